From an optimization exercise on the open Yosys and OpenROAD flow, aimed at small area; shortcuts taken in it are not production practice.
At most, simulation tests tie the RTL to the original design; equivalence was not proved.
The runs stand in the order in which they began. Some may have run side by side, so a run need not build on the results above it, and the first need not be the original design.
The series may have gaps, and a smaller design here may also do less where the tests do not look.
Function not checked in runs 2, 3, 10 to 12 and 22: the RTL went through the layout flow alone.
The flow treats the clock pin as an ideal source, which a real chip does not have.

File: run.sh
#!/bin/bash
# synth_recipe.tcl (not shown) runs the flow's synth.tcl, then flattens the netlist and writes it again
# the make line also repeats each setting of config.mk as NAME=value (left out here)
make -C /OpenROAD-flow-scripts/flow DESIGN_CONFIG=/design/flow/config.mk WORK_HOME=/design/flow/orfs CLKGATE_MAP_FILE= SYNTH_SCRIPT=/design/flow/synth_recipe.tcl finish
File: config.mk
export PLATFORM = sky130hd
export DESIGN_NAME = psone
export DESIGN_NICKNAME = psone
export VERILOG_FILES = /design/flow/design.v
export SDC_FILE = /design/flow/constraint.sdc
export NUM_CORES = 4
export LEC_CHECK = 0
export CAP_MARGIN = 20
export CORE_MARGIN = 2
export CORE_UTILIZATION = 40
export SLEW_MARGIN = 20
File: constraint.sdc
create_clock -name core_clock -period 10.0 [get_ports {iCLK}]
set_input_delay 2.0000 -clock core_clock [delete_from_list [all_inputs] [get_ports {iCLK}]]
set_output_delay 2.0000 -clock core_clock [all_outputs]
set_load 0.01 [all_outputs]
File: design.v
module psone_debounce(
	input	iCLK,
	input	iRESET,
	input	iKEY,
	output	oKEY_FRONT
);
reg key_deb;
reg [1:0]  dff;
reg [1:0]  pressed;
reg [10:0] cnt;
always @(posedge iCLK or negedge iRESET) begin
	if (!iRESET) begin
		dff     <= 2'd0;
		pressed <= 2'd0;
		key_deb <= 1'b0;
	end else begin
		dff     <= {dff[0], iKEY};
		pressed <= {pressed[0], key_deb};
		if (cnt[10]) key_deb <= dff[1];
	end
end
always @(posedge iCLK) begin
	if (dff[0] ^ dff[1]) cnt <= 11'd0;
	else if (!cnt[10]) cnt <= cnt + 1'b1;
end
assign oKEY_FRONT = !pressed[0] & pressed[1];
endmodule
module psone(
	input		iCLK,
	input		iRESET,
	input		iKEY_ST,  
	output	oCS,
	output	oCLK,
	output	oMOSI,
	input		iMISO,
	input		iACK,
	input		iRX,
	output	oTX,
	output	oIND
);
wire KEY_PR;
reg en;		 
reg M;		 
reg cs;
reg clk;
reg mosi;
reg tx;
reg [11:0] H;
reg [4:0]  E;
reg [3:0]  B;
reg [1:0]  miso;
reg [71:0] sr;
wire HALF_PER   = (H == 12'd3500);
wire END_PACKET = (B == 4'd9);
wire EN_SPI     = en & ~M & ~END_PACKET;
wire SHIFT      = HALF_PER & E[0] & ~E[4];
always @(posedge iCLK or negedge iRESET) begin
	if (!iRESET) en <= 1'b0;
	else if (KEY_PR) en <= ~en;
end
always @(posedge iCLK or negedge iRESET) begin
	if (!iRESET) begin
		cs   <= 1'b1;
		clk  <= 1'b1;
		mosi <= 1'b0;
	end else begin
		cs   <= EN_SPI ? ((B == 4'd0) ? 1'b0 : cs) : 1'b1;
		clk  <= cs ? 1'b1 : ((HALF_PER & ~E[4]) ? ~clk : clk);
		mosi <= ~cs & (((B == 4'd0) & (E < 5'd3)) |
		               ((B == 4'd1) & ((E == 5'd3) | (E == 5'd4) | (E == 5'd13) | (E == 5'd14))));
	end
end
always @(posedge iCLK or negedge iRESET) begin
	if (!iRESET) begin
		M <= 1'b0;
		E <= 5'd0;
		B <= 4'd0;
	end else if (M) begin
		if (E == 5'd24) E <= 5'd0;
		else if (E >= 5'd22) E <= E + 1'b1;
		else if (HALF_PER) begin
			if (E == 5'd21) begin
				if (B == 4'd8) begin
					M <= 1'b0;
					E <= 5'd0;
					B <= 4'd0;
				end else begin
					E <= 5'd22;
					B <= B + 1'b1;
				end
			end else E <= E + 1'b1;
		end
	end else if (END_PACKET) begin
		M <= 1'b1;
		E <= 5'd24;
		B <= 4'd0;
	end else if (!cs) begin
		if (E == 5'd25) begin
			E <= 5'd0;
			B <= B + 1'b1;
		end else if (HALF_PER) E <= E + 1'b1;
	end else begin
		E <= 5'd0;
		B <= 4'd0;
	end
end
always @(posedge iCLK) begin
	if (M) begin
		if ((HALF_PER & (E == 5'd21) & (B == 4'd8))) H <= 12'd0;
		else if (HALF_PER | (E == 5'd24)) H <= 12'd897;
		else H <= H + 1'b1;
	end else begin
		if (EN_SPI & ~HALF_PER) H <= H + 1'b1;
		else H <= 12'd0;
	end
end
always @(posedge iCLK or negedge iRESET) begin
	if (!iRESET) tx <= 1'b1;
	else if (M) begin
		if (E == 5'd24) tx <= 1'b0;
		else if (HALF_PER & E[0]) tx <= sr[0] | E[4];
	end else tx <= 1'b1;
end
always @(posedge iCLK) begin
	miso <= {miso[0], iMISO};
	if (SHIFT) sr <= {miso[1], sr[71:1]};
end
psone_debounce DEB(
	.iCLK(iCLK),
	.iRESET(iRESET),
	.iKEY(iKEY_ST),
	.oKEY_FRONT(KEY_PR)
);
assign oCS   = cs;
assign oCLK  = clk;
assign oMOSI = mosi;
assign oTX   = tx;
assign oIND  = en;
endmodule
==> results of run 1 <==
[kinds of logic after synthesis]
kind of cell,Yosys count
AND/OR/NAND/NOR,111
flip-flops,117
XOR/XNOR,18
AO/OA/AOI/OAI,57
buffers and inverters,21
adder cells (fa/ha/maj),10
multiplexers,4
[area by class of cell]
class,count,area [um2],share of cell area [%]
multi-input combinational,200,1320,24.6
sequential,117,3170,58.9
clock inverter,14,153,2.84
tap,143,179,3.33
inverter,11,41.3,0.768
timing repair buffer,9,87.6,1.63
clock buffer,18,429,7.98
[stage by stage]
step                      area, um2  std cells  utilization, %  hold slack [ns]
after CTS                      5380        512            47.5            0.336
after floorplan                4600        338               -            0.310
after global placement         4800        480            42.4            0.316
after global routing           5380        512            47.5            0.351
final                          5380        512            47.5            0.332
after detailed placement       4800        480            42.4            0.317
[path summary, 6_finish.rpt]
kind / from / end / slack [ns] / cells past startpoint
max in group asynchronous: iRESET / M / 7.27 / 1
worst min register to register: miso[0] / miso[1] / 0.33 / 0
worst max-delay path: cs / oCS / 6.45 / 1
worst min-delay path: miso[0] / miso[1] / 0.33 / 0
min in group asynchronous: iRESET / B[2] / 2.12 / 1
worst max register to register: H[0] / sr[69] / 7.41 / 6
[routing by layer]
metal | vias up | global-route usage [%] | part of all wire (%)
met5 | - | 0 | 0
met4 | 0 | 6.17 | 1.3
met3 | 8 | 5.14 | 4.7
met2 | 43 | 18.1 | 45
met1 | 1259 | 17.1 | 49
li1 | 1286 | - | -
[layout by cell type, fill, tap and decap left out, types with 2 or more instances in the layout]
cell / netlist / layout
edfxtp_1: 72 / 72
clkinv_2: 0 / 2
nor3b_1: 2 / 2
and2_1: 3 / 3
o211ai_1: 6 / 6
dfstp_2: 3 / 3
nor2b_1: 3 / 3
and3_1: 3 / 3
clkinvlp_4: 0 / 2
xor2_1: 11 / 11
dfxtp_1: 25 / 25
nor3_1: 4 / 3
nand3b_1: 4 / 4
clkdlybuf4s50_1: 0 / 8
nand4b_1: 3 / 3
inv_1: 11 / 11
o22ai_1: 2 / 2
xnor2_1: 7 / 7
nor4_1: 2 / 2
o31ai_1: 5 / 5
nand3_1: 12 / 12
mux2_2: 3 / 3
inv_6: 0 / 2
dfrtp_1: 17 / 17
clkinv_4: 0 / 4
a31oi_1: 3 / 3
a21oi_1: 13 / 13
nand4_1: 4 / 4
o21ai_0: 16 / 16
ha_1: 10 / 10
bufinv_16: 0 / 2
clkbuf_16: 0 / 17
or3_1: 3 / 3
nor2_1: 31 / 31
a21o_1: 2 / 2
nand2_1: 25 / 25
[flip-flops by register name (all words and copies together) (netlist names), 2 cells and up]
register     count
E                5
B                4
sr              72
H               12
DEB.dff          2
DEB.pressed      2
DEB.cnt         11
miso             2
==> summary.txt, run 1 <==
Critical path endpoint category: output port
# IOs: 11
GRT Util Overall: 12.8%
Vias per cell: 5.07
Area delta synth->final: 17.0%
Initial DRT Pass Iterations: 4
Residual DRC count: 0
ANT nets after route: 0
Core Area: 11300 um2
CP Buf/Inv Count: 1
CTS buffer count: 17
Critical Path Start Type: flip-flop
Vias in the first global route: 2521
CTS sink cnt: 117
Die area: 12400 um2
Post-synth top cells: edfxtp_1 (72), nor2_1 (31), dfxtp_1 (25), nand2_1 (25), dfrtp_1 (17)
Port buffer count: 8
Mapped Cells: 338
Fillers: 1005
Starting DRT DRC Count: 214
Worst Path Max Fanout: 7
XOR/XNOR Fraction of Synth Area: 3.43%
Arrival @ worst endpoint: 1.55 ns
Cell Rows: 39
Fin worst setup slack: 6.45 ns
Clk_skew: 0.0142 ns
Synth Area in Compound Gates: 7.92%
Post-synth top flop: edfxtp_1
Unrepaired setup endpoints after global routing: no
Synth Area in Adders: 2.72%
Synth Cell Area: 4600 um2
CTS hold repair buffers: 0
Initial antenna violation count: 0
CTS root buffer: clkbuf_16
Critical-path cell list: clkdlybuf4s50_1
Share of the synthesized area in the top cell type: 47.0%
Die Y: 111 um
Global route total overflow: 0
Die Wd: 111 um
Max-slew headroom: 35.2%
Synthesized flop and latch total: 117
Clock-pin slew on the worst setup and hold paths: 0.06 ns
Ys async rst share: 17.1%
Post-synth top area cell: edfxtp_1
First-pass GRT wire length: 12.4 mm
Mux cell area share after synthesis: 0.953%
Yosys warnings: 2
CTS Buffer Depth: 2
Starting Density: 40.6%
Most numerous cell in the Yosys netlist: edfxtp_1
Total wire length: 7.33 mm
Area share of and/or/nand/nor cells after synthesis: 13.6%
Vias: 2596
Slowest Stage Delay on Critical Path: 0.59 ns
Pre-CTS setup slack: 6.78 ns
Post-synth EDFFs: 72
Final Slew Violations: 0
CTS tree: yes
DP HPWL: 4.32 mm
CP top delay family: flip-flops
Setup TNS: 0 ns
WP data required: 8.00 ns
Antenna Cells: 0
Largest family of logic cells by synthesized area: simple AND/OR/NAND/NOR gates
Crit share post-route: 35.5%
Layout cells sized above 1: 12.7%
Syn Nets: 354
Skew-Pair Late Insertion Delay: 0.41 ns
Hold Path Class: reg2reg
Post-CTS setup buffer count: 0
CTS H-tree depth: 4
Final hold violations: 0
# resized after CTS: 0
Max cap viols: 0
Slowest cell on the critical path: dfstp_2
Status: complete, no violations
Largest net degree at the start of global routing: 73
Syn avg cell area: 13.6 um2
Fin crit period: 3.55 ns
Largest cells by area after synthesis: edfxtp_1 (47%), dfxtp_1 (11%), dfrtp_1 (9.3%)
Setup violators final: 0
Worst Path Class, Setup: reg2out
Fin nets: 372
Wire per inst: 14.3 um
Slew @ Worst Pin: 0.970 ns
Placer Congestion: 0.809
Post-synthesis sequential area ratio: 68.9%
Unique masters post-synth: 57
Fmax achieved: 0.282 GHz
Power of run 1 is not shown: the default activity estimate is doubtful for this run.
==> run 2, diff against run 1 <==
--- a/design.v
+++ b/design.v
@@ -7,7 +7,8 @@
 reg key_deb;
 reg [1:0]  dff;
 reg [1:0]  pressed;
-reg [10:0] cnt;
+localparam N = 11;
+reg [N-1:0] cnt;
 always @(posedge iCLK or negedge iRESET) begin
 	if (!iRESET) begin
 		dff     <= 2'd0;
@@ -16,12 +17,12 @@
 	end else begin
 		dff     <= {dff[0], iKEY};
 		pressed <= {pressed[0], key_deb};
-		if (cnt[10]) key_deb <= dff[1];
+		if (cnt[N-1]) key_deb <= dff[1];
 	end
 end
 always @(posedge iCLK) begin
-	if (dff[0] ^ dff[1]) cnt <= 11'd0;
-	else if (!cnt[10]) cnt <= cnt + 1'b1;
+	if (dff[0] ^ dff[1]) cnt <= 0;
+	else if (!cnt[N-1]) cnt <= cnt + 1'b1;
 end
 assign oKEY_FRONT = !pressed[0] & pressed[1];
 endmodule
@@ -38,6 +39,9 @@
 	output	oTX,
 	output	oIND
 );
+localparam HP = 3500;			 
+localparam HB = 2604;			 
+localparam HR = HP - HB + 1;	 
 wire KEY_PR;
 reg en;		 
 reg M;		 
@@ -50,7 +54,7 @@
 reg [3:0]  B;
 reg [1:0]  miso;
 reg [71:0] sr;
-wire HALF_PER   = (H == 12'd3500);
+wire HALF_PER   = (H == HP);
 wire END_PACKET = (B == 4'd9);
 wire EN_SPI     = en & ~M & ~END_PACKET;
 wire SHIFT      = HALF_PER & E[0] & ~E[4];
@@ -107,7 +111,7 @@
 always @(posedge iCLK) begin
 	if (M) begin
 		if ((HALF_PER & (E == 5'd21) & (B == 4'd8))) H <= 12'd0;
-		else if (HALF_PER | (E == 5'd24)) H <= 12'd897;
+		else if (HALF_PER | (E == 5'd24)) H <= HR;
 		else H <= H + 1'b1;
 	end else begin
 		if (EN_SPI & ~HALF_PER) H <= H + 1'b1;
--- a/config.mk
+++ b/config.mk
@@ -8,4 +8,7 @@
 export CAP_MARGIN = 20
 export CORE_MARGIN = 2
 export CORE_UTILIZATION = 40
+export CTS_BUF_LIST = sky130_fd_sc_hd__clkbuf_4
+export CTS_CLUSTER_DIAMETER = 100
+export CTS_CLUSTER_SIZE = 40
 export SLEW_MARGIN = 20
==> run 2 against run 1 <==
Effect of this change: still clean on timing, DRC and antenna; cell count unchanged; count of clock-buffer cells in the layout unchanged; die area unchanged; worst setup slack got worse by 0.11 ns; via count increased by 0.31%; core utilization decreased by 2.6 points; global-route usage decreased by 0.11 points; clock skew increased by 0.0029 ns; first-iteration DRC count decreased by 5.1%; critical path type unchanged; critical endpoint unchanged.
==> summary.txt, run 2 <==
Cell count along the critical path: 1 (unchanged)
Setup TNS: 0 ns (unchanged)
Vias per cell: 5.09 (was 5.07)
CP endpoint: oCS (unchanged)
Arrival @ worst endpoint: 1.66 ns (was 1.55 ns)
Hold Path Class: reg2reg (unchanged)
CTS hold repair buffers: 0 (unchanged)
Clk_skew: 0.0172 ns (was 0.0142 ns)
# IOs: 11 (unchanged)
Worst Path Max Fanout: 7 (unchanged)
Post-CTS setup buffer count: 0 (unchanged)
Antenna Cells: 0 (unchanged)
Clock-pin slew on the worst setup and hold paths: 0.12 ns (was 0.06 ns)
Fmax achieved: 0.273 GHz (was 0.282 GHz)
Wire per inst: 14.1 um (was 14.3 um)
Crit share post-route: 36.6% (was 35.5%)
R2R Setup Slk: 7.42 ns (was 7.41 ns)
Post-synth top area cell: edfxtp_1 (unchanged)
Commonest non-fill, non-tap cell in the layout: edfxtp_1 (unchanged)
Vias in the first global route: 2471 (was 2521)
CTS Buffer Depth: 2 (unchanged)
Slowest cell on the critical path: dfstp_2 (unchanged)
Worst Path Class, Setup: reg2out (unchanged)
Top flop regs: sr (72), H (12), DEB.cnt (11) (unchanged)
Global route total overflow: 0 (unchanged)
CTS buffer count: 17 (unchanged)
Final hold violations: 0 (unchanged)
Top reg by flops: sr (unchanged)
Setup violators final: 0 (unchanged)
Worst Reg2Reg Path Length in Cells: 6 (unchanged)
Core Area: 11300 um2 (unchanged)
DP HPWL: 4.32 mm (unchanged)
Yosys warnings: 2 (unchanged)
Fillers: 1040 (was 1005)
Most frequent cells in the layout: edfxtp_1 (72), nor2_1 (31), dfxtp_1 (25), nand2_1 (25), clkbuf_4 (18) (was edfxtp_1 (72), nor2_1 (31), dfxtp_1 (25), nand2_1 (25))
Fin crit period: 3.66 ns (was 3.55 ns)
Share of the synthesized area in the top cell type: 47.0% (unchanged)
Syn avg cell area: 13.6 um2 (unchanged)
Largest register FFs: 72 (unchanged)
Cell Rows: 39 (unchanged)
Synth Cell Area: 4600 um2 (unchanged)
Crit Reg-Reg Endpoint: sr[69] (unchanged)
Die area: 12400 um2 (unchanged)
CP Buf/Inv Count: 1 (unchanged)
CTS sink cnt: 117 (unchanged)
Initial antenna violation count: 0 (unchanged)
Skew-Pair Late Insertion Delay: 0.51 ns (was 0.41 ns)
CTS tree: yes (unchanged)
Final Slew Violations: 0 (unchanged)
Status: complete, no violations (unchanged)
Min-Delay Startpoint: miso[0] (unchanged)
Total wire length: 7.23 mm (was 7.33 mm)
Port buffer count: 8 (unchanged)
Area delta synth->final: 10.5% (was 17.0%)
CTS root buffer: clkbuf_4 (was clkbuf_16)
Starting DRT DRC Count: 203 (was 214)
Post-synthesis sequential area ratio: 68.9% (unchanged)
Largest net degree at the start of global routing: 73 (unchanged)
Die Y: 111 um (unchanged)
Critical Path Start Type: flip-flop (unchanged)
Critical path startpoint: cs (unchanged)
Die Wd: 111 um (unchanged)
GRT Util Overall: 12.7% (was 12.8%)
Critical path endpoint category: output port (unchanged)
Critical-path cell list: clkdlybuf4s50_1 (unchanged)
Initial DRT Pass Iterations: 4 (unchanged)
Vias: 2604 (was 2596)
Residual DRC count: 0 (unchanged)
Ys async rst share: 17.1% (unchanged)
Syn Nets: 354 (unchanged)
Placer Congestion: 0.809 (unchanged)
Slew @ Worst Pin: 0.833 ns (was 0.970 ns)
Reg area: 3170 um2 (unchanged)
Area of the multi-input gates: 1320 um2 (unchanged)
R2R Path Start: H[0] (unchanged)
First-pass GRT wire length: 12.2 mm (was 12.4 mm)
Post-synth top flop: edfxtp_1 (unchanged)
CP top delay family: flip-flops (unchanged)
Unrepaired setup endpoints after global routing: no (unchanged)
Most numerous cell in the Yosys netlist: edfxtp_1 (unchanged)
Starting Density: 40.6% (unchanged)
Largest cells by area after synthesis: edfxtp_1 (47%), dfxtp_1 (11%), dfrtp_1 (9.3%) (unchanged)
Max cap viols: 0 (unchanged)
Synthesized flop and latch total: 117 (unchanged)
Post-synth EDFFs: 72 (unchanged)
Fin nets: 372 (unchanged)
# resized after CTS: 0 (unchanged)
ANT nets after route: 0 (unchanged)
Max-slew headroom: 44.2% (was 35.2%)
CTS H-tree depth: 4 (unchanged)
Layout cells sized above 1: 13.3% (was 12.7%)
Slowest Stage Delay on Critical Path: 0.61 ns (was 0.59 ns)
Unique masters post-synth: 57 (unchanged)
Post-synth top cells: edfxtp_1 (72), nor2_1 (31), dfxtp_1 (25), nand2_1 (25), dfrtp_1 (17) (unchanged)
WP data required: 8.00 ns (about the same)
Mapped Cells: 338 (unchanged)
run 2: cell types whose count changed in the layout (fill, tap and decap cells not counted), sizes merged:
cell / before / now
clkdlybuf4s50: 8 / 7
buf: 1 / 2
run 2: layout make-up:
class / count / area share (%)
repair buffers: 9 / 1.63
clock buffers: 18 / 2.66
flip-flops and latches: 117 / 62.3
inverters: 11 / 0.813
clock inverters: 14 / 3.00
well taps: 143 / 3.52
multi-input cells: 200 / 26.0
run 2: cells by family (layout without fill, tap and decap cells):
kind of cell	after synthesis	after routing	share of synthesized area (%)
adders and majority gates	10	10	2.72
AOI/OAI and AO/OA	57	57	7.92
and+or+nand+nor	111	111	13.6
DFF	117	117	68.9
buffers and inverters	21	52	2.42
xor gates and xnor gates	18	18	3.43
muxes	4	4	0.953
run 2: how the worst min path moves through the flow:
stage          endpoint  slack [ns]  cells after the start
2_1_floorplan   miso[1]        0.31                      0
6_report        miso[1]        0.35                      0
4_1_cts         miso[1]        0.35                      0
5_1_grt         miso[1]        0.36                      0
3_3_place_gp    miso[1]        0.32                      0
3_5_place_dp    miso[1]        0.32                      0
run 2: metrics by stage:
stage | setup slack (ns) | cells | hold slack [ns] | utilization [%] | area, um2
5_1_grt | 6.24 | 512 | 0.361 | 44.9 | 5080
2_1_floorplan | 3.16 | 338 | 0.310 | - | 4600
4_1_cts | 6.29 | 512 | 0.350 | 44.9 | 5080
6_report | 6.34 | 512 | 0.347 | 44.9 | 5080
3_3_place_gp | 6.84 | 480 | 0.316 | 42.4 | 4800
3_5_place_dp | 6.78 | 480 | 0.317 | 42.4 | 4800
run 2: layer usage:
layer  global-route usage (%)  wire (um)
met5                        0          0
met4                     5.76        105
met3                     5.30        301
met2                     17.9       3230
met1                     17.1       3600
Power of run 2 is not shown: the default activity estimate is doubtful for this run.
==> run 3, diff against run 2 <==
==> design.v (replaced) <==
module psone_debounce(
	input	iCLK,
	input	iRESET,
	input	iKEY,
	output	oKEY_FRONT
);
localparam N = 11;
function [N-1:0] lstep(input [N-1:0] s);
	if (N == 11) lstep = {s[N-2:0], ~(s[10] ^ s[8])};
	else         lstep = {s[N-2:0], ~(s[3] ^ s[2])};	 
endfunction
function [N-1:0] lpow(input integer n);
	integer i;
	begin
		lpow = {N{1'b0}};
		for (i = 0; i < n; i = i + 1) lpow = lstep(lpow);
	end
endfunction
localparam [N-1:0] L_LAST = lpow((1 << (N-1)) - 1);
reg key_deb;
reg [1:0]  dff;
reg [1:0]  pressed;
reg [N-1:0] cnt;
reg done;
always @(posedge iCLK or negedge iRESET) begin
	if (!iRESET) begin
		dff     <= 2'd0;
		pressed <= 2'd0;
		key_deb <= 1'b0;
	end else begin
		dff     <= {dff[0], iKEY};
		pressed <= {pressed[0], key_deb};
		if (done) key_deb <= dff[1];
	end
end
always @(posedge iCLK) begin
	if (dff[0] ^ dff[1]) begin
		cnt  <= {N{1'b0}};
		done <= 1'b0;
	end else begin
		cnt <= lstep(cnt);
		if (cnt == L_LAST) done <= 1'b1;
	end
end
assign oKEY_FRONT = !pressed[0] & pressed[1];
endmodule
module psone(
	input		iCLK,
	input		iRESET,
	input		iKEY_ST,  
	output	oCS,
	output	oCLK,
	output	oMOSI,
	input		iMISO,
	input		iACK,
	input		iRX,
	output	oTX,
	output	oIND
);
localparam HP = 3500;			 
localparam HB = 2604;			 
localparam HR = HP - HB + 1;	 
function [11:0] hstep(input [11:0] s);
	hstep = {s[10:0], ~(s[11] ^ s[5] ^ s[3] ^ s[0])};
endfunction
function [11:0] hpow(input integer n);
	integer i;
	begin
		hpow = 12'd0;
		for (i = 0; i < n; i = i + 1) hpow = hstep(hpow);
	end
endfunction
localparam [11:0] H_END = hpow(HP);	 
localparam [11:0] H_RE  = hpow(HR);	 
wire KEY_PR;
reg en;		 
reg M;		 
reg cs;
reg mosi;
reg tx;
reg [11:0] H;
reg [4:0]  E;
reg [3:0]  B;
reg [1:0]  miso;
reg        bit_buf;
reg [71:0] ring;
reg [3:0]  P9;
reg [2:0]  P8;
wire HALF_PER   = (H == H_END);
wire E25        = (E == 5'd25);
wire END_PACKET = (B == 4'd9);
wire EN_SPI     = en & ~M & ~END_PACKET;
wire FRONT      = HALF_PER & E[0] & ~E[4] & ~cs;	 
wire LAST       = HALF_PER & (E == 5'd22) & (B == 4'd8);	 
wire MATCH      = (P9 == B) & (P8 == E[3:1]);
wire WR         = MATCH & ~cs & (~E[4] | (E[3:1] == 3'd0));
always @(posedge iCLK or negedge iRESET) begin
	if (!iRESET) en <= 1'b0;
	else if (KEY_PR) en <= ~en;
end
always @(posedge iCLK or negedge iRESET) begin
	if (!iRESET) begin
		cs   <= 1'b1;
		mosi <= 1'b0;
	end else begin
		cs   <= EN_SPI ? ((B == 4'd0) ? 1'b0 : cs) : 1'b1;
		mosi <= ~cs & (((B == 4'd0) & (E < 5'd3)) |
		               ((B == 4'd1) & ((E == 5'd3) | (E == 5'd4) | (E == 5'd13) | (E == 5'd14))));
	end
end
always @(posedge iCLK or negedge iRESET) begin
	if (!iRESET) begin
		M <= 1'b0;
		E <= 5'd0;
		B <= 4'd0;
	end else if (M) begin
		if (E25) E <= 5'd1;
		else if (LAST) begin
			M <= 1'b0;
			E <= 5'd0;
			B <= 4'd0;
		end else if (HALF_PER | (E >= 5'd23)) begin
			E <= E + 1'b1;
			if (E == 5'd22) B <= B + 1'b1;
		end
	end else if (END_PACKET) begin
		M <= 1'b1;
		E <= 5'd25;
		B <= 4'd0;
	end else if (!cs) begin
		if (E25) begin
			E <= 5'd0;
			B <= B + 1'b1;
		end else if (HALF_PER) E <= E + 1'b1;
	end else begin
		E <= 5'd0;
		B <= 4'd0;
	end
end
always @(posedge iCLK) begin
	if (M) begin
		if (LAST) H <= 12'd0;
		else if (HALF_PER | E25) H <= H_RE;
		else H <= hstep(H);
	end else begin
		if (EN_SPI & ~HALF_PER) H <= hstep(H);
		else H <= 12'd0;
	end
end
always @(posedge iCLK or negedge iRESET) begin
	if (!iRESET) tx <= 1'b1;
	else if (M) begin
		if (E25) tx <= 1'b0;
		else if (HALF_PER & ~E[0]) tx <= bit_buf | (E[4] & (E[3:1] != 3'd0));
	end else tx <= 1'b1;
end
always @(posedge iCLK or negedge iRESET) begin
	if (!iRESET) begin
		P9 <= 4'd0;
		P8 <= 3'd0;
	end else begin
		P9 <= (P9 == 4'd8) ? 4'd0 : P9 + 1'b1;
		P8 <= P8 + 1'b1;
	end
end
always @(posedge iCLK) begin
	miso <= {miso[0], iMISO};
	if (FRONT) bit_buf <= miso[1];
	else if (M & MATCH) bit_buf <= ring[0];
	ring <= {WR ? bit_buf : ring[0], ring[71:1]};
end
psone_debounce DEB(
	.iCLK(iCLK),
	.iRESET(iRESET),
	.iKEY(iKEY_ST),
	.oKEY_FRONT(KEY_PR)
);
assign oCS   = cs;
assign oCLK  = ~(E[0] & ~E[4] & ~M);
assign oMOSI = mosi;
assign oTX   = tx;
assign oIND  = en;
endmodule
==> flow/run.sh (new file) <==
#!/bin/bash
# Standard layout, but clock tree synthesis without dummy loads.
set -euo pipefail
export CTS_ARGS="-sink_clustering_enable -repair_clock_nets -dont_use_dummy_load -buf_list sky130_fd_sc_hd__clkbuf_4 -sink_clustering_size 40 -sink_clustering_max_diameter 100"
bash standard.sh > standard.log 2>&1
==> standard.sh (new file) <==
#!/bin/bash
# synth_recipe.tcl (not shown) runs the flow's synth.tcl, then flattens the netlist and writes it again
# the make line also repeats each setting of config.mk as NAME=value (left out here)
make -C /OpenROAD-flow-scripts/flow DESIGN_CONFIG=/design/flow/config.mk WORK_HOME=/design/flow/orfs CLKGATE_MAP_FILE= SYNTH_SCRIPT=/design/flow/synth_recipe.tcl "${@:-finish}"
removed: run.sh
==> run 3 against run 2 <==
Effect of this change: die area is 15% lower; via count down 20%; synthesized area decreased by 16%; still clean on timing, DRC and antenna.
==> summary.txt, run 3 <==
Skew-Pair Late Insertion Delay: 0.48 ns (was 0.51 ns)
CTS buffer count: 17 (unchanged)
CTS hold repair buffers: 0 (unchanged)
Slew @ Worst Pin: 0.646 ns (was 0.833 ns)
First-pass GRT wire length: 9.35 mm (was 12.2 mm)
Post-synth top flop: dfxtp_1 (was edfxtp_1)
Top flop regs: ring (72), H (12), DEB.cnt (11) (was sr (72), H (12), DEB.cnt (11))
CTS Buffer Depth: 2 (unchanged)
Share of the synthesized area in the top cell type: 50.6% (was 47.0%)
Placer Congestion: 0.814 (was 0.809)
CTS root buffer: clkbuf_4 (unchanged)
Status: complete, no violations (unchanged)
Fmax achieved: 0.253 GHz (was 0.273 GHz)
Post-CTS setup buffer count: 0 (unchanged)
Largest register FFs: 72 (unchanged)
Vias per cell: 4.63 (was 5.09)
Critical Path Start Type: flip-flop (unchanged)
CTS sink cnt: 125 (was 117)
Final Slew Violations: 0 (unchanged)
Die Y: 102 um (was 111 um)
GRT Util Overall: 12.0% (was 12.7%)
Largest net degree at the start of global routing: 27 (was 73)
Die area: 10500 um2 (was 12400 um2)
Clock-pin slew on the worst setup and hold paths: 0.09 ns (was 0.12 ns)
Starting DRT DRC Count: 72 (was 203)
Pre-CTS setup slack: 6.54 ns (was 6.78 ns)
Post-synth top area cell: dfxtp_1 (was edfxtp_1)
Yosys warnings: 2 (unchanged)
Area delta synth->final: 8.97% (was 10.5%)
Critical path endpoint category: output port (unchanged)
Residual DRC count: 0 (unchanged)
Top reg by flops: ring (was sr)
Core Area: 9330 um2 (was 11300 um2)
Synthesized flop and latch total: 125 (was 117)
Initial antenna violation count: 0 (unchanged)
Starting Density: 41.6% (was 40.6%)
CTS tree: yes (unchanged)
Global route total overflow: 0 (unchanged)
Post-synth top cells: dfxtp_1 (98), dfrtp_1 (24), nand2_1 (20) (was edfxtp_1 (72), nor2_1 (31), dfxtp_1 (25), nand2_1 (25), dfrtp_1 (17))
Vias in the first global route: 1969 (was 2471)
Fin worst setup slack: 6.04 ns (was 6.34 ns)
Unique masters post-synth: 59 (was 57)
Wire per inst: 12.2 um (was 14.1 um)
Die Wd: 102 um (was 111 um)
Worst Path Class, Setup: reg2out (unchanged)
WP data required: 8.00 ns (about the same)
Hold Path Class: reg2reg (unchanged)
CTS H-tree depth: 4 (unchanged)
Syn Nets: 319 (was 354)
Max-slew headroom: 56.6% (was 44.2%)
Ys async rst share: 20.8% (was 17.1%)
Layout cells sized above 1: 12.1% (was 13.3%)
Fin nets: 341 (was 372)
Final hold violations: 0 (unchanged)
Syn avg cell area: 12.8 um2 (was 13.6 um2)
Synth Cell Area: 3880 um2 (was 4600 um2)
Setup TNS: 0 ns (unchanged)
Port buffer count: 8 (unchanged)
Initial DRT Pass Iterations: 4 (unchanged)
Total wire length: 5.50 mm (was 7.23 mm)
DP HPWL: 3.59 mm (was 4.32 mm)
ANT nets after route: 0 (unchanged)
Arrival @ worst endpoint: 1.96 ns (was 1.66 ns)
# IOs: 11 (unchanged)
Worst Path Max Fanout: 10 (was 7)
Most frequent cells in the layout: dfxtp_1 (98), dfrtp_1 (24), nand2_1 (20), clkbuf_4 (17), and2_1 (15) (was edfxtp_1 (72), nor2_1 (31), dfxtp_1 (25), nand2_1 (25), clkbuf_4 (18))
Setup violators final: 0 (unchanged)
Finished Core Util: 45.3% (was 44.9%)
Vias: 2093 (was 2604)
Cell Rows: 35 (was 39)
Commonest non-fill, non-tap cell in the layout: dfxtp_1 (was edfxtp_1)
Most numerous cell in the Yosys netlist: dfxtp_1 (was edfxtp_1)
Unrepaired setup endpoints after global routing: no (unchanged)
# resized after CTS: 0 (unchanged)
Post-synthesis sequential area ratio: 68.2% (was 68.9%)
Fin crit period: 3.96 ns (was 3.66 ns)
Clk_skew: 0.0302 ns (was 0.0172 ns)
Post-synth EDFFs: 1 (was 72)
Mapped Cells: 303 (was 338)
Antenna Cells: 0 (unchanged)
Largest cells by area after synthesis: dfxtp_1 (51%), dfrtp_1 (15%), ha_1 (3.2%) (was edfxtp_1 (47%), dfxtp_1 (11%), dfrtp_1 (9.3%))
Crit share post-route: 39.6% (was 36.6%)
Max cap viols: 0 (unchanged)
-- run 3: critical path, stage by stage (launching register included) --
cell	delay, ns
dfrtp_1	0.53
inv_1	0.13
or3_1	0.34
clkdlybuf4s50_1	0.49
-- run 3: final cells by class --
class / instances / area [um2]
Clock buffer: 17 / 128
Fill cell: 884 / 5100
Inverter: 11 / 41.3
Multi-Input combinational cell: 161 / 1160
Sequential cell: 125 / 2650
Tap cell: 129 / 161
Timing Repair Buffer: 9 / 87.6
-- run 3: worst paths after layout --
| kind | startpoint | cells after the start | slack, ns | end |
|---|---|---|---|---|
| setup / recovery | E[0] | 3 | 6.04 | oCLK |
| min in group asynchronous | iRESET | 2 | 1.90 | DEB.dff[0] |
| setup reg to reg | E[0] | 6 | 7.91 | E[2] |
| hold / removal | ring[71] | 0 | 0.30 | ring[70] |
| max in group asynchronous | iRESET | 2 | 7.79 | cs |
| hold reg to reg | ring[71] | 0 | 0.30 | ring[70] |
-- run 3: stage by stage --
step | std cells | area [um2] | hold WS, ns
4_1_cts | 452 | 4220 | 0.301
5_1_grt | 452 | 4220 | 0.304
3_5_place_dp | 435 | 4100 | 0.312
3_3_place_gp | 435 | 4100 | 0.312
2_1_floorplan | 303 | 3880 | 0.310
6_report | 452 | 4220 | 0.299
-- run 3: metal layers --
layer / part of all wire [%] / wire [um] / GRT usage, %
met2: 41 / 2240 / 16.2
met4: 0.76 / 42 / 4.31
met1: 53 / 2930 / 16.5
met3: 5.2 / 287 / 6.16
met5: 0 / 0 / 0
-- run 3: kinds of logic (layout without fill, tap and decap cells) --
logic type               after synthesis  after routing  share of synthesized area (%)
flip-flops                           125            125                           68.2
AND/OR/NAND/NOR                       86             86                           13.3
AO/OA/AOI/OAI                         47             47                           9.20
buffers and inverters                 17             37                           1.81
XOR/XNOR                              15             15                           3.39
adder cells (fa/ha/maj)               10             10                           3.23
multiplexers                           3              3                          0.871
Power of run 3 is not shown: the default activity estimate is doubtful for this run.
==> run 4, diff against run 3 <==
--- a/design.v
+++ b/design.v
@@ -81,7 +81,7 @@
 reg [11:0] H;
 reg [4:0]  E;
 reg [3:0]  B;
-reg [1:0]  miso;
+reg        miso;
 reg        bit_buf;
 reg [71:0] ring;
 reg [3:0]  P9;
@@ -90,10 +90,9 @@
 wire E25        = (E == 5'd25);
 wire END_PACKET = (B == 4'd9);
 wire EN_SPI     = en & ~M & ~END_PACKET;
-wire FRONT      = HALF_PER & E[0] & ~E[4] & ~cs;	 
 wire LAST       = HALF_PER & (E == 5'd22) & (B == 4'd8);	 
 wire MATCH      = (P9 == B) & (P8 == E[3:1]);
-wire WR         = MATCH & ~cs & (~E[4] | (E[3:1] == 3'd0));
+wire WR         = MATCH & ~M & ~E[0] & (~E[4] | (E[3:1] == 3'd0));
 always @(posedge iCLK or negedge iRESET) begin
 	if (!iRESET) en <= 1'b0;
 	else if (KEY_PR) en <= ~en;
@@ -113,39 +112,23 @@
 		M <= 1'b0;
 		E <= 5'd0;
 		B <= 4'd0;
-	end else if (M) begin
-		if (E25) E <= 5'd1;
-		else if (LAST) begin
-			M <= 1'b0;
-			E <= 5'd0;
-			B <= 4'd0;
-		end else if (HALF_PER | (E >= 5'd23)) begin
-			E <= E + 1'b1;
-			if (E == 5'd22) B <= B + 1'b1;
-		end
 	end else if (END_PACKET) begin
 		M <= 1'b1;
 		E <= 5'd25;
-		B <= 4'd0;
-	end else if (!cs) begin
-		if (E25) begin
-			E <= 5'd0;
-			B <= B + 1'b1;
-		end else if (HALF_PER) E <= E + 1'b1;
-	end else begin
+		B <= 4'd15;
+	end else if (M ? LAST : cs) begin
+		M <= 1'b0;
 		E <= 5'd0;
 		B <= 4'd0;
-	end
+	end else if (E25) begin
+		E <= {4'd0, M};
+		B <= B + 1'b1;
+	end else if (HALF_PER | (M & (E >= 5'd23))) E <= E + 1'b1;
 end
 always @(posedge iCLK) begin
-	if (M) begin
-		if (LAST) H <= 12'd0;
-		else if (HALF_PER | E25) H <= H_RE;
-		else H <= hstep(H);
-	end else begin
-		if (EN_SPI & ~HALF_PER) H <= hstep(H);
-		else H <= 12'd0;
-	end
+	if (M ? LAST : ~(EN_SPI & ~HALF_PER)) H <= 12'd0;
+	else if (M & (HALF_PER | E25)) H <= H_RE;
+	else H <= hstep(H);
 end
 always @(posedge iCLK or negedge iRESET) begin
 	if (!iRESET) tx <= 1'b1;
@@ -164,9 +147,10 @@
 	end
 end
 always @(posedge iCLK) begin
-	miso <= {miso[0], iMISO};
-	if (FRONT) bit_buf <= miso[1];
-	else if (M & MATCH) bit_buf <= ring[0];
+	miso <= iMISO;
+	if (M) begin
+		if (MATCH) bit_buf <= ring[0];
+	end else if (E[0] & ~HALF_PER) bit_buf <= miso;
 	ring <= {WR ? bit_buf : ring[0], ring[71:1]};
 end
 psone_debounce DEB(
==> run.sh (new file) <==
#!/bin/bash
# synth_recipe.tcl (not shown) runs the flow's synth.tcl, then flattens the netlist and writes it again
# the make line also repeats each setting of config.mk as NAME=value (left out here)
make -C /OpenROAD-flow-scripts/flow DESIGN_CONFIG=/design/flow/config.mk WORK_HOME=/design/flow/orfs CLKGATE_MAP_FILE= SYNTH_SCRIPT=/design/flow/synth_recipe.tcl finish
--- a/config.mk
+++ b/config.mk
@@ -8,7 +8,5 @@
 export CAP_MARGIN = 20
 export CORE_MARGIN = 2
 export CORE_UTILIZATION = 40
-export CTS_BUF_LIST = sky130_fd_sc_hd__clkbuf_4
-export CTS_CLUSTER_DIAMETER = 100
-export CTS_CLUSTER_SIZE = 40
+export CTS_BUF_LIST = sky130_fd_sc_hd__clkbuf_8
 export SLEW_MARGIN = 20
removed: flow/run.sh
removed: standard.sh
==> run 4 against run 3 <==
Effect of this change: maximum frequency fell by 0.78%; synthesized cell count fell by 1.7%; design area rose by 2.5%; still clean; global-route usage rose by 0.35 points; first-iteration DRC count fell by 25%; die area fell by 2.6%; core utilization rose by 1.8 points; via count fell by 1.9%; routed wire length fell by 0.85%; critical endpoint unchanged; largest cell class unchanged; cell count fell by 2.7%; worst hold slack improved by 0.024 ns.
==> summary.txt, run 4 <==
Status: complete, no violations (unchanged)
Fmax achieved: 0.251 GHz (was 0.253 GHz)
Setup TNS: 0 ns (unchanged)
Crit share post-route: 39.9% (was 39.6%)
Post-synth top flop: dfxtp_1 (unchanged)
Met2 WL: 2.53 mm (was 2.24 mm)
Setup violators final: 0 (unchanged)
Pre-CTS setup slack: 6.42 ns (was 6.54 ns)
CTS sink cnt: 124 (was 125)
Min-Delay Startpoint: ring[27] (was ring[71])
Mapped Cells: 298 (was 303)
Crit Reg-Reg Endpoint: E[0] (was E[2])
Port buffer count: 8 (unchanged)
Vias per cell: 4.67 (was 4.63)
Post-synth EDFFs: 1 (unchanged)
Largest cells by area after synthesis: dfxtp_1 (51%), dfrtp_1 (16%), ha_1 (3.3%) (was dfxtp_1 (51%), dfrtp_1 (15%), ha_1 (3.2%))
Critical Path Start Type: flip-flop (unchanged)
CTS buffer count: 17 (unchanged)
WP data required: 8.00 ns (about the same)
Initial DRT Pass Iterations: 4 (unchanged)
Most frequent cells in the layout: dfxtp_1 (97), dfrtp_1 (24), clkbuf_8 (19), nand2_1 (18), and2_1 (18) (was dfxtp_1 (98), dfrtp_1 (24), nand2_1 (20), clkbuf_4 (17), and2_1 (15))
CTS hold repair buffers: 0 (unchanged)
CTS H-tree depth: 4 (unchanged)
ANT nets after route: 0 (unchanged)
Layout cells sized above 1: 12.5% (was 12.1%)
Synthesized flop and latch total: 124 (was 125)
Starting Density: 41.0% (was 41.6%)
Slew @ Worst Pin: 0.630 ns (was 0.646 ns)
Critical path endpoint category: output port (unchanged)
WL met1: 2.63 mm (was 2.93 mm)
Synth Cell Area: 3770 um2 (was 3880 um2)
Max-slew headroom: 57.7% (was 56.6%)
Share of the synthesized area in the top cell type: 51.5% (was 50.6%)
Total wire length: 5.45 mm (was 5.50 mm)
DR WL met3: 217 um (was 287 um)
Fin worst setup slack: 6.01 ns (was 6.04 ns)
Arrival @ worst endpoint: 1.99 ns (was 1.96 ns)
Clk_skew: 0.00916 ns (was 0.0302 ns)
Clock-pin slew on the worst setup and hold paths: 0.07 ns (was 0.09 ns)
Final Slew Violations: 0 (unchanged)
Post-synthesis sequential area ratio: 69.6% (was 68.2%)
Die area: 10200 um2 (was 10500 um2)
DP HPWL: 3.42 mm (was 3.59 mm)
Yosys warnings: 2 (unchanged)
CTS tree: yes (unchanged)
Cell Rows: 35 (unchanged)
# resized after CTS: 0 (unchanged)
Post-synth top cells: dfxtp_1 (97), dfrtp_1 (24), and2_1 (18), nand2_1 (18), a21oi_1 (13) (was dfxtp_1 (98), dfrtp_1 (24), nand2_1 (20))
GRT Util Overall: 12.4% (was 12.0%)
Fillers: 818 (was 884)
Residual DRC count: 0 (unchanged)
Area of the multi-input gates: 1070 um2 (was 1160 um2)
Final hold violations: 0 (unchanged)
Top reg by flops: ring (unchanged)
Antenna Cells: 0 (unchanged)
Worst Path Class, Setup: reg2out (unchanged)
Vias: 2054 (was 2093)
Syn Nets: 314 (was 319)
Global route total overflow: 0 (unchanged)
Largest net degree at the start of global routing: 27 (unchanged)
Wire per inst: 12.4 um (was 12.2 um)
Unrepaired setup endpoints after global routing: no (unchanged)
Hold Path Class: reg2reg (unchanged)
Critical path startpoint: M (was E[0])
# IOs: 11 (unchanged)
Reg area: 2630 um2 (was 2650 um2)
Initial antenna violation count: 0 (unchanged)
Worst Reg2Reg Path Length in Cells: 5 (was 6)
Core Area: 9200 um2 (was 9330 um2)
R2R Path Start: H[8] (was E[0])
Placer Congestion: 0.765 (was 0.814)
Slowest cell on the critical path: dfrtp_1 (unchanged)
Syn avg cell area: 12.7 um2 (was 12.8 um2)
Ys async rst share: 21.0% (was 20.8%)
Most numerous cell in the Yosys netlist: dfxtp_1 (unchanged)
Hold EP: ring[26] (was ring[70])
Skew-Pair Late Insertion Delay: 0.41 ns (was 0.48 ns)
Fin nets: 332 (was 341)
Commonest non-fill, non-tap cell in the layout: dfxtp_1 (unchanged)
Critical-path cell list: or3_1 > clkdlybuf4s50_1 (was inv_1 > or3_1 > clkdlybuf4s50_1)
Worst Path Max Fanout: 21 (was 10)
Fin crit period: 3.99 ns (was 3.96 ns)
Max cap viols: 0 (unchanged)
Post-CTS setup buffer count: 0 (unchanged)
Area delta synth->final: 14.9% (was 8.97%)
First-pass GRT wire length: 9.45 mm (was 9.35 mm)
DR top layer: met4 (unchanged)
Slowest Stage Delay on Critical Path: 0.61 ns (was 0.53 ns)
Hold depth: 0 (unchanged)
Vias in the first global route: 2080 (was 1969)
Die Y: 101 um (was 102 um)
Die Wd: 101 um (was 102 um)
Post-synth top area cell: dfxtp_1 (unchanged)
Unique masters post-synth: 46 (was 59)
Starting DRT DRC Count: 54 (was 72)
CTS root buffer: clkbuf_8 (was clkbuf_4)
CTS Buffer Depth: 2 (unchanged)
Largest register FFs: 72 (unchanged)
R2R Setup Slk: 7.68 ns (was 7.91 ns)
Top flop regs: ring (72), H (12), DEB.cnt (11) (unchanged)
-- run 4: changes by cell type after synthesis, moves of 3 or more --
cell	change
clkbuf_1	+4
nand3_1	-5
and2_1	+3
a21oi_1	+4
o21a_1	-4
a211o_1	+3
xor2_1	+4
-- run 4: final cells by class --
cell class | count | area share [%]
well taps | 111 | 3.21
multi-input cells | 155 | 24.7
clock inverters | 13 | 2.63
flip-flops and latches | 124 | 60.6
inverters | 9 | 0.780
repair buffers | 9 | 2.02
clock buffers | 19 | 6.04
-- run 4: critical path, delay by kind of cell (launching register included) --
family | cells | cell delay, ns
flip-flops | 1 | 0.61
buffers and inverters | 1 | 0.49
AND/OR/NAND/NOR | 1 | 0.48
-- run 4: kinds of logic (layout without fill, tap and decap cells) --
group / after synthesis / after routing / share of synthesized area [%]
muxes: 5 / 5 / 1.46
buffers and inverters: 19 / 50 / 1.99
xor gates and xnor gates: 20 / 20 / 4.65
adders and majority gates: 10 / 10 / 3.32
AOI/OAI and AO/OA: 41 / 41 / 6.87
and+or+nand+nor: 79 / 79 / 12.1
DFF: 124 / 124 / 69.6
-- run 4: through the flow --
stage,area [um2],hold WS [ns],cells,util (%)
after global routing,4330,0.333,440,47.1
after global placement,3960,0.312,408,43.0
after CTS,4330,0.328,440,47.1
final,4330,0.323,440,47.1
after detailed placement,3960,0.312,408,43.0
after floorplan,3770,0.310,298,-
-- run 4: layer usage --
metal / vias up / global-route usage (%)
li1: 1039 / -
met1: 980 / 15.7
met2: 26 / 18.0
met3: 9 / 5.62
met4: 0 / 5.82
met5: - / 0
-- run 4: worst max path at each step --
stage               slack [ns]   end
finish                    6.01  oCLK
global route              5.92  oCLK
CTS                       5.96  oCLK
detailed placement        6.42  oCLK
global placement          6.43  oCLK
floorplan                 6.83  oCLK
Power of run 4 is not shown: the default activity estimate is doubtful for this run.
==> run 5, diff against run 4 <==
==> flow/run.sh (new file) <==
#!/bin/bash
# The standard layout (standard.sh), with two changes:
#  - clock tree synthesis without dummy loads, from clkbuf_4 buffers;
#  - port buffers are buf_1 cells.
set -euo pipefail
export CTS_ARGS="-sink_clustering_enable -repair_clock_nets -dont_use_dummy_load -buf_list sky130_fd_sc_hd__clkbuf_4 -sink_clustering_size 40 -sink_clustering_max_diameter 100"
export BUFFER_PORTS_ARGS="-buffer_cell sky130_fd_sc_hd__buf_1"
bash standard.sh > standard.log 2>&1
==> standard.sh (new file) <==
#!/bin/bash
# synth_recipe.tcl (not shown) runs the flow's synth.tcl, then flattens the netlist and writes it again
# the make line also repeats each setting of config.mk as NAME=value (left out here)
make -C /OpenROAD-flow-scripts/flow DESIGN_CONFIG=/design/flow/config.mk WORK_HOME=/design/flow/orfs CLKGATE_MAP_FILE= SYNTH_SCRIPT=/design/flow/synth_recipe.tcl "${@:-finish}"
--- a/config.mk
+++ b/config.mk
@@ -8,5 +8,7 @@
 export CAP_MARGIN = 20
 export CORE_MARGIN = 2
 export CORE_UTILIZATION = 40
-export CTS_BUF_LIST = sky130_fd_sc_hd__clkbuf_8
+export CTS_BUF_LIST = sky130_fd_sc_hd__clkbuf_4
+export CTS_CLUSTER_DIAMETER = 100
+export CTS_CLUSTER_SIZE = 40
 export SLEW_MARGIN = 20
removed: run.sh
==> run 5 against run 4 <==
Effect of this change: critical path type unchanged; largest cell class unchanged; synthesized area did not move; worst hold slack got worse by 0.018 ns; die area did not move; still clean; routed wire length rose by 0.77%; global-route usage rose by 0.12 points; clock skew rose by 0.026 ns; worst setup slack improved by 0.29 ns; maximum frequency rose by 7.8%; design area fell by 6.9%; via count fell by 1.8%; count of clock-buffer cells in the layout fell by 2.
==> summary.txt, run 5 <==
Clk_skew: 0.0350 ns (was 0.00916 ns)
Most frequent cells in the layout: dfxtp_1 (97), dfrtp_1 (24), nand2_1 (18), and2_1 (18), clkbuf_4 (17) (was dfxtp_1 (97), dfrtp_1 (24), clkbuf_8 (19), nand2_1 (18), and2_1 (18))
Final hold violations: 0 (unchanged)
Post-CTS setup buffer count: 0 (unchanged)
Synth Cell Area: 3770 um2 (unchanged)
Area delta synth->final: 6.97% (was 14.9%)
First-pass GRT wire length: 9.50 mm (was 9.45 mm)
ANT nets after route: 0 (unchanged)
Fmax achieved: 0.270 GHz (was 0.251 GHz)
Antenna Cells: 0 (unchanged)
Setup TNS: 0 ns (unchanged)
Setup violators final: 0 (unchanged)
Commonest non-fill, non-tap cell in the layout: dfxtp_1 (unchanged)
CTS H-tree depth: 4 (unchanged)
Max-slew headroom: 55.0% (was 57.7%)
Placer Congestion: 0.831 (was 0.765)
Hold Path Class: reg2reg (unchanged)
DP HPWL: 3.58 mm (was 3.42 mm)
Total wire length: 5.49 mm (was 5.45 mm)
Largest cells by area after synthesis: dfxtp_1 (51%), dfrtp_1 (16%), ha_1 (3.3%) (unchanged)
Critical-path cell list: or3_1 > buf_1 (was or3_1 > clkdlybuf4s50_1)
Die Wd: 101 um (unchanged)
Worst Reg2Reg Path Length in Cells: 5 (unchanged)
Global route total overflow: 0 (unchanged)
Largest net degree at the start of global routing: 22 (was 27)
CTS hold repair buffers: 0 (unchanged)
R2R Setup Slk: 7.66 ns (was 7.68 ns)
Cell Rows: 35 (unchanged)
Most numerous cell in the Yosys netlist: dfxtp_1 (unchanged)
Layout cells sized above 1: 8.60% (was 12.5%)
CP top delay family: flip-flops (unchanged)
Post-synth top cells: dfxtp_1 (97), dfrtp_1 (24), and2_1 (18), nand2_1 (18), a21oi_1 (13) (unchanged)
Top flop regs: ring (72), H (12), DEB.cnt (11) (unchanged)
Cell count along the critical path: 2 (unchanged)
Starting Density: 41.0% (unchanged)
CTS Buffer Depth: 2 (unchanged)
Die area: 10200 um2 (unchanged)
Die Y: 101 um (unchanged)
Syn avg cell area: 12.7 um2 (unchanged)
Starting DRT DRC Count: 45 (was 54)
Status: complete, no violations (unchanged)
Wire per inst: 12.9 um (was 12.4 um)
Critical Path Start Type: flip-flop (unchanged)
Initial DRT Pass Iterations: 4 (unchanged)
CP Buf/Inv Count: 1 (unchanged)
Post-synth top flop: dfxtp_1 (unchanged)
Worst Path Max Fanout: 21 (unchanged)
Clock-pin slew on the worst setup and hold paths: 0.09 ns (was 0.07 ns)
Critical path endpoint category: output port (unchanged)
Share of the synthesized area in the top cell type: 51.5% (unchanged)
Syn Nets: 314 (unchanged)
CTS root buffer: clkbuf_4 (was clkbuf_8)
Post-synth top area cell: dfxtp_1 (unchanged)
Worst Path Class, Setup: reg2out (unchanged)
Ys async rst share: 21.0% (unchanged)
CTS tree: yes (unchanged)
# resized after CTS: 0 (unchanged)
Synthesized flop and latch total: 124 (unchanged)
Post-synth EDFFs: 1 (unchanged)
Slowest Stage Delay on Critical Path: 0.62 ns (was 0.61 ns)
GRT Util Overall: 12.5% (was 12.4%)
Vias in the first global route: 2048 (was 2080)
Post-synthesis sequential area ratio: 69.6% (unchanged)
Hold depth: 0 (unchanged)
CTS buffer count: 17 (unchanged)
Vias: 2018 (was 2054)
Fin crit period: 3.70 ns (was 3.99 ns)
Residual DRC count: 0 (unchanged)
Final Slew Violations: 0 (unchanged)
Mapped Cells: 298 (unchanged)
Arrival @ worst endpoint: 1.70 ns (was 1.99 ns)
Max cap viols: 0 (unchanged)
Core Area: 9200 um2 (unchanged)
Slowest cell on the critical path: dfrtp_1 (unchanged)
# IOs: 11 (unchanged)
Skew-Pair Late Insertion Delay: 0.49 ns (was 0.41 ns)
Fin nets: 332 (unchanged)
Vias per cell: 4.75 (was 4.67)
Unrepaired setup endpoints after global routing: no (unchanged)
Unique masters post-synth: 46 (unchanged)
Top reg by flops: ring (unchanged)
Port buffer count: 8 (unchanged)
Slew @ Worst Pin: 0.670 ns (was 0.630 ns)
Initial antenna violation count: 0 (unchanged)
Yosys warnings: 2 (unchanged)
CTS sink cnt: 124 (unchanged)
WP data required: 8.00 ns (about the same)
Largest register FFs: 72 (unchanged)
Finished Core Util: 43.9% (was 47.1%)
Crit share post-route: 37.0% (was 39.9%)
run 5: logic make-up after synthesis:
group / synth area share (%)
XOR/XNOR: 4.65
AND/OR/NAND/NOR: 12.1
buffers and inverters: 1.99
multiplexers: 1.46
flip-flops: 69.6
adder cells (fa/ha/maj): 3.32
AO/OA/AOI/OAI: 6.87
run 5: cell type report:
type | instances | area [um2]
repair buffers | 9 | 37.5
well taps | 111 | 139
inverters | 9 | 33.8
flip-flops and latches | 124 | 2630
clock buffers | 17 | 128
multi-input cells | 155 | 1070
fillers | 867 | 5160
run 5: routing by layer:
| metal | track usage (%) | vias up | share of wire, % |
|---|---|---|---|
| met5 | 0 | - | 0 |
| met4 | 6.03 | 0 | 1.7 |
| met3 | 5.41 | 8 | 3.9 |
| met2 | 18.5 | 27 | 44 |
| met1 | 15.6 | 958 | 51 |
| li1 | - | 1025 | - |
run 5: stage by stage:
step	cell area, um2	hold WS, ns	worst slack (ns)	std cells
2_1_floorplan	3770	0.310	6.83	298
3_3_place_gp	3910	0.312	6.77	408
3_5_place_dp	3910	0.312	6.77	408
4_1_cts	4030	0.305	6.22	425
5_1_grt	4030	0.305	6.18	425
6_report	4030	0.305	6.30	425
run 5: worst paths after layout:
| path | end | start |
|---|---|---|
| max | oCLK | M |
| min | ring[22] | ring[23] |
| max reg2reg | E[0] | H[5] |
| min reg2reg | ring[22] | ring[23] |
| max in group asynchronous | cs | iRESET |
| min in group asynchronous | B[3] | iRESET |
Power of run 5 is not shown: the default activity estimate is doubtful for this run.
==> run 6, diff against run 5 <==
==> flow/run.sh (replaced) <==
#!/bin/bash
# The standard layout (standard.sh) with three changes:
#  - synthesis maps the logic with an area-oriented ABC script (flow/abc_area.script)
#    in place of ORFS's speed script; everything else in the synthesis is the
#    standard one (synth_recipe.tcl on ORFS's synth.tcl), so the registers and
#    their names are the standard synthesis's;
#  - clock tree synthesis without dummy loads, from clkbuf_4 buffers;
#  - port buffers are buf_1 cells.
# Each tool's output goes to a log file here.
set -euo pipefail
W=$(pwd)

# A copy of ORFS's scripts in which the speed ABC script is ours.
rm -rf "$W/orfs_scripts"
cp -r "$FLOW_HOME/scripts" "$W/orfs_scripts"
cp "$W/flow/abc_area.script" "$W/orfs_scripts/abc_speed.script"
{
  echo "set ::env(SCRIPTS_DIR) {$W/orfs_scripts}"
  cat "$W/synth_recipe.tcl"
} > "$W/area_synth.tcl"

export CTS_ARGS="-sink_clustering_enable -repair_clock_nets -dont_use_dummy_load -buf_list sky130_fd_sc_hd__clkbuf_4 -sink_clustering_size 40 -sink_clustering_max_diameter 100"
export BUFFER_PORTS_ARGS="-buffer_cell sky130_fd_sc_hd__buf_1"

# Synthesis only, with our script; standard.sh then finds it done and goes on.
make -C "$FLOW_HOME" DESIGN_CONFIG="$W/config.mk" WORK_HOME="$W/orfs" CLKGATE_MAP_FILE= \
  SYNTH_SCRIPT="$W/area_synth.tcl" synth > "$W/synth.log" 2>&1
bash standard.sh > "$W/standard.log" 2>&1
==> flow/abc_area.script (new file) <==
strash
&get -n
&st
&dch
&nf -p -R 1000 -C 32
&put
mfs2
strash
&get -n
&st
&dch
&nf -p -R 1000 -C 32
&put
mfs2
strash
&get -n
&st
&dch
&nf -p -R 1000 -C 32
&put
topo
==> run 6 against run 5 <==
Effect of this change: critical path depth grew 1; maximum frequency grew 2.0%; non-clock buffer count is the same; clock skew grew 0.0038 ns; routed wire length shrank 9.9%; register-to-register slack lost 0.26 ns; synthesized cell count shrank 8.4%; largest cell class unchanged.
==> summary.txt, run 6 <==
Status: complete, no violations (unchanged)
Clk_skew: 0.0388 ns (was 0.0350 ns)
Area of the multi-input gates: 963 um2 (was 1070 um2)
Critical path endpoint category: output port (unchanged)
Pre-CTS setup slack: 6.82 ns (was 6.77 ns)
Initial DRT Pass Iterations: 4 (unchanged)
Synth Cell Area: 3610 um2 (was 3770 um2)
R2R Setup Slk: 7.40 ns (was 7.66 ns)
CP top delay family: flip-flops (unchanged)
CTS hold repair buffers: 0 (unchanged)
Starting Density: 41.2% (was 41.0%)
Post-synth top flop: dfxtp_1 (unchanged)
Die area: 9810 um2 (was 10200 um2)
Total wire length: 4.95 mm (was 5.49 mm)
Core Area: 8760 um2 (was 9200 um2)
Final hold violations: 0 (unchanged)
Vias: 1903 (was 2018)
Final Slew Violations: 0 (unchanged)
CTS buffer count: 17 (unchanged)
First-pass GRT wire length: 8.94 mm (was 9.50 mm)
Largest cells by area after synthesis: dfxtp_1 (54%), dfrtp_1 (17%), ha_1 (3.5%) (was dfxtp_1 (51%), dfrtp_1 (16%), ha_1 (3.3%))
CTS sink cnt: 124 (unchanged)
Unrepaired setup endpoints after global routing: no (unchanged)
Die Wd: 99.1 um (was 101 um)
Post-synth top area cell: dfxtp_1 (unchanged)
Fin cells: 407 (was 425)
Clock-pin slew on the worst setup and hold paths: 0.10 ns (was 0.09 ns)
Worst Path Class, Setup: reg2out (unchanged)
CTS Buffer Depth: 2 (unchanged)
Fin worst setup slack: 6.38 ns (was 6.30 ns)
Skew-Pair Late Insertion Delay: 0.48 ns (was 0.49 ns)
Syn Nets: 289 (was 314)
ANT nets after route: 0 (unchanged)
Die Y: 99.1 um (was 101 um)
Area delta synth->final: 8.31% (was 6.97%)
Top flop regs: ring (72), H (12), DEB.cnt (11) (unchanged)
Cells after DPL: 390 (was 408)
Crit share post-route: 36.2% (was 37.0%)
Post-synth EDFFs: 1 (unchanged)
Fmax achieved: 0.276 GHz (was 0.270 GHz)
CTS tree: yes (unchanged)
Fin crit period: 3.62 ns (was 3.70 ns)
# IOs: 11 (unchanged)
Wire per inst: 12.2 um (was 12.9 um)
Ys async rst share: 21.0% (unchanged)
Arrival @ worst endpoint: 1.62 ns (was 1.70 ns)
Port buffer count: 8 (unchanged)
Largest register FFs: 72 (unchanged)
Layout cells sized above 1: 6.69% (was 8.60%)
WP data required: 8.00 ns (about the same)
Commonest non-fill, non-tap cell in the layout: dfxtp_1 (unchanged)
Unique masters post-synth: 32 (was 46)
Largest net degree at the start of global routing: 27 (was 22)
Most numerous cell in the Yosys netlist: dfxtp_1 (unchanged)
Post-synthesis sequential area ratio: 72.6% (was 69.6%)
Starting DRT DRC Count: 43 (was 45)
Slowest cell on the critical path: dfrtp_1 (unchanged)
Reg area: 2630 um2 (unchanged)
Slew @ Worst Pin: 0.694 ns (was 0.670 ns)
CTS root buffer: clkbuf_4 (unchanged)
Vias per cell: 4.68 (was 4.75)
Residual DRC count: 0 (unchanged)
CP Buf/Inv Count: 2 (was 1)
Fillers: 850 (was 867)
Yosys warnings: 2 (unchanged)
Vias in the first global route: 1915 (was 2048)
Initial antenna violation count: 0 (unchanged)
Hold Path Class: reg2reg (unchanged)
Post-CTS setup buffer count: 0 (unchanged)
Critical-path cell list: clkinv_1 > or3_1 > buf_1 (was or3_1 > buf_1)
Top reg by flops: ring (unchanged)
Syn avg cell area: 13.2 um2 (was 12.7 um2)
Post-synth top cells: dfxtp_1 (97), dfrtp_1 (24), and2_0 (19) (was dfxtp_1 (97), dfrtp_1 (24), and2_1 (18), nand2_1 (18), a21oi_1 (13))
DP HPWL: 3.20 mm (was 3.58 mm)
CTS H-tree depth: 4 (unchanged)
Worst Path Max Fanout: 7 (was 21)
Global route total overflow: 0 (unchanged)
Placer Congestion: 0.808 (was 0.831)
Most frequent cells in the layout: dfxtp_1 (97), dfrtp_1 (24), and2_0 (19), clkbuf_4 (17), nand2_1 (15) (was dfxtp_1 (97), dfrtp_1 (24), nand2_1 (18), and2_1 (18), clkbuf_4 (17))
Setup violators final: 0 (unchanged)
Max-slew headroom: 53.4% (was 55.0%)
GRT Util Overall: 11.9% (was 12.5%)
Setup TNS: 0 ns (unchanged)
# resized after CTS: 0 (unchanged)
Max cap viols: 0 (unchanged)
Share of the synthesized area in the top cell type: 53.7% (was 51.5%)
Slowest Stage Delay on Critical Path: 0.48 ns (was 0.62 ns)
Fin nets: 317 (was 332)
Mapped Cells: 273 (was 298)
Antenna Cells: 0 (unchanged)
Synthesized flop and latch total: 124 (unchanged)
Cell Rows: 34 (was 35)
Critical Path Start Type: flip-flop (unchanged)
run 6: cell types whose count changed in the layout (fill, tap and decap cells not counted), sizes merged, moves of 5 or more:
cell,previous run,this run
a21oi,13,7
inv,9,0
o21a,2,7
clkinv,0,7
run 6: per-layer routing:
| layer | vias to the layer above | GRT usage [%] | wire, um | part of all wire, % |
|---|---|---|---|---|
| li1 | 961 | - | - | - |
| met1 | 911 | 16.0 | 2640 | 53 |
| met2 | 20 | 16.1 | 2020 | 41 |
| met3 | 11 | 5.25 | 171 | 3.5 |
| met4 | 0 | 6.53 | 121 | 2.4 |
| met5 | - | 0 | 0 | 0 |
run 6: cell type report:
type | count | share of cell area (%)
flip-flops and latches | 124 | 67.1
multi-input cells | 142 | 24.6
well taps | 108 | 3.45
clock buffers | 17 | 3.26
repair buffers | 9 | 0.959
inverters | 7 | 0.671
run 6: path summary, 6_finish.rpt:
path	startpoint	endpoint	depth (start not counted)
worst max-delay path	E[0]	oCLK	3
worst min-delay path	ring[6]	ring[5]	0
worst min register to register	ring[6]	ring[5]	0
min in group asynchronous	iRESET	DEB.dff[0]	2
max in group asynchronous	iRESET	cs	2
worst max register to register	H[0]	B[3]	6
run 6: stage by stage:
step,cell area [um2],util [%],hold slack (ns)
after floorplan,3610,-,0.310
after global placement,3790,43.2,0.313
after detailed placement,3790,43.2,0.312
after CTS,3920,44.7,0.304
after global routing,3920,44.7,0.304
final,3920,44.7,0.303
run 6: worst register-to-register path: stages, from the launching register on:
cell and delay (ns):
dfxtp_1 0.35, nor4_1 0.31, nand4_1 0.33, o21ai_0 0.47, o21ai_0 0.35, and3_1 0.33, a221o_1 0.35
run 6: kinds of logic after synthesis:
logic type | share of synthesized area [%]
compound gates | 5.71
xor+xnor | 5.33
fa+ha+maj | 3.46
buf+inv | 0.727
flops | 72.6
mux | 1.80
simple gates | 10.3
Power of run 6 is not shown: the default activity estimate is doubtful for this run.
==> run 7, diff against run 6 <==
--- a/flow/run.sh
+++ b/flow/run.sh
@@ -24,5 +24,5 @@
 
 # Synthesis only, with our script; standard.sh then finds it done and goes on.
 make -C "$FLOW_HOME" DESIGN_CONFIG="$W/config.mk" WORK_HOME="$W/orfs" CLKGATE_MAP_FILE= \
-  SYNTH_SCRIPT="$W/area_synth.tcl" synth > "$W/synth.log" 2>&1
+  SYNTH_SCRIPT="$W/area_synth.tcl" ADDER_MAP_FILE= synth > "$W/synth.log" 2>&1
 bash standard.sh > "$W/standard.log" 2>&1
--- a/config.mk
+++ b/config.mk
@@ -7,8 +7,9 @@
 export LEC_CHECK = 0
 export CAP_MARGIN = 20
 export CORE_MARGIN = 2
-export CORE_UTILIZATION = 40
+export CORE_UTILIZATION = 65
 export CTS_BUF_LIST = sky130_fd_sc_hd__clkbuf_4
 export CTS_CLUSTER_DIAMETER = 100
 export CTS_CLUSTER_SIZE = 40
+export PLACE_DENSITY = 0.8
 export SLEW_MARGIN = 20
==> run 7 against run 6 <==
Effect of this change: sequential share of layout area is 2.3 points higher; maximum frequency increased by 6.2%; non-clock buffer count stayed put; global-route usage increased by 7.3 points; cell count is 12% lower; worst setup slack better by 0.21 ns; critical endpoint unchanged.
==> summary.txt, run 7 <==
Status: complete, no violations (unchanged)
CTS root buffer: clkbuf_4 (unchanged)
Ys async rst share: 21.0% (unchanged)
Starting Density: 68.3% (was 41.2%)
Largest net degree at the start of global routing: 27 (unchanged)
Syn Nets: 267 (was 289)
Skew-Pair Late Insertion Delay: 0.49 ns (was 0.48 ns)
CTS hold repair buffers: 0 (unchanged)
Met2 Track Usage GR: 26.5% (was 16.1%)
Vias per cell: 5.35 (was 4.68)
Syn avg cell area: 13.5 um2 (was 13.2 um2)
Most numerous cell in the Yosys netlist: dfxtp_1 (unchanged)
DP HPWL: 3.24 mm (was 3.20 mm)
Synth Cell Area: 3530 um2 (was 3610 um2)
R2R Path Start: H[0] (unchanged)
Total wire length: 4.92 mm (was 4.95 mm)
Die Y: 77.7 um (was 99.1 um)
Critical-path cell list: nor2b_1 > nand2b_1 > buf_1 (was clkinv_1 > or3_1 > buf_1)
Vias in the first global route: 1855 (was 1915)
GR Util met1: 25.3% (was 16.0%)
Unrepaired setup endpoints after global routing: no (unchanged)
Worst Path Max Fanout: 12 (was 7)
CTS sink cnt: 124 (unchanged)
Post-synthesis sequential area ratio: 74.3% (was 72.6%)
Largest cells by area after synthesis: dfxtp_1 (55%), dfrtp_1 (17%), xnor2_1 (3.5%) (was dfxtp_1 (54%), dfrtp_1 (17%), ha_1 (3.5%))
Global route total overflow: 0 (unchanged)
Vias: 1911 (was 1903)
Post-synth top flop: dfxtp_1 (unchanged)
ANT nets after route: 0 (unchanged)
Critical path startpoint: E[0] (unchanged)
Max-slew headroom: 52.9% (was 53.4%)
Final Slew Violations: 0 (unchanged)
Cell Rows: 26 (was 34)
Synthesized flop and latch total: 124 (unchanged)
Setup violators final: 0 (unchanged)
Clk_skew: 0.0391 ns (was 0.0388 ns)
GRT Util Overall: 19.2% (was 11.9%)
R2R Setup Slk: 7.33 ns (was 7.40 ns)
Antenna Cells: 0 (unchanged)
CP Buf/Inv Count: 1 (was 2)
Slowest Stage Delay on Critical Path: 0.53 ns (was 0.48 ns)
# resized after CTS: 0 (unchanged)
Mapped Cells: 261 (was 273)
Post-synth EDFFs: 1 (unchanged)
Area delta synth->final: 7.16% (was 8.31%)
CP top delay family: flip-flops (unchanged)
Placer Congestion: 0.823 (was 0.808)
Fin crit period: 3.41 ns (was 3.62 ns)
Port buffer count: 8 (unchanged)
Post-synth top cells: dfxtp_1 (97), dfrtp_1 (24), xnor2_1 (14) (was dfxtp_1 (97), dfrtp_1 (24), and2_0 (19))
Final hold violations: 0 (unchanged)
Initial DRT Pass Iterations: 5 (was 4)
# IOs: 11 (unchanged)
Share of the synthesized area in the top cell type: 55.0% (was 53.7%)
CTS H-tree depth: 4 (unchanged)
Wire per inst: 13.8 um (was 12.2 um)
Min-Delay Startpoint: ring[55] (was ring[6])
Yosys warnings: 2 (unchanged)
Commonest non-fill, non-tap cell in the layout: dfxtp_1 (unchanged)
First-pass GRT wire length: 8.51 mm (was 8.94 mm)
Die area: 6040 um2 (was 9810 um2)
Unique masters post-synth: 35 (was 32)
CTS buffer count: 17 (unchanged)
Setup TNS: 0 ns (unchanged)
Fmax achieved: 0.293 GHz (was 0.276 GHz)
Clock-pin slew on the worst setup and hold paths: 0.11 ns (was 0.10 ns)
GRT busiest layer: met2 (unchanged)
Crit share post-route: 34.1% (was 36.2%)
Max cap viols: 0 (unchanged)
Layout cells sized above 1: 6.97% (was 6.69%)
Post-CTS setup buffer count: 0 (unchanged)
Initial antenna violation count: 0 (unchanged)
Die Wd: 77.7 um (was 99.1 um)
Arrival @ worst endpoint: 1.41 ns (was 1.62 ns)
Residual DRC count: 0 (unchanged)
Met3 Usage GRT: 8.02% (was 5.25%)
Critical path endpoint category: output port (unchanged)
Slowest cell on the critical path: dfrtp_1 (unchanged)
Critical Path Start Type: flip-flop (unchanged)
Post-synth top area cell: dfxtp_1 (unchanged)
Largest register FFs: 72 (unchanged)
Top flop regs: ring (72), H (12), DEB.cnt (11) (unchanged)
CTS Buffer Depth: 2 (unchanged)
Fin nets: 295 (was 317)
Top reg by flops: ring (unchanged)
CTS tree: yes (unchanged)
Starting DRT DRC Count: 133 (was 43)
Worst Path Class, Setup: reg2out (unchanged)
Most frequent cells in the layout: dfxtp_1 (97), dfrtp_1 (24), clkbuf_4 (17), xnor2_1 (14), nor2b_1 (12) (was dfxtp_1 (97), dfrtp_1 (24), and2_0 (19), clkbuf_4 (17), nand2_1 (15))
Core Area: 5170 um2 (was 8760 um2)
WP data required: 8.00 ns (about the same)
Hold Path Class: reg2reg (unchanged)
Slew @ Worst Pin: 0.701 ns (was 0.694 ns)
==> run 7: worst reg2reg max path, delay by kind of cell (launching register included) <==
family           cells  cell delay, ns
AND/OR/NAND/NOR      4            1.08
flip-flops           1            0.34
AO/OA/AOI/OAI        2            0.77
multiplexers         1            0.36
==> run 7: path summary, 6_finish.rpt <==
path,depth (start not counted),endpoint
max,3,oCLK
min in group asynchronous,2,P9[0]
max in group asynchronous,2,tx
max reg2reg,7,E[2]
min reg2reg,0,ring[54]
min,0,ring[54]
==> run 7: final cells by class <==
cell class              instances  area (um2)
clock buffers                  17         128
fillers                       352        1390
inverters                       2        7.51
multi-input cells             135         898
flip-flops and latches        124        2630
well taps                      70        87.6
repair buffers                  9        37.5
==> run 7: cell families (layout without fill, tap and decap cells) <==
family                    after synthesis  after routing  synth area share (%)
AOI/OAI and AO/OA                      30             30                  5.71
and+or+nand+nor                        77             77                  12.5
buffers and inverters                   2             28                 0.213
muxes                                   4              4                  1.28
DFF                                   124            124                  74.3
xor gates and xnor gates               24             24                  5.95
==> run 7: layer usage <==
layer	part of all wire, %	vias up
li1	-	946
met1	48	916
met2	45	37
met3	5.0	12
met4	1.9	0
met5	0	-
==> run 7: metrics by stage <==
step	area, um2	hold slack, ns	instances	worst slack [ns]	util (%)
after floorplan	3530	0.310	261	7.25	-
after global placement	3660	0.312	340	7.07	70.7
after detailed placement	3660	0.312	340	7.08	70.7
after CTS	3780	0.304	357	6.55	73.1
after global routing	3780	0.306	357	6.50	73.1
final	3780	0.306	357	6.59	73.1
Power of run 7 is not shown: the default activity estimate is doubtful for this run.
==> run 8, diff against run 7 <==
--- a/config.mk
+++ b/config.mk
@@ -7,9 +7,8 @@
 export LEC_CHECK = 0
 export CAP_MARGIN = 20
 export CORE_MARGIN = 2
-export CORE_UTILIZATION = 65
+export CORE_UTILIZATION = 40
 export CTS_BUF_LIST = sky130_fd_sc_hd__clkbuf_4
 export CTS_CLUSTER_DIAMETER = 100
 export CTS_CLUSTER_SIZE = 40
-export PLACE_DENSITY = 0.8
 export SLEW_MARGIN = 20
==> run 8 against run 7 <==
Effect of this change: clock skew shrank 0.0022 ns; worst hold slack got worse by 0.0064 ns; maximum frequency is 1.5% lower; synthesized cell count unchanged; first-iteration DRC count shrank 38%; global-route usage decreased by 7.1 points; die area is 59% higher; count of clock-buffer cells in the layout unchanged; design area rose by 1.3%; worst setup slack worse by 0.051 ns; via count shrank 3.7%; sequential cell count is the same.
==> summary.txt, run 8 <==
Status: complete, no violations (unchanged)
Fillers: 822 (was 352)
ANT nets after route: 0 (unchanged)
Commonest non-fill, non-tap cell in the layout: dfxtp_1 (unchanged)
Unique masters post-synth: 35 (unchanged)
Arrival @ worst endpoint: 1.46 ns (was 1.41 ns)
Largest cells by area after synthesis: dfxtp_1 (55%), dfrtp_1 (17%), xnor2_1 (3.5%) (unchanged)
Global route total overflow: 0 (unchanged)
Cell Rows: 34 (was 26)
Vias: 1841 (was 1911)
CTS H-tree depth: 4 (unchanged)
Critical path endpoint category: output port (unchanged)
Initial antenna violation count: 0 (unchanged)
Post-CTS setup buffer count: 0 (unchanged)
Post-synth EDFFs: 1 (unchanged)
Port buffer count: 8 (unchanged)
Area delta synth->final: 8.50% (was 7.16%)
Slew @ Worst Pin: 0.683 ns (was 0.701 ns)
Starting DRT DRC Count: 82 (was 133)
Die Wd: 98.0 um (was 77.7 um)
CTS tree: yes (unchanged)
Skew-Pair Late Insertion Delay: 0.47 ns (was 0.49 ns)
Fin area: 3830 um2 (was 3780 um2)
Syn avg cell area: 13.5 um2 (unchanged)
Top reg by flops: ring (unchanged)
Top flop regs: ring (72), H (12), DEB.cnt (11) (unchanged)
Starting Density: 40.9% (was 68.3%)
Crit share post-route: 34.6% (was 34.1%)
Setup violators final: 0 (unchanged)
Die Y: 98.0 um (was 77.7 um)
Wire per inst: 12.6 um (was 13.8 um)
Area of the multi-input gates: 898 um2 (unchanged)
WP data required: 8.00 ns (about the same)
Vias in the first global route: 1825 (was 1855)
Post-synth top area cell: dfxtp_1 (unchanged)
Fmax achieved: 0.289 GHz (was 0.293 GHz)
Largest net degree at the start of global routing: 27 (unchanged)
# IOs: 11 (unchanged)
Critical Path Start Type: flip-flop (unchanged)
Largest register FFs: 72 (unchanged)
CTS sink cnt: 124 (unchanged)
Antenna Cells: 0 (unchanged)
CTS Buffer Depth: 2 (unchanged)
Ys async rst share: 21.0% (unchanged)
GRT Util Overall: 12.1% (was 19.2%)
Setup TNS: 0 ns (unchanged)
Vias per cell: 4.66 (was 5.35)
Post-synth top cells: dfxtp_1 (97), dfrtp_1 (24), xnor2_1 (14) (unchanged)
Placer Congestion: 0.823 (about the same)
Synthesized flop and latch total: 124 (unchanged)
Layout cells sized above 1: 6.97% (unchanged)
Hold Path Class: reg2reg (unchanged)
Hold Slack: 0.299 ns (was 0.306 ns)
Worst Path Max Fanout: 12 (unchanged)
Worst Reg2Reg Path Length in Cells: 7 (unchanged)
# resized after CTS: 0 (unchanged)
Max-slew headroom: 54.1% (was 52.9%)
Hold depth: 0 (unchanged)
Most frequent cells in the layout: dfxtp_1 (97), dfrtp_1 (24), clkbuf_4 (17), xnor2_1 (14), nor2b_1 (12) (unchanged)
Die area: 9600 um2 (was 6040 um2)
Unrepaired setup endpoints after global routing: no (unchanged)
Total wire length: 4.99 mm (was 4.92 mm)
Final Slew Violations: 0 (unchanged)
Most numerous cell in the Yosys netlist: dfxtp_1 (unchanged)
Placed Area: 3700 um2 (was 3660 um2)
Post-synth top flop: dfxtp_1 (unchanged)
CTS hold repair buffers: 0 (unchanged)
Mapped Cells: 261 (unchanged)
CTS root buffer: clkbuf_4 (unchanged)
Post-synthesis sequential area ratio: 74.3% (unchanged)
Final hold violations: 0 (unchanged)
Clk_skew: 0.0369 ns (was 0.0391 ns)
CTS buffer count: 17 (unchanged)
Fin crit period: 3.46 ns (was 3.41 ns)
Fin nets: 295 (unchanged)
Residual DRC count: 0 (unchanged)
Syn Nets: 267 (unchanged)
Synth Cell Area: 3530 um2 (unchanged)
Max cap viols: 0 (unchanged)
First-pass GRT wire length: 8.87 mm (was 8.51 mm)
Share of the synthesized area in the top cell type: 55.0% (unchanged)
Worst Path Class, Setup: reg2out (unchanged)
Clock-pin slew on the worst setup and hold paths: 0.10 ns (was 0.11 ns)
DP HPWL: 3.09 mm (was 3.24 mm)
Core Area: 8640 um2 (was 5170 um2)
Yosys warnings: 2 (unchanged)
Reg area: 2630 um2 (unchanged)
Initial DRT Pass Iterations: 4 (was 5)
-- run 8: cell counts after synthesis --
No cell type changed its count.
-- run 8: stage by stage --
stage	cells	setup slack (ns)	util, %
after floorplan	261	7.25	-
after global routing	395	6.38	44.4
after detailed placement	378	7.02	42.9
after global placement	378	7.02	42.9
after CTS	395	6.49	44.4
final	395	6.54	44.4
-- run 8: cells by family (layout without fill, tap and decap cells) --
logic type                count (synthesis)  count (layout)  synth area share, %
and+or+nand+nor                          77              77                 12.5
DFF                                     124             124                 74.3
buffers and inverters                     2              28                0.213
muxes                                     4               4                 1.28
xor gates and xnor gates                 24              24                 5.95
AOI/OAI and AO/OA                        30              30                 5.71
-- run 8: path summary, 6_finish.rpt --
path | end | slack [ns] | start
hold reg to reg | ring[4] | 0.30 | ring[5]
setup / recovery | oCLK | 6.54 | E[0]
min in group asynchronous | en | 1.51 | iRESET
setup reg to reg | E[2] | 7.21 | H[0]
hold / removal | ring[4] | 0.30 | ring[5]
max in group asynchronous | cs | 8.17 | iRESET
-- run 8: layout make-up --
class                           instances  area share, %
Inverter                                2          0.196
Timing Repair Buffer                    9          0.980
Multi-Input combinational cell        135           23.4
Sequential cell                       124           68.5
Clock buffer                           17           3.33
Tap cell                              108           3.53
-- run 8: critical path, cell delays in order, from the launching register on --
cell and delay, ns:
dfrtp_1 0.54, nor2b_1 0.25, nand2b_1 0.09, buf_1 0.13
-- run 8: per-layer routing --
layer  up-vias  GRT usage, %  wire (um)
li1        946             -          -
met1       856          16.7       2620
met2        29          15.8       2080
met3        10          6.01        216
met4         0          5.77         76
met5         -             0          0
Power of run 8 is not shown: the default activity estimate is doubtful for this run.
==> run 9, diff against run 8 <==
--- a/design.v
+++ b/design.v
@@ -5,23 +5,14 @@
 	output	oKEY_FRONT
 );
 localparam N = 11;
-function [N-1:0] lstep(input [N-1:0] s);
-	if (N == 11) lstep = {s[N-2:0], ~(s[10] ^ s[8])};
-	else         lstep = {s[N-2:0], ~(s[3] ^ s[2])};	 
-endfunction
-function [N-1:0] lpow(input integer n);
-	integer i;
-	begin
-		lpow = {N{1'b0}};
-		for (i = 0; i < n; i = i + 1) lpow = lstep(lpow);
-	end
-endfunction
-localparam [N-1:0] L_LAST = lpow((1 << (N-1)) - 1);
+localparam TAP = (N == 11) ? 8 : 2;	 
+localparam [N-1:0] SEED = (N == 11) ? 'h01f : 'h5;
 reg key_deb;
 reg [1:0]  dff;
 reg [1:0]  pressed;
 reg [N-1:0] cnt;
-reg done;
+wire low_ones = &cnt[N-2:0];
+wire done     = low_ones & cnt[N-1];
 always @(posedge iCLK or negedge iRESET) begin
 	if (!iRESET) begin
 		dff     <= 2'd0;
@@ -34,13 +25,8 @@
 	end
 end
 always @(posedge iCLK) begin
-	if (dff[0] ^ dff[1]) begin
-		cnt  <= {N{1'b0}};
-		done <= 1'b0;
-	end else begin
-		cnt <= lstep(cnt);
-		if (cnt == L_LAST) done <= 1'b1;
-	end
+	if (dff[0] ^ dff[1]) cnt <= SEED;
+	else cnt <= {cnt[N-2:0], ~(cnt[N-1] ^ cnt[TAP]) | low_ones};
 end
 assign oKEY_FRONT = !pressed[0] & pressed[1];
 endmodule
@@ -137,13 +123,16 @@
 		else if (HALF_PER & ~E[0]) tx <= bit_buf | (E[4] & (E[3:1] != 3'd0));
 	end else tx <= 1'b1;
 end
+function [2:0] p8step(input [2:0] s);
+	p8step = {s[1:0], s[2] ^ (s[1] | ~s[0])};
+endfunction
 always @(posedge iCLK or negedge iRESET) begin
 	if (!iRESET) begin
 		P9 <= 4'd0;
 		P8 <= 3'd0;
 	end else begin
-		P9 <= (P9 == 4'd8) ? 4'd0 : P9 + 1'b1;
-		P8 <= P8 + 1'b1;
+		P9 <= P9[3] ? 4'd0 : (P9[2:0] == 3'd4) ? 4'd8 : {1'b0, p8step(P9[2:0])};
+		P8 <= p8step(P8);
 	end
 end
 always @(posedge iCLK) begin
--- a/config.mk
+++ b/config.mk
@@ -7,8 +7,9 @@
 export LEC_CHECK = 0
 export CAP_MARGIN = 20
 export CORE_MARGIN = 2
-export CORE_UTILIZATION = 40
+export CORE_UTILIZATION = 65
 export CTS_BUF_LIST = sky130_fd_sc_hd__clkbuf_4
 export CTS_CLUSTER_DIAMETER = 100
 export CTS_CLUSTER_SIZE = 40
+export PLACE_DENSITY = 0.8
 export SLEW_MARGIN = 20
==> run 9 against run 8 <==
Effect of this change: still clean on timing, DRC and antenna; global-route usage is 7.5 points higher; count of clock-buffer cells in the layout unchanged; critical path depth unchanged; synthesized cell count rose by 0.38%; cell count is 9.4% lower; synthesized area down 1.8%; sequential cell count is 1 lower; core utilization grew 28 points; non-clock buffer count unchanged.
==> summary.txt, run 9 <==
Worst Reg2Reg Path Length in Cells: 7 (unchanged)
Critical path endpoint category: output port (unchanged)
R2R Setup Slk: 7.05 ns (was 7.21 ns)
CTS H-tree depth: 4 (unchanged)
DP HPWL: 3.17 mm (was 3.09 mm)
Synth Cell Area: 3470 um2 (was 3530 um2)
Post-synth top area cell: dfxtp_1 (unchanged)
Worst Path Class, Setup: reg2out (unchanged)
Mapped Cells: 262 (was 261)
Final hold violations: 0 (unchanged)
Wire per inst: 13.9 um (was 12.6 um)
Vias per cell: 5.26 (was 4.66)
CTS buffer count: 17 (unchanged)
Fmax achieved: 0.281 GHz (was 0.289 GHz)
Yosys warnings: 2 (unchanged)
Max cap viols: 0 (unchanged)
Largest net degree at the start of global routing: 27 (unchanged)
Fillers: 378 (was 822)
Die area: 5930 um2 (was 9600 um2)
Port buffer count: 8 (unchanged)
Post-synthesis sequential area ratio: 75.2% (was 74.3%)
Initial DRT Pass Iterations: 4 (unchanged)
Worst Path Max Fanout: 13 (was 12)
Share of the synthesized area in the top cell type: 55.5% (was 55.0%)
Clk_skew: 0.0277 ns (was 0.0369 ns)
CTS Buffer Depth: 2 (unchanged)
Top flop regs: ring (72), H (12), DEB.cnt (11) (unchanged)
ANT nets after route: 0 (unchanged)
Top reg by flops: ring (unchanged)
Largest register FFs: 72 (unchanged)
Core Area: 5140 um2 (was 8640 um2)
Max-slew headroom: 48.5% (was 54.1%)
CTS hold repair buffers: 0 (unchanged)
Largest cells by area after synthesis: dfxtp_1 (55%), dfrtp_1 (17%), xnor2_1 (3.3%) (was dfxtp_1 (55%), dfrtp_1 (17%), xnor2_1 (3.5%))
Status: complete, no violations (unchanged)
Fin crit period: 3.56 ns (was 3.46 ns)
Hold EP: ring[8] (was ring[4])
Vias: 1883 (was 1841)
CTS tree: yes (unchanged)
Hold depth: 0 (unchanged)
Clock-pin slew on the worst setup and hold paths: 0.09 ns (was 0.10 ns)
Setup TNS: 0 ns (unchanged)
Antenna Cells: 0 (unchanged)
Cell Rows: 26 (was 34)
GRT Util Overall: 19.7% (was 12.1%)
Placer Congestion: 0.833 (was 0.823)
Layout cells sized above 1: 6.94% (was 6.97%)
Area delta synth->final: 7.29% (was 8.50%)
Unique masters post-synth: 33 (was 35)
Total wire length: 4.96 mm (was 4.99 mm)
Area of the multi-input gates: 861 um2 (was 898 um2)
Ys async rst share: 21.1% (was 21.0%)
CTS root buffer: clkbuf_4 (unchanged)
R2R Path Start: H[1] (was H[0])
Die Y: 77.0 um (was 98.0 um)
# IOs: 11 (unchanged)
Min-Delay Startpoint: ring[9] (was ring[5])
Commonest non-fill, non-tap cell in the layout: dfxtp_1 (unchanged)
Post-synth top cells: dfxtp_1 (96), dfrtp_1 (24), nand2_1 (20) (was dfxtp_1 (97), dfrtp_1 (24), xnor2_1 (14))
Syn avg cell area: 13.2 um2 (was 13.5 um2)
Arrival @ worst endpoint: 1.56 ns (was 1.46 ns)
First-pass GRT wire length: 8.46 mm (was 8.87 mm)
Reg area: 2610 um2 (was 2630 um2)
Residual DRC count: 0 (unchanged)
Hold Path Class: reg2reg (unchanged)
WP data required: 8.00 ns (about the same)
Slew @ Worst Pin: 0.762 ns (was 0.683 ns)
Post-synth top flop: dfxtp_1 (unchanged)
Vias in the first global route: 1806 (was 1825)
CTS sink cnt: 123 (was 124)
Syn Nets: 268 (was 267)
Post-synth EDFFs: 1 (unchanged)
Unrepaired setup endpoints after global routing: no (unchanged)
Most numerous cell in the Yosys netlist: dfxtp_1 (unchanged)
Skew-Pair Late Insertion Delay: 0.48 ns (was 0.47 ns)
Setup violators final: 0 (unchanged)
Crit Reg-Reg Endpoint: E[3] (was E[2])
Critical Path Start Type: flip-flop (unchanged)
Fin nets: 296 (was 295)
Most frequent cells in the layout: dfxtp_1 (96), dfrtp_1 (24), nand2_1 (20), clkbuf_4 (17), and2_0 (14) (was dfxtp_1 (97), dfrtp_1 (24), clkbuf_4 (17), xnor2_1 (14), nor2b_1 (12))
Die Wd: 77.0 um (was 98.0 um)
Initial antenna violation count: 0 (unchanged)
Final Slew Violations: 0 (unchanged)
Starting Density: 67.4% (was 40.9%)
Starting DRT DRC Count: 154 (was 82)
Post-CTS setup buffer count: 0 (unchanged)
Global route total overflow: 0 (unchanged)
Crit share post-route: 35.6% (was 34.6%)
# resized after CTS: 0 (unchanged)
Synthesized flop and latch total: 123 (was 124)
## run 9: final cells by class
cell class	instances	share of cell area, %
Clock buffer	17	3.43
Multi-Input combinational cell	139	23.1
Sequential cell	123	70.1
Timing Repair Buffer	9	1.01
Tap cell	70	2.36
## run 9: per-stage QoR
| step | utilization [%] | worst slack, ns | cells | hold WS, ns | instance area [um2] |
|---|---|---|---|---|---|
| floorplan | - | 7.25 | 262 | 0.310 | 3470 |
| global placement | 69.9 | 7.02 | 341 | 0.313 | 3590 |
| detailed placement | 69.9 | 6.95 | 341 | 0.312 | 3590 |
| CTS | 72.3 | 6.41 | 358 | 0.304 | 3720 |
| global route | 72.3 | 6.30 | 358 | 0.305 | 3720 |
| finish | 72.3 | 6.44 | 358 | 0.301 | 3720 |
## run 9: how the worst max path moves through the flow
| stage | start | end | slack, ns | depth (start not counted) |
|---|---|---|---|---|
| finish | E[0] | oCLK | 6.44 | 3 |
| global route | E[0] | oCLK | 6.30 | 3 |
| CTS | E[0] | oCLK | 6.41 | 3 |
| detailed placement | E[0] | oCLK | 6.95 | 3 |
| global placement | E[0] | oCLK | 7.02 | 3 |
| floorplan | E[0] | oCLK | 7.25 | 2 |
## run 9: kinds of logic after synthesis
kind of cell	share of synthesized area, %
simple gates	12.9
xor+xnor	4.80
compound gates	6.21
mux	0.975
flops	75.2
## run 9: routing by layer
metal / track usage, % / part of all wire, % / vias up
li1: - / - / 946
met1: 26.1 / 49 / 879
met2: 25.9 / 43 / 47
met3: 10.9 / 5.3 / 11
met4: 9.64 / 1.9 / 0
met5: 0 / 0 / -
## run 9: worst max-delay path, stage by stage, from the launching register on
cell and delay (ns):
dfrtp_1 0.57, nor2b_1 0.31, nand2b_1 0.08, buf_1 0.13
Power of run 9 is not shown: the default activity estimate is doubtful for this run.
==> run 10, diff against run 9 <==
--- a/design.v
+++ b/design.v
@@ -10,9 +10,11 @@
 reg key_deb;
 reg [1:0]  dff;
 reg [1:0]  pressed;
-reg [N-1:0] cnt;
-wire low_ones = &cnt[N-2:0];
-wire done     = low_ones & cnt[N-1];
+reg [N-1:0] cnt;	 
+localparam [N-1:0] CPOL = {(N+1)/2{2'b01}};
+wire [N-1:0] cv = cnt ^ CPOL;
+wire low_ones = &cv[N-2:0];
+wire done     = low_ones & cv[N-1];
 always @(posedge iCLK or negedge iRESET) begin
 	if (!iRESET) begin
 		dff     <= 2'd0;
@@ -25,8 +27,8 @@
 	end
 end
 always @(posedge iCLK) begin
-	if (dff[0] ^ dff[1]) cnt <= SEED;
-	else cnt <= {cnt[N-2:0], ~(cnt[N-1] ^ cnt[TAP]) | low_ones};
+	if (dff[0] ^ dff[1]) cnt <= SEED ^ CPOL;
+	else cnt <= {cv[N-2:0], ~(cv[N-1] ^ cv[TAP]) | low_ones} ^ CPOL;
 end
 assign oKEY_FRONT = !pressed[0] & pressed[1];
 endmodule
@@ -64,7 +66,9 @@
 reg cs;
 reg mosi;
 reg tx;
-reg [11:0] H;
+reg [11:0] H;		 
+localparam [11:0] HPOL = 12'b101010101010;
+wire [11:0] hv = H ^ HPOL;
 reg [4:0]  E;
 reg [3:0]  B;
 reg        miso;
@@ -72,10 +76,9 @@
 reg [71:0] ring;
 reg [3:0]  P9;
 reg [2:0]  P8;
-wire HALF_PER   = (H == H_END);
+wire HALF_PER   = (hv == H_END);
 wire E25        = (E == 5'd25);
-wire END_PACKET = (B == 4'd9);
-wire EN_SPI     = en & ~M & ~END_PACKET;
+wire EN_SPI     = en & ~M;
 wire LAST       = HALF_PER & (E == 5'd22) & (B == 4'd8);	 
 wire MATCH      = (P9 == B) & (P8 == E[3:1]);
 wire WR         = MATCH & ~M & ~E[0] & (~E[4] | (E[3:1] == 3'd0));
@@ -98,23 +101,25 @@
 		M <= 1'b0;
 		E <= 5'd0;
 		B <= 4'd0;
-	end else if (END_PACKET) begin
-		M <= 1'b1;
-		E <= 5'd25;
-		B <= 4'd15;
 	end else if (M ? LAST : cs) begin
 		M <= 1'b0;
 		E <= 5'd0;
 		B <= 4'd0;
 	end else if (E25) begin
-		E <= {4'd0, M};
-		B <= B + 1'b1;
+		if (~M & (B == 4'd8)) begin
+			M <= 1'b1;
+			E <= 5'd24;
+			B <= 4'd15;
+		end else begin
+			E <= {4'd0, M};
+			B <= B + 1'b1;
+		end
 	end else if (HALF_PER | (M & (E >= 5'd23))) E <= E + 1'b1;
 end
 always @(posedge iCLK) begin
-	if (M ? LAST : ~(EN_SPI & ~HALF_PER)) H <= 12'd0;
-	else if (M & (HALF_PER | E25)) H <= H_RE;
-	else H <= hstep(H);
+	if (M ? LAST : ~(EN_SPI & ~HALF_PER)) H <= HPOL;
+	else if (M & (HALF_PER | E25)) H <= H_RE ^ HPOL;
+	else H <= hstep(hv) ^ HPOL;
 end
 always @(posedge iCLK or negedge iRESET) begin
 	if (!iRESET) tx <= 1'b1;
==> run 10 against run 9 <==
Effect of this change: still clean; first-iteration DRC count down 21%; register-to-register slack got worse by 0.02 ns; count of clock-buffer cells in the layout did not move; critical path depth stayed put; die area shrank 2.1%; sequential share of layout area is 1.5 points higher; routed wire length shrank 5.4%; synthesized area fell by 2.2%; worst hold slack worse by 0.0061 ns; via count fell by 1.6%; critical endpoint unchanged.
==> summary.txt, run 10 <==
Status: complete, no violations (unchanged)
Vias per cell: 5.21 (was 5.26)
First-pass GRT wire length: 8.20 mm (was 8.46 mm)
WP data required: 8.00 ns (about the same)
Area delta synth->final: 7.46% (was 7.29%)
Worst Path Class, Setup: reg2out (unchanged)
Slew @ Worst Pin: 0.845 ns (was 0.762 ns)
Worst Reg2Reg Path Length in Cells: 10 (was 7)
GRT Util Overall: 19.0% (was 19.7%)
Crit share post-route: 33.6% (was 35.6%)
Commonest non-fill, non-tap cell in the layout: dfxtp_1 (unchanged)
Max-slew headroom: 43.3% (was 48.5%)
# IOs: 11 (unchanged)
Crit Reg-Reg Endpoint: E[3] (unchanged)
Hold EP: ring[19] (was ring[8])
Post-synth EDFFs: 1 (unchanged)
Post-CTS setup buffer count: 0 (unchanged)
Met2 WL: 2.13 mm (was 2.15 mm)
DP HPWL: 3.02 mm (was 3.17 mm)
Ys async rst share: 21.1% (unchanged)
XOR/XNOR Fraction of Synth Area: 5.17% (was 4.80%)
Layout cells sized above 1: 6.99% (was 6.94%)
Core Area: 5070 um2 (was 5140 um2)
Vias: 1853 (was 1883)
CTS root buffer: clkbuf_4 (unchanged)
DR top layer: met4 (unchanged)
Mapped Cells: 260 (was 262)
Final Slew Violations: 0 (unchanged)
Unique masters post-synth: 32 (was 33)
Critical path endpoint category: output port (unchanged)
Syn avg cell area: 13.0 um2 (was 13.2 um2)
Most frequent cells in the layout: dfxtp_1 (96), nand2_1 (28), dfrtp_1 (24), nor2_1 (23), clkbuf_4 (17) (was dfxtp_1 (96), dfrtp_1 (24), nand2_1 (20), clkbuf_4 (17), and2_0 (14))
Hold depth: 0 (unchanged)
Wire per inst: 13.2 um (was 13.9 um)
WL met1: 2.25 mm (was 2.45 mm)
Fin crit period: 3.36 ns (was 3.56 ns)
Syn Nets: 266 (was 268)
DR WL met3: 255 um (was 265 um)
Cell Rows: 26 (unchanged)
Setup TNS: 0 ns (unchanged)
Critical Path Start Type: flip-flop (unchanged)
Fmax achieved: 0.298 GHz (was 0.281 GHz)
R2R Path Start: H[3] (was H[1])
CTS buffer count: 17 (unchanged)
Synth Cell Area: 3390 um2 (was 3470 um2)
Die Wd: 76.2 um (was 77.0 um)
Die Y: 76.2 um (was 77.0 um)
Residual DRC count: 0 (unchanged)
Largest net degree at the start of global routing: 27 (unchanged)
Largest register FFs: 72 (unchanged)
Final hold violations: 0 (unchanged)
Antenna Cells: 0 (unchanged)
Worst Path Max Fanout: 14 (was 13)
Hold Path Class: reg2reg (unchanged)
Most numerous cell in the Yosys netlist: dfxtp_1 (unchanged)
Post-synthesis sequential area ratio: 76.9% (was 75.2%)
Synthesized flop and latch total: 123 (unchanged)
Synth Area in Compound Gates: 5.28% (was 6.21%)
Top flop regs: ring (72), H (12), DEB.cnt (11) (unchanged)
Initial DRT Pass Iterations: 5 (was 4)
Yosys warnings: 2 (unchanged)
# resized after CTS: 0 (unchanged)
Skew-Pair Late Insertion Delay: 0.47 ns (was 0.48 ns)
Port buffer count: 8 (unchanged)
Max cap viols: 0 (unchanged)
Post-synth top flop: dfxtp_1 (unchanged)
Top reg by flops: ring (unchanged)
Setup violators final: 0 (unchanged)
CTS Buffer Depth: 2 (unchanged)
R2R Setup Slk: 7.03 ns (was 7.05 ns)
Vias in the first global route: 1784 (was 1806)
Initial antenna violation count: 0 (unchanged)
Placer Congestion: 0.819 (was 0.833)
Total wire length: 4.70 mm (was 4.96 mm)
Fin nets: 294 (was 296)
Mux cell area share after synthesis: 0.997% (was 0.975%)
Largest cells by area after synthesis: dfxtp_1 (57%), dfrtp_1 (18%), nand2_1 (3.1%) (was dfxtp_1 (55%), dfrtp_1 (17%), xnor2_1 (3.3%))
Area share of and/or/nand/nor cells after synthesis: 11.6% (was 12.9%)
CTS H-tree depth: 4 (unchanged)
CTS sink cnt: 123 (unchanged)
Starting DRT DRC Count: 122 (was 154)
Post-synth top cells: dfxtp_1 (96), nand2_1 (28), dfrtp_1 (24) (was dfxtp_1 (96), dfrtp_1 (24), nand2_1 (20))
Largest family of logic cells by synthesized area: simple AND/OR/NAND/NOR gates (unchanged)
CTS hold repair buffers: 0 (unchanged)
Min-Delay Startpoint: ring[20] (was ring[9])
Post-synth top area cell: dfxtp_1 (unchanged)
Share of the synthesized area in the top cell type: 56.7% (was 55.5%)
Unrepaired setup endpoints after global routing: no (unchanged)
Global route total overflow: 0 (unchanged)
ANT nets after route: 0 (unchanged)
CTS tree: yes (unchanged)
Clk_skew: 0.0408 ns (was 0.0277 ns)
Synth Area in Adders: 0% (unchanged)
Arrival @ worst endpoint: 1.36 ns (was 1.56 ns)
Die area: 5810 um2 (was 5930 um2)
Clock-pin slew on the worst setup and hold paths: 0.10 ns (was 0.09 ns)
Starting Density: 66.8% (was 67.4%)
==> run 10: cell types whose count changed in the layout (fill, tap and decap cells not counted), moves of 4 or more <==
| cell | change |
|---|---|
| nand2_1 | +8 |
| nor2_1 | +12 |
| nand2b_1 | -6 |
| and2_0 | -12 |
| xor2_1 | +4 |
| o21a_1 | -5 |
==> run 10: layer usage <==
| metal | vias up | global-route usage, % |
|---|---|---|
| met3 | 6 | 10.3 |
| met4 | 0 | 8.18 |
| met5 | - | 0 |
| met1 | 874 | 25.0 |
| li1 | 933 | - |
| met2 | 40 | 26.2 |
==> run 10: worst max path at each step <==
stage / cells past startpoint / from / slack, ns / end
2_1_floorplan: 2 / M / 7.33 / oCLK
3_5_place_dp: 3 / M / 7.10 / oCLK
5_1_grt: 3 / M / 6.44 / oCLK
4_1_cts: 3 / M / 6.59 / oCLK
6_report: 3 / M / 6.64 / oCLK
3_3_place_gp: 3 / M / 7.10 / oCLK
==> run 10: logic make-up after synthesis <==
family          count (synthesis)
compound gates                 30
xor+xnor                       20
buf+inv                         1
flops                         123
mux                             3
simple gates                   83
==> run 10: stage by stage <==
stage	cells	util [%]	setup WS (ns)	area, um2	hold WS [ns]
after floorplan	260	-	7.33	3390	0.310
after global placement	339	69.3	7.10	3510	0.312
after detailed placement	339	69.3	7.10	3510	0.312
after CTS	356	71.8	6.59	3640	0.302
after global routing	356	71.8	6.44	3640	0.303
final	356	71.8	6.64	3640	0.295
==> run 10: final cells by class <==
class                   count  area (um2)
flip-flops and latches    123        2610
fillers                   365        1430
repair buffers              9        37.5
well taps                  70        87.6
inverters                   1        3.75
multi-input cells         136         781
clock buffers              17         128
==> run 10: critical path: stages, from the launching register on <==
cell     delay, ns
dfrtp_1       0.59
nor2_1        0.07
nand2_1       0.09
buf_1         0.16
Power of run 10 is not shown: the default activity estimate is doubtful for this run.
==> run 11, diff against run 10 <==
--- a/design.v
+++ b/design.v
@@ -60,6 +60,9 @@
 endfunction
 localparam [11:0] H_END = hpow(HP);	 
 localparam [11:0] H_RE  = hpow(HR);	 
+function [3:0] bstep(input [3:0] s);
+	bstep = {s[2:0], s[3] ^ ~(s[2] | s[1])};
+endfunction
 wire KEY_PR;
 reg en;		 
 reg M;		 
@@ -109,10 +112,9 @@
 		if (~M & (B == 4'd8)) begin
 			M <= 1'b1;
 			E <= 5'd24;
-			B <= 4'd15;
 		end else begin
 			E <= {4'd0, M};
-			B <= B + 1'b1;
+			B <= bstep(B);
 		end
 	end else if (HALF_PER | (M & (E >= 5'd23))) E <= E + 1'b1;
 end
@@ -136,7 +138,7 @@
 		P9 <= 4'd0;
 		P8 <= 3'd0;
 	end else begin
-		P9 <= P9[3] ? 4'd0 : (P9[2:0] == 3'd4) ? 4'd8 : {1'b0, p8step(P9[2:0])};
+		P9 <= bstep(P9);
 		P8 <= p8step(P8);
 	end
 end
==> run 11 against run 10 <==
Effect of this change: cell count down 3.1%; non-clock buffer count stayed put; register-to-register slack improved by 0.28 ns; worst setup slack lost 0.098 ns; design area shrank 1.4%; critical path type unchanged; critical endpoint unchanged.
==> summary.txt, run 11 <==
Slowest Stage Delay on Critical Path: 0.53 ns (was 0.59 ns)
CP Buf/Inv Count: 1 (unchanged)
Post-synth EDFFs: 1 (unchanged)
Hold Path Class: reg2reg (unchanged)
DP HPWL: 2.97 mm (was 3.02 mm)
Crit share post-route: 34.5% (was 33.6%)
Fin worst setup slack: 6.55 ns (was 6.64 ns)
# resized after CTS: 0 (unchanged)
Slowest cell on the critical path: dfrtp_1 (unchanged)
Arrival @ worst endpoint: 1.45 ns (was 1.36 ns)
Most numerous cell in the Yosys netlist: dfxtp_1 (unchanged)
Vias per cell: 5.13 (was 5.21)
Share of the synthesized area in the top cell type: 57.6% (was 56.7%)
R2R Path Start: E[1] (was H[3])
CTS H-tree depth: 4 (unchanged)
Crit Reg-Reg Endpoint: E[0] (was E[3])
Unrepaired setup endpoints after global routing: no (unchanged)
CTS root buffer: clkbuf_4 (unchanged)
Largest net degree at the start of global routing: 27 (unchanged)
Antenna Cells: 0 (unchanged)
Initial antenna violation count: 0 (unchanged)
Starting DRT DRC Count: 154 (was 122)
Port buffer count: 8 (unchanged)
Post-CTS setup buffer count: 0 (unchanged)
Wire per inst: 13.8 um (was 13.2 um)
Worst Reg2Reg Path Length in Cells: 7 (was 10)
Most frequent cells in the layout: dfxtp_1 (96), dfrtp_1 (24), nand2_1 (22), nor2_1 (20), clkbuf_4 (17) (was dfxtp_1 (96), nand2_1 (28), dfrtp_1 (24), nor2_1 (23), clkbuf_4 (17))
Final Slew Violations: 0 (unchanged)
Core Area: 5040 um2 (was 5070 um2)
Layout cells sized above 1: 7.27% (was 6.99%)
Fmax achieved: 0.289 GHz (was 0.298 GHz)
Fin crit period: 3.45 ns (was 3.36 ns)
Placer Congestion: 0.828 (was 0.819)
Die Y: 75.7 um (was 76.2 um)
CTS sink cnt: 123 (unchanged)
Residual DRC count: 0 (unchanged)
Syn avg cell area: 13.4 um2 (was 13.0 um2)
Fin nets: 283 (was 294)
Synth Cell Area: 3340 um2 (was 3390 um2)
CTS tree: yes (unchanged)
Synthesized flop and latch total: 123 (unchanged)
Skew-Pair Late Insertion Delay: 0.48 ns (was 0.47 ns)
Unique masters post-synth: 30 (was 32)
Max cap viols: 0 (unchanged)
Worst Path Max Fanout: 10 (was 14)
First-pass GRT wire length: 7.59 mm (was 8.20 mm)
Ys async rst share: 21.1% (unchanged)
Top reg by flops: ring (unchanged)
Critical path endpoint category: output port (unchanged)
Die area: 5730 um2 (was 5810 um2)
ANT nets after route: 0 (unchanged)
Initial DRT Pass Iterations: 4 (was 5)
Syn Nets: 255 (was 266)
Post-synth top area cell: dfxtp_1 (unchanged)
Largest cells by area after synthesis: dfxtp_1 (58%), dfrtp_1 (18%), xnor2_1 (3.4%) (was dfxtp_1 (57%), dfrtp_1 (18%), nand2_1 (3.1%))
CTS hold repair buffers: 0 (unchanged)
Post-synth top cells: dfxtp_1 (96), dfrtp_1 (24), nand2_1 (22) (was dfxtp_1 (96), nand2_1 (28), dfrtp_1 (24))
Clock-pin slew on the worst setup and hold paths: 0.08 ns (was 0.10 ns)
GRT Util Overall: 19.2% (was 19.0%)
Critical Path Start Type: flip-flop (unchanged)
Pre-CTS setup slack: 7.07 ns (was 7.10 ns)
Largest register FFs: 72 (unchanged)
Yosys warnings: 2 (unchanged)
Fin area: 3590 um2 (was 3640 um2)
Hold depth: 0 (unchanged)
Min-Delay Startpoint: ring[15] (was ring[20])
Commonest non-fill, non-tap cell in the layout: dfxtp_1 (unchanged)
Placed Area: 3460 um2 (was 3510 um2)
Mapped Cells: 249 (was 260)
Worst Path Class, Setup: reg2out (unchanged)
CTS buffer count: 17 (unchanged)
Total wire length: 4.74 mm (was 4.70 mm)
Setup violators final: 0 (unchanged)
Setup TNS: 0 ns (unchanged)
Final hold violations: 0 (unchanged)
WP data required: 8.00 ns (about the same)
Hold EP: ring[14] (was ring[19])
# IOs: 11 (unchanged)
Critical-path cell list: nor2b_1 > nand2b_1 > buf_1 (was nor2_1 > nand2_1 > buf_1)
CTS Buffer Depth: 2 (unchanged)
CP top delay family: flip-flops (unchanged)
Post-synthesis sequential area ratio: 78.0% (was 76.9%)
Status: complete, no violations (unchanged)
R2R Setup Slk: 7.31 ns (was 7.03 ns)
Vias in the first global route: 1644 (was 1784)
Global route total overflow: 0 (unchanged)
Clk_skew: 0.0334 ns (was 0.0408 ns)
Hold Slack: 0.318 ns (was 0.295 ns)
Vias: 1771 (was 1853)
Area delta synth->final: 7.57% (was 7.46%)
Post-synth top flop: dfxtp_1 (unchanged)
Max-slew headroom: 42.9% (was 43.3%)
Die Wd: 75.7 um (was 76.2 um)
Cell Rows: 26 (unchanged)
Starting Density: 66.2% (was 66.8%)
Top flop regs: ring (72), H (12), DEB.cnt (11) (unchanged)
Slew @ Worst Pin: 0.851 ns (was 0.845 ns)
[run 11: cell type report]
class,count,area [um2]
inverters,1,3.75
well taps,70,87.6
multi-input cells,125,729
repair buffers,9,37.5
flip-flops and latches,123,2610
clock buffers,17,128
fillers,355,1450
[run 11: cells by family after synthesis]
group                     Yosys count  share of synthesized area, %
AOI/OAI and AO/OA                  32                          5.73
xor gates and xnor gates           18                          4.72
buffers and inverters               1                         0.112
DFF                               123                          78.0
muxes                               4                          1.35
and+or+nand+nor                    71                          10.0
[run 11: layer usage]
metal  GRT usage [%]  routed length, um  up-vias
met5               0                  0        -
li1                -                  -      891
met3            7.54                200       12
met4            13.1                104        0
met1            26.1               2380      825
met2            25.2               2060       43
[run 11: through the flow]
stage | util (%) | std cells
detailed placement | 68.7 | 328
finish | 71.2 | 345
CTS | 71.2 | 345
floorplan | - | 249
global placement | 68.7 | 328
global route | 71.2 | 345
[run 11: worst reg2reg max path: cells and delay by family, from the launching register on]
kind	cells	cell delay, ns
DFF	1	0.54
and+or+nand+nor	4	0.69
AOI/OAI and AO/OA	2	1.00
muxes	1	0.36
[run 11: worst max-delay path by stage]
stage               startpoint    to  cells past startpoint
floorplan                 E[0]  oCLK                      2
global placement          E[0]  oCLK                      3
detailed placement        E[0]  oCLK                      3
CTS                       E[0]  oCLK                      3
global route              E[0]  oCLK                      3
finish                    E[0]  oCLK                      3
Power of run 11 is not shown: the default activity estimate is doubtful for this run.
==> run 12, diff against run 11 <==
--- a/design.v
+++ b/design.v
@@ -103,20 +103,19 @@
 	if (!iRESET) begin
 		M <= 1'b0;
 		E <= 5'd0;
-		B <= 4'd0;
 	end else if (M ? LAST : cs) begin
 		M <= 1'b0;
 		E <= 5'd0;
-		B <= 4'd0;
 	end else if (E25) begin
 		if (~M & (B == 4'd8)) begin
 			M <= 1'b1;
 			E <= 5'd24;
-		end else begin
-			E <= {4'd0, M};
-			B <= bstep(B);
-		end
+		end else E <= {4'd0, M};
 	end else if (HALF_PER | (M & (E >= 5'd23))) E <= E + 1'b1;
+end
+always @(posedge iCLK) begin
+	if (M ? LAST : cs) B <= 4'd0;
+	else if (E25 & (M | (B != 4'd8))) B <= bstep(B);
 end
 always @(posedge iCLK) begin
 	if (M ? LAST : ~(EN_SPI & ~HALF_PER)) H <= HPOL;
==> run 12 against run 11 <==
Effect of this change: via count rose by 0.56%; maximum frequency rose by 3.7%; global-route usage decreased by 0.52 points; first-iteration DRC count fell by 27%; clock skew decreased by 0.0016 ns; design area about the same; worst setup slack improved by 0.12 ns; largest cell class unchanged.
==> summary.txt, run 12 <==
Fin crit period: 3.33 ns (was 3.45 ns)
Mux cell area share after synthesis: 1.32% (was 1.35%)
WP data required: 8.00 ns (about the same)
Met2 Track Usage GR: 24.6% (was 25.2%)
XOR/XNOR Fraction of Synth Area: 5.01% (was 4.72%)
Syn Nets: 258 (was 255)
Placer Congestion: 0.879 (was 0.828)
Starting Density: 66.4% (was 66.2%)
Worst Path Class, Setup: reg2out (unchanged)
# IOs: 11 (unchanged)
Final hold violations: 0 (unchanged)
Clk_skew: 0.0317 ns (was 0.0334 ns)
# resized after CTS: 0 (unchanged)
Fmax achieved: 0.300 GHz (was 0.289 GHz)
Area of the multi-input gates: 724 um2 (was 729 um2)
Vias per cell: 5.09 (was 5.13)
Post-synthesis sequential area ratio: 77.8% (was 78.0%)
Critical path startpoint: M (was E[0])
Max-slew headroom: 58.2% (was 42.9%)
Starting DRT DRC Count: 113 (was 154)
Ys async rst share: 17.9% (was 21.1%)
Die Y: 75.5 um (was 75.7 um)
Area share of and/or/nand/nor cells after synthesis: 9.86% (was 10.0%)
Synth Area in Compound Gates: 5.61% (was 5.73%)
CTS hold repair buffers: 0 (unchanged)
Residual DRC count: 0 (unchanged)
Die Wd: 75.5 um (was 75.7 um)
Vias: 1781 (was 1771)
Fillers: 359 (was 355)
Fin nets: 288 (was 283)
Commonest non-fill, non-tap cell in the layout: dfxtp_1 (unchanged)
CTS H-tree depth: 4 (unchanged)
Met3 Usage GRT: 9.52% (was 7.54%)
ANT nets after route: 0 (unchanged)
CTS buffer count: 17 (unchanged)
CTS Buffer Depth: 2 (unchanged)
Initial DRT Pass Iterations: 4 (unchanged)
Largest net degree at the start of global routing: 23 (was 27)
Die area: 5700 um2 (was 5730 um2)
Arrival @ worst endpoint: 1.33 ns (was 1.45 ns)
Port buffer count: 8 (unchanged)
Worst Path Max Fanout: 12 (was 10)
Layout cells sized above 1: 7.86% (was 7.27%)
Finished Core Util: 71.7% (was 71.2%)
Global route total overflow: 0 (unchanged)
Critical Path Start Type: flip-flop (unchanged)
Slew @ Worst Pin: 0.624 ns (was 0.851 ns)
Syn avg cell area: 13.2 um2 (was 13.4 um2)
CTS sink cnt: 123 (unchanged)
Reg area: 2580 um2 (was 2610 um2)
Vias in the first global route: 1582 (was 1644)
Area delta synth->final: 8.05% (was 7.57%)
Clock-pin slew on the worst setup and hold paths: 0.10 ns (was 0.08 ns)
Post-synth top cells: dfxtp_1 (100), nor2_1 (24), nand2_1 (22) (was dfxtp_1 (96), dfrtp_1 (24), nand2_1 (22))
R2R Path Start: E[1] (unchanged)
Max cap viols: 0 (unchanged)
GRT busiest layer: met1 (unchanged)
Status: complete, no violations (unchanged)
Core Area: 5010 um2 (was 5040 um2)
Hold Path Class: reg2reg (unchanged)
First-pass GRT wire length: 7.35 mm (was 7.59 mm)
DP HPWL: 2.87 mm (was 2.97 mm)
Post-synth EDFFs: 1 (unchanged)
Mapped Cells: 252 (was 249)
Post-synth top flop: dfxtp_1 (unchanged)
Setup TNS: 0 ns (unchanged)
Antenna Cells: 0 (unchanged)
Synth Area in Adders: 0% (unchanged)
Final Slew Violations: 0 (unchanged)
Top flop regs: ring (72), H (12), DEB.cnt (11) (unchanged)
Crit share post-route: 33.3% (was 34.5%)
Share of the synthesized area in the top cell type: 60.2% (was 57.6%)
Most frequent cells in the layout: dfxtp_1 (100), nor2_1 (24), nand2_1 (22), dfrtp_1 (20), clkbuf_4 (17) (was dfxtp_1 (96), dfrtp_1 (24), nand2_1 (22), nor2_1 (20), clkbuf_4 (17))
Post-synth top area cell: dfxtp_1 (unchanged)
Yosys warnings: 2 (unchanged)
Most numerous cell in the Yosys netlist: dfxtp_1 (unchanged)
Cell Rows: 26 (unchanged)
Unique masters post-synth: 30 (unchanged)
Skew-Pair Late Insertion Delay: 0.47 ns (was 0.48 ns)
Post-CTS setup buffer count: 0 (unchanged)
Setup violators final: 0 (unchanged)
Largest family of logic cells by synthesized area: simple AND/OR/NAND/NOR gates (unchanged)
Synthesized flop and latch total: 123 (unchanged)
Unrepaired setup endpoints after global routing: no (unchanged)
Synth Cell Area: 3320 um2 (was 3340 um2)
GRT Util Overall: 18.7% (was 19.2%)
Largest cells by area after synthesis: dfxtp_1 (60%), dfrtp_1 (15%), xnor2_1 (2.9%) (was dfxtp_1 (58%), dfrtp_1 (18%), xnor2_1 (3.4%))
Wire per inst: 12.9 um (was 13.8 um)
Top reg by flops: ring (unchanged)
Initial antenna violation count: 0 (unchanged)
GR Util met1: 25.0% (was 26.1%)
Critical path endpoint category: output port (unchanged)
CTS root buffer: clkbuf_4 (unchanged)
Total wire length: 4.53 mm (was 4.74 mm)
Largest register FFs: 72 (unchanged)
Min-Delay Startpoint: ring[8] (was ring[15])
CTS tree: yes (unchanged)
Hold Slack: 0.292 ns (was 0.318 ns)
==> run 12: critical path: stages (launching register included) <==
cell,delay [ns]
dfrtp_1,0.56
nor2_1,0.08
nand2_1,0.09
buf_1,0.15
==> run 12: logic make-up after synthesis <==
logic type,after synthesis
AOI/OAI and AO/OA,30
xor gates and xnor gates,19
buffers and inverters,4
DFF,123
muxes,4
and+or+nand+nor,72
==> run 12: path summary, 6_finish.rpt <==
check | to | slack (ns) | cells after the start
min | ring[7] | 0.29 | 0
max in group asynchronous | cs | 8.23 | 2
min in group asynchronous | DEB.pressed[0] | 1.48 | 2
max | oCLK | 6.67 | 3
min reg2reg | ring[7] | 0.29 | 0
max reg2reg | H[8] | 7.78 | 8
==> run 12: layout make-up <==
class / instances / area share [%]
clock buffers: 17 / 3.55
multi-input cells: 125 / 20.2
inverters: 4 / 0.418
repair buffers: 11 / 1.46
well taps: 70 / 2.44
flip-flops and latches: 123 / 72.0
==> run 12: through the flow <==
stage	std cells	cell area (um2)	setup slack, ns
final	350	3590	6.67
after CTS	350	3590	6.64
after global routing	350	3590	6.53
after detailed placement	333	3460	7.16
after floorplan	252	3320	7.34
after global placement	333	3460	7.16
==> run 12: metal layers <==
metal	vias to the layer above	wire (um)	share of wire [%]
li1	901	-	-
met1	833	2250	50
met2	42	2010	44
met3	5	209	4.6
met4	0	54	1.2
met5	-	0	0
Power of run 12 is not shown: the default activity estimate is doubtful for this run.
==> run 13, diff against run 12 <==
--- a/design.v
+++ b/design.v
@@ -49,7 +49,7 @@
 localparam HB = 2604;			 
 localparam HR = HP - HB + 1;	 
 function [11:0] hstep(input [11:0] s);
-	hstep = {s[10:0], ~(s[11] ^ s[5] ^ s[3] ^ s[0])};
+	hstep = {s[10:0], ~(s[11] ^ s[6] ^ s[1])};
 endfunction
 function [11:0] hpow(input integer n);
 	integer i;
@@ -60,6 +60,19 @@
 endfunction
 localparam [11:0] H_END = hpow(HP);	 
 localparam [11:0] H_RE  = hpow(HR);	 
+function integer pick_sk(input integer hp);
+	integer k;
+	reg [11:0] a, b, c;
+	begin
+		a = hpow(hp - 2);
+		b = hpow(hp - 1);
+		c = hpow(hp);
+		pick_sk = -1;
+		for (k = 11; k >= 0; k = k - 1)
+			if (a[k] & ~b[k] & ~c[k]) pick_sk = k;
+	end
+endfunction
+localparam integer SK = pick_sk(HP);
 function [3:0] bstep(input [3:0] s);
 	bstep = {s[2:0], s[3] ^ ~(s[2] | s[1])};
 endfunction
@@ -74,7 +87,6 @@
 wire [11:0] hv = H ^ HPOL;
 reg [4:0]  E;
 reg [3:0]  B;
-reg        miso;
 reg        bit_buf;
 reg [71:0] ring;
 reg [3:0]  P9;
@@ -142,10 +154,9 @@
 	end
 end
 always @(posedge iCLK) begin
-	miso <= iMISO;
 	if (M) begin
 		if (MATCH) bit_buf <= ring[0];
-	end else if (E[0] & ~HALF_PER) bit_buf <= miso;
+	end else if (E[0] & hv[SK]) bit_buf <= iMISO;
 	ring <= {WR ? bit_buf : ring[0], ring[71:1]};
 end
 psone_debounce DEB(
==> run 13 against run 12 <==
Effect of this change: global-route usage up 1.8 points; sequential cell count down 1; cell count down 2.6%; still clean; via count up 2.0%; sequential share of layout area down 0.16 points; design area down 0.56%; routed wire length up 6.0%; first-iteration DRC count unchanged.
==> summary.txt, run 13 <==
DP HPWL: 3.08 mm (was 2.87 mm)
Starting Density: 68.8% (was 66.4%)
GRT Util Overall: 20.4% (was 18.7%)
Critical-path cell list: clkinv_1 > nand2_1 > or2_0 > buf_1 (was nor2_1 > nand2_1 > buf_1)
Setup TNS: 0 ns (unchanged)
Slew @ Worst Pin: 0.976 ns (was 0.624 ns)
Reg area: 2560 um2 (was 2580 um2)
Antenna Cells: 0 (unchanged)
Area delta synth->final: 7.74% (was 8.05%)
Fillers: 327 (was 359)
Final Slew Violations: 0 (unchanged)
Top reg by flops: ring (unchanged)
Residual DRC count: 0 (unchanged)
Skew-Pair Late Insertion Delay: 0.48 ns (was 0.47 ns)
Top flop regs: ring (72), H (12), DEB.cnt (11) (unchanged)
CTS sink cnt: 122 (was 123)
Syn avg cell area: 13.4 um2 (was 13.2 um2)
CTS hold repair buffers: 0 (unchanged)
Total wire length: 4.80 mm (was 4.53 mm)
ANT nets after route: 0 (unchanged)
Initial DRT Pass Iterations: 4 (unchanged)
Port buffer count: 8 (unchanged)
Post-synth top cells: dfxtp_1 (99), nor2_1 (24), nand2_1 (22) (was dfxtp_1 (100), nor2_1 (24), nand2_1 (22))
Max-slew headroom: 34.5% (was 58.2%)
CTS H-tree depth: 4 (unchanged)
Fin nets: 282 (was 288)
Post-synth top area cell: dfxtp_1 (unchanged)
Placer Congestion: 0.828 (was 0.879)
CTS Buffer Depth: 2 (unchanged)
Largest cells by area after synthesis: dfxtp_1 (60%), dfrtp_1 (15%), nor2_1 (2.7%) (was dfxtp_1 (60%), dfrtp_1 (15%), xnor2_1 (2.9%))
Worst Reg2Reg Path Length in Cells: 6 (was 8)
Post-synthesis sequential area ratio: 77.4% (was 77.8%)
Most frequent cells in the layout: dfxtp_1 (99), nor2_1 (24), nand2_1 (22), dfrtp_1 (20), clkbuf_4 (17) (was dfxtp_1 (100), nor2_1 (24), nand2_1 (22), dfrtp_1 (20), clkbuf_4 (17))
Slowest cell on the critical path: dfrtp_1 (unchanged)
Wire per inst: 14.1 um (was 12.9 um)
# resized after CTS: 0 (unchanged)
Share of the synthesized area in the top cell type: 59.8% (was 60.2%)
Global route total overflow: 0 (unchanged)
Clk_skew: 0.0333 ns (was 0.0317 ns)
CTS root buffer: clkbuf_4 (unchanged)
Crit share post-route: 36.3% (was 33.3%)
Max cap viols: 0 (unchanged)
Post-synth top flop: dfxtp_1 (unchanged)
Vias: 1817 (was 1781)
CP endpoint: oCLK (unchanged)
Commonest non-fill, non-tap cell in the layout: dfxtp_1 (unchanged)
Crit Reg-Reg Endpoint: E[1] (was H[8])
Initial antenna violation count: 0 (unchanged)
Hold Slack: 0.310 ns (was 0.292 ns)
Vias in the first global route: 1724 (was 1582)
Cell Rows: 25 (was 26)
Ys async rst share: 18.0% (was 17.9%)
R2R Path Start: E[0] (was E[1])
First-pass GRT wire length: 8.05 mm (was 7.35 mm)
Slowest Stage Delay on Critical Path: 0.49 ns (was 0.56 ns)
Worst Path Class, Setup: reg2out (unchanged)
Die Y: 75.4 um (was 75.5 um)
Critical path startpoint: M (unchanged)
Vias per cell: 5.33 (was 5.09)
Fmax achieved: 0.275 GHz (was 0.300 GHz)
R2R Setup Slk: 7.42 ns (was 7.78 ns)
CTS buffer count: 17 (unchanged)
Unique masters post-synth: 36 (was 30)
Post-CTS setup buffer count: 0 (unchanged)
Status: complete, no violations (unchanged)
Die area: 5690 um2 (was 5700 um2)
# IOs: 11 (unchanged)
Synthesized flop and latch total: 122 (was 123)
Unrepaired setup endpoints after global routing: no (unchanged)
Final hold violations: 0 (unchanged)
Hold Path Class: reg2reg (unchanged)
Fin worst setup slack: 6.37 ns (was 6.67 ns)
Starting DRT DRC Count: 113 (unchanged)
Largest register FFs: 72 (unchanged)
Largest net degree at the start of global routing: 23 (unchanged)
Worst Path Max Fanout: 9 (was 12)
Clock-pin slew on the worst setup and hold paths: 0.09 ns (was 0.10 ns)
CTS tree: yes (unchanged)
Die Wd: 75.4 um (was 75.5 um)
Yosys warnings: 2 (unchanged)
Layout cells sized above 1: 7.66% (was 7.86%)
Pre-CTS setup slack: 6.87 ns (was 7.16 ns)
Critical Path Start Type: flip-flop (unchanged)
WP data required: 8.00 ns (about the same)
Critical path endpoint category: output port (unchanged)
Syn Nets: 253 (was 258)
Post-synth EDFFs: 1 (unchanged)
Most numerous cell in the Yosys netlist: dfxtp_1 (unchanged)
Arrival @ worst endpoint: 1.63 ns (was 1.33 ns)
Fin crit period: 3.63 ns (was 3.33 ns)
Core Area: 4820 um2 (was 5010 um2)
Setup violators final: 0 (unchanged)
Mapped Cells: 247 (was 252)
Synth Cell Area: 3320 um2 (about the same)
Area of the multi-input gates: 747 um2 (was 724 um2)
==> run 13: worst max-delay path, delay by kind of cell (launching register included) <==
| kind | cells | cell delay [ns] |
|---|---|---|
| DFF | 1 | 0.49 |
| and+or+nand+nor | 2 | 0.27 |
| buffers and inverters | 2 | 0.41 |
==> run 13: worst min-delay path by stage <==
stage / start / end / slack [ns] / cells after the start
after floorplan: ring[1] / ring[0] / 0.31 / 0
after global placement: ring[36] / ring[35] / 0.31 / 0
after detailed placement: ring[7] / ring[6] / 0.31 / 0
after CTS: ring[3] / ring[2] / 0.31 / 0
after global routing: ring[3] / ring[2] / 0.32 / 0
final: ring[3] / ring[2] / 0.31 / 0
==> run 13: cell type report <==
| cell class | count | area share, % |
|---|---|---|
| multi-input combinational | 124 | 20.9 |
| tap | 67 | 2.35 |
| clock buffer | 17 | 3.57 |
| inverter | 1 | 0.105 |
| timing repair buffer | 10 | 1.26 |
| sequential | 122 | 71.8 |
==> run 13: per-layer routing <==
metal  track usage (%)  wire [um]  vias to the layer above
met4              10.9         69                        0
met1              25.7       2320                      869
li1                  -          -                      901
met5                 0          0                        -
met3              10.6        205                        7
met2              28.7       2200                       40
==> run 13: kinds of logic (layout without fill, tap and decap cells) <==
logic type,count (synthesis),after routing,synth area share [%]
DFF,122,122,77.4
buffers and inverters,1,28,0.113
xor gates and xnor gates,17,17,4.49
muxes,6,6,1.96
AOI/OAI and AO/OA,32,32,6.42
and+or+nand+nor,69,69,9.66
==> run 13: stage by stage <==
stage / utilization, % / std cells / cell area [um2]
after CTS: 74.2 / 341 / 3570
after detailed placement: 71.5 / 324 / 3440
final: 74.2 / 341 / 3570
after global routing: 74.2 / 341 / 3570
after floorplan: - / 247 / 3320
after global placement: 71.5 / 324 / 3440
Power of run 13 is not shown: the default activity estimate is doubtful for this run.
==> run 14, diff against run 13 <==
--- a/flow/run.sh
+++ b/flow/run.sh
@@ -5,7 +5,8 @@
 #    standard one (synth_recipe.tcl on ORFS's synth.tcl), so the registers and
 #    their names are the standard synthesis's;
 #  - clock tree synthesis without dummy loads, from clkbuf_4 buffers;
-#  - port buffers are buf_1 cells.
+#  - port buffers are buf_1 cells;
+#  - after CTS, clock leaf buffers are downsized where the slew allows (flow/post_cts.tcl).
 # Each tool's output goes to a log file here.
 set -euo pipefail
 W=$(pwd)
@@ -21,6 +22,7 @@
 
 export CTS_ARGS="-sink_clustering_enable -repair_clock_nets -dont_use_dummy_load -buf_list sky130_fd_sc_hd__clkbuf_4 -sink_clustering_size 40 -sink_clustering_max_diameter 100"
 export BUFFER_PORTS_ARGS="-buffer_cell sky130_fd_sc_hd__buf_1"
+export POST_CTS_TCL="$W/flow/post_cts.tcl"
 
 # Synthesis only, with our script; standard.sh then finds it done and goes on.
 make -C "$FLOW_HOME" DESIGN_CONFIG="$W/config.mk" WORK_HOME="$W/orfs" CLKGATE_MAP_FILE= \
==> flow/post_cts.tcl (new file) <==
# After CTS: give each clock leaf buffer the smallest clkbuf cell that keeps
# the clock slew at its register pins (placement parasitics) under a target.
set leaf_slew_target 0.095
set sizes {sky130_fd_sc_hd__clkbuf_1 sky130_fd_sc_hd__clkbuf_2}
proc clk_pin_worst_slew {buf} {
  set worst 0
  set net [get_nets -of_objects [get_pins $buf/X]]
  foreach p [get_pins -of_objects $net] {
    if {[get_property $p direction] ne "input"} { continue }
    set s [get_property $p slew_max]
    if {$s > $worst} { set worst $s }
  }
  return $worst
}
estimate_parasitics -placement
foreach inst [[ord::get_db_block] getInsts] {
  set name [$inst getName]
  if {![string match "clkbuf_*" $name]} { continue }
  set orig [[$inst getMaster] getName]
  # leaves only: all loads are register clock pins
  set net [get_nets -of_objects [get_pins $name/X]]
  set leaf 1
  foreach p [get_pins -of_objects $net] {
    if {[get_property $p direction] eq "input" && [get_property [get_property $p lib_pin] name] ne "CLK"} { set leaf 0 }
  }
  if {!$leaf} { continue }
  foreach cell $sizes {
    replace_cell $name $cell
    estimate_parasitics -placement
    if {[clk_pin_worst_slew $name] <= $leaf_slew_target} {
      puts "post_cts: $name $orig -> $cell"
      break
    }
    replace_cell $name $orig
    estimate_parasitics -placement
  }
}
==> run 14 against run 13 <==
Effect of this change: the run now fails in 4_1_cts; synthesized cell count stayed put; synthesized area stayed put.
==> summary.txt, run 14 <==
Post-synth top area cell: dfxtp_1 (unchanged)
Synthesized flop and latch total: 122 (unchanged)
Yosys warnings: 2 (unchanged)
Post-synth top cells: dfxtp_1 (99), nor2_1 (24), nand2_1 (22) (unchanged)
# IOs: 11 (unchanged)
Ys async rst share: 18.0% (unchanged)
Post-synthesis sequential area ratio: 77.4% (unchanged)
Starting Density: 68.8% (unchanged)
Status: aborted with a tool error (was complete, no violations)
Die Y: 75.4 um (unchanged)
Error Message: Error: cts.tcl, 90 pin objects do not have a lib_pin property.
Syn Nets: 253 (unchanged)
Post-synth EDFFs: 1 (unchanged)
Synth Cell Area: 3320 um2 (unchanged)
Placer Congestion: 0.828 (unchanged)
Share of the synthesized area in the top cell type: 59.8% (unchanged)
Port buffer count: 8 (unchanged)
CTS sink cnt: 122 (unchanged)
Mapped Cells: 247 (unchanged)
Most numerous cell in the Yosys netlist: dfxtp_1 (unchanged)
Die Wd: 75.4 um (unchanged)
Syn avg cell area: 13.4 um2 (unchanged)
Post-synth top flop: dfxtp_1 (unchanged)
Cell Rows: 25 (unchanged)
DP HPWL: 3.08 mm (unchanged)
Cells after DPL: 324 (unchanged)
Largest cells by area after synthesis: dfxtp_1 (60%), dfrtp_1 (15%), nor2_1 (2.7%) (unchanged)
Unique masters post-synth: 36 (unchanged)
Fail Step: 4_1_cts
[run 14: through the flow]
stage	instance area, um2	worst slack, ns
after floorplan	3320	7.10
after global placement	3440	6.88
after detailed placement	3440	6.87
[run 14: cells by family after synthesis]
logic type | after synthesis | synth area share (%)
AND/OR/NAND/NOR | 69 | 9.66
buffers and inverters | 1 | 0.113
flip-flops | 122 | 77.4
multiplexers | 6 | 1.96
XOR/XNOR | 17 | 4.49
AO/OA/AOI/OAI | 32 | 6.42
[run 14: worst min-delay path by stage]
stage / end / slack (ns) / cells past startpoint
after floorplan: ring[0] / 0.31 / 0
after global placement: ring[35] / 0.31 / 0
after detailed placement: ring[6] / 0.31 / 0
==> run 15, diff against run 14 <==
==> flow/post_cts.tcl (replaced) <==
# After CTS: give each clock leaf buffer (one that drives only register clock
# pins) the smallest clkbuf cell that keeps the clock slew at those pins,
# with placement parasitics, under a target.
set leaf_slew_target 0.095
set sizes {sky130_fd_sc_hd__clkbuf_1 sky130_fd_sc_hd__clkbuf_2}
proc leaf_sink_pins {inst} {
  set pins {}
  set net [[$inst findITerm X] getNet]
  foreach it [$net getITerms] {
    if {[$it getInst] eq $inst} { continue }
    if {[[$it getMTerm] getName] ne "CLK"} { return {} }
    lappend pins "[[$it getInst] getName]/CLK"
  }
  return $pins
}
proc worst_slew {pins} {
  set worst 0
  foreach p $pins {
    set s [get_property [get_pins $p] slew_max]
    if {$s > $worst} { set worst $s }
  }
  return $worst
}
estimate_parasitics -placement
foreach inst [[ord::get_db_block] getInsts] {
  set name [$inst getName]
  if {![string match "clkbuf_*" $name]} { continue }
  set pins [leaf_sink_pins $inst]
  if {[llength $pins] == 0} { continue }
  set orig [[$inst getMaster] getName]
  foreach cell $sizes {
    replace_cell $name $cell
    estimate_parasitics -placement
    if {[worst_slew $pins] <= $leaf_slew_target} {
      puts "post_cts: $name ($orig, [llength $pins] sinks) -> $cell"
      break
    }
    replace_cell $name $orig
    estimate_parasitics -placement
  }
}
==> run 15 against run 14 <==
Effect of this change: now clean on timing, DRC and antenna; synthesized cell count unchanged; synthesized area unchanged.
==> summary.txt, run 15 <==
Status: complete, no violations (was aborted with a tool error)
# IOs: 11 (unchanged)
CTS tree: yes
XOR/XNOR Fraction of Synth Area: 4.49% (unchanged)
Slew @ Worst Pin: 0.975 ns
DP HPWL: 3.08 mm (unchanged)
Wire per inst: 14.0 um
Synthesized flop and latch total: 122 (unchanged)
Arrival @ worst endpoint: 1.63 ns
Synth Area in Compound Gates: 6.42% (unchanged)
Most numerous cell in the Yosys netlist: dfxtp_1 (unchanged)
Initial antenna violation count: 0
Slowest cell on the critical path: dfrtp_1
Max cap viols: 0
Core Area: 4820 um2
Largest net degree at the start of global routing: 23
Setup violators final: 0
Vias in the first global route: 1724
CTS sink cnt: 122 (unchanged)
Area share of and/or/nand/nor cells after synthesis: 9.66% (unchanged)
Most frequent cells in the layout: dfxtp_1 (99), nor2_1 (24), nand2_1 (22), dfrtp_1 (20), clkbuf_4 (14)
Port buffer count: 8 (unchanged)
Largest register FFs: 72
CP top delay family: flip-flops
Clk_skew: 0.0518 ns
Cell Rows: 25 (unchanged)
Mux cell area share after synthesis: 1.96% (unchanged)
Fin nets: 282
WP data required: 8.00 ns
Slowest Stage Delay on Critical Path: 0.49 ns
First-pass GRT wire length: 8.05 mm
CP Buf/Inv Count: 2
ANT nets after route: 0
Worst Path Class, Setup: reg2out
Starting DRT DRC Count: 113
Syn Nets: 253 (unchanged)
Unique masters post-synth: 36 (unchanged)
Synth Area in Adders: 0% (unchanged)
Post-synthesis sequential area ratio: 77.4% (unchanged)
Critical path endpoint category: output port
Mapped Cells: 247 (unchanged)
Vias: 1818
Layout cells sized above 1: 7.66%
Starting Density: 68.8% (unchanged)
Unrepaired setup endpoints after global routing: no
Clock-pin slew on the worst setup and hold paths: 0.09 ns
Final hold violations: 0
Synth Cell Area: 3320 um2 (unchanged)
Syn avg cell area: 13.4 um2 (unchanged)
Placed Area: 3440 um2 (unchanged)
Top reg by flops: ring
Ys async rst share: 18.0% (unchanged)
Post-synth top flop: dfxtp_1 (unchanged)
Pre-CTS setup slack: 6.87 ns (unchanged)
Post-synth EDFFs: 1 (unchanged)
Fin worst setup slack: 6.37 ns
Fmax achieved: 0.276 GHz
Total wire length: 4.79 mm
Critical-path cell list: clkinv_1 > nand2_1 > or2_0 > buf_1
Max-slew headroom: 34.6%
Critical Path Start Type: flip-flop
Worst Path Max Fanout: 9
Post-synth top area cell: dfxtp_1 (unchanged)
Commonest non-fill, non-tap cell in the layout: dfxtp_1
Share of the synthesized area in the top cell type: 59.8% (unchanged)
Fin area: 3560 um2
Initial DRT Pass Iterations: 4
Area delta synth->final: 7.51%
Placer Congestion: 0.828 (unchanged)
Die area: 5690 um2
Largest family of logic cells by synthesized area: simple AND/OR/NAND/NOR gates (unchanged)
Antenna Cells: 0
GRT Util Overall: 20.4%
Setup TNS: 0 ns
Vias per cell: 5.33
Post-synth top cells: dfxtp_1 (99), nor2_1 (24), nand2_1 (22) (unchanged)
Global route total overflow: 0
Skew-Pair Late Insertion Delay: 0.48 ns
Top flop regs: ring (72), H (12), DEB.cnt (11)
Hold Path Class: reg2reg
Crit share post-route: 36.3%
Die Y: 75.4 um (unchanged)
Fin crit period: 3.63 ns
Yosys warnings: 2 (unchanged)
Die Wd: 75.4 um (unchanged)
Residual DRC count: 0
Largest cells by area after synthesis: dfxtp_1 (60%), dfrtp_1 (15%), nor2_1 (2.7%) (unchanged)
Final Slew Violations: 0
## run 15: cell counts after synthesis
Identical to the previous run, type by type.
## run 15: worst reg2reg max path: stages, from the launching register on
cell and delay, ns:
dfrtp_1 0.57, nand3_1 0.17, nand2b_1 0.21, o41ai_1 0.15, a311oi_1 0.81, nor2_1 0.22, a32o_1 0.33
## run 15: routing by layer
metal	vias up	track usage, %	wire [um]
met4	0	10.9	68
met5	-	0	0
met1	865	25.7	2300
li1	900	-	-
met3	7	10.6	227
met2	46	28.7	2190
## run 15: final cells by class
class                           count  area, um2
Timing Repair Buffer               10       45.0
Clock buffer                       17        120
Inverter                            1       3.75
Multi-Input combinational cell    124        747
Sequential cell                   122       2560
Tap cell                           67       83.8
Fill cell                         330       1250
## run 15: path summary, 6_finish.rpt
path | start | to | slack, ns | cells after the start
setup reg to reg | E[0] | E[1] | 7.42 | 6
hold / removal | ring[3] | ring[2] | 0.31 | 0
max in group asynchronous | iRESET | cs | 8.20 | 2
setup / recovery | M | oCLK | 6.37 | 4
min in group asynchronous | iRESET | P9[1] | 1.48 | 2
hold reg to reg | ring[3] | ring[2] | 0.31 | 0
## run 15: cell families (layout without fill, tap and decap cells)
family,count (synthesis),after routing
buffers and inverters,1,28
AND/OR/NAND/NOR,69,69
multiplexers,6,6
flip-flops,122,122
AO/OA/AOI/OAI,32,32
XOR/XNOR,17,17
## run 15: metrics by stage
stage                     cells  util, %  hold WS, ns
final                       341     74.0        0.310
after global routing        341     74.0        0.317
after detailed placement    324     71.5        0.312
after global placement      324     71.5        0.312
after floorplan             247        -        0.310
Power of run 15 is not shown: the default activity estimate is doubtful for this run.
==> run 16, diff against run 15 <==
--- a/design.v
+++ b/design.v
@@ -92,9 +92,10 @@
 reg [3:0]  P9;
 reg [2:0]  P8;
 wire HALF_PER   = (hv == H_END);
-wire E25        = (E == 5'd25);
+wire E25        = E[4] & E[3] & E[0];			 
+wire B8         = B[3] & ~B[2] & ~B[0];			 
 wire EN_SPI     = en & ~M;
-wire LAST       = HALF_PER & (E == 5'd22) & (B == 4'd8);	 
+wire LAST       = HALF_PER & E[4] & E[2] & E[1] & B8;	 
 wire MATCH      = (P9 == B) & (P8 == E[3:1]);
 wire WR         = MATCH & ~M & ~E[0] & (~E[4] | (E[3:1] == 3'd0));
 always @(posedge iCLK or negedge iRESET) begin
@@ -106,9 +107,10 @@
 		cs   <= 1'b1;
 		mosi <= 1'b0;
 	end else begin
-		cs   <= EN_SPI ? ((B == 4'd0) ? 1'b0 : cs) : 1'b1;
-		mosi <= ~cs & (((B == 4'd0) & (E < 5'd3)) |
-		               ((B == 4'd1) & ((E == 5'd3) | (E == 5'd4) | (E == 5'd13) | (E == 5'd14))));
+		cs   <= ~EN_SPI;
+		mosi <= ~cs & ~B[3] & ~B[1] &
+		        (B[0] ? ((E == 5'd3) | (E == 5'd4) | (E == 5'd13) | (E == 5'd14))
+		              : (~B[2] & (E < 5'd3)));
 	end
 end
 always @(posedge iCLK or negedge iRESET) begin
@@ -119,15 +121,15 @@
 		M <= 1'b0;
 		E <= 5'd0;
 	end else if (E25) begin
-		if (~M & (B == 4'd8)) begin
+		if (~M & B8) begin
 			M <= 1'b1;
 			E <= 5'd24;
 		end else E <= {4'd0, M};
-	end else if (HALF_PER | (M & (E >= 5'd23))) E <= E + 1'b1;
+	end else if (HALF_PER | (M & E[4] & (E[3] | (E[2] & E[1] & E[0])))) E <= E + 1'b1;	 
 end
 always @(posedge iCLK) begin
 	if (M ? LAST : cs) B <= 4'd0;
-	else if (E25 & (M | (B != 4'd8))) B <= bstep(B);
+	else if (E25 & (M | ~B8)) B <= bstep(B);
 end
 always @(posedge iCLK) begin
 	if (M ? LAST : ~(EN_SPI & ~HALF_PER)) H <= HPOL;
@@ -138,7 +140,7 @@
 	if (!iRESET) tx <= 1'b1;
 	else if (M) begin
 		if (E25) tx <= 1'b0;
-		else if (HALF_PER & ~E[0]) tx <= bit_buf | (E[4] & (E[3:1] != 3'd0));
+		else if (HALF_PER & ~E[0]) tx <= bit_buf | (E[4] & (E[2] | E[1]));	 
 	end else tx <= 1'b1;
 end
 function [2:0] p8step(input [2:0] s);
==> run 16 against run 15 <==
Effect of this change: clock skew grew 0.0018 ns; worst hold slack lost 0.00071 ns; critical endpoint unchanged; register-to-register slack gained 0.32 ns; die area shrank 0.38%; largest cell class unchanged; synthesized area shrank 0.42%; sequential cell count is the same; critical path type unchanged; maximum frequency grew 0.50%; non-clock buffer count is the same; routed wire length shrank 7.9%; count of clock-buffer cells in the layout is the same.
==> summary.txt, run 16 <==
Synth Cell Area: 3300 um2 (was 3320 um2)
Post-synth top area cell: dfxtp_1 (unchanged)
Starting DRT DRC Count: 109 (was 113)
CTS tree: yes (unchanged)
Port buffer count: 8 (unchanged)
Setup TNS: 0 ns (unchanged)
Critical-path cell list: clkinv_1 > nand2_1 > or2_0 > buf_1 (unchanged)
Die area: 5670 um2 (was 5690 um2)
Syn avg cell area: 13.3 um2 (was 13.4 um2)
Largest cells by area after synthesis: dfxtp_1 (60%), dfrtp_1 (15%), xnor2_1 (2.9%) (was dfxtp_1 (60%), dfrtp_1 (15%), nor2_1 (2.7%))
Die Y: 75.3 um (was 75.4 um)
Largest register FFs: 72 (unchanged)
Worst Path Max Fanout: 11 (was 9)
Top flop regs: ring (72), H (12), DEB.cnt (11) (unchanged)
XOR/XNOR Fraction of Synth Area: 4.77% (was 4.49%)
Clk_skew: 0.0536 ns (was 0.0518 ns)
Syn Nets: 255 (was 253)
Finished Core Util: 73.8% (was 74.0%)
Max-slew headroom: 67.1% (was 34.6%)
Fmax achieved: 0.277 GHz (was 0.276 GHz)
Max cap viols: 0 (unchanged)
Synth Area in Compound Gates: 5.15% (was 6.42%)
Area share of and/or/nand/nor cells after synthesis: 10.1% (was 9.66%)
Layout cells sized above 1: 7.61% (was 7.66%)
Crit share post-route: 36.1% (was 36.3%)
Unique masters post-synth: 31 (was 36)
Final hold violations: 0 (unchanged)
Antenna Cells: 0 (unchanged)
Setup violators final: 0 (unchanged)
Largest family of logic cells by synthesized area: simple AND/OR/NAND/NOR gates (unchanged)
Mux cell area share after synthesis: 1.93% (was 1.96%)
Largest net degree at the start of global routing: 23 (unchanged)
Hold Path Class: reg2reg (unchanged)
Initial DRT Pass Iterations: 4 (unchanged)
Total wire length: 4.41 mm (was 4.79 mm)
Cell Rows: 25 (unchanged)
Yosys warnings: 2 (unchanged)
Worst Path Class, Setup: reg2out (unchanged)
CP Buf/Inv Count: 2 (unchanged)
Mapped Cells: 249 (was 247)
Area delta synth->final: 7.62% (was 7.51%)
Commonest non-fill, non-tap cell in the layout: dfxtp_1 (unchanged)
Synth Area in Adders: 0% (unchanged)
GRT Util Overall: 19.1% (was 20.4%)
Final Slew Violations: 0 (unchanged)
First-pass GRT wire length: 7.43 mm (was 8.05 mm)
Synthesized flop and latch total: 122 (unchanged)
DP HPWL: 2.86 mm (was 3.08 mm)
WP data required: 8.00 ns (about the same)
Critical Path Start Type: flip-flop (unchanged)
CP top delay family: flip-flops (unchanged)
Post-synthesis sequential area ratio: 77.7% (was 77.4%)
Status: complete, no violations (unchanged)
Share of the synthesized area in the top cell type: 60.0% (was 59.8%)
Vias per cell: 5.13 (was 5.33)
Starting Density: 68.5% (was 68.8%)
Slew @ Worst Pin: 0.489 ns (was 0.975 ns)
Fin nets: 284 (was 282)
Residual DRC count: 0 (unchanged)
Global route total overflow: 0 (unchanged)
Vias: 1761 (was 1818)
# IOs: 11 (unchanged)
Core Area: 4820 um2 (unchanged)
Die Wd: 75.3 um (was 75.4 um)
ANT nets after route: 0 (unchanged)
Critical path endpoint category: output port (unchanged)
Top reg by flops: ring (unchanged)
Post-synth top cells: dfxtp_1 (99), nor2_1 (23), nand2_1 (22) (was dfxtp_1 (99), nor2_1 (24), nand2_1 (22))
Clock-pin slew on the worst setup and hold paths: 0.11 ns (was 0.09 ns)
CTS sink cnt: 122 (unchanged)
Slowest Stage Delay on Critical Path: 0.55 ns (was 0.49 ns)
Fin worst setup slack: 6.39 ns (was 6.37 ns)
Wire per inst: 12.8 um (was 14.0 um)
Skew-Pair Late Insertion Delay: 0.47 ns (was 0.48 ns)
Fin crit period: 3.61 ns (was 3.63 ns)
Post-synth EDFFs: 1 (unchanged)
Arrival @ worst endpoint: 1.61 ns (was 1.63 ns)
Placer Congestion: 0.807 (was 0.828)
Ys async rst share: 18.0% (unchanged)
Most frequent cells in the layout: dfxtp_1 (99), nor2_1 (23), nand2_1 (22), dfrtp_1 (20), clkbuf_4 (15) (was dfxtp_1 (99), nor2_1 (24), nand2_1 (22), dfrtp_1 (20), clkbuf_4 (14))
Unrepaired setup endpoints after global routing: no (unchanged)
Pre-CTS setup slack: 6.85 ns (was 6.87 ns)
Post-synth top flop: dfxtp_1 (unchanged)
Initial antenna violation count: 0 (unchanged)
Most numerous cell in the Yosys netlist: dfxtp_1 (unchanged)
Vias in the first global route: 1648 (was 1724)
Slowest cell on the critical path: dfrtp_1 (unchanged)
run 16: cell count changes in the layout (fill, tap and decap cells not counted), sizes merged, moves of 2 or more:
cell,previous run,this run
o21ai,10,13
a211oi,1,3
a21oi,7,5
a31o,0,2
a32o,2,0
clkinv,1,3
nand3,2,4
nor2b,1,3
nor4,1,3
o41ai,3,1
run 16: cells by family after synthesis:
kind of cell	after synthesis
multiplexers	6
buffers and inverters	3
AO/OA/AOI/OAI	28
AND/OR/NAND/NOR	72
XOR/XNOR	18
flip-flops	122
run 16: through the flow:
stage               instance area, um2  hold slack [ns]  std cells
floorplan                         3300            0.310        249
global placement                  3430            0.312        326
detailed placement                3430            0.312        326
global route                      3550            0.304        343
finish                            3550            0.309        343
run 16: metal layers:
| metal | track usage [%] | wire [um] | vias up |
|---|---|---|---|
| li1 | - | - | 886 |
| met1 | 25.0 | 2240 | 831 |
| met2 | 25.3 | 1910 | 40 |
| met3 | 10.4 | 220 | 4 |
| met4 | 10.1 | 38 | 0 |
| met5 | 0 | 0 | - |
run 16: area by class of cell:
| cell class | instances | area [um2] |
|---|---|---|
| fill | 344 | 1260 |
| inverter | 3 | 11.3 |
| clock buffer | 17 | 123 |
| multi-input combinational | 124 | 726 |
| sequential | 122 | 2560 |
| tap | 67 | 83.8 |
| timing repair buffer | 10 | 45.0 |
run 16: worst reg2reg max path, cell delays in order, from the launching register on:
cell and delay [ns]:
dfxtp_1 0.42, nand2_1 0.09, nor4_1 0.28, nand4_1 0.23, o32ai_1 0.39, nor2_1 0.20, or3_1 0.35, o21ai_0 0.17
run 16: final timing paths:
check	endpoint	cells after the start	slack (ns)	start
min in group asynchronous	E[1]	2	1.51	iRESET
min	ring[15]	0	0.31	ring[16]
min reg2reg	ring[15]	0	0.31	ring[16]
max in group asynchronous	tx	2	8.19	iRESET
max reg2reg	E[2]	7	7.74	H[1]
max	oCLK	4	6.39	M
Power of run 16 is not shown: the default activity estimate is doubtful for this run.
==> run 17, diff against run 16 <==
--- a/config.mk
+++ b/config.mk
@@ -7,9 +7,9 @@
 export LEC_CHECK = 0
 export CAP_MARGIN = 20
 export CORE_MARGIN = 2
-export CORE_UTILIZATION = 65
+export CORE_UTILIZATION = 80
 export CTS_BUF_LIST = sky130_fd_sc_hd__clkbuf_4
 export CTS_CLUSTER_DIAMETER = 100
 export CTS_CLUSTER_SIZE = 40
-export PLACE_DENSITY = 0.8
+export PLACE_DENSITY = 0.9
 export SLEW_MARGIN = 20
==> run 17 against run 16 <==
Effect of this change: count of clock-buffer cells in the layout stayed put; routed wire length is 54% higher; core utilization is 15 points higher; sequential share of layout area is 0.28 points higher; critical path type unchanged; critical path depth stayed put; synthesized cell count stayed put; clock skew is 0.0049 ns lower; highest routed layer unchanged; maximum frequency is 5.3% lower; cell count is 5.0% lower.
==> summary.txt, run 17 <==
Hold depth: 0 (unchanged)
Status: complete, no violations (unchanged)
Final Slew Violations: 0 (unchanged)
Largest register FFs: 72 (unchanged)
Slowest cell on the critical path: dfrtp_1 (unchanged)
Synth Area in Adders: 0% (unchanged)
Post-synth EDFFs: 1 (unchanged)
Vias per cell: 6.14 (was 5.13)
Fillers: 161 (was 344)
Setup TNS: 0 ns (unchanged)
ANT nets after route: 0 (unchanged)
Post-synth top area cell: dfxtp_1 (unchanged)
Port buffer count: 8 (unchanged)
Die area: 4660 um2 (was 5670 um2)
Initial antenna violation count: 0 (unchanged)
Slowest Stage Delay on Critical Path: 0.58 ns (was 0.55 ns)
Vias: 2002 (was 1761)
Total wire length: 6.79 mm (was 4.41 mm)
Worst Path Class, Setup: reg2out (unchanged)
XOR/XNOR Fraction of Synth Area: 4.77% (unchanged)
Placer Congestion: 0.853 (was 0.807)
Area share of and/or/nand/nor cells after synthesis: 10.1% (unchanged)
Fmax achieved: 0.262 GHz (was 0.277 GHz)
# IOs: 11 (unchanged)
Largest family of logic cells by synthesized area: simple AND/OR/NAND/NOR gates (unchanged)
DP HPWL: 3.83 mm (was 2.86 mm)
Share of the synthesized area in the top cell type: 60.0% (unchanged)
Largest net degree at the start of global routing: 17 (was 23)
Vias in the first global route: 2009 (was 1648)
Most frequent cells in the layout: dfxtp_1 (99), nor2_1 (23), nand2_1 (22), dfrtp_1 (20), clkbuf_4 (15) (unchanged)
CTS sink cnt: 122 (unchanged)
Top flop regs: ring (72), H (12), DEB.cnt (11) (unchanged)
Starting Density: 82.5% (was 68.5%)
Setup violators final: 0 (unchanged)
Most numerous cell in the Yosys netlist: dfxtp_1 (unchanged)
Critical Path Start Type: flip-flop (unchanged)
Die Wd: 68.2 um (was 75.3 um)
Synth Cell Area: 3300 um2 (unchanged)
Final hold violations: 0 (unchanged)
Post-synth top cells: dfxtp_1 (99), nor2_1 (23), nand2_1 (22) (unchanged)
GRT Util Overall: 33.8% (was 19.1%)
Initial DRT Pass Iterations: 5 (was 4)
Mapped Cells: 249 (unchanged)
Synthesized flop and latch total: 122 (unchanged)
Critical-path cell list: clkinv_1 > nand2_1 > or2_0 > buf_1 (unchanged)
Worst Reg2Reg Path Length in Cells: 7 (unchanged)
Wire per inst: 20.8 um (was 12.8 um)
First-pass GRT wire length: 10.3 mm (was 7.43 mm)
Ys async rst share: 18.0% (unchanged)
Crit share post-route: 38.1% (was 36.1%)
Post-synth top flop: dfxtp_1 (unchanged)
Global route total overflow: 0 (unchanged)
Layout cells sized above 1: 7.61% (unchanged)
Cell Rows: 23 (was 25)
Fin crit period: 3.81 ns (was 3.61 ns)
Residual DRC count: 0 (unchanged)
Fin nets: 284 (unchanged)
Clk_skew: 0.0487 ns (was 0.0536 ns)
Die Y: 68.2 um (was 75.3 um)
Syn Nets: 255 (unchanged)
CTS tree: yes (unchanged)
Post-synthesis sequential area ratio: 77.7% (unchanged)
Mux cell area share after synthesis: 1.93% (unchanged)
Area delta synth->final: 7.20% (was 7.62%)
Skew-Pair Late Insertion Delay: 0.49 ns (was 0.47 ns)
Hold Path Class: reg2reg (unchanged)
Antenna Cells: 0 (unchanged)
Clock-pin slew on the worst setup and hold paths: 0.09 ns (was 0.11 ns)
Critical path endpoint category: output port (unchanged)
Starting DRT DRC Count: 383 (was 109)
Core Area: 4000 um2 (was 4820 um2)
Synth Area in Compound Gates: 5.15% (unchanged)
Unrepaired setup endpoints after global routing: no (unchanged)
Commonest non-fill, non-tap cell in the layout: dfxtp_1 (unchanged)
Slew @ Worst Pin: 0.710 ns (was 0.489 ns)
Unique masters post-synth: 31 (unchanged)
Yosys warnings: 2 (unchanged)
Worst Path Max Fanout: 11 (unchanged)
Arrival @ worst endpoint: 1.81 ns (was 1.61 ns)
Max cap viols: 0 (unchanged)
WP data required: 8.00 ns (about the same)
Largest cells by area after synthesis: dfxtp_1 (60%), dfrtp_1 (15%), xnor2_1 (2.9%) (unchanged)
Top reg by flops: ring (unchanged)
Max-slew headroom: 52.7% (was 67.1%)
Syn avg cell area: 13.3 um2 (unchanged)
==> run 17: final cells by class <==
type,instances,area (um2),area share [%]
clock buffers,17,123,3.46
inverters,3,11.3,0.318
multi-input cells,124,726,20.5
flip-flops and latches,122,2560,72.5
well taps,50,62.6,1.77
repair buffers,10,52.6,1.48
==> run 17: metal layers <==
metal  global-route usage, %  vias up  routed length (um)
met5                       0        -                   0
met4                    23.5        0                 380
met3                    16.6       54                 614
met2                    52.5      149                3300
met1                    35.8      915                2500
li1                        -      884                   -
==> run 17: critical path, delay by kind of cell, from the launching register on <==
family                 cells  cell delay [ns]
buffers and inverters      2             0.48
DFF                        1             0.58
and+or+nand+nor            2             0.28
==> run 17: worst paths after layout <==
kind                            endpoint  startpoint  slack (ns)
worst max-delay path                oCLK           M        6.19
worst min-delay path            ring[65]    ring[66]        0.31
worst max register to register      E[1]        H[1]        7.39
worst min register to register  ring[65]    ring[66]        0.31
max in group asynchronous             cs      iRESET        7.84
min in group asynchronous          P9[0]      iRESET        1.53
==> run 17: kinds of logic after synthesis <==
kind of cell	Yosys count
XOR/XNOR	18
multiplexers	6
AO/OA/AOI/OAI	28
flip-flops	122
buffers and inverters	3
AND/OR/NAND/NOR	72
==> run 17: through the flow <==
step | util [%] | instance area [um2] | worst slack (ns) | hold slack (ns) | instances
3_3_place_gp | 85.0 | 3400 | 6.89 | 0.311 | 308
2_1_floorplan | - | 3300 | 7.09 | 0.310 | 249
6_report | 88.5 | 3540 | 6.19 | 0.305 | 326
3_5_place_dp | 85.4 | 3420 | 6.80 | 0.312 | 309
5_1_grt | 88.5 | 3540 | 6.02 | 0.313 | 326
Power of run 17 is not shown: the default activity estimate is doubtful for this run.
==> run 18, diff against run 17 <==
--- a/config.mk
+++ b/config.mk
@@ -7,9 +7,9 @@
 export LEC_CHECK = 0
 export CAP_MARGIN = 20
 export CORE_MARGIN = 2
-export CORE_UTILIZATION = 80
+export CORE_UTILIZATION = 50
 export CTS_BUF_LIST = sky130_fd_sc_hd__clkbuf_4
 export CTS_CLUSTER_DIAMETER = 100
 export CTS_CLUSTER_SIZE = 40
-export PLACE_DENSITY = 0.9
+export PLACE_DENSITY = 0.7
 export SLEW_MARGIN = 20
==> run 18 against run 17 <==
Effect of this change: routed wire length shrank 35%; via count shrank 13%; register-to-register slack gained 0.43 ns; sequential cell count is the same; die area grew 56%; global-route usage shrank 19 points; sequential share of layout area shrank 0.53 points; core utilization shrank 33 points; first-iteration DRC count shrank 84%; non-clock buffer count is the same; critical path type unchanged; highest routed layer unchanged.
==> summary.txt, run 18 <==
Status: complete, no violations (unchanged)
Most frequent cells in the layout: dfxtp_1 (99), nor2_1 (23), nand2_1 (22), dfrtp_1 (20), clkbuf_4 (15) (unchanged)
Unrepaired setup endpoints after global routing: no (unchanged)
Unique masters post-synth: 31 (unchanged)
Layout cells sized above 1: 7.61% (unchanged)
Top reg by flops: ring (unchanged)
CP endpoint: oCLK (unchanged)
Top flop regs: ring (72), H (12), DEB.cnt (11) (unchanged)
Post-synth top area cell: dfxtp_1 (unchanged)
CTS sink cnt: 122 (unchanged)
Cell count along the critical path: 4 (unchanged)
Fin nets: 284 (unchanged)
Reg area: 2560 um2 (unchanged)
Largest net degree at the start of global routing: 23 (was 17)
Crit share post-route: 36.3% (was 38.1%)
First-pass GRT wire length: 7.72 mm (was 10.3 mm)
DR top layer: met4 (unchanged)
Die Wd: 85.3 um (was 68.2 um)
Area of the multi-input gates: 726 um2 (unchanged)
Antenna Cells: 0 (unchanged)
Cell Rows: 29 (was 23)
Setup violators final: 0 (unchanged)
Area delta synth->final: 8.00% (was 7.20%)
Fin area: 3570 um2 (was 3540 um2)
Die area: 7270 um2 (was 4660 um2)
Critical Path Start Type: flip-flop (unchanged)
CP Buf/Inv Count: 2 (unchanged)
DP HPWL: 2.76 mm (was 3.83 mm)
Initial antenna violation count: 0 (unchanged)
Ys async rst share: 18.0% (unchanged)
Starting Density: 51.7% (was 82.5%)
Most numerous cell in the Yosys netlist: dfxtp_1 (unchanged)
Synth Cell Area: 3300 um2 (unchanged)
Port buffer count: 8 (unchanged)
Starting DRT DRC Count: 61 (was 383)
Largest register FFs: 72 (unchanged)
Clk_skew: 0.0555 ns (was 0.0487 ns)
Vias in the first global route: 1730 (was 2009)
Synthesized flop and latch total: 122 (unchanged)
Post-synth top flop: dfxtp_1 (unchanged)
Worst Path Max Fanout: 11 (unchanged)
Critical path endpoint category: output port (unchanged)
Worst Reg2Reg Path Length in Cells: 8 (was 7)
Core Area: 6390 um2 (was 4000 um2)
R2R Setup Slk: 7.82 ns (was 7.39 ns)
Share of the synthesized area in the top cell type: 60.0% (unchanged)
Commonest non-fill, non-tap cell in the layout: dfxtp_1 (unchanged)
Total wire length: 4.42 mm (was 6.79 mm)
R2R Path Start: H[1] (unchanged)
Post-synth top cells: dfxtp_1 (99), nor2_1 (23), nand2_1 (22) (unchanged)
Slowest Stage Delay on Critical Path: 0.54 ns (was 0.58 ns)
Global route total overflow: 0 (unchanged)
Wire per inst: 12.5 um (was 20.8 um)
Largest cells by area after synthesis: dfxtp_1 (60%), dfrtp_1 (15%), xnor2_1 (2.9%) (unchanged)
Post-synthesis sequential area ratio: 77.7% (unchanged)
WL met1: 2.29 mm (was 2.50 mm)
Skew-Pair Late Insertion Delay: 0.49 ns (about the same)
Syn avg cell area: 13.3 um2 (unchanged)
CTS tree: yes (unchanged)
Hold Path Class: reg2reg (unchanged)
Final Slew Violations: 0 (unchanged)
Mapped Cells: 249 (unchanged)
Max cap viols: 0 (unchanged)
Met2 WL: 1.83 mm (was 3.30 mm)
Syn Nets: 255 (unchanged)
Placer Congestion: 0.789 (was 0.853)
Clock-pin slew on the worst setup and hold paths: 0.09 ns (about the same)
Critical path startpoint: M (unchanged)
Residual DRC count: 0 (unchanged)
Yosys warnings: 2 (unchanged)
Vias: 1741 (was 2002)
Fmax achieved: 0.275 GHz (was 0.262 GHz)
Die Y: 85.3 um (was 68.2 um)
Fin worst setup slack: 6.37 ns (was 6.19 ns)
Initial DRT Pass Iterations: 4 (was 5)
Fillers: 541 (was 161)
ANT nets after route: 0 (unchanged)
Max-slew headroom: 66.2% (was 52.7%)
Crit Reg-Reg Endpoint: H[0] (was E[1])
CP top delay family: flip-flops (unchanged)
Pre-CTS setup slack: 6.86 ns (was 6.80 ns)
Slowest cell on the critical path: dfrtp_1 (unchanged)
Slew @ Worst Pin: 0.503 ns (was 0.710 ns)
Critical-path cell list: clkinv_1 > nand2_1 > or2_0 > buf_1 (unchanged)
Final hold violations: 0 (unchanged)
Worst Path Class, Setup: reg2out (unchanged)
GRT Util Overall: 14.4% (was 33.8%)
Placed Area: 3440 um2 (was 3420 um2)
Post-synth EDFFs: 1 (unchanged)
Setup TNS: 0 ns (unchanged)
Vias per cell: 4.93 (was 6.14)
Fin crit period: 3.63 ns (was 3.81 ns)
Arrival @ worst endpoint: 1.63 ns (was 1.81 ns)
WP data required: 8.00 ns (about the same)
# IOs: 11 (unchanged)
DR WL met3: 238 um (was 614 um)
[run 18: cell counts after synthesis]
No cell type changed its count.
[run 18: how the worst min path moves through the flow]
stage	to	cells past startpoint	start
floorplan	ring[0]	0	ring[1]
global placement	ring[42]	0	ring[43]
detailed placement	ring[1]	0	ring[2]
global route	ring[13]	0	ring[14]
finish	ring[13]	0	ring[14]
[run 18: cells by family after synthesis]
logic type | share of synthesized area, %
buffers and inverters | 0.341
AOI/OAI and AO/OA | 5.15
and+or+nand+nor | 10.1
muxes | 1.93
xor gates and xnor gates | 4.77
DFF | 77.7
[run 18: routing by layer]
| metal | track usage [%] | up-vias |
|---|---|---|
| met5 | 0 | - |
| met4 | 9.96 | 0 |
| met3 | 7.78 | 6 |
| met2 | 18.0 | 37 |
| met1 | 18.7 | 815 |
| li1 | - | 883 |
[run 18: per-stage QoR]
step                instances  hold slack, ns  utilization, %
global placement          336           0.312            53.9
detailed placement        336           0.312            53.9
finish                    353           0.301            55.8
global route              353           0.313            55.8
floorplan                 249           0.310               -
[run 18: cell type report]
type / count / area share [%]
flip-flops and latches: 122 / 71.9
multi-input cells: 124 / 20.4
clock buffers: 17 / 3.44
well taps: 77 / 2.70
repair buffers: 10 / 1.26
inverters: 3 / 0.316
Power of run 18 is not shown: the default activity estimate is doubtful for this run.
==> run 19, diff against run 18 <==
--- a/flow/abc_area.script
+++ b/flow/abc_area.script
@@ -1,3 +1,10 @@
+strash
+&get -n
+&st
+&dch
+&nf -p -R 1000 -C 32
+&put
+mfs2
 strash
 &get -n
 &st
==> config.mk (replaced) <==
export PLATFORM = sky130hd
export DESIGN_NAME = psone
export DESIGN_NICKNAME = psone
export VERILOG_FILES = /design/flow/design.v
export SDC_FILE = /design/flow/constraint.sdc
export NUM_CORES = 4
export LEC_CHECK = 0
export CAP_MARGIN = 0
export CORE_MARGIN = 2
export CORE_UTILIZATION = 65
export CTS_BUF_LIST = sky130_fd_sc_hd__clkbuf_4
export CTS_CLUSTER_DIAMETER = 100
export CTS_CLUSTER_SIZE = 40
export PLACE_DENSITY = 0.8
export SLEW_MARGIN = 0
==> run 19 against run 18 <==
Effect of this change: global-route usage grew 4.3 points; non-clock buffer count shrank 1; maximum frequency shrank 0.17%; count of clock-buffer cells in the layout is the same; critical path depth is the same; sequential share of layout area grew 0.71 points; synthesized area shrank 0.38%; synthesized cell count shrank 1.6%; routed wire length grew 3.4%.
==> summary.txt, run 19 <==
Fin nets: 279 (was 284)
Critical-path cell list: clkinv_1 > nand2_1 > or2_0 > buf_1 (unchanged)
Global route total overflow: 0 (unchanged)
Die Y: 75.1 um (was 85.3 um)
Top flop regs: ring (72), H (12), DEB.cnt (11) (unchanged)
Most frequent cells in the layout: dfxtp_1 (99), nor2_1 (23), dfrtp_1 (20), nand2_1 (19), clkbuf_4 (14) (was dfxtp_1 (99), nor2_1 (23), nand2_1 (22), dfrtp_1 (20), clkbuf_4 (15))
Setup TNS: 0 ns (unchanged)
Arrival @ worst endpoint: 1.64 ns (was 1.63 ns)
Yosys warnings: 2 (unchanged)
First-pass GRT wire length: 7.34 mm (was 7.72 mm)
Initial DRT Pass Iterations: 4 (unchanged)
# IOs: 11 (unchanged)
Crit share post-route: 36.4% (was 36.3%)
Post-synth top flop: dfxtp_1 (unchanged)
Post-synth top cells: dfxtp_1 (99), nor2_1 (23), dfrtp_1 (20) (was dfxtp_1 (99), nor2_1 (23), nand2_1 (22))
Largest register FFs: 72 (unchanged)
Top reg by flops: ring (unchanged)
WP data required: 8.00 ns (about the same)
Reg area: 2560 um2 (unchanged)
Slowest cell on the critical path: dfrtp_1 (unchanged)
Fmax achieved: 0.275 GHz (about the same)
Layout cells sized above 1: 7.38% (was 7.61%)
Clock-pin slew on the worst setup and hold paths: 0.09 ns (about the same)
Cell Rows: 25 (was 29)
Core Area: 4820 um2 (was 6390 um2)
Antenna Cells: 0 (unchanged)
Total wire length: 4.57 mm (was 4.42 mm)
Worst Reg2Reg Path Length in Cells: 7 (was 8)
Fin crit period: 3.64 ns (was 3.63 ns)
ANT nets after route: 0 (unchanged)
CP top delay family: flip-flops (unchanged)
Starting DRT DRC Count: 185 (was 61)
Area of the multi-input gates: 717 um2 (was 726 um2)
Placer Congestion: 0.828 (was 0.789)
R2R Setup Slk: 7.23 ns (was 7.82 ns)
DP HPWL: 2.91 mm (was 2.76 mm)
Synth Cell Area: 3290 um2 (was 3300 um2)
Syn avg cell area: 13.4 um2 (was 13.3 um2)
Largest cells by area after synthesis: dfxtp_1 (60%), dfrtp_1 (15%), xnor2_1 (2.9%) (unchanged)
Final Slew Violations: 0 (unchanged)
Hold depth: 0 (unchanged)
Die area: 5650 um2 (was 7270 um2)
Most numerous cell in the Yosys netlist: dfxtp_1 (unchanged)
Ys async rst share: 18.0% (unchanged)
Critical path endpoint category: output port (unchanged)
GRT Util Overall: 18.7% (was 14.4%)
Share of the synthesized area in the top cell type: 60.3% (was 60.0%)
Worst Path Max Fanout: 12 (was 11)
Synthesized flop and latch total: 122 (unchanged)
Mapped Cells: 245 (was 249)
Post-synthesis sequential area ratio: 78.0% (was 77.7%)
Vias: 1782 (was 1741)
Unique masters post-synth: 33 (was 31)
Slowest Stage Delay on Critical Path: 0.57 ns (was 0.54 ns)
Max cap viols: 0 (unchanged)
Final hold violations: 0 (unchanged)
Post-synth top area cell: dfxtp_1 (unchanged)
Worst Path Class, Setup: reg2out (unchanged)
Starting Density: 68.3% (was 51.7%)
Cell count along the critical path: 4 (unchanged)
Slew @ Worst Pin: 1.12 ns (was 0.503 ns)
Skew-Pair Late Insertion Delay: 0.47 ns (was 0.49 ns)
Status: complete, no violations (unchanged)
Vias per cell: 5.27 (was 4.93)
Largest net degree at the start of global routing: 23 (unchanged)
Setup violators final: 0 (unchanged)
CTS tree: yes (unchanged)
Syn Nets: 251 (was 255)
Fillers: 331 (was 541)
Commonest non-fill, non-tap cell in the layout: dfxtp_1 (unchanged)
Wire per inst: 13.5 um (was 12.5 um)
Hold Path Class: reg2reg (unchanged)
Max-slew headroom: 25.2% (was 66.2%)
Post-synth EDFFs: 1 (unchanged)
Area delta synth->final: 7.34% (was 8.00%)
Unrepaired setup endpoints after global routing: no (unchanged)
CP Buf/Inv Count: 2 (unchanged)
Residual DRC count: 0 (unchanged)
Initial antenna violation count: 0 (unchanged)
Clk_skew: 0.0431 ns (was 0.0555 ns)
CTS sink cnt: 122 (unchanged)
Vias in the first global route: 1585 (was 1730)
Critical Path Start Type: flip-flop (unchanged)
Port buffer count: 8 (unchanged)
Die Wd: 75.1 um (was 85.3 um)
[run 19: final cells by class]
class                      count  share of cell area [%]
tap                           67                    2.37
sequential                   122                    72.6
timing repair buffer           9                    1.06
multi-input combinational    121                    20.3
inverter                       2                   0.213
clock buffer                  17                    3.40
[run 19: path summary, 6_finish.rpt]
kind,from,to
min in group asynchronous,iRESET,P9[0]
hold / removal,ring[13],ring[12]
max in group asynchronous,iRESET,P9[3]
setup / recovery,M,oCLK
setup reg to reg,H[1],E[3]
hold reg to reg,ring[13],ring[12]
[run 19: stage by stage]
stage          hold WS, ns  util [%]  instance area, um2  setup slack, ns  std cells
2_1_floorplan        0.310         -                3290             7.09        245
5_1_grt              0.309      73.3                3530             6.16        338
6_report             0.308      73.3                3530             6.36        338
3_5_place_dp         0.312      70.8                3410             6.84        321
3_3_place_gp         0.312      70.8                3410             6.86        321
[run 19: kinds of logic after synthesis]
logic type	Yosys count	synth area share (%)
AOI/OAI and AO/OA	28	5.44
buffers and inverters	2	0.228
DFF	122	78.0
muxes	6	1.94
xor gates and xnor gates	17	4.53
and+or+nand+nor	70	9.89
[run 19: routing by layer]
metal	GRT usage (%)	vias up	part of all wire (%)
met5	0	-	0
met2	25.7	56	44
li1	-	876	-
met4	6.82	0	1.4
met1	24.4	843	49
met3	11.4	7	6.2
Power of run 19 is not shown: the default activity estimate is doubtful for this run.
==> run 20, diff against run 19 <==
--- a/config.mk
+++ b/config.mk
@@ -5,11 +5,11 @@
 export SDC_FILE = /design/flow/constraint.sdc
 export NUM_CORES = 4
 export LEC_CHECK = 0
-export CAP_MARGIN = 0
+export CAP_MARGIN = 20
 export CORE_MARGIN = 2
 export CORE_UTILIZATION = 65
 export CTS_BUF_LIST = sky130_fd_sc_hd__clkbuf_4
 export CTS_CLUSTER_DIAMETER = 100
 export CTS_CLUSTER_SIZE = 40
 export PLACE_DENSITY = 0.8
-export SLEW_MARGIN = 0
+export SLEW_MARGIN = 20
==> run 20 against run 19 <==
Effect of this change: synthesized area did not move; die area did not move; maximum frequency barely moved; cell count did not move; count of clock-buffer cells in the layout did not move; design area barely moved; critical path type unchanged; critical endpoint unchanged; largest cell class unchanged.
==> summary.txt, run 20 <==
Crit share post-route: 36.4% (about the same)
Commonest non-fill, non-tap cell in the layout: dfxtp_1 (unchanged)
Largest register FFs: 72 (unchanged)
Cell Rows: 25 (unchanged)
CTS tree: yes (unchanged)
Vias per cell: 5.27 (unchanged)
Area of the multi-input gates: 717 um2 (unchanged)
Top flop regs: ring (72), H (12), DEB.cnt (11) (unchanged)
Syn avg cell area: 13.4 um2 (unchanged)
Reg area: 2560 um2 (unchanged)
CP top delay family: flip-flops (unchanged)
Die Wd: 75.1 um (unchanged)
Post-synth EDFFs: 1 (unchanged)
Core Area: 4820 um2 (unchanged)
Port buffer count: 8 (unchanged)
CTS sink cnt: 122 (unchanged)
Fin crit period: 3.64 ns (about the same)
Largest cells by area after synthesis: dfxtp_1 (60%), dfrtp_1 (15%), xnor2_1 (2.9%) (unchanged)
Unique masters post-synth: 33 (unchanged)
Skew-Pair Late Insertion Delay: 0.47 ns (about the same)
Yosys warnings: 2 (unchanged)
Finished Core Util: 73.3% (about the same)
Clock-pin slew on the worst setup and hold paths: 0.09 ns (about the same)
Slew @ Worst Pin: 1.08 ns (was 1.12 ns)
Top reg by flops: ring (unchanged)
WP data required: 8.00 ns (about the same)
Clk_skew: 0.0431 ns (about the same)
Most frequent cells in the layout: dfxtp_1 (99), nor2_1 (23), dfrtp_1 (20), nand2_1 (19), clkbuf_4 (14) (unchanged)
Post-synth top area cell: dfxtp_1 (unchanged)
Placer Congestion: 0.828 (unchanged)
Most numerous cell in the Yosys netlist: dfxtp_1 (unchanged)
DP HPWL: 2.91 mm (unchanged)
CP Buf/Inv Count: 2 (unchanged)
Share of the synthesized area in the top cell type: 60.3% (unchanged)
Unrepaired setup endpoints after global routing: no (unchanged)
Final Slew Violations: 0 (unchanged)
Global route total overflow: 0 (unchanged)
Starting Density: 68.3% (unchanged)
Final hold violations: 0 (unchanged)
Post-synthesis sequential area ratio: 78.0% (unchanged)
# IOs: 11 (unchanged)
Post-synth top flop: dfxtp_1 (unchanged)
Ys async rst share: 18.0% (unchanged)
Vias in the first global route: 1585 (unchanged)
Fmax achieved: 0.275 GHz (about the same)
Synthesized flop and latch total: 122 (unchanged)
ANT nets after route: 0 (unchanged)
Initial DRT Pass Iterations: 4 (unchanged)
Total wire length: 4.57 mm (about the same)
Antenna Cells: 0 (unchanged)
GRT Util Overall: 18.7% (unchanged)
Fin nets: 279 (unchanged)
Status: complete, no violations (unchanged)
Initial antenna violation count: 0 (unchanged)
Synth Cell Area: 3290 um2 (unchanged)
Critical path endpoint category: output port (unchanged)
Slowest Stage Delay on Critical Path: 0.57 ns (about the same)
Syn Nets: 251 (unchanged)
Die area: 5650 um2 (unchanged)
Setup TNS: 0 ns (unchanged)
Largest net degree at the start of global routing: 23 (unchanged)
Critical Path Start Type: flip-flop (unchanged)
Mapped Cells: 245 (unchanged)
Vias: 1782 (unchanged)
First-pass GRT wire length: 7.34 mm (unchanged)
Max-slew headroom: 27.2% (was 25.2%)
Wire per inst: 13.5 um (about the same)
Arrival @ worst endpoint: 1.64 ns (about the same)
Setup violators final: 0 (unchanged)
Worst Path Max Fanout: 12 (unchanged)
Critical-path cell list: clkinv_1 > nand2_1 > or2_0 > buf_1 (unchanged)
Post-synth top cells: dfxtp_1 (99), nor2_1 (23), dfrtp_1 (20) (unchanged)
Layout cells sized above 1: 7.75% (was 7.38%)
Area delta synth->final: 7.38% (was 7.34%)
Die Y: 75.1 um (unchanged)
Worst Path Class, Setup: reg2out (unchanged)
Slowest cell on the critical path: dfrtp_1 (unchanged)
Hold Path Class: reg2reg (unchanged)
Residual DRC count: 0 (unchanged)
Starting DRT DRC Count: 185 (unchanged)
Max cap viols: 0 (unchanged)
Fillers: 330 (was 331)
-- run 20: cell counts after synthesis --
No cell type changed its count.
-- run 20: kinds of logic after synthesis --
family,Yosys count,share of synthesized area [%]
DFF,122,78.0
and+or+nand+nor,70,9.89
AOI/OAI and AO/OA,28,5.44
xor gates and xnor gates,17,4.53
muxes,6,1.94
buffers and inverters,2,0.228
-- run 20: layout make-up --
| cell class | instances | share of cell area, % |
|---|---|---|
| sequential | 122 | 72.6 |
| multi-input combinational | 121 | 20.3 |
| clock buffer | 17 | 3.40 |
| tap | 67 | 2.37 |
| timing repair buffer | 9 | 1.10 |
| inverter | 2 | 0.213 |
-- run 20: per-stage QoR --
stage | area, um2 | setup slack [ns] | cells | hold slack [ns]
2_1_floorplan | 3290 | 7.09 | 245 | 0.310
3_3_place_gp | 3410 | 6.86 | 321 | 0.312
3_5_place_dp | 3410 | 6.84 | 321 | 0.312
5_1_grt | 3530 | 6.16 | 338 | 0.309
6_report | 3530 | 6.36 | 338 | 0.308
-- run 20: metal layers --
layer	vias up	global-route usage [%]	wire, um
met4	0	6.82	66
met3	7	11.4	281
li1	876	-	-
met1	843	24.4	2220
met2	56	25.7	2000
met5	-	0	0
-- run 20: worst reg2reg max path, cell delays in order (launching register included) --
cell	delay, ns
dfxtp_1	0.40
nand2_1	0.08
nor4_1	0.25
nand4_1	0.22
o32ai_1	0.84
buf_4	0.28
a311oi_1	0.14
o41ai_1	0.45
-- run 20: worst paths after layout --
kind / start / to / slack, ns / cells after the start
setup reg to reg: H[1] / E[3] / 7.23 / 7
hold reg to reg: ring[13] / ring[12] / 0.31 / 0
max in group asynchronous: iRESET / cs / 8.11 / 1
hold / removal: ring[13] / ring[12] / 0.31 / 0
min in group asynchronous: iRESET / P9[0] / 1.49 / 1
setup / recovery: M / oCLK / 6.36 / 4
Power of run 20 is not shown: the default activity estimate is doubtful for this run.
==> run 21, diff against run 20 <==
--- a/flow/post_cts.tcl
+++ b/flow/post_cts.tcl
@@ -1,7 +1,7 @@
 # After CTS: give each clock leaf buffer (one that drives only register clock
 # pins) the smallest clkbuf cell that keeps the clock slew at those pins,
 # with placement parasitics, under a target.
-set leaf_slew_target 0.095
+set leaf_slew_target 0.110
 set sizes {sky130_fd_sc_hd__clkbuf_1 sky130_fd_sc_hd__clkbuf_2}
 proc leaf_sink_pins {inst} {
   set pins {}
==> run 21 against run 20 <==
Effect of this change: still clean on timing, DRC and antenna; critical path depth stayed put; sequential cell count stayed put; sequential share of layout area rose by 0.051 points; cell count did not move; global-route usage is the same; via count did not move; synthesized area is the same; worst setup slack hardly changed; die area did not move; register-to-register slack about the same; routed wire length barely moved; highest routed layer unchanged.
==> summary.txt, run 21 <==
Fmax achieved: 0.275 GHz (about the same)
Mapped Cells: 245 (unchanged)
Syn avg cell area: 13.4 um2 (unchanged)
Max-slew headroom: 27.2% (unchanged)
Slowest Stage Delay on Critical Path: 0.57 ns (about the same)
Status: complete, no violations (unchanged)
Critical-path cell list: clkinv_1 > nand2_1 > or2_0 > buf_1 (unchanged)
R2R Path Start: H[1] (unchanged)
ANT nets after route: 0 (unchanged)
Port buffer count: 8 (unchanged)
DP HPWL: 2.91 mm (unchanged)
Fin crit period: 3.64 ns (about the same)
R2R Setup Slk: 7.23 ns (about the same)
Hold depth: 0 (unchanged)
Max cap viols: 0 (unchanged)
Vias: 1782 (unchanged)
Post-synth top flop: dfxtp_1 (unchanged)
Ys async rst share: 18.0% (unchanged)
First-pass GRT wire length: 7.34 mm (unchanged)
Pre-CTS setup slack: 6.84 ns (unchanged)
Final Slew Violations: 0 (unchanged)
Largest cells by area after synthesis: dfxtp_1 (60%), dfrtp_1 (15%), xnor2_1 (2.9%) (unchanged)
Fin cells: 338 (unchanged)
Post-synth EDFFs: 1 (unchanged)
Final hold violations: 0 (unchanged)
Cell Rows: 25 (unchanged)
Post-synthesis sequential area ratio: 78.0% (unchanged)
Fin worst setup slack: 6.36 ns (about the same)
Initial antenna violation count: 0 (unchanged)
Setup TNS: 0 ns (unchanged)
WP data required: 8.00 ns (about the same)
Hold EP: ring[12] (unchanged)
# IOs: 11 (unchanged)
CTS tree: yes (unchanged)
Yosys warnings: 2 (unchanged)
Largest net degree at the start of global routing: 23 (unchanged)
Layout cells sized above 1: 7.75% (unchanged)
Arrival @ worst endpoint: 1.64 ns (about the same)
Initial DRT Pass Iterations: 4 (unchanged)
Residual DRC count: 0 (unchanged)
Worst Path Max Fanout: 12 (unchanged)
Die area: 5650 um2 (unchanged)
Vias in the first global route: 1585 (unchanged)
Hold Slack: 0.304 ns (was 0.308 ns)
Area delta synth->final: 7.30% (was 7.38%)
Starting Density: 68.3% (unchanged)
Top reg by flops: ring (unchanged)
Fillers: 331 (was 330)
Fin nets: 279 (unchanged)
Area of the multi-input gates: 717 um2 (unchanged)
Largest register FFs: 72 (unchanged)
Critical path startpoint: M (unchanged)
Slew @ Worst Pin: 1.08 ns (unchanged)
Setup violators final: 0 (unchanged)
Slowest cell on the critical path: dfrtp_1 (unchanged)
Total wire length: 4.57 mm (about the same)
Share of the synthesized area in the top cell type: 60.3% (unchanged)
Clk_skew: 0.0431 ns (about the same)
GRT Util Overall: 18.7% (unchanged)
Wire per inst: 13.5 um (about the same)
Post-synth top cells: dfxtp_1 (99), nor2_1 (23), dfrtp_1 (20) (unchanged)
Reg area: 2560 um2 (unchanged)
Most frequent cells in the layout: dfxtp_1 (99), nor2_1 (23), dfrtp_1 (20), nand2_1 (19), clkbuf_4 (13) (was dfxtp_1 (99), nor2_1 (23), dfrtp_1 (20), nand2_1 (19), clkbuf_4 (14))
Worst Reg2Reg Path Length in Cells: 7 (unchanged)
Critical Path Start Type: flip-flop (unchanged)
Vias per cell: 5.27 (unchanged)
Cells after DPL: 321 (unchanged)
Unique masters post-synth: 33 (unchanged)
Post-synth top area cell: dfxtp_1 (unchanged)
Core Area: 4820 um2 (unchanged)
CTS sink cnt: 122 (unchanged)
Most numerous cell in the Yosys netlist: dfxtp_1 (unchanged)
Die Wd: 75.1 um (unchanged)
Top flop regs: ring (72), H (12), DEB.cnt (11) (unchanged)
Placer Congestion: 0.828 (unchanged)
Antenna Cells: 0 (unchanged)
Skew-Pair Late Insertion Delay: 0.47 ns (about the same)
Worst Path Class, Setup: reg2out (unchanged)
Die Y: 75.1 um (unchanged)
Unrepaired setup endpoints after global routing: no (unchanged)
Synth Cell Area: 3290 um2 (unchanged)
Min-Delay Startpoint: ring[13] (unchanged)
Global route total overflow: 0 (unchanged)
Starting DRT DRC Count: 185 (unchanged)
Crit share post-route: 36.4% (about the same)
Synthesized flop and latch total: 122 (unchanged)
Syn Nets: 251 (unchanged)
Critical path endpoint category: output port (unchanged)
Crit Reg-Reg Endpoint: E[3] (unchanged)
Clock-pin slew on the worst setup and hold paths: 0.09 ns (about the same)
Commonest non-fill, non-tap cell in the layout: dfxtp_1 (unchanged)
Hold Path Class: reg2reg (unchanged)
[run 21: changes by cell type in the layout (fill, tap and decap cells not counted)]
cell / delta
clkbuf_2: +1
clkbuf_4: -1
[run 21: cell type report]
type	count	share of cell area, %
Tap cell	67	2.38
Sequential cell	122	72.7
Timing Repair Buffer	9	1.10
Clock buffer	17	3.33
Inverter	2	0.213
Multi-Input combinational cell	121	20.3
[run 21: routing by layer]
layer	track usage [%]	vias to the layer above	share of wire, %
met5	0	-	0
met1	24.4	843	49
met2	25.7	56	44
met4	6.82	0	1.4
met3	11.4	7	6.2
li1	-	876	-
[run 21: kinds of logic (layout without fill, tap and decap cells)]
family | count (synthesis) | in the layout | synth area share [%]
xor+xnor | 17 | 17 | 4.53
mux | 6 | 6 | 1.94
compound gates | 28 | 28 | 5.44
simple gates | 70 | 70 | 9.89
flops | 122 | 122 | 78.0
buf+inv | 2 | 28 | 0.228
[run 21: worst max path at each step]
stage | slack [ns] | endpoint | cells after the start
after detailed placement | 6.84 | oCLK | 4
after floorplan | 7.09 | oCLK | 3
final | 6.36 | oCLK | 4
after global placement | 6.86 | oCLK | 4
after global routing | 6.16 | oCLK | 4
[run 21: metrics by stage]
stage / utilization, % / instance area, um2
3_3_place_gp: 70.8 / 3410
3_5_place_dp: 70.8 / 3410
6_report: 73.3 / 3530
5_1_grt: 73.3 / 3530
2_1_floorplan: - / 3290
[run 21: worst max-delay path: cells and delay by family (launching register included)]
family,cells,cell delay (ns)
and+or+nand+nor,2,0.24
DFF,1,0.57
buffers and inverters,2,0.39
Power of run 21 is not shown: the default activity estimate is doubtful for this run.
==> run 22, diff against run 21 <==
--- a/design.v
+++ b/design.v
@@ -48,13 +48,14 @@
 localparam HP = 3500;			 
 localparam HB = 2604;			 
 localparam HR = HP - HB + 1;	 
+localparam [11:0] H_0 = 12'd340;
 function [11:0] hstep(input [11:0] s);
-	hstep = {s[10:0], ~(s[11] ^ s[6] ^ s[1])};
+	hstep = {s[10:0], ~(s[11] ^ s[2] ^ s[0])};
 endfunction
 function [11:0] hpow(input integer n);
 	integer i;
 	begin
-		hpow = 12'd0;
+		hpow = H_0;
 		for (i = 0; i < n; i = i + 1) hpow = hstep(hpow);
 	end
 endfunction
@@ -69,10 +70,18 @@
 		c = hpow(hp);
 		pick_sk = -1;
 		for (k = 11; k >= 0; k = k - 1)
-			if (a[k] & ~b[k] & ~c[k]) pick_sk = k;
+			if ((a[k] != b[k]) && (b[k] == c[k])) pick_sk = k;
+	end
+endfunction
+function pick_skv(input integer hp);
+	reg [11:0] a;
+	begin
+		a = hpow(hp - 2);
+		pick_skv = a[pick_sk(hp)];
 	end
 endfunction
 localparam integer SK = pick_sk(HP);
+localparam SKV = pick_skv(HP);
 function [3:0] bstep(input [3:0] s);
 	bstep = {s[2:0], s[3] ^ ~(s[2] | s[1])};
 endfunction
@@ -132,7 +141,7 @@
 	else if (E25 & (M | ~B8)) B <= bstep(B);
 end
 always @(posedge iCLK) begin
-	if (M ? LAST : ~(EN_SPI & ~HALF_PER)) H <= HPOL;
+	if (M ? LAST : ~(EN_SPI & ~HALF_PER)) H <= H_0 ^ HPOL;
 	else if (M & (HALF_PER | E25)) H <= H_RE ^ HPOL;
 	else H <= hstep(hv) ^ HPOL;
 end
@@ -158,7 +167,7 @@
 always @(posedge iCLK) begin
 	if (M) begin
 		if (MATCH) bit_buf <= ring[0];
-	end else if (E[0] & hv[SK]) bit_buf <= iMISO;
+	end else if (E[0] & (hv[SK] == SKV)) bit_buf <= iMISO;
 	ring <= {WR ? bit_buf : ring[0], ring[71:1]};
 end
 psone_debounce DEB(
==> run 22 against run 21 <==
Effect of this change: sequential share of layout area increased by 0.10 points; clock skew increased by 0.017 ns; count of clock-buffer cells in the layout unchanged; design area decreased by 0.14%; critical path depth decreased by 1; routed wire length decreased by 0.44%; highest routed layer unchanged; cell count increased by 1.2%; global-route usage increased by 0.89 points; critical endpoint unchanged; die area decreased by 0.33%; synthesized area decreased by 0.34%.
==> summary.txt, run 22 <==
Status: complete, no violations (unchanged)
Initial DRT Pass Iterations: 4 (unchanged)
Skew-Pair Late Insertion Delay: 0.49 ns (was 0.47 ns)
Clock-pin slew on the worst setup and hold paths: 0.10 ns (was 0.09 ns)
GRT Util Overall: 19.6% (was 18.7%)
Placer Congestion: 0.825 (was 0.828)
Largest register FFs: 72 (unchanged)
Unrepaired setup endpoints after global routing: no (unchanged)
Mapped Cells: 248 (was 245)
Post-synthesis sequential area ratio: 78.2% (was 78.0%)
Fin nets: 283 (was 279)
Max cap viols: 0 (unchanged)
Fin crit period: 3.27 ns (was 3.64 ns)
Unique masters post-synth: 29 (was 33)
Wire per inst: 13.3 um (was 13.5 um)
Max-slew headroom: 59.3% (was 27.2%)
Critical Path Start Type: flip-flop (unchanged)
CTS sink cnt: 122 (unchanged)
Antenna Cells: 0 (unchanged)
Global route total overflow: 0 (unchanged)
Post-synth EDFFs: 1 (unchanged)
Worst Path Class, Setup: reg2out (unchanged)
Top flop regs: ring (72), H (12), DEB.cnt (11) (unchanged)
Yosys warnings: 2 (unchanged)
Core Area: 4790 um2 (was 4820 um2)
Post-synth top flop: dfxtp_1 (unchanged)
Port buffer count: 8 (unchanged)
Post-synth top area cell: dfxtp_1 (unchanged)
Ys async rst share: 18.0% (unchanged)
Syn avg cell area: 13.2 um2 (was 13.4 um2)
Vias per cell: 5.10 (was 5.27)
Post-synth top cells: dfxtp_1 (99), nand2_1 (32), nor2_1 (21) (was dfxtp_1 (99), nor2_1 (23), dfrtp_1 (20))
Syn Nets: 254 (was 251)
Setup TNS: 0 ns (unchanged)
Crit share post-route: 32.7% (was 36.4%)
First-pass GRT wire length: 7.60 mm (was 7.34 mm)
Critical path endpoint category: output port (unchanged)
Fmax achieved: 0.306 GHz (was 0.275 GHz)
Die area: 5630 um2 (was 5650 um2)
Die Wd: 75.0 um (was 75.1 um)
Starting DRT DRC Count: 102 (was 185)
# IOs: 11 (unchanged)
Top reg by flops: ring (unchanged)
Slew @ Worst Pin: 0.605 ns (was 1.08 ns)
Most numerous cell in the Yosys netlist: dfxtp_1 (unchanged)
Synthesized flop and latch total: 122 (unchanged)
Commonest non-fill, non-tap cell in the layout: dfxtp_1 (unchanged)
Die Y: 75.0 um (was 75.1 um)
Residual DRC count: 0 (unchanged)
Vias in the first global route: 1668 (was 1585)
Vias: 1745 (was 1782)
Final hold violations: 0 (unchanged)
Synth Cell Area: 3280 um2 (was 3290 um2)
Clk_skew: 0.0597 ns (was 0.0431 ns)
WP data required: 8.00 ns (about the same)
ANT nets after route: 0 (unchanged)
Hold Path Class: reg2reg (unchanged)
Share of the synthesized area in the top cell type: 60.5% (was 60.3%)
Starting Density: 68.5% (was 68.3%)
Most frequent cells in the layout: dfxtp_1 (99), nand2_1 (32), nor2_1 (21), dfrtp_1 (20), clkbuf_4 (13) (was dfxtp_1 (99), nor2_1 (23), dfrtp_1 (20), nand2_1 (19), clkbuf_4 (13))
Layout cells sized above 1: 7.64% (was 7.75%)
Final Slew Violations: 0 (unchanged)
DP HPWL: 2.96 mm (was 2.91 mm)
Arrival @ worst endpoint: 1.27 ns (was 1.64 ns)
Largest cells by area after synthesis: dfxtp_1 (60%), dfrtp_1 (15%), nand2_1 (3.7%) (was dfxtp_1 (60%), dfrtp_1 (15%), xnor2_1 (2.9%))
Worst Path Max Fanout: 10 (was 12)
Setup violators final: 0 (unchanged)
Total wire length: 4.55 mm (was 4.57 mm)
Cell Rows: 25 (unchanged)
Largest net degree at the start of global routing: 23 (unchanged)
Area delta synth->final: 7.52% (was 7.30%)
CTS tree: yes (unchanged)
Initial antenna violation count: 0 (unchanged)
## run 22: changes by cell type after synthesis, moves of 2 or more
cell / delta
or4_1: +2
a21o_1: -2
nor2_1: -2
a211oi_1: -2
o211ai_1: +2
xor2_1: +4
o21a_1: -2
nand2_1: +13
xnor2_1: -4
## run 22: layout make-up
| type | instances | area, um2 |
|---|---|---|
| multi-input combinational | 125 | 709 |
| inverter | 1 | 3.75 |
| tap | 67 | 83.8 |
| clock buffer | 17 | 118 |
| fill | 343 | 1260 |
| sequential | 122 | 2560 |
| timing repair buffer | 10 | 45.0 |
## run 22: metrics by stage
stage / hold slack (ns) / setup WS, ns / std cells / util [%] / area (um2)
2_1_floorplan: 0.310 / 7.36 / 248 / - / 3280
3_3_place_gp: 0.311 / 7.21 / 325 / 71.2 / 3410
3_5_place_dp: 0.312 / 7.21 / 325 / 71.2 / 3410
5_1_grt: 0.272 / 6.62 / 342 / 73.6 / 3520
6_report: 0.283 / 6.73 / 342 / 73.6 / 3520
## run 22: path summary, 6_finish.rpt
check,start,end,slack [ns],cells after the start
max,M,oCLK,6.73,3
min,ring[5],ring[4],0.28,0
max reg2reg,H[5],E[0],7.69,9
min reg2reg,ring[5],ring[4],0.28,0
max in group asynchronous,iRESET,tx,8.21,2
min in group asynchronous,iRESET,P9[0],1.46,2
## run 22: cell families (layout without fill, tap and decap cells)
family	Yosys count	in the layout	share of synthesized area [%]
compound gates	23	23	4.20
xor+xnor	17	17	4.54
buf+inv	1	28	0.114
flops	122	122	78.2
mux	7	7	2.25
simple gates	78	78	10.6
## run 22: critical path, stage by stage, from the launching register on
cell and delay (ns):
dfrtp_1 0.50, nor2_1 0.13, nand2_1 0.06, buf_1 0.14
## run 22: metal layers
layer | vias to the layer above | routed length, um | share of wire [%] | GRT usage (%)
met5 | - | 0 | 0 | 0
met4 | 0 | 81 | 1.8 | 13.3
met3 | 9 | 223 | 4.9 | 8.70
met2 | 37 | 2040 | 45 | 26.8
met1 | 823 | 2200 | 48 | 25.0
li1 | 876 | - | - | -
Power of run 22 is not shown: the default activity estimate is doubtful for this run.
==> run 23, diff against run 22 <==
--- a/design.v
+++ b/design.v
@@ -82,8 +82,11 @@
 endfunction
 localparam integer SK = pick_sk(HP);
 localparam SKV = pick_skv(HP);
+function bfb(input [3:0] s);
+	bfb = ~(s[3] ^ s[2]) & ~s[1];
+endfunction
 function [3:0] bstep(input [3:0] s);
-	bstep = {s[2:0], s[3] ^ ~(s[2] | s[1])};
+	bstep = {s[2:0], bfb(s)};
 endfunction
 wire KEY_PR;
 reg en;		 
@@ -152,17 +155,13 @@
 		else if (HALF_PER & ~E[0]) tx <= bit_buf | (E[4] & (E[2] | E[1]));	 
 	end else tx <= 1'b1;
 end
-function [2:0] p8step(input [2:0] s);
-	p8step = {s[1:0], s[2] ^ (s[1] | ~s[0])};
+function p8fb(input [2:0] s);
+	p8fb = s[2] ^ (s[1] | ~s[0]);
 endfunction
-always @(posedge iCLK or negedge iRESET) begin
-	if (!iRESET) begin
-		P9 <= 4'd0;
-		P8 <= 3'd0;
-	end else begin
-		P9 <= bstep(P9);
-		P8 <= p8step(P8);
-	end
+wire idle = cs & ~M;
+always @(posedge iCLK) begin
+	P9 <= {P9[2:0], bfb(P9) & ~idle};
+	P8 <= {P8[1:0], p8fb(P8) & ~idle};
 end
 always @(posedge iCLK) begin
 	if (M) begin
--- a/flow/post_cts.tcl
+++ b/flow/post_cts.tcl
@@ -1,7 +1,7 @@
 # After CTS: give each clock leaf buffer (one that drives only register clock
 # pins) the smallest clkbuf cell that keeps the clock slew at those pins,
 # with placement parasitics, under a target.
-set leaf_slew_target 0.110
+set leaf_slew_target 0.095
 set sizes {sky130_fd_sc_hd__clkbuf_1 sky130_fd_sc_hd__clkbuf_2}
 proc leaf_sink_pins {inst} {
   set pins {}
==> run 23 against run 22 <==
Effect of this change: still clean on timing, DRC and antenna; maximum frequency fell by 4.9%; first-iteration DRC count increased by 8.8%; routed wire length is 1.1% higher; design area decreased by 0.85%; global-route usage up 0.49 points; non-clock buffer count decreased by 2; die area down 0.51%; register-to-register slack got worse by 0.07 ns; critical endpoint unchanged; highest routed layer unchanged.
==> summary.txt, run 23 <==
Initial DRT Pass Iterations: 4 (unchanged)
Crit share post-route: 34.4% (was 32.7%)
Vias per cell: 5.25 (was 5.10)
Residual DRC count: 0 (unchanged)
Ys async rst share: 12.3% (was 18.0%)
Vias in the first global route: 1727 (was 1668)
Cell Rows: 25 (unchanged)
CP Buf/Inv Count: 1 (unchanged)
Synth Cell Area: 3260 um2 (was 3280 um2)
Critical-path cell list: nor2_1 > nand2_1 > buf_1 (unchanged)
WP data required: 8.00 ns (about the same)
Port buffer count: 8 (unchanged)
Die Wd: 74.8 um (was 75.0 um)
Max-slew headroom: 32.0% (was 59.3%)
First-pass GRT wire length: 7.90 mm (was 7.60 mm)
Clock-pin slew on the worst setup and hold paths: 0.09 ns (was 0.10 ns)
Die area: 5600 um2 (was 5630 um2)
Arrival @ worst endpoint: 1.44 ns (was 1.27 ns)
# IOs: 11 (unchanged)
Starting Density: 68.1% (was 68.5%)
Most numerous cell in the Yosys netlist: dfxtp_1 (unchanged)
Commonest non-fill, non-tap cell in the layout: dfxtp_1 (unchanged)
Post-synth EDFFs: 1 (unchanged)
Critical path endpoint category: output port (unchanged)
ANT nets after route: 0 (unchanged)
CTS tree: yes (unchanged)
Syn avg cell area: 13.2 um2 (about the same)
Most frequent cells in the layout: dfxtp_1 (106), nand2_1 (22), nor2_1 (21), clkbuf_4 (14), dfrtp_1 (13) (was dfxtp_1 (99), nand2_1 (32), nor2_1 (21), dfrtp_1 (20), clkbuf_4 (13))
GRT Util Overall: 20.1% (was 19.6%)
Worst Path Max Fanout: 16 (was 10)
Post-synth top cells: dfxtp_1 (106), nand2_1 (22), nor2_1 (21) (was dfxtp_1 (99), nand2_1 (32), nor2_1 (21))
Worst Path Class, Setup: reg2out (unchanged)
Initial antenna violation count: 0 (unchanged)
Share of the synthesized area in the top cell type: 65.1% (was 60.5%)
Top flop regs: ring (72), H (12), DEB.cnt (11) (unchanged)
Largest cells by area after synthesis: dfxtp_1 (65%), dfrtp_1 (10%), xor2_1 (2.7%) (was dfxtp_1 (60%), dfrtp_1 (15%), nand2_1 (3.7%))
Area delta synth->final: 7.18% (was 7.52%)
Slowest cell on the critical path: dfrtp_1 (unchanged)
Largest net degree at the start of global routing: 17 (was 23)
CP top delay family: flip-flops (unchanged)
Fillers: 346 (was 343)
Antenna Cells: 0 (unchanged)
Critical Path Start Type: flip-flop (unchanged)
Post-synth top area cell: dfxtp_1 (unchanged)
Vias: 1781 (was 1745)
Status: complete, no violations (unchanged)
Largest register FFs: 72 (unchanged)
Unrepaired setup endpoints after global routing: no (unchanged)
Layout cells sized above 1: 6.99% (was 7.64%)
CTS sink cnt: 122 (unchanged)
Slew @ Worst Pin: 1.01 ns (was 0.605 ns)
Starting DRT DRC Count: 111 (was 102)
Core Area: 4790 um2 (unchanged)
Top reg by flops: ring (unchanged)
Synthesized flop and latch total: 122 (unchanged)
Fin nets: 280 (was 283)
Fmax achieved: 0.291 GHz (was 0.306 GHz)
Setup violators final: 0 (unchanged)
Setup TNS: 0 ns (unchanged)
Slowest Stage Delay on Critical Path: 0.66 ns (was 0.50 ns)
Fin crit period: 3.44 ns (was 3.27 ns)
Die Y: 74.8 um (was 75.0 um)
DP HPWL: 2.88 mm (was 2.96 mm)
Unique masters post-synth: 32 (was 29)
Post-synth top flop: dfxtp_1 (unchanged)
Mapped Cells: 247 (was 248)
Hold Path Class: reg2reg (unchanged)
Global route total overflow: 0 (unchanged)
Final Slew Violations: 0 (unchanged)
Placer Congestion: 0.784 (was 0.825)
Final hold violations: 0 (unchanged)
Post-synthesis sequential area ratio: 77.6% (was 78.2%)
Syn Nets: 253 (was 254)
Skew-Pair Late Insertion Delay: 0.47 ns (was 0.49 ns)
Clk_skew: 0.0435 ns (was 0.0597 ns)
Max cap viols: 0 (unchanged)
Total wire length: 4.60 mm (was 4.55 mm)
Wire per inst: 13.6 um (was 13.3 um)
Yosys warnings: 2 (unchanged)
==> run 23: cell types whose count changed after synthesis, sizes merged, moves of 3 or more <==
cell	change
nand2	-10
dfrtp	-7
dfxtp	+7
o21ai	-5
mux2i	-4
a21oi	+3
a22o	+3
nand2b	+3
o31ai	+3
==> run 23: final cells by class <==
cell class                 instances  area, um2  share of cell area, %
inverter                           1       3.75                  0.107
sequential                       122       2530                   72.4
clock buffer                      17        120                   3.44
multi-input combinational        124        727                   20.8
tap                               67       83.8                   2.40
timing repair buffer               8       30.0                  0.859
==> run 23: metrics by stage <==
stage | hold slack [ns] | area, um2 | worst slack, ns | cells | utilization, %
2_1_floorplan | 0.310 | 3260 | 7.30 | 247 | -
3_3_place_gp | 0.312 | 3370 | 7.06 | 322 | 70.5
3_5_place_dp | 0.312 | 3370 | 7.05 | 322 | 70.5
5_1_grt | 0.313 | 3490 | 6.35 | 339 | 73.0
6_report | 0.299 | 3490 | 6.56 | 339 | 73.0
==> run 23: logic make-up after synthesis <==
logic type             synth area share (%)
AO/OA/AOI/OAI                          4.95
multiplexers                           1.04
XOR/XNOR                               5.10
AND/OR/NAND/NOR                        11.2
buffers and inverters                 0.115
flip-flops                             77.6
==> run 23: worst reg2reg max path, cell delays in order, from the launching register on <==
cell,delay [ns]
dfxtp_1,0.38
nand3_1,0.09
nor3b_1,0.19
nand4_1,0.31
nor3_1,0.32
or2_0,0.49
nor2b_1,0.22
a21oi_1,0.21
a21oi_1,0.05
==> run 23: path summary, 6_finish.rpt <==
kind,startpoint,end,slack [ns],cells past startpoint
worst min-delay path,ring[71],ring[70],0.30,0
min in group asynchronous,iRESET,DEB.dff[0],1.60,1
worst min register to register,ring[71],ring[70],0.30,0
max in group asynchronous,iRESET,E[2],7.85,1
worst max-delay path,M,oCLK,6.56,3
worst max register to register,H[2],E[2],7.62,8
==> run 23: routing by layer <==
metal	vias to the layer above	track usage (%)	routed length (um)
met1	843	26.4	2210
met4	0	10.1	73
li1	877	-	-
met3	10	10.6	292
met2	51	27.2	2020
met5	-	0	0
Power of run 23 is not shown: the default activity estimate is doubtful for this run.
==> run 24, diff against run 23 <==
--- a/design.v
+++ b/design.v
@@ -97,7 +97,9 @@
 reg [11:0] H;		 
 localparam [11:0] HPOL = 12'b101010101010;
 wire [11:0] hv = H ^ HPOL;
-reg [4:0]  E;
+reg        E0;		 
+reg [4:1]  Eh;		 
+wire [4:0] E = {Eh, E0};
 reg [3:0]  B;
 reg        bit_buf;
 reg [71:0] ring;
@@ -125,20 +127,31 @@
 		              : (~B[2] & (E < 5'd3)));
 	end
 end
+reg [4:0] e_next;
+reg       m_next;
+always @(*) begin
+	e_next = E;
+	m_next = M;
+	if (M ? LAST : cs) begin
+		m_next = 1'b0;
+		e_next = 5'd0;
+	end else if (E25) begin
+		if (~M & B8) begin
+			m_next = 1'b1;
+			e_next = 5'd24;
+		end else e_next = {4'd0, M};
+	end else if (HALF_PER | (M & E[4] & (E[3] | (E[2] & E[1] & E[0])))) e_next = E + 1'b1;	 
+end
 always @(posedge iCLK or negedge iRESET) begin
 	if (!iRESET) begin
-		M <= 1'b0;
-		E <= 5'd0;
-	end else if (M ? LAST : cs) begin
-		M <= 1'b0;
-		E <= 5'd0;
-	end else if (E25) begin
-		if (~M & B8) begin
-			M <= 1'b1;
-			E <= 5'd24;
-		end else E <= {4'd0, M};
-	end else if (HALF_PER | (M & E[4] & (E[3] | (E[2] & E[1] & E[0])))) E <= E + 1'b1;	 
+		M  <= 1'b0;
+		E0 <= 1'b0;
+	end else begin
+		M  <= m_next;
+		E0 <= e_next[0];
+	end
 end
+always @(posedge iCLK) Eh <= e_next[4:1];
 always @(posedge iCLK) begin
 	if (M ? LAST : cs) B <= 4'd0;
 	else if (E25 & (M | ~B8)) B <= bstep(B);
==> run 24 against run 23 <==
Effect of this change: worst hold slack better by 0.0049 ns; via count is 3.4% lower; critical endpoint unchanged; cell count is 0.29% lower; synthesized cell count is 0.40% lower; global-route usage is 0.17 points higher; core utilization hardly changed; worst setup slack worse by 0.039 ns; synthesized area is 0.84% lower; die area is 0.80% lower; highest routed layer unchanged; critical path depth stayed put; sequential cell count stayed put.
==> summary.txt, run 24 <==
Max cap viols: 0 (unchanged)
Vias: 1721 (was 1781)
Synthesized flop and latch total: 122 (unchanged)
GRT Util Overall: 20.3% (was 20.1%)
Global route total overflow: 0 (unchanged)
Initial DRT Pass Iterations: 5 (was 4)
Wire per inst: 13.4 um (was 13.6 um)
DR top layer: met4 (unchanged)
Antenna Cells: 0 (unchanged)
WP data required: 8.00 ns (about the same)
Total wire length: 4.54 mm (was 4.60 mm)
Clock-pin slew on the worst setup and hold paths: 0.10 ns (was 0.09 ns)
Vias per cell: 5.09 (was 5.25)
Layout cells sized above 1: 7.01% (was 6.99%)
Top reg by flops: ring (unchanged)
Post-synthesis sequential area ratio: 77.6% (about the same)
Die Y: 74.5 um (was 74.8 um)
Share of the synthesized area in the top cell type: 68.1% (was 65.1%)
Post-synth top cells: dfxtp_1 (110), nand2_1 (27), nor2_1 (20) (was dfxtp_1 (106), nand2_1 (22), nor2_1 (21))
Port buffer count: 8 (unchanged)
Slowest Stage Delay on Critical Path: 0.66 ns (about the same)
Syn Nets: 252 (was 253)
Slew @ Worst Pin: 0.732 ns (was 1.01 ns)
Commonest non-fill, non-tap cell in the layout: dfxtp_1 (unchanged)
Initial antenna violation count: 0 (unchanged)
Fin crit period: 3.48 ns (was 3.44 ns)
CP top delay family: flip-flops (unchanged)
ANT nets after route: 0 (unchanged)
Synth Cell Area: 3230 um2 (was 3260 um2)
CP Buf/Inv Count: 1 (unchanged)
Final hold violations: 0 (unchanged)
Ys async rst share: 9.02% (was 12.3%)
Yosys warnings: 2 (unchanged)
Pre-CTS setup slack: 7.05 ns (about the same)
Top flop regs: ring (72), H (12), DEB.cnt (11) (unchanged)
Setup violators final: 0 (unchanged)
Hold Path Class: reg2reg (unchanged)
Slowest cell on the critical path: dfrtp_1 (unchanged)
Largest net degree at the start of global routing: 17 (unchanged)
Setup TNS: 0 ns (unchanged)
Critical path endpoint category: output port (unchanged)
CTS tree: yes (unchanged)
Vias in the first global route: 1652 (was 1727)
Post-synth top flop: dfxtp_1 (unchanged)
Crit share post-route: 34.8% (was 34.4%)
Syn avg cell area: 13.1 um2 (was 13.2 um2)
Die Wd: 74.5 um (was 74.8 um)
Fin worst setup slack: 6.52 ns (was 6.56 ns)
Largest register FFs: 72 (unchanged)
Unrepaired setup endpoints after global routing: no (unchanged)
# IOs: 11 (unchanged)
DP HPWL: 2.80 mm (was 2.88 mm)
Worst Path Class, Setup: reg2out (unchanged)
Cell Rows: 25 (unchanged)
Most frequent cells in the layout: dfxtp_1 (110), nand2_1 (27), nor2_1 (20), clkbuf_4 (15) (was dfxtp_1 (106), nand2_1 (22), nor2_1 (21), clkbuf_4 (14), dfrtp_1 (13))
Critical Path Start Type: flip-flop (unchanged)
Clk_skew: 0.0624 ns (was 0.0435 ns)
Final Slew Violations: 0 (unchanged)
Critical-path cell list: nor2_1 > nand2_1 > buf_1 (unchanged)
Skew-Pair Late Insertion Delay: 0.49 ns (was 0.47 ns)
Max-slew headroom: 51.2% (was 32.0%)
Arrival @ worst endpoint: 1.48 ns (was 1.44 ns)
Post-synth top area cell: dfxtp_1 (unchanged)
DR WL met3: 278 um (was 292 um)
Most numerous cell in the Yosys netlist: dfxtp_1 (unchanged)
Mapped Cells: 246 (was 247)
Post-synth EDFFs: 1 (unchanged)
Largest cells by area after synthesis: dfxtp_1 (68%), dfrtp_1 (7.0%), nand2_1 (3.1%) (was dfxtp_1 (65%), dfrtp_1 (10%), xor2_1 (2.7%))
Status: complete, no violations (unchanged)
Starting Density: 68.0% (was 68.1%)
CTS sink cnt: 122 (unchanged)
Starting DRT DRC Count: 124 (was 111)
Residual DRC count: 0 (unchanged)
Hold Slack: 0.303 ns (was 0.299 ns)
Placer Congestion: 0.785 (was 0.784)
First-pass GRT wire length: 7.80 mm (was 7.90 mm)
Core Area: 4750 um2 (was 4790 um2)
Met2 WL: 1.95 mm (was 2.02 mm)
Die area: 5550 um2 (was 5600 um2)
Unique masters post-synth: 33 (was 32)
Fin nets: 279 (was 280)
Area delta synth->final: 7.31% (was 7.18%)
Worst Path Max Fanout: 16 (unchanged)
WL met1: 2.22 mm (was 2.21 mm)
Fmax achieved: 0.288 GHz (was 0.291 GHz)
-- run 24: changes by cell type in the layout (fill, tap and decap cells not counted), sizes merged, moves of 2 or more --
cell   previous run  this run
a31oi             0         3
and3              4         2
dfrtp            13         9
nand3             5         2
a22o              3         0
o21ai             4         2
nand2            22        27
or4               1         3
mux2i             0         2
dfxtp           106       110
o31ai             3         0
-- run 24: area by class of cell --
type	count	area, um2
timing repair buffer	8	30.0
multi-input combinational	124	723
sequential	122	2510
fill	345	1280
clock buffer	17	123
tap	67	83.8
-- run 24: cells by family after synthesis --
logic type       synth area share (%)
XOR/XNOR                         4.61
flip-flops                       77.6
AND/OR/NAND/NOR                  11.5
multiplexers                     1.66
AO/OA/AOI/OAI                    4.64
-- run 24: worst reg2reg max path, delay by kind of cell (launching register included) --
family	cells	cell delay [ns]
flip-flops	1	0.33
AND/OR/NAND/NOR	4	1.44
AO/OA/AOI/OAI	2	0.21
-- run 24: layer usage --
metal	vias to the layer above	track usage (%)
met5	-	0
met4	0	11.3
met3	10	11.0
met2	42	26.6
met1	792	26.6
li1	877	-
-- run 24: worst paths after layout --
path / startpoint / end / slack (ns) / cells after the start
max: M / oCLK / 6.52 / 3
min: ring[17] / ring[16] / 0.30 / 0
max reg2reg: H[7] / E0 / 7.92 / 6
min reg2reg: ring[17] / ring[16] / 0.30 / 0
max in group asynchronous: iRESET / tx / 8.09 / 1
min in group asynchronous: iRESET / en / 1.49 / 1
-- run 24: stage by stage --
step	std cells	utilization, %	instance area (um2)
3_5_place_dp	321	70.4	3350
6_report	338	73.0	3470
2_1_floorplan	246	-	3230
5_1_grt	338	73.0	3470
3_3_place_gp	321	70.4	3350
Power of run 24 is not shown: the default activity estimate is doubtful for this run.
==> run 25, diff against run 24 <==
--- a/design.v
+++ b/design.v
@@ -161,9 +161,8 @@
 	else if (M & (HALF_PER | E25)) H <= H_RE ^ HPOL;
 	else H <= hstep(hv) ^ HPOL;
 end
-always @(posedge iCLK or negedge iRESET) begin
-	if (!iRESET) tx <= 1'b1;
-	else if (M) begin
+always @(posedge iCLK) begin
+	if (M) begin
 		if (E25) tx <= 1'b0;
 		else if (HALF_PER & ~E[0]) tx <= bit_buf | (E[4] & (E[2] | E[1]));	 
 	end else tx <= 1'b1;
@@ -191,6 +190,6 @@
 assign oCS   = cs;
 assign oCLK  = ~(E[0] & ~E[4] & ~M);
 assign oMOSI = mosi;
-assign oTX   = tx;
+assign oTX   = tx | ~M;
 assign oIND  = en;
 endmodule
==> run 25 against run 24 <==
Effect of this change: clock skew down 0.027 ns; via count rose by 3.0%; count of clock-buffer cells in the layout is the same; routed wire length increased by 1.2%; critical path depth shrank 1; design area about the same; register-to-register slack got worse by 0.07 ns; still clean.
==> summary.txt, run 25 <==
Synthesized flop and latch total: 122 (unchanged)
Post-synth top flop: dfxtp_1 (unchanged)
Status: complete, no violations (unchanged)
Syn avg cell area: 12.9 um2 (was 13.1 um2)
Fin nets: 284 (was 279)
Min-Delay Startpoint: ring[71] (was ring[17])
Fin worst setup slack: 6.68 ns (was 6.52 ns)
Fin crit period: 3.32 ns (was 3.48 ns)
Cell Rows: 25 (unchanged)
Die Y: 74.5 um (about the same)
Antenna Cells: 0 (unchanged)
Core Area: 4750 um2 (unchanged)
Starting DRT DRC Count: 123 (was 124)
Total wire length: 4.59 mm (was 4.54 mm)
CTS sink cnt: 122 (unchanged)
Final hold violations: 0 (unchanged)
Post-synthesis sequential area ratio: 77.6% (about the same)
Port buffer count: 8 (unchanged)
Layout cells sized above 1: 6.88% (was 7.01%)
Unrepaired setup endpoints after global routing: no (unchanged)
Slew @ Worst Pin: 0.612 ns (was 0.732 ns)
XOR/XNOR Fraction of Synth Area: 5.16% (was 4.61%)
Vias: 1772 (was 1721)
Vias in the first global route: 1682 (was 1652)
Synth Cell Area: 3230 um2 (about the same)
ANT nets after route: 0 (unchanged)
Initial DRT Pass Iterations: 4 (was 5)
Vias per cell: 5.17 (was 5.09)
Setup TNS: 0 ns (unchanged)
R2R Path Start: H[7] (unchanged)
Mux cell area share after synthesis: 0.698% (was 1.66%)
Die Wd: 74.5 um (about the same)
Hold Slack: 0.303 ns (about the same)
DP HPWL: 3.02 mm (was 2.80 mm)
Residual DRC count: 0 (unchanged)
GRT Util Overall: 19.9% (was 20.3%)
Post-synth top cells: dfxtp_1 (111), nand2_1 (26), nor2_1 (19) (was dfxtp_1 (110), nand2_1 (27), nor2_1 (20))
Clock-pin slew on the worst setup and hold paths: 0.11 ns (was 0.10 ns)
Yosys warnings: 2 (unchanged)
Die area: 5540 um2 (was 5550 um2)
Unique masters post-synth: 32 (was 33)
Post-synth top area cell: dfxtp_1 (unchanged)
Fmax achieved: 0.301 GHz (was 0.288 GHz)
Critical path endpoint category: output port (unchanged)
Slowest Stage Delay on Critical Path: 0.58 ns (was 0.66 ns)
Share of the synthesized area in the top cell type: 68.9% (was 68.1%)
Worst Path Max Fanout: 12 (was 16)
Clk_skew: 0.0352 ns (was 0.0624 ns)
Skew-Pair Late Insertion Delay: 0.45 ns (was 0.49 ns)
Largest register FFs: 72 (unchanged)
Top flop regs: ring (72), H (12), DEB.cnt (11) (unchanged)
Synth Area in Compound Gates: 5.39% (was 4.64%)
Area share of and/or/nand/nor cells after synthesis: 10.6% (was 11.5%)
Setup violators final: 0 (unchanged)
Area delta synth->final: 7.56% (was 7.31%)
Worst Path Class, Setup: reg2out (unchanged)
Crit share post-route: 33.2% (was 34.8%)
Wire per inst: 13.4 um (about the same)
Max-slew headroom: 59.2% (was 51.2%)
Pre-CTS setup slack: 7.13 ns (was 7.05 ns)
Initial antenna violation count: 0 (unchanged)
Ys async rst share: 8.20% (was 9.02%)
Syn Nets: 256 (was 252)
CTS tree: yes (unchanged)
Largest net degree at the start of global routing: 17 (unchanged)
WP data required: 8.00 ns (about the same)
Most numerous cell in the Yosys netlist: dfxtp_1 (unchanged)
Largest family of logic cells by synthesized area: simple AND/OR/NAND/NOR gates (unchanged)
# IOs: 11 (unchanged)
Commonest non-fill, non-tap cell in the layout: dfxtp_1 (unchanged)
Post-synth EDFFs: 1 (unchanged)
Most frequent cells in the layout: dfxtp_1 (111), nand2_1 (26), nor2_1 (19), clkbuf_4 (15), xnor2_1 (11) (was dfxtp_1 (110), nand2_1 (27), nor2_1 (20), clkbuf_4 (15))
Global route total overflow: 0 (unchanged)
Placer Congestion: 0.862 (was 0.785)
Synth Area in Adders: 0% (unchanged)
Starting Density: 67.9% (was 68.0%)
Slowest cell on the critical path: dfrtp_1 (unchanged)
Mapped Cells: 250 (was 246)
Final Slew Violations: 0 (unchanged)
First-pass GRT wire length: 7.76 mm (was 7.80 mm)
Arrival @ worst endpoint: 1.32 ns (was 1.48 ns)
Critical Path Start Type: flip-flop (unchanged)
Largest cells by area after synthesis: dfxtp_1 (69%), dfrtp_1 (7.0%), nand2_1 (3.0%) (was dfxtp_1 (68%), dfrtp_1 (7.0%), nand2_1 (3.1%))
Top reg by flops: ring (unchanged)
Max cap viols: 0 (unchanged)
Critical-path cell list: nand2b_1 > buf_1 (was nor2_1 > nand2_1 > buf_1)
Hold Path Class: reg2reg (unchanged)
Critical path startpoint: M (unchanged)
-- run 25: logic make-up after synthesis --
logic type / after synthesis
mux: 2
flops: 122
buf+inv: 5
xor+xnor: 19
compound gates: 28
simple gates: 74
-- run 25: metal layers --
metal | global-route usage (%) | wire, um | up-vias
met5 | 0 | 0 | -
met4 | 9.52 | 51 | 0
met3 | 9.89 | 204 | 10
met2 | 27.5 | 2100 | 35
met1 | 26.0 | 2240 | 835
li1 | - | - | 892
-- run 25: final timing paths --
| kind | endpoint | slack, ns | cells after the start |
|---|---|---|---|
| setup / recovery | oTX | 6.68 | 2 |
| hold / removal | ring[70] | 0.30 | 0 |
| setup reg to reg | H[10] | 7.85 | 6 |
| hold reg to reg | ring[70] | 0.30 | 0 |
| max in group asynchronous | en | 8.05 | 1 |
| min in group asynchronous | DEB.key_deb | 1.52 | 1 |
-- run 25: final cells by class --
class	count	area [um2]
clock buffers	17	123
fillers	352	1280
inverters	5	18.8
multi-input cells	123	704
flip-flops and latches	122	2500
well taps	67	83.8
repair buffers	9	37.5
-- run 25: stage by stage --
| step | instance area (um2) | std cells | util (%) |
|---|---|---|---|
| 6_report | 3470 | 343 | 73.0 |
| 5_1_grt | 3470 | 343 | 73.0 |
| 3_5_place_dp | 3350 | 326 | 70.4 |
| 3_3_place_gp | 3350 | 326 | 70.4 |
| 2_1_floorplan | 3230 | 250 | - |
-- run 25: worst max-delay path, delay by kind of cell, from the launching register on --
| kind | cells | cell delay, ns |
|---|---|---|
| flip-flops | 1 | 0.58 |
| AND/OR/NAND/NOR | 1 | 0.16 |
| buffers and inverters | 1 | 0.16 |
Power of run 25 is not shown: the default activity estimate is doubtful for this run.
==> run 26, diff against run 25 <==
--- a/flow/post_cts.tcl
+++ b/flow/post_cts.tcl
@@ -1,7 +1,7 @@
 # After CTS: give each clock leaf buffer (one that drives only register clock
 # pins) the smallest clkbuf cell that keeps the clock slew at those pins,
 # with placement parasitics, under a target.
-set leaf_slew_target 0.095
+set leaf_slew_target 0.100
 set sizes {sky130_fd_sc_hd__clkbuf_1 sky130_fd_sc_hd__clkbuf_2}
 proc leaf_sink_pins {inst} {
   set pins {}
==> run 26 against run 25 <==
Effect of this change: largest cell class unchanged; maximum frequency did not move; still clean; core utilization stayed put; worst setup slack is the same; first-iteration DRC count unchanged; count of clock-buffer cells in the layout stayed put; register-to-register slack about the same; critical path depth unchanged; highest routed layer unchanged; routed wire length unchanged; synthesized cell count unchanged; critical endpoint unchanged; worst hold slack is the same; critical path type unchanged; die area did not move.
==> summary.txt, run 26 <==
Status: complete, no violations (unchanged)
Hold Path Class: reg2reg (unchanged)
Largest net degree at the start of global routing: 17 (unchanged)
Post-synth top cells: dfxtp_1 (111), nand2_1 (26), nor2_1 (19) (unchanged)
Area delta synth->final: 7.56% (unchanged)
Reg area: 2500 um2 (unchanged)
Most numerous cell in the Yosys netlist: dfxtp_1 (unchanged)
Share of the synthesized area in the top cell type: 68.9% (unchanged)
Fin crit period: 3.32 ns (unchanged)
Fillers: 352 (unchanged)
Die Y: 74.5 um (unchanged)
Fin cells: 343 (unchanged)
Cell Rows: 25 (unchanged)
WP data required: 8.00 ns (about the same)
Arrival @ worst endpoint: 1.32 ns (about the same)
Crit share post-route: 33.2% (unchanged)
Top reg by flops: ring (unchanged)
Cells after DPL: 326 (unchanged)
Wire per inst: 13.4 um (unchanged)
Vias: 1772 (unchanged)
Skew-Pair Late Insertion Delay: 0.45 ns (about the same)
Fin nets: 284 (unchanged)
Post-synthesis sequential area ratio: 77.6% (unchanged)
Most frequent cells in the layout: dfxtp_1 (111), nand2_1 (26), nor2_1 (19), clkbuf_4 (15), xnor2_1 (11) (unchanged)
Slew @ Worst Pin: 0.612 ns (unchanged)
Ys async rst share: 8.20% (unchanged)
Final hold violations: 0 (unchanged)
ANT nets after route: 0 (unchanged)
Top flop regs: ring (72), H (12), DEB.cnt (11) (unchanged)
Initial antenna violation count: 0 (unchanged)
# IOs: 11 (unchanged)
Area of the multi-input gates: 704 um2 (unchanged)
Critical Path Start Type: flip-flop (unchanged)
Yosys warnings: 2 (unchanged)
Port buffer count: 8 (unchanged)
Largest register FFs: 72 (unchanged)
Critical path endpoint category: output port (unchanged)
Finished Core Util: 73.0% (unchanged)
Syn Nets: 256 (unchanged)
Final Slew Violations: 0 (unchanged)
Max-slew headroom: 59.2% (unchanged)
Max cap viols: 0 (unchanged)
Mapped Cells: 250 (unchanged)
Worst Path Max Fanout: 12 (unchanged)
DP HPWL: 3.02 mm (unchanged)
Placer Congestion: 0.862 (unchanged)
Vias in the first global route: 1682 (unchanged)
CTS tree: yes (unchanged)
Fmax achieved: 0.301 GHz (unchanged)
Residual DRC count: 0 (unchanged)
Total wire length: 4.59 mm (unchanged)
Setup TNS: 0 ns (unchanged)
Commonest non-fill, non-tap cell in the layout: dfxtp_1 (unchanged)
GRT Util Overall: 19.9% (unchanged)
Clock-pin slew on the worst setup and hold paths: 0.11 ns (about the same)
Unique masters post-synth: 32 (unchanged)
Vias per cell: 5.17 (unchanged)
Post-synth EDFFs: 1 (unchanged)
Initial DRT Pass Iterations: 4 (unchanged)
Core Area: 4750 um2 (unchanged)
Layout cells sized above 1: 6.88% (unchanged)
Setup violators final: 0 (unchanged)
Largest cells by area after synthesis: dfxtp_1 (69%), dfrtp_1 (7.0%), nand2_1 (3.0%) (unchanged)
Post-synth top flop: dfxtp_1 (unchanged)
Post-synth top area cell: dfxtp_1 (unchanged)
Unrepaired setup endpoints after global routing: no (unchanged)
Global route total overflow: 0 (unchanged)
Starting Density: 67.9% (unchanged)
Die Wd: 74.5 um (unchanged)
Worst Path Class, Setup: reg2out (unchanged)
Clk_skew: 0.0352 ns (unchanged)
Antenna Cells: 0 (unchanged)
CTS sink cnt: 122 (unchanged)
Syn avg cell area: 12.9 um2 (unchanged)
First-pass GRT wire length: 7.76 mm (unchanged)
Die area: 5540 um2 (unchanged)
Synth Cell Area: 3230 um2 (unchanged)
Starting DRT DRC Count: 123 (unchanged)
Synthesized flop and latch total: 122 (unchanged)
## run 26: cell families after synthesis
| family | Yosys count | synth area share (%) |
|---|---|---|
| buf+inv | 5 | 0.582 |
| mux | 2 | 0.698 |
| flops | 122 | 77.6 |
| compound gates | 28 | 5.39 |
| simple gates | 74 | 10.6 |
| xor+xnor | 19 | 5.16 |
## run 26: layer usage
metal	up-vias	wire length, um	track usage (%)
met5	-	0	0
met4	0	51	9.52
met3	10	204	9.89
met2	35	2100	27.5
met1	835	2240	26.0
li1	892	-	-
## run 26: final timing paths
check | from | endpoint | slack [ns] | cells after the start
worst max-delay path | M | oTX | 6.68 | 2
worst min-delay path | ring[71] | ring[70] | 0.30 | 0
worst max register to register | H[7] | H[10] | 7.85 | 6
worst min register to register | ring[71] | ring[70] | 0.30 | 0
max in group asynchronous | iRESET | en | 8.05 | 1
min in group asynchronous | iRESET | DEB.key_deb | 1.52 | 1
## run 26: area by class of cell
type | instances | area share, %
flip-flops and latches | 122 | 72.1
multi-input cells | 123 | 20.3
clock buffers | 17 | 3.53
inverters | 5 | 0.541
repair buffers | 9 | 1.08
well taps | 67 | 2.42
## run 26: per-stage QoR
stage,hold WS (ns),area [um2],setup WS (ns)
floorplan,0.310,3230,7.34
global placement,0.312,3350,7.16
detailed placement,0.312,3350,7.13
global route,0.309,3470,6.54
finish,0.303,3470,6.68
## run 26: critical path: stages, from the launching register on
cell	delay, ns
dfrtp_1	0.58
nand2b_1	0.16
buf_1	0.16
Power of run 26 is not shown: the default activity estimate is doubtful for this run.
==> run 27, diff against run 26 <==
--- a/design.v
+++ b/design.v
@@ -161,8 +161,9 @@
 	else if (M & (HALF_PER | E25)) H <= H_RE ^ HPOL;
 	else H <= hstep(hv) ^ HPOL;
 end
-always @(posedge iCLK) begin
-	if (M) begin
+always @(posedge iCLK or negedge iRESET) begin
+	if (!iRESET) tx <= 1'b1;
+	else if (M) begin
 		if (E25) tx <= 1'b0;
 		else if (HALF_PER & ~E[0]) tx <= bit_buf | (E[4] & (E[2] | E[1]));	 
 	end else tx <= 1'b1;
@@ -190,6 +191,6 @@
 assign oCS   = cs;
 assign oCLK  = ~(E[0] & ~E[4] & ~M);
 assign oMOSI = mosi;
-assign oTX   = tx | ~M;
+assign oTX   = tx;
 assign oIND  = en;
 endmodule
==> flow/abc_area.script (replaced) <==
strash
&get -n
&st
&dch -x
&nf -p -R 1000 -C 32
&put
mfs2
strash
&get -n
&st
&dch -x
&nf -p -R 1000 -C 32
&put
mfs2
strash
&get -n
&st
&dch -x
&nf -p -R 1000 -C 32
&put
mfs2
strash
&get -n
&st
&dch -x
&nf -p -R 1000 -C 32
&put
topo
--- a/flow/post_cts.tcl
+++ b/flow/post_cts.tcl
@@ -1,7 +1,7 @@
 # After CTS: give each clock leaf buffer (one that drives only register clock
 # pins) the smallest clkbuf cell that keeps the clock slew at those pins,
 # with placement parasitics, under a target.
-set leaf_slew_target 0.100
+set leaf_slew_target 0.095
 set sizes {sky130_fd_sc_hd__clkbuf_1 sky130_fd_sc_hd__clkbuf_2}
 proc leaf_sink_pins {inst} {
   set pins {}
==> run 27 against run 26 <==
Effect of this change: global-route usage up 0.086 points; first-iteration DRC count rose by 20%; via count is 1.9% lower; core utilization down 0.16 points; clock skew rose by 0.020 ns; synthesized area about the same; count of clock-buffer cells in the layout did not move; sequential share of layout area rose by 0.34 points; register-to-register slack got worse by 0.03 ns; synthesized cell count is 2.0% lower; sequential cell count stayed put; design area is 0.22% lower; critical path type unchanged; largest cell class unchanged; highest routed layer unchanged.
==> summary.txt, run 27 <==
Max cap viols: 0 (unchanged)
Fin nets: 278 (was 284)
Clock-pin slew on the worst setup and hold paths: 0.10 ns (was 0.11 ns)
Starting DRT DRC Count: 148 (was 123)
Vias: 1739 (was 1772)
Layout cells sized above 1: 7.04% (was 6.88%)
Critical path endpoint category: output port (unchanged)
Largest register FFs: 72 (unchanged)
Fin crit period: 3.45 ns (was 3.32 ns)
Worst Path Class, Setup: reg2out (unchanged)
Max-slew headroom: 50.0% (was 59.2%)
Initial DRT Pass Iterations: 5 (was 4)
Synth Cell Area: 3220 um2 (was 3230 um2)
Unrepaired setup endpoints after global routing: no (unchanged)
Setup TNS: 0 ns (unchanged)
Most frequent cells in the layout: dfxtp_1 (110), nand2_1 (23), nor2_1 (22), clkbuf_4 (16), a21oi_1 (11) (was dfxtp_1 (111), nand2_1 (26), nor2_1 (19), clkbuf_4 (15), xnor2_1 (11))
Initial antenna violation count: 0 (unchanged)
Final hold violations: 0 (unchanged)
Setup violators final: 0 (unchanged)
Die area: 5540 um2 (about the same)
WP data required: 8.00 ns (about the same)
CTS sink cnt: 122 (unchanged)
Share of the synthesized area in the top cell type: 68.3% (was 68.9%)
Status: complete, no violations (unchanged)
Vias in the first global route: 1622 (was 1682)
Post-synth top cells: dfxtp_1 (110), nand2_1 (23), nor2_1 (22) (was dfxtp_1 (111), nand2_1 (26), nor2_1 (19))
Crit share post-route: 34.5% (was 33.2%)
Port buffer count: 8 (unchanged)
Syn Nets: 251 (was 256)
Slowest Stage Delay on Critical Path: 0.64 ns (was 0.58 ns)
Arrival @ worst endpoint: 1.45 ns (was 1.32 ns)
Post-synth EDFFs: 1 (unchanged)
Skew-Pair Late Insertion Delay: 0.46 ns (was 0.45 ns)
Slowest cell on the critical path: dfrtp_1 (unchanged)
Top flop regs: ring (72), H (12), DEB.cnt (11) (unchanged)
Residual DRC count: 0 (unchanged)
Critical Path Start Type: flip-flop (unchanged)
Placer Congestion: 0.816 (was 0.862)
Clk_skew: 0.0550 ns (was 0.0352 ns)
Hold Path Class: reg2reg (unchanged)
Top reg by flops: ring (unchanged)
GRT Util Overall: 19.9% (about the same)
Antenna Cells: 0 (unchanged)
Slew @ Worst Pin: 0.750 ns (was 0.612 ns)
Largest net degree at the start of global routing: 18 (was 17)
Global route total overflow: 0 (unchanged)
Ys async rst share: 9.02% (was 8.20%)
Post-synth top flop: dfxtp_1 (unchanged)
Syn avg cell area: 13.2 um2 (was 12.9 um2)
Area delta synth->final: 7.41% (was 7.56%)
DP HPWL: 2.90 mm (was 3.02 mm)
Total wire length: 4.55 mm (was 4.59 mm)
Fillers: 336 (was 352)
Mapped Cells: 245 (was 250)
Wire per inst: 13.5 um (was 13.4 um)
Die Wd: 74.4 um (was 74.5 um)
# IOs: 11 (unchanged)
Largest cells by area after synthesis: dfxtp_1 (68%), dfrtp_1 (7.0%), nand2_1 (2.7%) (was dfxtp_1 (69%), dfrtp_1 (7.0%), nand2_1 (3.0%))
Cell Rows: 25 (unchanged)
Core Area: 4750 um2 (unchanged)
Unique masters post-synth: 35 (was 32)
First-pass GRT wire length: 7.78 mm (was 7.76 mm)
Final Slew Violations: 0 (unchanged)
Yosys warnings: 2 (unchanged)
ANT nets after route: 0 (unchanged)
Post-synth top area cell: dfxtp_1 (unchanged)
Starting Density: 67.8% (was 67.9%)
Commonest non-fill, non-tap cell in the layout: dfxtp_1 (unchanged)
Critical-path cell list: nor2_1 > nand2_1 > buf_1 (was nand2b_1 > buf_1)
Die Y: 74.4 um (was 74.5 um)
CTS tree: yes (unchanged)
Worst Path Max Fanout: 17 (was 12)
Vias per cell: 5.16 (was 5.17)
Most numerous cell in the Yosys netlist: dfxtp_1 (unchanged)
Post-synthesis sequential area ratio: 77.8% (was 77.6%)
Synthesized flop and latch total: 122 (unchanged)
Fmax achieved: 0.290 GHz (was 0.301 GHz)
run 27: cell types whose count changed in the layout (fill, tap and decap cells not counted), sizes merged, moves of 2 or more:
cell	delta
nand2	-3
nor2	+3
nor4	+2
clkinv	-5
o21ai	-4
nor3	-3
a22o	-3
a21oi	+2
mux2i	+2
xnor2	-3
a31oi	-2
run 27: cell families (layout without fill, tap and decap cells):
kind of cell,after synthesis,count (layout),synth area share [%]
simple gates,79,79,11.8
buf+inv,0,25,0
flops,122,122,77.8
compound gates,23,23,4.35
mux,5,5,1.67
xor+xnor,16,16,4.35
run 27: layer usage:
layer / wire length, um / part of all wire, % / GRT usage [%] / vias to the layer above
met5: 0 / 0 / 0 / -
met4: 54 / 1.2 / 10.1 / 0
met3: 262 / 5.8 / 8.27 / 7
met2: 2030 / 45 / 27.8 / 46
met1: 2210 / 48 / 26.8 / 815
li1: - / - / - / 871
run 27: layout make-up:
cell class / count / area, um2 / area share [%]
clock buffers: 17 / 125 / 3.61
multi-input cells: 123 / 714 / 20.6
repair buffers: 8 / 30.0 / 0.867
flip-flops and latches: 122 / 2510 / 72.5
well taps: 67 / 83.8 / 2.42
run 27: per-stage QoR:
stage	worst slack [ns]	utilization, %	instance area, um2	hold WS [ns]	cells
finish	6.55	72.8	3460	0.304	337
global route	6.39	72.8	3460	0.303	337
detailed placement	7.03	70.2	3340	0.312	320
global placement	7.05	70.2	3340	0.312	320
floorplan	7.29	-	3220	0.310	245
run 27: final timing paths:
path                           from         end  slack, ns  depth (start not counted)
max in group asynchronous    iRESET  DEB.dff[1]       8.12                          1
min                        ring[26]    ring[25]       0.30                          0
min in group asynchronous    iRESET          E0       1.50                          1
max                               M        oCLK       6.55                          3
max reg2reg                    H[7]          E0       7.82                          6
min reg2reg                ring[26]    ring[25]       0.30                          0
run 27: worst max-delay path: cells and delay by family, from the launching register on:
| kind | cells | cell delay (ns) |
|---|---|---|
| and+or+nand+nor | 2 | 0.18 |
| buffers and inverters | 1 | 0.16 |
| DFF | 1 | 0.64 |
Power of run 27 is not shown: the default activity estimate is doubtful for this run.
==> run 28, diff against run 27 <==
--- a/design.v
+++ b/design.v
@@ -161,9 +161,8 @@
 	else if (M & (HALF_PER | E25)) H <= H_RE ^ HPOL;
 	else H <= hstep(hv) ^ HPOL;
 end
-always @(posedge iCLK or negedge iRESET) begin
-	if (!iRESET) tx <= 1'b1;
-	else if (M) begin
+always @(posedge iCLK) begin
+	if (M) begin
 		if (E25) tx <= 1'b0;
 		else if (HALF_PER & ~E[0]) tx <= bit_buf | (E[4] & (E[2] | E[1]));	 
 	end else tx <= 1'b1;
@@ -191,6 +190,6 @@
 assign oCS   = cs;
 assign oCLK  = ~(E[0] & ~E[4] & ~M);
 assign oMOSI = mosi;
-assign oTX   = tx;
+assign oTX   = tx | ~M;
 assign oIND  = en;
 endmodule
==> run 28 against run 27 <==
Effect of this change: count of clock-buffer cells in the layout unchanged; largest cell class unchanged; core utilization decreased by 0.18 points; via count decreased by 0.23%; register-to-register slack improved by 0.19 ns; synthesized area decreased by 0.12%; still clean on timing, DRC and antenna; cell count increased by 0.59%.
==> summary.txt, run 28 <==
Status: complete, no violations (unchanged)
Skew-Pair Late Insertion Delay: 0.49 ns (was 0.46 ns)
Placer Congestion: 0.822 (was 0.816)
Vias in the first global route: 1642 (was 1622)
Initial DRT Pass Iterations: 4 (was 5)
Most frequent cells in the layout: dfxtp_1 (111), nor2_1 (22), nand2_1 (20), clkbuf_4 (14), nor3_1 (10) (was dfxtp_1 (110), nand2_1 (23), nor2_1 (22), clkbuf_4 (16), a21oi_1 (11))
Cell Rows: 25 (unchanged)
CTS sink cnt: 122 (unchanged)
Mapped Cells: 247 (was 245)
Max cap viols: 0 (unchanged)
Vias per cell: 5.12 (was 5.16)
Synthesized flop and latch total: 122 (unchanged)
Clk_skew: 0.0535 ns (was 0.0550 ns)
Fmax achieved: 0.289 GHz (was 0.290 GHz)
Unique masters post-synth: 32 (was 35)
Largest cells by area after synthesis: dfxtp_1 (69%), dfrtp_1 (7.0%), nor2_1 (2.6%) (was dfxtp_1 (68%), dfrtp_1 (7.0%), nand2_1 (2.7%))
Global route total overflow: 0 (unchanged)
Critical path endpoint category: output port (unchanged)
Pre-CTS setup slack: 7.05 ns (was 7.03 ns)
GRT Util Overall: 19.8% (was 19.9%)
Synth Cell Area: 3220 um2 (about the same)
Post-synth top area cell: dfxtp_1 (unchanged)
Max-slew headroom: 54.8% (was 50.0%)
Most numerous cell in the Yosys netlist: dfxtp_1 (unchanged)
Post-synth top cells: dfxtp_1 (111), nor2_1 (22), nand2_1 (20) (was dfxtp_1 (110), nand2_1 (23), nor2_1 (22))
Syn avg cell area: 13.0 um2 (was 13.2 um2)
Min-Delay Startpoint: ring[14] (was ring[26])
Slew @ Worst Pin: 0.679 ns (was 0.750 ns)
First-pass GRT wire length: 7.58 mm (was 7.78 mm)
ANT nets after route: 0 (unchanged)
Vias: 1735 (was 1739)
# IOs: 11 (unchanged)
Final hold violations: 0 (unchanged)
Worst Path Class, Setup: reg2out (unchanged)
Ys async rst share: 8.20% (was 9.02%)
Fin crit period: 3.45 ns (about the same)
Die area: 5530 um2 (was 5540 um2)
Top reg by flops: ring (unchanged)
Post-synthesis sequential area ratio: 77.7% (was 77.8%)
Worst Path Max Fanout: 18 (was 17)
Yosys warnings: 2 (unchanged)
Final Slew Violations: 0 (unchanged)
CTS tree: yes (unchanged)
Fin worst setup slack: 6.55 ns (about the same)
Hold Path Class: reg2reg (unchanged)
Unrepaired setup endpoints after global routing: no (unchanged)
Share of the synthesized area in the top cell type: 69.0% (was 68.3%)
Post-synth EDFFs: 1 (unchanged)
WP data required: 8.00 ns (about the same)
Antenna Cells: 0 (unchanged)
DP HPWL: 2.87 mm (was 2.90 mm)
Initial antenna violation count: 0 (unchanged)
Starting Density: 67.7% (was 67.8%)
Layout cells sized above 1: 6.62% (was 7.04%)
Die Y: 74.4 um (about the same)
Wire per inst: 13.2 um (was 13.5 um)
Die Wd: 74.4 um (about the same)
Fin cells: 339 (was 337)
R2R Setup Slk: 8.01 ns (was 7.82 ns)
Crit Reg-Reg Endpoint: Eh[2] (was E0)
Critical Path Start Type: flip-flop (unchanged)
Top flop regs: ring (72), H (12), DEB.cnt (11) (unchanged)
R2R Path Start: H[7] (unchanged)
Hold EP: ring[13] (was ring[25])
Arrival @ worst endpoint: 1.45 ns (about the same)
Setup TNS: 0 ns (unchanged)
Port buffer count: 8 (unchanged)
Commonest non-fill, non-tap cell in the layout: dfxtp_1 (unchanged)
Residual DRC count: 0 (unchanged)
Hold depth: 0 (unchanged)
Starting DRT DRC Count: 191 (was 148)
Clock-pin slew on the worst setup and hold paths: 0.09 ns (was 0.10 ns)
Setup violators final: 0 (unchanged)
Area delta synth->final: 7.26% (was 7.41%)
Largest register FFs: 72 (unchanged)
Crit share post-route: 34.5% (about the same)
Core Area: 4750 um2 (unchanged)
Largest net degree at the start of global routing: 19 (was 18)
Fin nets: 280 (was 278)
Total wire length: 4.48 mm (was 4.55 mm)
Post-synth top flop: dfxtp_1 (unchanged)
Syn Nets: 253 (was 251)
Cells after DPL: 322 (was 320)
Worst Reg2Reg Path Length in Cells: 5 (was 6)
## run 28: worst max-delay path by stage
stage          from    to  depth (start not counted)
5_1_grt           M  oCLK                          3
3_5_place_dp      M  oCLK                          3
6_report          M  oCLK                          3
3_3_place_gp      M  oCLK                          3
2_1_floorplan     M  oCLK                          2
## run 28: final cells by class
class	instances	area [um2]
well taps	67	83.8
multi-input cells	124	713
fillers	345	1300
repair buffers	8	30.0
flip-flops and latches	122	2500
clock buffers	17	120
inverters	1	3.75
## run 28: cells by family (layout without fill, tap and decap cells)
kind of cell / after synthesis / after routing / synth area share, %
flops: 122 / 122 / 77.7
simple gates: 78 / 78 / 11.6
compound gates: 25 / 25 / 4.62
xor+xnor: 18 / 18 / 4.90
mux: 3 / 3 / 1.05
buf+inv: 1 / 26 / 0.116
## run 28: worst max-delay path, stage by stage, from the launching register on
cell	delay, ns
dfrtp_1	0.68
nor2_1	0.08
nand2_1	0.08
buf_1	0.15
## run 28: through the flow
| stage | utilization (%) | hold slack (ns) | instance area [um2] |
|---|---|---|---|
| 3_3_place_gp | 70.1 | 0.312 | 3330 |
| 5_1_grt | 72.7 | 0.301 | 3450 |
| 2_1_floorplan | - | 0.310 | 3220 |
| 6_report | 72.7 | 0.297 | 3450 |
| 3_5_place_dp | 70.1 | 0.312 | 3330 |
## run 28: metal layers
metal | global-route usage [%] | routed length (um) | up-vias
met5 | 0 | 0 | -
met2 | 26.6 | 2050 | 31
met4 | 10.1 | 65 | 0
met3 | 10.6 | 190 | 6
li1 | - | - | 877
met1 | 25.8 | 2180 | 821
Power of run 28 is not shown: the default activity estimate is doubtful for this run.

## port drivers added, routing unchanged
The results above use ideal ports. As a check the final layouts listed here were re-extracted and re-timed, cells and wires unchanged. Step 1: set_driving_cell puts a clkbuf_16 on iCLK and a buf_2 on each other input, an assumption about the parent block. Step 2 adds t to the input delays and takes it off the output delays; t is the mean of the earliest and latest rising clock arrival at the registers after step 1. Input paths then give back, and output paths get back, about the clock's delay inside the block. Slacks: ideal / step 1 / step 2; pairs: ideal / step 1.
run | shift t [ns] | slack for setup (ns) | worst setup path at the end
run 1 | 0.440 | 6.454 / 6.418 / 6.839 | input, reset recovery
run 2 | 0.528 | 6.343 / 6.316 / 6.843 | register to output
run 3 | 0.487 | 6.045 / 6.017 / 6.504 | register to output
run 4 | 0.433 | 6.014 / 5.984 / 6.417 | register to output
run 5 | 0.496 | 6.303 / 6.276 / 6.772 | register to output
run 6 | 0.487 | 6.376 / 6.346 / 6.832 | register to output
run 7 | 0.494 | 6.586 / 6.561 / 7.055 | register to output
run 8 | 0.487 | 6.535 / 6.505 / 6.992 | register to output
run 9 | 0.497 | 6.440 / 6.412 / 6.909 | register to output
run 10 | 0.480 | 6.644 / 6.618 / 7.026 | register to register
run 11 | 0.494 | 6.545 / 6.518 / 7.013 | register to output
run 12 | 0.482 | 6.668 / 6.639 / 7.121 | register to output
run 13 | 0.491 | 6.368 / 6.339 / 6.831 | register to output
run 15 | 0.482 | 6.371 / 6.342 / 6.824 | register to output
run 16 | 0.470 | 6.389 / 6.363 / 6.833 | register to output
run 17 | 0.497 | 6.189 / 6.163 / 6.661 | register to output
run 18 | 0.484 | 6.369 / 6.343 / 6.827 | register to output
run 19 | 0.478 | 6.362 / 6.336 / 6.814 | register to output
run 20 | 0.479 | 6.362 / 6.335 / 6.814 | register to output
run 21 | 0.479 | 6.362 / 6.335 / 6.814 | register to output
run 22 | 0.486 | 6.730 / 6.700 / 7.186 | register to output
run 23 | 0.481 | 6.563 / 6.535 / 7.016 | register to output
run 24 | 0.490 | 6.524 / 6.495 / 6.985 | register to output
run 25 | 0.472 | 6.683 / 6.657 / 7.129 | register to output
run 26 | 0.472 | 6.683 / 6.657 / 7.129 | register to output
run 27 | 0.462 | 6.553 / 6.526 / 6.988 | register to output
run 28 | 0.489 | 6.545 / 6.517 / 7.006 | register to output
After both steps setup and hold are still met in every run listed. Setup slack includes reset recovery checks.
